This is an optimization exercise on Yosys and OpenROAD, whose aim is small area and few clock cycles per item, not a production implementation.
At most, simulation tests tie the RTL to the original design; equivalence was not proved.
Order is by start time. A run may have started before the one above it ended, and the first run may already hold edits.
The series may have gaps, and a smaller design here may also do less where the tests do not look.
Only the layout flow was run in runs 2 to 15; the RTL was not checked for function there.

### design/flow/config.mk
export PLATFORM = sky130hd
export DESIGN_NAME = keccak
export DESIGN_NICKNAME = keccak
export VERILOG_FILES = /design/flow/design.v
export SDC_FILE = /design/flow/constraint.sdc
export NUM_CORES = 8
export LEC_CHECK = 0
export CAP_MARGIN = 35
export CORE_MARGIN = 2
export CORE_UTILIZATION = 25
export SLEW_MARGIN = 35
### design/flow/constraint.sdc
create_clock -name core_clock -period 5.0 [get_ports {clk}]
set_input_delay 1.0000 -clock core_clock [delete_from_list [all_inputs] [get_ports {clk}]]
set_output_delay 1.0000 -clock core_clock [all_outputs]
set_load 0.01 [all_outputs]
### design/flow/design.v
module padder1(in, byte_num, out);
    input      [63:0] in;
    input      [2:0]  byte_num;
    output reg [63:0] out;
    always @ (*)
      case (byte_num)
        0: out =             64'h0100000000000000;
        1: out = {in[63:56], 56'h01000000000000};
        2: out = {in[63:48], 48'h010000000000};
        3: out = {in[63:40], 40'h0100000000};
        4: out = {in[63:32], 32'h01000000};
        5: out = {in[63:24], 24'h010000};
        6: out = {in[63:16], 16'h0100};
        7: out = {in[63:8],   8'h01};
      endcase
endmodule
module padder(clk, reset, in, in_ready, is_last, byte_num, buffer_full, out, out_ready, f_ack);
    input              clk, reset;
    input      [63:0]  in;
    input              in_ready, is_last;
    input      [2:0]   byte_num;
    output             buffer_full;  
    output reg [575:0] out;          
    output             out_ready;    
    input              f_ack;        
    reg                state;       
    reg                done;         
    reg        [8:0]   i;            
    wire       [63:0]  v0;           
    reg        [63:0]  v1;           
    wire               accept,       
                       update;
    wire reset_r;
    assign buffer_full = i[8] | state;
    assign out_ready = i[8];
    assign accept = (~ state) & in_ready & (~ buffer_full);  
    assign update = (accept | (state & (~ out_ready))) & (~ done);  
    assign reset_r = reset | f_ack;
    always @ (posedge clk)
      if (reset_r)
        out <= 0;
      else if (update)
        out <= {out[575-64:0], v1};
    always @ (posedge clk)
      if (reset_r)
        i <= 0;
      else if (f_ack | update)
        i <= {i[7:0], 1'b1} & {9{~ f_ack}};
    always @ (posedge clk)
      if (reset_r)
        state <= 0;
      else if (accept & is_last)
        state <= 1;
    always @ (posedge clk)
      if (reset_r)
        done <= 0;
      else if (state & out_ready)
        done <= 1;
    padder1 p0 (in, byte_num, v0);
    always @ (*)
      begin
        if (state)
          begin
            v1 = 0;
            v1[7] = v1[7] | i[7];  
          end
        else if (is_last == 0)
          v1 = in;
        else
          begin
            v1 = v0;
            v1[7] = v1[7] | i[7];
          end
      end
endmodule
module rconst2in1 (
    i1,
    i2,
    rc1,
    rc2
);
    input [11:0] i1, i2;
    output [63:0] rc1, rc2;
    reg [63:0] rc1, rc2;
    always @(i1) begin
        rc1     = 0;
        rc1[0]  = i1[0] | i1[2] | i1[3] | i1[5] | i1[6] | i1[7] | i1[10] | i1[11];
        rc1[1]  = i1[1] | i1[2] | i1[4] | i1[6] | i1[8] | i1[9];
        rc1[3]  = i1[1] | i1[2] | i1[4] | i1[5] | i1[6] | i1[7] | i1[9];
        rc1[7]  = i1[1] | i1[2] | i1[3] | i1[4] | i1[6] | i1[7] | i1[10];
        rc1[15] = i1[1] | i1[2] | i1[3] | i1[5] | i1[6] | i1[7] | i1[8] | i1[9] | i1[10];
        rc1[31] = i1[3] | i1[5] | i1[6] | i1[10] | i1[11];
        rc1[63] = i1[1] | i1[3] | i1[7] | i1[8] | i1[10];
    end
    always @(i2) begin
        rc2     = 0;
        rc2[0]  = i2[2] | i2[3] | i2[6] | i2[7];
        rc2[1]  = i2[0] | i2[5] | i2[6] | i2[7] | i2[9];
        rc2[3]  = i2[3] | i2[4] | i2[5] | i2[6] | i2[9] | i2[11];
        rc2[7]  = i2[0] | i2[4] | i2[6] | i2[8] | i2[10];
        rc2[15] = i2[0] | i2[1] | i2[3] | i2[7] | i2[10] | i2[11];
        rc2[31] = i2[1] | i2[2] | i2[5] | i2[9] | i2[11];
        rc2[63] = i2[1] | i2[3] | i2[6] | i2[7] | i2[8] | i2[9] | i2[10] | i2[11];
    end
endmodule
module round2in1 (
    clk,
    reset,
    in,
    round_const_1,
    round_const_2,
    out
);
    input clk;
    input reset;
    input [1599:0] in;
    input [63:0] round_const_1, round_const_2;
    output [1599:0] out;
    wire [63:0] a[4:0] [4:0];
    wire [63:0] b[4:0];
    wire [63:0] c[4:0][4:0], d[4:0][4:0], e[4:0][4:0], f[4:0][4:0], g[4:0][4:0];
    reg  [63:0] e_r[4:0] [4:0];
    reg  [63:0] g_r[4:0] [4:0];
    wire [63:0] bb [4:0];
    wire [63:0] cc[4:0][4:0], dd[4:0][4:0], ee[4:0][4:0], ff[4:0][4:0], gg[4:0][4:0];
    reg [63:0] cc_r [4:0][4:0];
    genvar x, y;
    generate
        for (y = 0; y < 5; y = y + 1) begin : L0
            for (x = 0; x < 5; x = x + 1) begin : L1
                assign a[x][y] = in[1599 - 64*(5*y+x) : 1599 - 64*(5*y+x) - 63];
            end
        end
    endgenerate
    generate
        for (x = 0; x < 5; x = x + 1) begin : L2
            assign b[x] = a[x][0] ^ a[x][1] ^ a[x][2] ^ a[x][3] ^ a[x][4];
        end
    endgenerate
    generate
        for (y = 0; y < 5; y = y + 1) begin : L3
            for (x = 0; x < 5; x = x + 1) begin : L4
                assign c[x][y] = a[x][y] ^ b[(x == 0 ? 4 : x - 1)] ^ {b[(x == 4 ? 0 : x + 1)][62:0], b[(x == 4 ? 0 : x + 1)][63]};
            end
        end
    endgenerate
     assign d[0][0] = c[0][0];
     assign d[1][0] = {c[1][0][62:0], c[1][0][63]};
     assign d[2][0] = {c[2][0][63-62:0], c[2][0][63:63-62+1]};
     assign d[3][0] = {c[3][0][63-28:0], c[3][0][63:63-28+1]};
     assign d[4][0] = {c[4][0][63-27:0], c[4][0][63:63-27+1]};
     assign d[0][1] = {c[0][1][63-36:0], c[0][1][63:63-36+1]};
     assign d[1][1] = {c[1][1][63-44:0], c[1][1][63:63-44+1]};
     assign d[2][1] = {c[2][1][63-6:0], c[2][1][63:63-6+1]};
     assign d[3][1] = {c[3][1][63-55:0], c[3][1][63:63-55+1]};
     assign d[4][1] = {c[4][1][63-20:0], c[4][1][63:63-20+1]};
     assign d[0][2] = {c[0][2][63-3:0], c[0][2][63:63-3+1]};
     assign d[1][2] = {c[1][2][63-10:0], c[1][2][63:63-10+1]};
     assign d[2][2] = {c[2][2][63-43:0], c[2][2][63:63-43+1]};
     assign d[3][2] = {c[3][2][63-25:0], c[3][2][63:63-25+1]};
     assign d[4][2] = {c[4][2][63-39:0], c[4][2][63:63-39+1]};
     assign d[0][3] = {c[0][3][63-41:0], c[0][3][63:63-41+1]};
     assign d[1][3] = {c[1][3][63-45:0], c[1][3][63:63-45+1]};
     assign d[2][3] = {c[2][3][63-15:0], c[2][3][63:63-15+1]};
     assign d[3][3] = {c[3][3][63-21:0], c[3][3][63:63-21+1]};
     assign d[4][3] = {c[4][3][63-8:0], c[4][3][63:63-8+1]};
     assign d[0][4] = {c[0][4][63-18:0], c[0][4][63:63-18+1]};
     assign d[1][4] = {c[1][4][63-2:0], c[1][4][63:63-2+1]};
     assign d[2][4] = {c[2][4][63-61:0], c[2][4][63:63-61+1]};
     assign d[3][4] = {c[3][4][63-56:0], c[3][4][63:63-56+1]};
     assign d[4][4] = {c[4][4][63-14:0], c[4][4][63:63-14+1]};
    assign e[0][0] = d[0][0];
    assign e[0][2] = d[1][0];
    assign e[0][4] = d[2][0];
    assign e[0][1] = d[3][0];
    assign e[0][3] = d[4][0];
    assign e[1][3] = d[0][1];
    assign e[1][0] = d[1][1];
    assign e[1][2] = d[2][1];
    assign e[1][4] = d[3][1];
    assign e[1][1] = d[4][1];
    assign e[2][1] = d[0][2];
    assign e[2][3] = d[1][2];
    assign e[2][0] = d[2][2];
    assign e[2][2] = d[3][2];
    assign e[2][4] = d[4][2];
    assign e[3][4] = d[0][3];
    assign e[3][1] = d[1][3];
    assign e[3][3] = d[2][3];
    assign e[3][0] = d[3][3];
    assign e[3][2] = d[4][3];
    assign e[4][2] = d[0][4];
    assign e[4][4] = d[1][4];
    assign e[4][1] = d[2][4];
    assign e[4][3] = d[3][4];
    assign e[4][0] = d[4][4];
    integer yy, xx;
    always @(posedge clk) begin
        if (reset) begin
            for (yy = 0; yy < 5; yy = yy + 1) begin
                for (xx = 0; xx < 5; xx = xx + 1) begin
                    e_r[xx][yy] <= 0;
                end
            end
        end else begin
            for (yy = 0; yy < 5; yy = yy + 1) begin
                for (xx = 0; xx < 5; xx = xx + 1) begin
                    e_r[xx][yy] <= e[xx][yy];
                end
            end
        end
    end
    generate
        for (y = 0; y < 5; y = y + 1) begin : L5
            for (x = 0; x < 5; x = x + 1) begin : L6
                assign f[x][y] = e_r[x][y] ^ ((~e_r[(x == 4 ? 0 : x + 1)][y]) & e_r[(x == 3 ? 0 : x == 4 ? 1 : x + 2)][y]);
            end
        end
    endgenerate
    generate
        for (x = 0; x < 64; x = x + 1) begin : L60
            if (x == 0 || x == 1 || x == 3 || x == 7 || x == 15 || x == 31 || x == 63)
                assign g[0][0][x] = f[0][0][x] ^ round_const_1[x];
            else assign g[0][0][x] = f[0][0][x];
        end
    endgenerate
    generate
        for (y = 0; y < 5; y = y + 1) begin : L7
            for (x = 0; x < 5; x = x + 1) begin : L8
                if (x != 0 || y != 0) assign g[x][y] = f[x][y];
            end
        end
    endgenerate
    always @(posedge clk) begin
        if (reset) begin
            for (yy = 0; yy < 5; yy = yy + 1) begin
                for (xx = 0; xx < 5; xx = xx + 1) begin
                    g_r[xx][yy] <= 0;
                end
            end
        end else begin
            for (yy = 0; yy < 5; yy = yy + 1) begin
                for (xx = 0; xx < 5; xx = xx + 1) begin
                    g_r[xx][yy] <= g[xx][yy];
                end
            end
        end
    end
    generate
        for (x = 0; x < 5; x = x + 1) begin : L12
            assign bb[x] = g_r[x][0] ^ g_r[x][1] ^ g_r[x][2] ^ g_r[x][3] ^ g_r[x][4];
        end
    endgenerate
    generate
        for (y = 0; y < 5; y = y + 1) begin : L13
            for (x = 0; x < 5; x = x + 1) begin : L14
                assign cc[x][y] = g_r[x][y] ^ bb[(x == 0 ? 4 : x - 1)] ^ {bb[(x == 4 ? 0 : x + 1)][62:0], bb[(x == 4 ? 0 : x + 1)][63]};
            end
        end
    endgenerate
    always @(posedge clk) begin
        if (reset) begin
            for (yy = 0; yy < 5; yy = yy + 1) begin
                for (xx = 0; xx < 5; xx = xx + 1) begin
                    cc_r[xx][yy] <= 0;
                end
            end
        end else begin
            for (yy = 0; yy < 5; yy = yy + 1) begin
                for (xx = 0; xx < 5; xx = xx + 1) begin
                    cc_r[xx][yy] <= cc[xx][yy];
                end
            end
        end
    end
    assign dd[0][0] = cc_r[0][0];
    assign dd[1][0] = {cc_r[1][0][62:0], cc_r[1][0][63]};
    assign dd[2][0] = {cc_r[2][0][63-62:0], cc_r[2][0][63:63-62+1]};
    assign dd[3][0] = {cc_r[3][0][63-28:0], cc_r[3][0][63:63-28+1]};
    assign dd[4][0] = {cc_r[4][0][63-27:0], cc_r[4][0][63:63-27+1]};
    assign dd[0][1] = {cc_r[0][1][63-36:0], cc_r[0][1][63:63-36+1]};
    assign dd[1][1] = {cc_r[1][1][63-44:0], cc_r[1][1][63:63-44+1]};
    assign dd[2][1] = {cc_r[2][1][63-6:0], cc_r[2][1][63:63-6+1]};
    assign dd[3][1] = {cc_r[3][1][63-55:0], cc_r[3][1][63:63-55+1]};
    assign dd[4][1] = {cc_r[4][1][63-20:0], cc_r[4][1][63:63-20+1]};
    assign dd[0][2] = {cc_r[0][2][63-3:0], cc_r[0][2][63:63-3+1]};
    assign dd[1][2] = {cc_r[1][2][63-10:0], cc_r[1][2][63:63-10+1]};
    assign dd[2][2] = {cc_r[2][2][63-43:0], cc_r[2][2][63:63-43+1]};
    assign dd[3][2] = {cc_r[3][2][63-25:0], cc_r[3][2][63:63-25+1]};
    assign dd[4][2] = {cc_r[4][2][63-39:0], cc_r[4][2][63:63-39+1]};
    assign dd[0][3] = {cc_r[0][3][63-41:0], cc_r[0][3][63:63-41+1]};
    assign dd[1][3] = {cc_r[1][3][63-45:0], cc_r[1][3][63:63-45+1]};
    assign dd[2][3] = {cc_r[2][3][63-15:0], cc_r[2][3][63:63-15+1]};
    assign dd[3][3] = {cc_r[3][3][63-21:0], cc_r[3][3][63:63-21+1]};
    assign dd[4][3] = {cc_r[4][3][63-8:0], cc_r[4][3][63:63-8+1]};
    assign dd[0][4] = {cc_r[0][4][63-18:0], cc_r[0][4][63:63-18+1]};
    assign dd[1][4] = {cc_r[1][4][63-2:0], cc_r[1][4][63:63-2+1]};
    assign dd[2][4] = {cc_r[2][4][63-61:0], cc_r[2][4][63:63-61+1]};
    assign dd[3][4] = {cc_r[3][4][63-56:0], cc_r[3][4][63:63-56+1]};
    assign dd[4][4] = {cc_r[4][4][63-14:0], cc_r[4][4][63:63-14+1]};
    assign ee[0][0] = dd[0][0];
    assign ee[0][2] = dd[1][0];
    assign ee[0][4] = dd[2][0];
    assign ee[0][1] = dd[3][0];
    assign ee[0][3] = dd[4][0];
    assign ee[1][3] = dd[0][1];
    assign ee[1][0] = dd[1][1];
    assign ee[1][2] = dd[2][1];
    assign ee[1][4] = dd[3][1];
    assign ee[1][1] = dd[4][1];
    assign ee[2][1] = dd[0][2];
    assign ee[2][3] = dd[1][2];
    assign ee[2][0] = dd[2][2];
    assign ee[2][2] = dd[3][2];
    assign ee[2][4] = dd[4][2];
    assign ee[3][4] = dd[0][3];
    assign ee[3][1] = dd[1][3];
    assign ee[3][3] = dd[2][3];
    assign ee[3][0] = dd[3][3];
    assign ee[3][2] = dd[4][3];
    assign ee[4][2] = dd[0][4];
    assign ee[4][4] = dd[1][4];
    assign ee[4][1] = dd[2][4];
    assign ee[4][3] = dd[3][4];
    assign ee[4][0] = dd[4][4];
    generate
        for (y = 0; y < 5; y = y + 1) begin : L15
            for (x = 0; x < 5; x = x + 1) begin : L16
                assign ff[x][y] = ee[x][y] ^ ((~ee[(x == 4 ? 0 : x + 1)][y]) & ee[(x == 3 ? 0 : x == 4 ? 1 : x + 2)][y]);
            end
        end
    endgenerate
    generate
        for (x = 0; x < 64; x = x + 1) begin : L160
            if (x == 0 || x == 1 || x == 3 || x == 7 || x == 15 || x == 31 || x == 63)
                assign gg[0][0][x] = ff[0][0][x] ^ round_const_2[x];
            else assign gg[0][0][x] = ff[0][0][x];
        end
    endgenerate
    generate
        for (y = 0; y < 5; y = y + 1) begin : L17
            for (x = 0; x < 5; x = x + 1) begin : L18
                if (x != 0 || y != 0) assign gg[x][y] = ff[x][y];
            end
        end
    endgenerate
    generate
        for (y = 0; y < 5; y = y + 1) begin : L99
            for (x = 0; x < 5; x = x + 1) begin : L100
                assign out[1599 - 64*(5*y+x) : 1599 - 64*(5*y+x) - 63] = gg[x][y];
            end
        end
    endgenerate
endmodule
module f_permutation (
    clk,
    reset,
    in,
    in_ready,
    ack,
    out,
    out_ready
);
    input clk, reset;
    input [575:0] in;
    input in_ready;
    output ack;
    output reg [1599:0] out;
    output out_ready;
    reg [10:0] i;   
    reg [10:0] i1_r, i2_r, i3_r, i4_r;
    reg [10:0]
        i1_d_r, i2_d_r, i3_d_r, i4_d_r;  
    reg [10:0] i1_d_r1, i2_d_r1, i3_d_r1, i4_d_r1;  
    reg [10:0] i1_d_r2, i2_d_r2, i3_d_r2, i4_d_r2;
    reg [10:0] i1_d_r3, i2_d_r3, i3_d_r3, i4_d_r3;
    reg [10:0] i1_d_r4, i2_d_r4, i3_d_r4, i4_d_r4;
    reg i1_next_exce, i2_next_exce, i3_next_exce, i4_next_exce;
    reg [3:0] i1_h_rr, i2_h_rr, i3_h_rr, i4_h_rr;
    wire i1_h_fall, i2_h_fall, i3_h_fall, i4_h_fall;
    reg [ 3:0] pp_state_r; 
    reg [ 3:0] pp_state_r1;
    reg [10:0] i_d_r1;
    reg [ 3:0] clk_shift;
    wire [1599:0] round_in, round_out;
    wire [63:0] rc1, rc2;
    reg [11:0] rconst_i1, rconst_i2;
    reg  [575:0] in_buf; 
    wire         update;
    reg update_r1, update_r2, update_r3, update_r4;
    wire accept;
    reg accept_r1, accept_r2;
    reg        calc;   
    wire       in_ready_rise;
    reg  [1:0] in_ready_rr;
    reg input_change_r1, input_change_r2;
    wire input_hold;
    assign update        = calc | accept;
    assign accept        = in_ready & (|(clk_shift & ~pp_state_r));
    assign in_ready_rise = in_ready_rr == 2'b01 ? 1'b1 : 1'b0;
    assign ack           = accept;
    always @(posedge clk) begin
        if (reset) begin
            in_buf <= 0;
        end else if (accept) begin
            in_buf <= in;
        end
    end
    always @(posedge clk) begin
        if (reset) begin
            in_ready_rr <= 0;
        end else begin
            in_ready_rr <= {in_ready_rr[0], in_ready};
        end
    end
    always @(posedge clk)
        if (reset) begin
            calc <= 0;
        end else begin
            calc <= (pp_state_r != 4'b0000) | accept;
        end
    always @(posedge clk) begin
        if (reset) begin
            accept_r1 <= 0;
        end else begin
            accept_r1 <= accept;
        end
    end
    always @(posedge clk) begin
        if (reset) begin
            update_r1 <= 0;
            update_r2 <= 0;
            update_r3 <= 0;
            update_r4 <= 0;
        end else begin
            update_r1 <= update;
            update_r2 <= update_r1;
            update_r3 <= update_r2;
            update_r4 <= update_r3;
        end
    end
    always @(posedge clk) begin
        if (reset) begin
            clk_shift <= 2'b01;
        end else begin
            clk_shift <= {clk_shift[2:0], clk_shift[3]};
        end
    end
    always @(posedge clk)
        if (reset) begin
            i <= 0;
        end else if (accept) begin
            i <= {i[9:0], 1'b1};
        end else if (clk_shift == 2'd1) begin
            i <= {i[9:0], 1'b0};
        end
    always @(posedge clk) begin
        if (reset) begin
            i_d_r1 <= 0;
        end else begin
            i_d_r1 <= i;
        end
    end
    always @(posedge clk) begin
        if (reset) begin
            input_change_r1 <= 0;
            pp_state_r      <= 0;
            i1_r <= 0;
            i2_r <= 0;
            i3_r <= 0;
            i4_r <= 0;
            i1_d_r       <= 0;
            i2_d_r       <= 0;
            i3_d_r       <= 0;
            i4_d_r       <= 0;
            pp_state_r   <= 0;
            i1_next_exce <= 0;
            i2_next_exce <= 0;
            i3_next_exce <= 0;
            i4_next_exce <= 0;
        end else begin
            input_change_r1 <= 0;
            if (i1_h_fall) pp_state_r[0] <= 0;
            else if (i2_h_fall) pp_state_r[1] <= 0;
            else if (i3_h_fall) pp_state_r[2] <= 0;
            else if (i4_h_fall) pp_state_r[3] <= 0;
            case (clk_shift)
                'b0001: begin
                    i1_r        <= {i1_r[9:0], 1'b0};
                    i1_d_r      <= i1_r;
                    if (accept & ~pp_state_r[0]) begin
                        input_change_r1 <= 1;
                        pp_state_r[0]   <= 1;
                        i1_next_exce    <= 1;
                        i1_r            <= {10'b0, 1'b1};
                    end else if (i1_next_exce) begin
                        i1_next_exce <= 0;
                    end
                end
                'b0010: begin
                    i2_r   <= {i2_r[9:0], 1'b0};
                    i2_d_r <= i2_r;
                    if (accept & ~pp_state_r[1]) begin
                        input_change_r1 <= 1;
                        pp_state_r[1]   <= 1;
                        i2_next_exce    <= 1;
                        i2_r            <= {10'b0, 1'b1};
                    end else if (i2_next_exce) begin
                        i2_next_exce <= 0;
                    end
                end
                'b0100: begin
                    i3_r   <= {i3_r[9:0], 1'b0};
                    i3_d_r <= i3_r;
                    if (accept & ~pp_state_r[2]) begin
                        input_change_r1 <= 1;
                        pp_state_r[2]   <= 1;
                        i3_next_exce    <= 1;
                        i3_r            <= {10'b0, 1'b1};
                    end else if (i3_next_exce) begin
                        i3_next_exce <= 0;
                    end
                end
                'b1000: begin
                    i4_r   <= {i4_r[9:0], 1'b0};
                    i4_d_r <= i4_r;
                    if (accept & ~pp_state_r[3]) begin
                        input_change_r1 <= 1;
                        pp_state_r[3]   <= 1;
                        i4_next_exce    <= 1;
                        i4_r            <= {10'b0, 1'b1};
                    end else if (i4_next_exce) begin
                        i4_next_exce <= 0;
                    end
                end
            endcase
        end
    end
    always @(posedge clk) begin
        if (reset) begin
            i1_d_r1 <= 0;
            i2_d_r1 <= 0;
            i3_d_r1 <= 0;
            i4_d_r1 <= 0;
            i1_d_r2 <= 0;
            i2_d_r2 <= 0;
            i3_d_r2 <= 0;
            i4_d_r2 <= 0;
            i1_d_r3 <= 0;
            i2_d_r3 <= 0;
            i3_d_r3 <= 0;
            i4_d_r3 <= 0;
            i1_d_r4 <= 0;
            i2_d_r4 <= 0;
            i3_d_r4 <= 0;
            i4_d_r4 <= 0;
        end else begin
            i1_d_r1 <= i1_r;
            i1_d_r2 <= i1_d_r1;
            i1_d_r3 <= i1_d_r2;
            i1_d_r4 <= i1_d_r3;
            i2_d_r1 <= i2_r;
            i2_d_r2 <= i2_d_r1;
            i2_d_r3 <= i2_d_r2;
            i2_d_r4 <= i2_d_r3;
            i3_d_r1 <= i3_r;
            i3_d_r2 <= i3_d_r1;
            i3_d_r3 <= i3_d_r2;
            i3_d_r4 <= i3_d_r3;
            i4_d_r1 <= i4_r;
            i4_d_r2 <= i4_d_r1;
            i4_d_r3 <= i4_d_r2;
            i4_d_r4 <= i4_d_r3;
        end
    end
    always @(posedge clk) begin
        if (reset) input_change_r2 <= 0;
        else input_change_r2 <= input_change_r1;
    end
    assign i1_h_fall = i1_h_rr[3:0] == 4'b1111 ? 1'b1 : 1'b0;
    assign i2_h_fall = i2_h_rr[3:0] == 4'b1111 ? 1'b1 : 1'b0;
    assign i3_h_fall = i3_h_rr[3:0] == 4'b1111 ? 1'b1 : 1'b0;
    assign i4_h_fall = i4_h_rr[3:0] == 4'b1111 ? 1'b1 : 1'b0;
    always @(posedge clk) begin
        if (reset) begin
            i1_h_rr <= 0;
            i2_h_rr <= 0;
            i3_h_rr <= 0;
            i4_h_rr <= 0;
        end else begin
            i1_h_rr <= {i1_h_rr[2:0], i1_d_r[10]};
            i2_h_rr <= {i2_h_rr[2:0], i2_d_r[10]};
            i3_h_rr <= {i3_h_rr[2:0], i3_d_r[10]};
            i4_h_rr <= {i4_h_rr[2:0], i4_d_r[10]};
        end
    end
    assign out_ready  = i1_h_fall | i2_h_fall | i3_h_fall | i4_h_fall;
    assign input_hold = input_change_r1 | input_change_r2;
    assign round_in   = input_change_r1 ? {in_buf ^ 576'b0, 1024'b0} : out;
    always @(posedge clk) begin
        if (reset) begin
            rconst_i1 <= 0;
            rconst_i2 <= 0;
        end else begin
            case (clk_shift)
                'b0001: begin 
                    rconst_i1 <= {i4_d_r[10], i4_r};
                    rconst_i2 <= {i2_d_r[10], i2_r};
                end
                'b0010: begin 
                    rconst_i1 <= {i1_d_r[10], i1_r};
                    rconst_i2 <= {i3_d_r[10], i3_r};
                end
                'b0100: begin 
                    rconst_i1 <= {i2_d_r[10], i2_r};
                    rconst_i2 <= {i4_d_r[10], i4_r};
                end
                'b1000: begin 
                    rconst_i1 <= {i3_d_r[10], i3_r};
                    rconst_i2 <= {i1_d_r[10], i1_r};
                end
                default: begin
                    rconst_i1 <= 0;
                    rconst_i2 <= 0;
                end
            endcase
        end
    end
    rconst2in1 rconst_ (
        rconst_i1,
        rconst_i2,
        rc1,
        rc2
    );
    round2in1 round_ (
        clk,
        reset,
        round_in,
        rc1,
        rc2,
        round_out
    );
    always @(posedge clk)
        if (reset) begin
            out <= 0;
        end else if (update_r3) begin
            out <= round_out;
        end else begin
            out <= 0;
        end
endmodule
module keccak(clk, reset, in, in_ready, is_last, byte_num, buffer_full, out, out_ready);
    input              clk, reset;
    input      [63:0]  in;
    input              in_ready, is_last;
    input      [2:0]   byte_num;
    output             buffer_full;  
    output     [511:0] out;
    output out_ready;
    reg                state;     
    wire       [575:0] padder_out,
                       padder_out_1;  
    wire               padder_out_ready;
    wire               f_ack;
    wire      [1599:0] f_out;
    wire               f_out_ready;
    wire       [511:0] out1;       
    reg        [10:0]  i;          
    genvar w, b;
    assign out1 = f_out[1599:1599-511];
    always @ (posedge clk)
      if (reset)
        i <= 0;
      else
        i <= {i[9:0], state & f_ack};
    always @ (posedge clk)
      if (reset)
        state <= 0;
      else if (is_last)
        state <= 1;
    generate
      for(w=0; w<8; w=w+1)
        begin : L0
          for(b=0; b<8; b=b+1)
            begin : L1
              assign out[(((w)*64 + (b)*8) + 7):((w)*64 + (b)*8)] = out1[(((w)*64 + (7-b)*8) + 7):((w)*64 + (7-b)*8)];
            end
        end
    endgenerate
    generate
      for(w=0; w<9; w=w+1)
        begin : L2
          for(b=0; b<8; b=b+1)
            begin : L3
              assign padder_out[(((w)*64 + (b)*8) + 7):((w)*64 + (b)*8)] = padder_out_1[(((w)*64 + (7-b)*8) + 7):((w)*64 + (7-b)*8)];
            end
        end
    endgenerate
    padder
      padder_ (clk, reset, in, in_ready, is_last, byte_num, buffer_full, padder_out_1, padder_out_ready, f_ack);
    f_permutation
      f_permutation_ (clk, reset, padder_out, padder_out_ready, f_ack, f_out, f_out_ready);
    assign out_ready = f_out_ready;
endmodule
### design/flow/run.sh
#!/bin/bash
# synth_recipe.tcl (not shown) runs the flow's synth.tcl, then flattens the netlist and writes it again
# the make line also repeats each setting of config.mk as NAME=value (left out here)
make -C /OpenROAD-flow-scripts/flow DESIGN_CONFIG=/design/flow/config.mk WORK_HOME=/design/flow/orfs CLKGATE_MAP_FILE= SYNTH_SCRIPT=/design/flow/synth_recipe.tcl finish
==> results of run 1 <==
[worst register-to-register path: cells and delay by family (launching register included)]
kind / cells / cell delay (ns)
buffers and inverters: 6 / 2.17
DFF: 1 / 0.98
and+or+nand+nor: 1 / 0.39
AOI/OAI and AO/OA: 1 / 0.38
xor gates and xnor gates: 1 / 0.30
[cell families after synthesis]
group,after synthesis
AND/OR/NAND/NOR,15138
flip-flops,7664
XOR/XNOR,6029
AO/OA/AOI/OAI,4317
buffers and inverters,2337
multiplexers,1471
[cell usage in the layout (no fill, tap or decap), types with 241 or more instances in the layout]
cell | Yosys | routed
dfxtp_1 | 7664 | 6846
diode_2 | 0 | 4699
xnor2_1 | 4625 | 4458
nor2_1 | 4105 | 4072
nand2_1 | 3742 | 3741
nor2b_1 | 3287 | 3281
a21oi_1 | 3173 | 2884
buf_4 | 532 | 1814
or2_2 | 1288 | 1288
nor3b_1 | 1024 | 1024
clkbuf_16 | 0 | 978
mux2_2 | 940 | 941
xnor3_1 | 895 | 895
dfxtp_2 | 0 | 662
and2_1 | 640 | 640
clkdlybuf4s50_1 | 0 | 579
o21ai_0 | 418 | 417
mux2i_1 | 428 | 391
a21boi_0 | 385 | 385
nor3_1 | 647 | 379
nand2b_1 | 328 | 326
buf_12 | 0 | 308
xor2_1 | 261 | 258
xor2_2 | 248 | 251
clkbuf_8 | 0 | 250
nor3_2 | 0 | 241
[state kept, by name (all words and copies together), names as in the netlist, 4 cells and up]
signal,cells
f_permutation_.out,1600
f_permutation_.round_.cc_r,1600
f_permutation_.round_.e_r,1600
f_permutation_.round_.g_r,1600
f_permutation_.in_buf,576
padder_.out,576
f_permutation_.rconst_i1,12
f_permutation_.rconst_i2,12
f_permutation_.i1_r,11
f_permutation_.i2_r,11
f_permutation_.i3_r,11
f_permutation_.i4_r,11
padder_.i,9
f_permutation_.clk_shift,4
f_permutation_.i1_h_rr,4
f_permutation_.i2_h_rr,4
f_permutation_.i3_h_rr,4
f_permutation_.i4_h_rr,4
f_permutation_.pp_state_r,4
[routing by layer]
layer | global-route usage [%] | vias to the layer above | share of wire [%]
met4 | 44.7 | 232 | 11
met2 | 59.3 | 21408 | 38
met3 | 16.4 | 4565 | 11
li1 | - | 126545 | -
met5 | 0.233 | - | 0.069
met1 | 56.6 | 159746 | 40
[worst max path at each step]
stage / from / to / cells past startpoint / slack, ns
6_report: f_permutation_.input_change_r1 / f_permutation_.round_.e_r[16][63] / 9 / 0.68
4_1_cts: f_permutation_.out[1401] / out[257] / 1 / 0.63
5_1_grt: f_permutation_.out[1401] / out[257] / 1 / 0.77
3_5_place_dp: f_permutation_.input_change_r1 / f_permutation_.round_.e_r[23][55] / 9 / 0.91
3_3_place_gp: f_permutation_.input_change_r1 / f_permutation_.round_.e_r[23][55] / 9 / 0.63
2_1_floorplan: reset / f_permutation_.round_.g_r[0][56] / 7 / 2.29
[per-stage QoR]
step | instances | instance area (sq um) | worst slack, ns | util (%) | hold slack [ns]
3_3_place_gp | 55799 | 387000 | 0.628 | 28.0 | 0.417
6_report | 62430 | 437000 | 0.680 | 31.7 | 0.142
5_1_grt | 61453 | 435000 | 0.772 | 31.5 | 0.127
2_1_floorplan | 36956 | 346000 | 2.29 | - | 0.414
4_1_cts | 57722 | 425000 | 0.635 | 30.8 | 0.193
3_5_place_dp | 55938 | 392000 | 0.915 | 28.4 | 0.426
[area by class of cell]
class | instances | share of cell area (%)
multi-input combinational | 26955 | 42.7
sequential | 7664 | 35.4
clock buffer | 1432 | 6.56
timing repair buffer | 2747 | 6.13
tap | 18445 | 5.28
antenna | 4699 | 2.69
clock inverter | 352 | 1.09
inverter | 136 | 0.118
==> key figures, run 1 <==
Yosys
  • Synth warn: 9
  • Synth Area in Simple Gates: 21.8%
  • Biggest area consumer among synthesized cells: dfxtp_1
  • Mux contribution to synthesized area: 4.65%
  • Post-synth cell types: 45
  • Most common cell in the netlist: dfxtp_1
  • Post-synth EDFFs: 0
  • Syn Area/Cell: 9.36 sq um
  • Sequential share of the synthesized area: 44.4%
  • Synth Register Bits: 7,664
  • Ys async rst share: 0%
  • XOR/XNOR Fraction of Synth Area: 19.4%
  • Mapped Area: 346,000 sq um
  • Main area contributors after synthesis: dfxtp_1, xnor2_1, nor2b_1, xnor3_1, a21oi_1
  • Synth cell count leaders: dfxtp_1, xnor2_1, nor2_1
  • Top FF cell, synth: dfxtp_1
  • Top-area cell type share of the netlist area: 44.4%
  • Largest family of logic cells by synthesized area: simple AND/OR/NAND/NOR gates
  • Syn Inst Count: 37.0k
  • Adder-cell share of the synthesized area: 0%
  • Compound-gate portion of the synthesized area: 6.60%
  • Synthesized Nets: 37.0k

GRT
  • Gr usage total: 45.6%
  • First-pass GRT wire length: 3870 mm
  • Vias in the first global route: 261k
  • Total gr overflow: 0
  • Initial antenna violation count: 990
  • Largest net degree at the start of global routing: 137

Floorplan
  • Die area: 1,390,000 sq um
  • Die width: 1.18 mm
  • Number of cell rows: 432
  • I/O pin cnt: 585
  • Core area: 1,380,000 sq um
  • Initial Utilization: 25.0%
  • DIE HEIGHT: 1.18 mm

Worst setup path
  • Crit path max fanout: 19
  • Reg2reg path depth: 9
  • Crit path kind: flip-flop to flip-flop
  • Launching point of the worst reg2reg path: f_permutation_.input_change_r1
  • CP endpoint kind: flip-flop
  • Critical Path RT: 6.20 ns
  • CP Buf/Inv Count: 6
  • Crit-path most repeated cell: buf_4
  • Critical Path Source Type: flip-flop
  • R2R Setup Slk: 0.68 ns
  • Worst path top cell family by delay: buffers and inverters
  • R2r endpoint: f_permutation_.round_.e_r[16][63]
  • Arrival time worst endpoint: 5.52 ns
  • CP max stage cell: dfxtp_4
  • CP peak stage delay: 0.98 ns
  • Crit path cell chain: inv_8 -> buf_16 -> buf_12 -> buf_4 -> buf_4 -> a21boi_0 -> xnor3_1 -> nor2_2 -> buf_4

Timing
  • Setup_tns: 0 ns
  • Slew Viols, Final: 0
  • RSZ-0062 raised after global routing: no
  • Worst-margin pin slew: 1.29 ns
  • Tcrit/Tclk final: 86.4%
  • Clock skew: 0.143 ns
  • Setup-failing EPs final: 0
  • Fmax achieved: 0.231 GHz
  • Post-layout min period: 4.32 ns
  • Final Hold Viols: 0
  • Slew HR: 14.1%

Cells and area
  • # fillers: 145k
  • Synth-to-Final Area Change: 26.5%
  • Multi-input logic area: 187,000 sq um
  • Final nets: 38.5k
  • Register area: 155,000 sq um
  • Share of post-route cells with drive strength above 1: 20.1%

Routing
  • Initial DRC count: 55.0k
  • DRC viols: 0
  • Post-DRT Antenna Nets: 0
  • Via Count: 312k
  • Wire per inst: 53.0 um
  • First-pass DRT Iterations: 7
  • Total wire length: 3310 mm
  • Vias per cell: 5.01

Clock tree
  • Clock latency on the worst-skew pair: 1.37 ns
  • Clock-pin slew on the worst setup and hold paths: 0.06 ns
  • Root buf cell: clkbuf_16
  • Max H-tree Level: 6
  • CTS buffer count: 962
  • Setup Buffers After CTS: 0
  • Hold Buf Count CTS: 0
  • CTS Sinks: 7,664
  • Longest Clk Path Bufs: 5
  • CTS tree: done
  • Post-CTS Resized: 0

Placed design
  • Gpl congestion: 1.12
  • Hpwl dp: 2920 mm
  • IO Port Bufs: 584

Run
  • Max-cap violations: 0

Hold path
  • Hold Path Cell Cnt: 2
  • Worst min-delay path class: input pin to flip-flop
  • Hold worst-path end: f_permutation_.in_buf[185]
  • Min-delay src: reset

Outcome
  • Outcome: finished clean
Testbench counts, summed over its fixed seeds: cycles 21,104, items 1,600.
Power of run 1 is not shown: the default activity estimate is doubtful for this run.
==> run 2: changes to the inputs <==
==> design/flow/design.v (replaced) <==
module padder1(in, byte_num, out);
    input      [63:0] in;
    input      [2:0]  byte_num;
    output     [63:0] out;
    genvar j;
    generate
      for (j = 0; j < 8; j = j + 1) begin : B
        assign out[8*j+7:8*j] = (j < byte_num) ? in[8*j+7:8*j] :
                                (j == byte_num) ? 8'h01 : 8'h00;
      end
    endgenerate
endmodule
module padder(clk, reset, in, in_ready, is_last, byte_num, buffer_full, out, out_ready, out_ready_next, f_ack);
    input              clk, reset;
    input      [63:0]  in;
    input              in_ready, is_last;
    input      [2:0]   byte_num;
    output             buffer_full;
    output     [575:0] out;          
    output             out_ready;    
    output             out_ready_next;  
    input              f_ack;        
    reg        [63:0]  lane [0:8];
    reg        [8:0]   wp;           
    reg        [8:0]   vmask;        
    reg                full;
    wire       [63:0]  w, wpad, wd;
    wire               accept;
    assign buffer_full = full & ~f_ack;
    assign out_ready   = full;
    assign accept      = in_ready & ~buffer_full;
    assign out_ready_next = ~reset & ((full & ~f_ack) | (accept & is_last));
    genvar j;
    generate
      for (j = 0; j < 8; j = j + 1) begin : SW
        assign w[8*j+7:8*j] = in[63-8*j:56-8*j];
      end
    endgenerate
    padder1 p0 (w, byte_num, wpad);
    assign wd = is_last ? wpad : w;
    always @ (posedge clk)
      if (reset) begin
        wp    <= 9'b1;
        full  <= 1'b0;
        vmask <= 9'b0;
      end else begin
        if (f_ack)
          full <= 1'b0;
        if (accept) begin
          if (is_last) begin
            wp    <= 9'b1;
            full  <= 1'b1;
            vmask <= {wp[8], |wp[8:7], |wp[8:6], |wp[8:5], |wp[8:4],
                      |wp[8:3], |wp[8:2], |wp[8:1], 1'b1};
          end else
            wp <= {wp[7:0], 1'b0};
        end
      end
    generate
      for (j = 0; j < 9; j = j + 1) begin : L
        always @ (posedge clk)
          if (accept & wp[j])
            lane[j] <= wd;
        if (j == 8)
          assign out[64*j+63:64*j] = (lane[j] & {64{vmask[j]}}) | 64'h8000000000000000;
        else
          assign out[64*j+63:64*j] = lane[j] & {64{vmask[j]}};
      end
    endgenerate
endmodule
module rconst2in1(i, rc);
    input      [4:0]  i;
    output reg [63:0] rc;
    always @ (*)
      case (i)
        5'd0:  rc = 64'h0000000000000001;
        5'd1:  rc = 64'h0000000000008082;
        5'd2:  rc = 64'h800000000000808A;
        5'd3:  rc = 64'h8000000080008000;
        5'd4:  rc = 64'h000000000000808B;
        5'd5:  rc = 64'h0000000080000001;
        5'd6:  rc = 64'h8000000080008081;
        5'd7:  rc = 64'h8000000000008009;
        5'd8:  rc = 64'h000000000000008A;
        5'd9:  rc = 64'h0000000000000088;
        5'd10: rc = 64'h0000000080008009;
        5'd11: rc = 64'h000000008000000A;
        5'd12: rc = 64'h000000008000808B;
        5'd13: rc = 64'h800000000000008B;
        5'd14: rc = 64'h8000000000008089;
        5'd15: rc = 64'h8000000000008003;
        5'd16: rc = 64'h8000000000008002;
        5'd17: rc = 64'h8000000000000080;
        5'd18: rc = 64'h000000000000800A;
        5'd19: rc = 64'h800000008000000A;
        5'd20: rc = 64'h8000000080008081;
        5'd21: rc = 64'h8000000000008080;
        5'd22: rc = 64'h0000000080000001;
        5'd23: rc = 64'h8000000080008008;
        default: rc = 64'h0;
      endcase
endmodule
module round2in1(in, rc, out);
    input  [1599:0] in;
    input  [63:0]   rc;
    output [1599:0] out;
    wire [63:0] a [0:24];
    wire [63:0] c [0:4];
    wire [63:0] d [0:4];
    wire [63:0] b [0:24];
    wire [63:0] e [0:24];
    genvar x, y;
    generate
      for (x = 0; x < 25; x = x + 1) begin : A
        assign a[x] = in[64*x+63:64*x];
      end
      for (x = 0; x < 5; x = x + 1) begin : C
        assign c[x] = a[x] ^ a[x+5] ^ a[x+10] ^ a[x+15] ^ a[x+20];
      end
      for (x = 0; x < 5; x = x + 1) begin : D
        assign d[x] = c[(x+4)%5] ^ {c[(x+1)%5][62:0], c[(x+1)%5][63]};
      end
      for (x = 0; x < 5; x = x + 1) begin : RP
        for (y = 0; y < 5; y = y + 1) begin : RPY
          localparam integer N = (x == 0 && y == 0) ? 0 :
                                 (x == 1 && y == 0) ? 1 :
                                 (x == 2 && y == 0) ? 62 :
                                 (x == 3 && y == 0) ? 28 :
                                 (x == 4 && y == 0) ? 27 :
                                 (x == 0 && y == 1) ? 36 :
                                 (x == 1 && y == 1) ? 44 :
                                 (x == 2 && y == 1) ? 6 :
                                 (x == 3 && y == 1) ? 55 :
                                 (x == 4 && y == 1) ? 20 :
                                 (x == 0 && y == 2) ? 3 :
                                 (x == 1 && y == 2) ? 10 :
                                 (x == 2 && y == 2) ? 43 :
                                 (x == 3 && y == 2) ? 25 :
                                 (x == 4 && y == 2) ? 39 :
                                 (x == 0 && y == 3) ? 41 :
                                 (x == 1 && y == 3) ? 45 :
                                 (x == 2 && y == 3) ? 15 :
                                 (x == 3 && y == 3) ? 21 :
                                 (x == 4 && y == 3) ? 8 :
                                 (x == 0 && y == 4) ? 18 :
                                 (x == 1 && y == 4) ? 2 :
                                 (x == 2 && y == 4) ? 61 :
                                 (x == 3 && y == 4) ? 56 : 14;
          wire [63:0] t = a[x+5*y] ^ d[x];
          if (N == 0)
            assign b[y + 5*((2*x+3*y)%5)] = t;
          else
            assign b[y + 5*((2*x+3*y)%5)] = {t[63-N:0], t[63:64-N]};
        end
      end
      for (x = 0; x < 5; x = x + 1) begin : CHI
        for (y = 0; y < 5; y = y + 1) begin : CHIY
          assign e[x+5*y] = b[x+5*y] ^ (~b[(x+1)%5+5*y] & b[(x+2)%5+5*y]);
        end
      end
      for (x = 0; x < 25; x = x + 1) begin : O
        if (x == 0)
          assign out[63:0] = e[0] ^ rc;
        else
          assign out[64*x+63:64*x] = e[x];
      end
    endgenerate
endmodule
module f_permutation(clk, reset, in, in_ready, in_ready_next, ack, out, out_ready);
    parameter NR = 2;
    localparam NC = 24 / NR;
    input              clk, reset;
    input      [575:0] in;
    input              in_ready;
    input              in_ready_next;
    output reg         ack;           
    output     [1599:0] out;
    output reg         out_ready;
    reg        [1599:0] s;
    reg                 act;          
    reg         [4:0]   cnt;          
    wire                last = (cnt == NC - 1);
    wire                act_next = ack | (act & ~last);
    wire       [1599:0] r [0:NR];
    assign out = s;
    always @ (posedge clk)
      if (reset) begin
        act       <= 1'b0;
        ack       <= 1'b0;
        out_ready <= 1'b0;
      end else begin
        act       <= act_next;
        ack       <= in_ready_next & ~act_next;
        out_ready <= act & last;
      end
    always @ (posedge clk)
      if (reset | (in_ready_next & ~act_next))
        cnt <= 5'd0;
      else
        cnt <= cnt + 5'd1;
    assign r[0] = ack ? {1024'b0, in} : s;
    genvar k;
    generate
      for (k = 0; k < NR; k = k + 1) begin : R
        wire [63:0] rc;
        wire [4:0]  ri = cnt * NR + k;
        rconst2in1 rc_ (ri, rc);
        round2in1 round_ (r[k], rc, r[k+1]);
      end
    endgenerate
    always @ (posedge clk)
      s <= r[NR];
endmodule
module keccak(clk, reset, in, in_ready, is_last, byte_num, buffer_full, out, out_ready);
    input              clk, reset;
    input      [63:0]  in;
    input              in_ready, is_last;
    input      [2:0]   byte_num;
    output             buffer_full;
    output     [511:0] out;
    output             out_ready;
    wire       [575:0] block;
    wire               block_ready, block_ready_next;
    wire               f_ack;
    wire      [1599:0] f_out;
    padder
      padder_ (clk, reset, in, in_ready, is_last, byte_num, buffer_full, block, block_ready, block_ready_next, f_ack);
    f_permutation
      f_permutation_ (clk, reset, block, block_ready, block_ready_next, f_ack, f_out, out_ready);
    genvar j;
    generate
      for (j = 0; j < 64; j = j + 1) begin : O
        assign out[511-8*j:504-8*j] = f_out[64*(j/8)+8*(j%8)+7:64*(j/8)+8*(j%8)];
      end
    endgenerate
endmodule
--- a/design/flow/config.mk
+++ b/design/flow/config.mk
@@ -9,3 +9,3 @@
 export CORE_MARGIN = 2
-export CORE_UTILIZATION = 25
+export CORE_UTILIZATION = 40
 export SLEW_MARGIN = 35
==> run 2 against run 1 <==
The run now fails in 5_1_grt. Area after synthesis decreased by 34%. Synthesized cell count decreased by 28%.
==> key figures, run 2 <==
Yosys
  • Top FF cell, synth: dfxtp_1 (unchanged)
  • Ys async rst share: 0% (unchanged)
  • Synth Register Bits: 2,209 (was 7,664)
  • Main area contributors after synthesis: xnor2_1, dfxtp_1, xor2_1, edfxtp_1, xnor3_1 (was dfxtp_1, xnor2_1, nor2b_1, xnor3_1, a21oi_1)
  • Sequential share of the synthesized area: 21.9% (was 44.4%)
  • Most common cell in the netlist: xnor2_1 (was dfxtp_1)
  • Syn Inst Count: 26.5k (was 37.0k)
  • Post-synth cell types: 108 (was 45)
  • Synth cell count leaders: xnor2_1, nor2_1, xor2_1 (was dfxtp_1, xnor2_1, nor2_1)
  • Top-area cell type share of the netlist area: 23.4% (was 44.4%)
  • Synth warn: 5 (was 9)
  • Syn Area/Cell: 8.63 sq um (was 9.36 sq um)
  • Post-synth EDFFs: 575 (was 0)
  • Synthesized Nets: 26.6k (was 37.0k)
  • Biggest area consumer among synthesized cells: xnor2_1 (was dfxtp_1)
  • Mapped Area: 229,000 sq um (was 346,000 sq um)

Placed design
  • IO Port Bufs: 584 (unchanged)
  • Placed cell area: 345,000 sq um (was 392,000 sq um)
  • Hpwl dp: 2100 mm (was 2920 mm)
  • Gpl congestion: 1.75 (was 1.12)

Floorplan
  • I/O pin cnt: 585 (unchanged)
  • DIE HEIGHT: 760 um (was 1.18 mm)
  • Number of cell rows: 277 (was 432)
  • Initial Utilization: 40.2% (was 25.0%)
  • Die width: 760 um (was 1.18 mm)

Clock tree
  • Longest Clk Path Bufs: 4 (was 5)
  • Root buf cell: clkbuf_16 (unchanged)
  • CTS buffer count: 290 (was 962)
  • Max H-tree Level: 5 (was 6)
  • Hold Buf Count CTS: 0 (unchanged)
  • CTS Sinks: 2,209 (was 7,664)

GRT
  • Largest net degree at the start of global routing: 63
  • First-pass GRT wire length: 3700 mm
  • Vias in the first global route: 334k
  • Total gr overflow: 36.0k
  • Gr usage total: 93.3%

Outcome
  • Stopped at: 5_1_grt
  • Tool error: [ERROR GRT-0116] Global routing finished with congestion. Check the congestion regions in the DRC Viewer.
  • Outcome: did not finish (was finished clean)
## run 2: changes by cell type after synthesis, moves of 931 or more
cell     delta
xnor2_1  +1487
nand2_1  -1820
nor2b_1  -2741
nor3b_1   -931
xor2_1   +1939
a21oi_1  -2618
dfxtp_1  -6030
nor2_1   -1829
or2_2    -1236
## run 2: cells by family after synthesis
| kind of cell | Yosys count | share of synthesized area (%) |
|---|---|---|
| fa+ha+maj | 8 | 0.0438 |
| xor+xnor | 9560 | 43.0 |
| flops | 2209 | 21.9 |
| buf+inv | 2747 | 6.09 |
| mux | 232 | 1.06 |
| compound gates | 4278 | 12.2 |
| simple gates | 7467 | 15.8 |
## run 2: worst max-delay path by stage
| stage | endpoint | startpoint | slack [ns] | cells after the start |
|---|---|---|---|---|
| floorplan | padder_.lane[7][0] | f_permutation_.ack | 0.17 | 17 |
| global placement | f_permutation_.s[1491] | f_permutation_.ack | -2.79 | 25 |
| detailed placement | f_permutation_.s[1376] | f_permutation_.ack | -2.08 | 21 |
| CTS | f_permutation_.s[1581] | f_permutation_.ack | -0.89 | 24 |
## run 2: timing repair
action                                  in CTS
setup buffers                              124
endpoints found under the setup margin    1600
endpoints found under the hold margin        0
pin swaps                                  135
gates resized for setup                   1007
cloned                                       5
## run 2: metrics by stage
| stage | worst slack [ns] | cells | setup TNS (ns) | hold slack (ns) |
|---|---|---|---|---|
| 2_1_floorplan | 0.174 | 26501 | 0 | 0.444 |
| 3_3_place_gp | -2.79 | 44456 | -2286.86 | 0.469 |
| 3_5_place_dp | -2.08 | 44464 | -2050.27 | 0.475 |
| 4_1_cts | -0.889 | 45119 | -1125.62 | 0.480 |
## run 2: routing by layer
| layer | track usage [%] | overflow |
|---|---|---|
| met1 | 88.8 | 2385 |
| met2 | 110 | 25797 |
| met3 | 84.1 | 1933 |
| met4 | 88.0 | 5677 |
| met5 | 72.9 | 190 |
==> run 3: changes to the inputs <==
==> design/flow/flow/run.sh (new file) <==
#!/bin/bash
# Layout flow: the standard ORFS flow, except that ABC maps the logic for
# area (map -a) instead of the speed script. Registers are mapped before ABC
# runs, so they are the standard synthesis's, with the same names and cells.
set -euo pipefail
W=$PWD
rm -rf scripts_mod
mkdir -p scripts_mod
cp -r "$FLOW_HOME"/scripts/. scripts_mod/
cp flow/abc_area.script scripts_mod/abc_area.script
make -C "$FLOW_HOME" DESIGN_CONFIG="$W/config.mk" WORK_HOME="$W/orfs" CLKGATE_MAP_FILE= \
  SYNTH_SCRIPT="$W/synth_recipe.tcl" SCRIPTS_DIR="$W/scripts_mod" ABC_AREA=1 synth > synth.log 2>&1
bash standard.sh > standard.log 2>&1
==> design/flow/flow/abc_area.script (new file) <==
strash
dch
map -a
topo
==> design/flow/standard.sh (new file) <==
#!/bin/bash
# synth_recipe.tcl (not shown) runs the flow's synth.tcl, then flattens the netlist and writes it again
# the make line also repeats each setting of config.mk as NAME=value (left out here)
make -C /OpenROAD-flow-scripts/flow DESIGN_CONFIG=/design/flow/config.mk WORK_HOME=/design/flow/orfs CLKGATE_MAP_FILE= SYNTH_SCRIPT=/design/flow/synth_recipe.tcl "${@:-finish}"
removed: design/flow/run.sh
==> run 3 against run 2 <==
The flow again stops in 5_1_grt. Synthesized cell count shrank 19%. Area after synthesis shrank 24%.
==> key figures, run 3 <==
Yosys
  • Sequential share of the synthesized area: 28.9% (was 21.9%)
  • Adder-cell share of the synthesized area: 0.0579% (was 0.0438%)
  • Synth cell count leaders: xor2_1, nand2_1, xnor2_1 (was xnor2_1, nor2_1, xor2_1)
  • Top FF cell, synth: dfxtp_1 (unchanged)
  • Synth Area in Simple Gates: 14.4% (was 15.8%)
  • Synthesized Nets: 21.6k (was 26.6k)
  • Post-synth cell types: 26 (was 108)
  • Mapped Area: 173,000 sq um (was 229,000 sq um)
  • Compound-gate portion of the synthesized area: 3.65% (was 12.2%)
  • Syn Area/Cell: 8.04 sq um (was 8.63 sq um)
  • Synth warn: 5 (unchanged)
  • Main area contributors after synthesis: xor2_1, dfxtp_1, xnor2_1, edfxtp_1, nand2_1 (was xnor2_1, dfxtp_1, xor2_1, edfxtp_1, xnor3_1)
  • Syn Inst Count: 21.5k (was 26.5k)
  • Top-area cell type share of the netlist area: 28.1% (was 23.4%)
  • Largest family of logic cells by synthesized area: XOR/XNOR gates (unchanged)
  • Biggest area consumer among synthesized cells: xor2_1 (was xnor2_1)
  • XOR/XNOR Fraction of Synth Area: 44.9% (was 43.0%)
  • Mux contribution to synthesized area: 0% (was 1.06%)
  • Synth Register Bits: 2,209 (unchanged)
  • Most common cell in the netlist: xor2_1 (was xnor2_1)
  • Ys async rst share: 0% (unchanged)
  • Post-synth EDFFs: 575 (unchanged)

Clock tree
  • Max H-tree Level: 5 (unchanged)
  • Root buf cell: clkbuf_16 (unchanged)
  • CTS Sinks: 2,209 (unchanged)
  • Longest Clk Path Bufs: 4 (unchanged)
  • CTS buffer count: 270 (was 290)
  • Hold Buf Count CTS: 0 (unchanged)

Floorplan
  • DIE HEIGHT: 661 um (was 760 um)
  • I/O pin cnt: 585 (unchanged)
  • Number of cell rows: 241 (was 277)
  • Initial Utilization: 40.1% (was 40.2%)
  • Die width: 661 um (was 760 um)

Outcome
  • Tool error: [ERROR GRT-0116] Global routing finished with congestion. Check the congestion regions in the DRC Viewer. (unchanged)
  • Stopped at: 5_1_grt (unchanged)
  • Outcome: did not finish (unchanged)

GRT
  • Gr usage total: 83.2%
  • Vias in the first global route: 249k
  • Largest net degree at the start of global routing: 46
  • Total gr overflow: 13.6k
  • First-pass GRT wire length: 2540 mm

Placed design
  • Pre-CTS setup slack: -2.18 ns (was -2.08 ns)
  • IO Port Bufs: 584 (unchanged)
  • Gpl congestion: 1.75 (unchanged)
  • Hpwl dp: 1380 mm (was 2100 mm)
-- run 3: worst min-delay path by stage --
stage,start,end,slack (ns),depth (start not counted)
after detailed placement,f_permutation_.act,f_permutation_.out_ready,0.46,2
after floorplan,padder_.vmask[0],padder_.vmask[0],0.42,2
after global placement,padder_.wp[0],padder_.wp[0],0.46,2
after CTS,f_permutation_.act,f_permutation_.out_ready,0.47,2
-- run 3: what timing repair did --
| action | in CTS |
|---|---|
| hold endpoints to repair | 0 |
| gates resized for setup | 698 |
| pin swaps | 94 |
| cloned | 4 |
| setup endpoints to repair | 1600 |
| buffers inserted | 70 |
-- run 3: cell families after synthesis --
| group | after synthesis |
|---|---|
| compound gates | 837 |
| simple gates | 6387 |
| xor+xnor | 8856 |
| buf+inv | 3179 |
| flops | 2209 |
| fa+ha+maj | 8 |
-- run 3: metrics by stage --
stage          cells  util (%)  instance area [sq um]
2_1_floorplan  21476         -                 175000
3_3_place_gp   38433      65.0                 280000
3_5_place_dp   38437      65.0                 280000
4_1_cts        39005      68.5                 295000
-- run 3: metal layers --
| metal | overflow | track usage (%) |
|---|---|---|
| met1 | 408 | 81.4 |
| met4 | 3064 | 76.2 |
| met3 | 299 | 74.5 |
| met2 | 9823 | 98.1 |
| met5 | 22 | 55.2 |
==> run 4: changes to the inputs <==
--- a/design/flow/design.v
+++ b/design/flow/design.v
@@ -102,5 +102,4 @@
 endmodule
-module round2in1(in, rc, out);
+module keccak_theta(in, out);
     input  [1599:0] in;
-    input  [63:0]   rc;
     output [1599:0] out;
@@ -109,4 +108,2 @@
     wire [63:0] d [0:4];
-    wire [63:0] b [0:24];
-    wire [63:0] e [0:24];
     genvar x, y;
@@ -148,8 +145,21 @@
                                  (x == 3 && y == 4) ? 56 : 14;
+          localparam integer T = y + 5*((2*x+3*y)%5);
           wire [63:0] t = a[x+5*y] ^ d[x];
           if (N == 0)
-            assign b[y + 5*((2*x+3*y)%5)] = t;
+            assign out[64*T+63:64*T] = t;
           else
-            assign b[y + 5*((2*x+3*y)%5)] = {t[63-N:0], t[63:64-N]};
+            assign out[64*T+63:64*T] = {t[63-N:0], t[63:64-N]};
         end
+      end
+    endgenerate
+endmodule
+module keccak_chi(in, rc, out);
+    input  [1599:0] in;
+    input  [63:0]   rc;
+    output [1599:0] out;
+    wire [63:0] b [0:24];
+    genvar x, y;
+    generate
+      for (x = 0; x < 25; x = x + 1) begin : B
+        assign b[x] = in[64*x+63:64*x];
       end
@@ -157,11 +167,9 @@
         for (y = 0; y < 5; y = y + 1) begin : CHIY
-          assign e[x+5*y] = b[x+5*y] ^ (~b[(x+1)%5+5*y] & b[(x+2)%5+5*y]);
+          if (x == 0 && y == 0)
+            assign out[63:0] = b[0] ^ (~b[1] & b[2]) ^ rc;
+          else
+            assign out[64*(x+5*y)+63:64*(x+5*y)] =
+              b[x+5*y] ^ (~b[(x+1)%5+5*y] & b[(x+2)%5+5*y]);
         end
       end
-      for (x = 0; x < 25; x = x + 1) begin : O
-        if (x == 0)
-          assign out[63:0] = e[0] ^ rc;
-        else
-          assign out[64*x+63:64*x] = e[x];
-      end
     endgenerate
@@ -169,4 +177,2 @@
 module f_permutation(clk, reset, in, in_ready, in_ready_next, ack, out, out_ready);
-    parameter NR = 2;
-    localparam NC = 24 / NR;
     input              clk, reset;
@@ -177,37 +183,45 @@
     output     [1599:0] out;
-    output reg         out_ready;
-    reg        [1599:0] s;
-    reg                 act;          
-    reg         [4:0]   cnt;          
-    wire                last = (cnt == NC - 1);
-    wire                act_next = ack | (act & ~last);
-    wire       [1599:0] r [0:NR];
-    assign out = s;
+    output             out_ready;
+    reg        [1599:0] ra, rb;       
+    reg                 va, vb;       
+    reg         [2:0]   pa, pb;       
+    wire                b_busy  = vb & (pb != 3'd7);   
+    wire                va_in   = ack | b_busy;
+    wire        [2:0]   pa_in   = ack ? 3'd0 : pb + 3'd1;
+    wire                b_busy_next = va & (pa != 3'd7);
+    assign out       = rb;
+    assign out_ready = vb & (pb == 3'd7);
     always @ (posedge clk)
       if (reset) begin
-        act       <= 1'b0;
-        ack       <= 1'b0;
-        out_ready <= 1'b0;
+        va  <= 1'b0;
+        vb  <= 1'b0;
+        ack <= 1'b0;
       end else begin
-        act       <= act_next;
-        ack       <= in_ready_next & ~act_next;
-        out_ready <= act & last;
-      end
-    always @ (posedge clk)
-      if (reset | (in_ready_next & ~act_next))
-        cnt <= 5'd0;
-      else
-        cnt <= cnt + 5'd1;
-    assign r[0] = ack ? {1024'b0, in} : s;
-    genvar k;
-    generate
-      for (k = 0; k < NR; k = k + 1) begin : R
-        wire [63:0] rc;
-        wire [4:0]  ri = cnt * NR + k;
-        rconst2in1 rc_ (ri, rc);
-        round2in1 round_ (r[k], rc, r[k+1]);
-      end
-    endgenerate
-    always @ (posedge clk)
-      s <= r[NR];
+        va  <= va_in;
+        vb  <= va;
+        ack <= in_ready_next & ~b_busy_next;
+      end
+    always @ (posedge clk) begin
+      pa <= pa_in;
+      pb <= pa;
+    end
+    wire [4:0]    ia  = {pa_in, 1'b0} + pa_in;    
+    wire [4:0]    ib1 = {pa, 1'b0} + pa + 5'd1;
+    wire [4:0]    ib2 = {pa, 1'b0} + pa + 5'd2;
+    wire [63:0]   rca, rcb1, rcb2;
+    rconst2in1 rca_  (ia,  rca);
+    rconst2in1 rcb1_ (ib1, rcb1);
+    rconst2in1 rcb2_ (ib2, rcb2);
+    wire [1599:0] a0 = ack ? {1024'b0, in} : rb;
+    wire [1599:0] a1, a2, a3, b1, b2, b3;
+    keccak_theta ta1 (a0, a1);
+    keccak_chi   ca2 (a1, rca, a2);
+    keccak_theta ta3 (a2, a3);
+    keccak_chi   cb1 (ra, rcb1, b1);
+    keccak_theta tb2 (b1, b2);
+    keccak_chi   cb3 (b2, rcb2, b3);
+    always @ (posedge clk) begin
+      ra <= a3;
+      rb <= b3;
+    end
 endmodule
==> run 4 against run 3 <==
The flow again stops in 5_1_grt. Area after synthesis up 50%. Synthesized cell count rose by 44%.
==> key figures, run 4 <==
GRT
  • Total gr overflow: 32.4k
  • Vias in the first global route: 344k
  • First-pass GRT wire length: 4020 mm
  • Largest net degree at the start of global routing: 66
  • Gr usage total: 89.3%

Outcome
  • Outcome: did not finish (unchanged)
  • Tool error: [ERROR GRT-0116] Global routing finished with congestion. Check the congestion regions in the DRC Viewer. (unchanged)
  • Stopped at: 5_1_grt (unchanged)

Placed design
  • IO Port Bufs: 584 (unchanged)
  • Hpwl dp: 2250 mm (was 1380 mm)
  • Gpl congestion: 1.90 (was 1.75)
  • Pre-CTS setup slack: -1.69 ns (was -2.18 ns)

Clock tree
  • Root buf cell: clkbuf_16 (unchanged)
  • Longest Clk Path Bufs: 4 (unchanged)
  • Max H-tree Level: 5 (unchanged)
  • CTS buffer count: 437 (was 270)
  • CTS Sinks: 3,803 (was 2,209)

Yosys
  • Biggest area consumer among synthesized cells: xor2_1 (unchanged)
  • Synthesized Nets: 31.1k (was 21.6k)
  • Main area contributors after synthesis: xor2_1, dfxtp_1, xnor2_1, nand2_1, edfxtp_1 (was xor2_1, dfxtp_1, xnor2_1, edfxtp_1, nand2_1)
  • Synth warn: 6 (was 5)
  • Mapped Area: 259,000 sq um (was 173,000 sq um)
  • Post-synth EDFFs: 575 (unchanged)
  • Syn Inst Count: 31.0k (was 21.5k)
  • Post-synth cell types: 30 (was 26)
  • Syn Area/Cell: 8.35 sq um (was 8.04 sq um)
  • Synth cell count leaders: xor2_1, nand2_1, xnor2_1 (unchanged)
  • Ys async rst share: 0% (unchanged)
  • Top-area cell type share of the netlist area: 31.6% (was 28.1%)
  • Synth Register Bits: 3,803 (was 2,209)
  • Top FF cell, synth: dfxtp_1 (unchanged)
  • Sequential share of the synthesized area: 31.6% (was 28.9%)
  • Most common cell in the netlist: xor2_1 (unchanged)

Floorplan
  • Die width: 808 um (was 661 um)
  • Number of cell rows: 295 (was 241)
  • DIE HEIGHT: 808 um (was 661 um)
  • I/O pin cnt: 585 (unchanged)
  • Initial Utilization: 40.1% (about the same)
==> run 4: cells by family after synthesis <==
kind of cell    count (synthesis)  share of synthesized area [%]
fa+ha+maj                      26                          0.131
xor+xnor                    13539                           45.8
compound gates                898                           2.61
buf+inv                      4350                           7.05
mux                             1                        0.00387
simple gates                 8379                           12.8
flops                        3803                           31.6
==> run 4: per-layer routing <==
layer / GRT overflow / track usage [%]
met5: 162 / 67.1
met3: 1331 / 80.2
met2: 23319 / 106
met1: 1642 / 85.9
met4: 5963 / 82.4
==> run 4: how the worst max path moves through the flow <==
| stage | slack [ns] | cells after the start | endpoint |
|---|---|---|---|
| 4_1_cts | -0.53 | 25 | f_permutation_.ra[1279] |
| 3_5_place_dp | -1.69 | 24 | f_permutation_.ra[810] |
| 3_3_place_gp | -2.05 | 24 | f_permutation_.ra[810] |
| 2_1_floorplan | -29.86 | 19 | f_permutation_.ra[1090] |
==> run 4: what timing repair did <==
| item | CTS |
|---|---|
| hold buffers | 0 |
| buffers inserted | 56 |
| cloned | 1 |
| gates resized for setup | 554 |
| endpoints found under the setup margin | 1605 |
| pin swaps | 96 |
==> run 4: through the flow <==
stage | cell area [sq um] | utilization (%) | instances
2_1_floorplan | 260000 | - | 30996
3_3_place_gp | 366000 | 56.8 | 50004
3_5_place_dp | 367000 | 56.9 | 50010
4_1_cts | 387000 | 60.0 | 50891
==> run 5: changes to the inputs <==
==> design/flow/run.sh (new file) <==
#!/bin/bash
# synth_recipe.tcl (not shown) runs the flow's synth.tcl, then flattens the netlist and writes it again
# the make line also repeats each setting of config.mk as NAME=value (left out here)
make -C /OpenROAD-flow-scripts/flow DESIGN_CONFIG=/design/flow/config.mk WORK_HOME=/design/flow/orfs CLKGATE_MAP_FILE= SYNTH_SCRIPT=/design/flow/synth_recipe.tcl finish
removed: design/flow/flow/run.sh
removed: design/flow/flow/abc_area.script
removed: design/flow/standard.sh
==> run 5 against run 4 <==
The flow again stops in 5_1_grt. Synthesized cell count increased by 7.7%. Area after synthesis increased by 19%.
==> key figures, run 5 <==
Outcome
  • Outcome: did not finish (unchanged)
  • Stopped at: 5_1_grt (unchanged)
  • Tool error: [ERROR GRT-0116] Global routing finished with congestion. Check the congestion regions in the DRC Viewer. (unchanged)

Clock tree
  • CTS buffer count: 447 (was 437)
  • Longest Clk Path Bufs: 4 (unchanged)
  • Hold Buf Count CTS: 0 (unchanged)
  • CTS Sinks: 3,803 (unchanged)
  • Max H-tree Level: 5 (unchanged)
  • Root buf cell: clkbuf_16 (unchanged)

Placed design
  • Hpwl dp: 2880 mm (was 2250 mm)
  • IO Port Bufs: 584 (unchanged)
  • Placed cell area: 411,000 sq um (was 367,000 sq um)
  • Gpl congestion: 1.95 (was 1.90)

Floorplan
  • Number of cell rows: 322 (was 295)
  • DIE HEIGHT: 883 um (was 808 um)
  • I/O pin cnt: 585 (unchanged)
  • Die width: 883 um (was 808 um)
  • Initial Utilization: 40.2% (was 40.1%)

Yosys
  • Most common cell in the netlist: xnor2_1 (was xor2_1)
  • Ys async rst share: 0% (unchanged)
  • Post-synth EDFFs: 575 (unchanged)
  • Syn Area/Cell: 9.26 sq um (was 8.35 sq um)
  • Post-synth cell types: 123 (was 30)
  • Top-area cell type share of the netlist area: 26.6% (was 31.6%)
  • Syn Inst Count: 33.4k (was 31.0k)
  • Top FF cell, synth: dfxtp_1 (unchanged)
  • Mapped Area: 309,000 sq um (was 259,000 sq um)
  • Synth warn: 6 (unchanged)
  • Biggest area consumer among synthesized cells: xnor2_1 (was xor2_1)
  • Synth cell count leaders: xnor2_1, xor2_1, dfxtp_1 (was xor2_1, nand2_1, xnor2_1)
  • Synthesized Nets: 33.5k (was 31.1k)
  • Main area contributors after synthesis: xnor2_1, dfxtp_1, xor2_1, edfxtp_1, xnor3_1 (was xor2_1, dfxtp_1, xnor2_1, nand2_1, edfxtp_1)
  • Sequential share of the synthesized area: 26.5% (was 31.6%)
  • Synth Register Bits: 3,803 (unchanged)

GRT
  • Total gr overflow: 56.7k
  • First-pass GRT wire length: 5020 mm
  • Vias in the first global route: 404k
  • Largest net degree at the start of global routing: 51
  • Gr usage total: 95.4%
run 5: per-stage QoR:
stage	setup WS (ns)	cells	TNS (ns)	util [%]
3_3_place_gp	-1.39	51819	-686.51	53.2
2_1_floorplan	0.0252	33369	0	-
4_1_cts	-0.179	52917	-74.60	56.5
3_5_place_dp	-1.43	51825	-683.33	53.4
run 5: what timing repair did:
| item | 4_1_cts |
|---|---|
| pin swaps | 232 |
| setup endpoints to repair | 1617 |
| gates resized for setup | 822 |
| cloned | 12 |
| setup buffers | 241 |
run 5: how the worst max path moves through the flow:
stage                  startpoint                 endpoint  cells past startpoint
2_1_floorplan  f_permutation_.ack  f_permutation_.ra[1553]                     30
3_3_place_gp   f_permutation_.ack   f_permutation_.ra[939]                     18
3_5_place_dp   f_permutation_.ack  f_permutation_.ra[1085]                     18
4_1_cts        f_permutation_.ack   f_permutation_.ra[704]                     18
run 5: logic make-up after synthesis:
logic type                 after synthesis  share of synthesized area (%)
AOI/OAI and AO/OA                     3978                           8.39
buffers and inverters                 2504                           4.33
and+or+nand+nor                       8599                           14.1
muxes                                  237                          0.820
xor gates and xnor gates             14222                           45.8
adders and majority gates               26                          0.110
DFF                                   3803                           26.5
run 5: metal layers:
metal,track usage (%),GRT overflow
met4,90.1,7936
met2,114,37435
met1,90.5,6245
met3,85.2,4675
met5,74.4,404
==> run 6: changes to the inputs <==
--- a/design/flow/design.v
+++ b/design/flow/design.v
@@ -12,3 +12,3 @@
 endmodule
-module padder(clk, reset, in, in_ready, is_last, byte_num, buffer_full, out, out_ready, out_ready_next, f_ack);
+module padder(clk, reset, in, in_ready, is_last, byte_num, buffer_full, out, out_ready, f_ack);
     input              clk, reset;
@@ -20,3 +20,2 @@
     output             out_ready;    
-    output             out_ready_next;  
     input              f_ack;        
@@ -31,3 +30,2 @@
     assign accept      = in_ready & ~buffer_full;
-    assign out_ready_next = ~reset & ((full & ~f_ack) | (accept & is_last));
     genvar j;
@@ -176,3 +174,3 @@
 endmodule
-module f_permutation(clk, reset, in, in_ready, in_ready_next, ack, out, out_ready);
+module f_permutation(clk, reset, in, in_ready, ack, out, out_ready);
     input              clk, reset;
@@ -180,6 +178,5 @@
     input              in_ready;
-    input              in_ready_next;
-    output reg         ack;           
-    output     [1599:0] out;
-    output             out_ready;
+    output             ack;           
+    output reg [511:0] out;           
+    output reg         out_ready;
     reg        [1599:0] ra, rb;       
@@ -187,23 +184,19 @@
     reg         [2:0]   pa, pb;       
-    wire                b_busy  = vb & (pb != 3'd7);   
-    wire                va_in   = ack | b_busy;
-    wire        [2:0]   pa_in   = ack ? 3'd0 : pb + 3'd1;
-    wire                b_busy_next = va & (pa != 3'd7);
-    assign out       = rb;
-    assign out_ready = vb & (pb == 3'd7);
+    wire                fin = va & (pa == 3'd7);   
+    assign ack = in_ready & (~va | fin);
     always @ (posedge clk)
       if (reset) begin
-        va  <= 1'b0;
-        vb  <= 1'b0;
-        ack <= 1'b0;
+        va        <= 1'b0;
+        vb        <= 1'b0;
+        out_ready <= 1'b0;
       end else begin
-        va  <= va_in;
-        vb  <= va;
-        ack <= in_ready_next & ~b_busy_next;
+        va        <= vb;
+        vb        <= ack | (va & ~fin);
+        out_ready <= fin;
       end
     always @ (posedge clk) begin
-      pa <= pa_in;
-      pb <= pa;
+      pa <= pb;
+      pb <= ack ? 3'd0 : pa + 3'd1;
     end
-    wire [4:0]    ia  = {pa_in, 1'b0} + pa_in;    
+    wire [4:0]    ia  = {pb, 1'b0} + pb;          
     wire [4:0]    ib1 = {pa, 1'b0} + pa + 5'd1;
@@ -214,5 +207,4 @@
     rconst2in1 rcb2_ (ib2, rcb2);
-    wire [1599:0] a0 = ack ? {1024'b0, in} : rb;
     wire [1599:0] a1, a2, a3, b1, b2, b3;
-    keccak_theta ta1 (a0, a1);
+    keccak_theta ta1 (rb, a1);
     keccak_chi   ca2 (a1, rca, a2);
@@ -223,4 +215,5 @@
     always @ (posedge clk) begin
-      ra <= a3;
-      rb <= b3;
+      ra  <= a3;
+      rb  <= ack ? {1024'b0, in} : b3;
+      out <= b3[511:0];
     end
@@ -236,9 +229,9 @@
     wire       [575:0] block;
-    wire               block_ready, block_ready_next;
+    wire               block_ready;
     wire               f_ack;
-    wire      [1599:0] f_out;
+    wire       [511:0] f_out;
     padder
-      padder_ (clk, reset, in, in_ready, is_last, byte_num, buffer_full, block, block_ready, block_ready_next, f_ack);
+      padder_ (clk, reset, in, in_ready, is_last, byte_num, buffer_full, block, block_ready, f_ack);
     f_permutation
-      f_permutation_ (clk, reset, block, block_ready, block_ready_next, f_ack, f_out, out_ready);
+      f_permutation_ (clk, reset, block, block_ready, f_ack, f_out, out_ready);
     genvar j;
==> design/flow/flow/run.sh (new file) <==
#!/bin/bash
# Layout flow: the standard ORFS flow, except that ABC maps the logic for
# area (map -a) instead of the speed script. Registers are mapped before ABC
# runs, so they are the standard synthesis's, with the same names and cells.
set -euo pipefail
W=$PWD
rm -rf scripts_mod
mkdir -p scripts_mod
cp -r "$FLOW_HOME"/scripts/. scripts_mod/
cp flow/abc_area.script scripts_mod/abc_area.script
make -C "$FLOW_HOME" DESIGN_CONFIG="$W/config.mk" WORK_HOME="$W/orfs" CLKGATE_MAP_FILE= \
  SYNTH_SCRIPT="$W/synth_recipe.tcl" SCRIPTS_DIR="$W/scripts_mod" ABC_AREA=1 synth > synth.log 2>&1
bash standard.sh > standard.log 2>&1
==> design/flow/flow/abc_area.script (new file) <==
strash
dch
map -a
topo
==> design/flow/standard.sh (new file) <==
#!/bin/bash
# synth_recipe.tcl (not shown) runs the flow's synth.tcl, then flattens the netlist and writes it again
# the make line also repeats each setting of config.mk as NAME=value (left out here)
make -C /OpenROAD-flow-scripts/flow DESIGN_CONFIG=/design/flow/config.mk WORK_HOME=/design/flow/orfs CLKGATE_MAP_FILE= SYNTH_SCRIPT=/design/flow/synth_recipe.tcl "${@:-finish}"
--- a/design/flow/config.mk
+++ b/design/flow/config.mk
@@ -9,3 +9,3 @@
 export CORE_MARGIN = 2
-export CORE_UTILIZATION = 40
+export CORE_UTILIZATION = 25
 export SLEW_MARGIN = 35
removed: design/flow/run.sh
==> run 6 against run 5 <==
The flow again stops in 5_1_grt. Area after synthesis shrank 15%. Synthesized cell count shrank 7.1%.
==> key figures, run 6 <==
Yosys
  • Top-area cell type share of the netlist area: 28.6% (was 26.6%)
  • Syn Inst Count: 31.0k (was 33.4k)
  • Synth Register Bits: 4,315 (was 3,803)
  • Adder-cell share of the synthesized area: 0.130% (was 0.110%)
  • Ys async rst share: 0% (unchanged)
  • Post-synth cell types: 26 (was 123)
  • Post-synth EDFFs: 575 (unchanged)
  • Main area contributors after synthesis: dfxtp_1, xor2_1, xnor2_1, nand2_1, edfxtp_1 (was xnor2_1, dfxtp_1, xor2_1, edfxtp_1, xnor3_1)
  • Synth warn: 6 (unchanged)
  • Syn Area/Cell: 8.45 sq um (was 9.26 sq um)
  • Synthesized Nets: 31.1k (was 33.5k)
  • Most common cell in the netlist: xor2_1 (was xnor2_1)
  • Synth cell count leaders: xor2_1, nand2_1, xnor2_1 (was xnor2_1, xor2_1, dfxtp_1)
  • XOR/XNOR Fraction of Synth Area: 43.0% (was 45.8%)
  • Largest family of logic cells by synthesized area: XOR/XNOR gates (unchanged)
  • Synth Area in Simple Gates: 12.7% (was 14.1%)
  • Mux contribution to synthesized area: 0% (was 0.820%)
  • Compound-gate portion of the synthesized area: 4.21% (was 8.39%)
  • Top FF cell, synth: dfxtp_1 (unchanged)
  • Sequential share of the synthesized area: 35.2% (was 26.5%)
  • Mapped Area: 262,000 sq um (was 309,000 sq um)
  • Biggest area consumer among synthesized cells: dfxtp_1 (was xnor2_1)

GRT
  • First-pass GRT wire length: 5320 mm
  • Vias in the first global route: 361k
  • Total gr overflow: 4,677
  • Gr usage total: 76.1%
  • Largest net degree at the start of global routing: 110

Outcome
  • Tool error: [ERROR GRT-0116] Global routing finished with congestion. Check the congestion regions in the DRC Viewer. (unchanged)
  • Outcome: did not finish (unchanged)
  • Stopped at: 5_1_grt (unchanged)

Clock tree
  • Root buf cell: clkbuf_16 (unchanged)
  • CTS buffer count: 608 (was 447)
  • Longest Clk Path Bufs: 5 (was 4)
  • Max H-tree Level: 6 (was 5)
  • CTS Sinks: 4,315 (was 3,803)

Floorplan
  • Number of cell rows: 376 (was 322)
  • Initial Utilization: 25.0% (was 40.2%)
  • Die width: 1.03 mm (was 883 um)
  • I/O pin cnt: 585 (unchanged)
  • DIE HEIGHT: 1.03 mm (was 883 um)

Placed design
  • Gpl congestion: 1.40 (was 1.95)
  • Hpwl dp: 3390 mm (was 2880 mm)
  • IO Port Bufs: 584 (unchanged)
==> run 6: metal layers <==
metal | overflow | global-route usage, %
met5 | 0 | 31.8
met4 | 1943 | 68.9
met3 | 0 | 64.6
met2 | 2733 | 88.4
met1 | 1 | 79.6
==> run 6: worst max-delay path by stage <==
| stage | start | cells past startpoint | to |
|---|---|---|---|
| after floorplan | f_permutation_.pa[1] | 7 | f_permutation_.rb[1019] |
| after global placement | f_permutation_.pa[1] | 23 | f_permutation_.rb[1001] |
| after detailed placement | f_permutation_.pa[1] | 23 | f_permutation_.rb[1001] |
| after CTS | f_permutation_.pa[1] | 23 | f_permutation_.rb[1001] |
==> run 6: logic make-up after synthesis <==
family          count (synthesis)
fa+ha+maj                      26
flops                        4315
xor+xnor                    12861
compound gates               2189
simple gates                 8293
buf+inv                      3323
==> run 6: metrics by stage <==
step	utilization, %	std cells	area [sq um]	TNS, ns	setup slack (ns)
after floorplan	-	31007	262000	-	-26.71
after detailed placement	40.1	58024	419000	-39.18	-1.07
after CTS	42.1	59134	440000	-0.142	-0.141
after global placement	40.0	58006	418000	-144.77	-1.10
==> run 6: repair_timing <==
| action | CTS |
|---|---|
| hold buffers | 0 |
| gates resized for setup | 52 |
| pin swaps | 1 |
| buffers inserted | 1 |
| endpoints found under the setup margin | 266 |
==> run 7: changes to the inputs <==
--- a/design/flow/config.mk
+++ b/design/flow/config.mk
@@ -9,3 +9,3 @@
 export CORE_MARGIN = 2
-export CORE_UTILIZATION = 25
+export CORE_UTILIZATION = 32
 export SLEW_MARGIN = 35
==> run 7 against run 6 <==
The run again fails in 5_1_grt. Area after synthesis unchanged. Synthesized cell count unchanged.
==> key figures, run 7 <==
Outcome
  • Outcome: did not finish (unchanged)
  • Stopped at: 5_1_grt (unchanged)
  • Tool error: [ERROR GRT-0116] Global routing finished with congestion. Check the congestion regions in the DRC Viewer. (unchanged)

GRT
  • Total gr overflow: 21.1k
  • Gr usage total: 78.3%
  • Vias in the first global route: 354k
  • Largest net degree at the start of global routing: 147
  • First-pass GRT wire length: 4420 mm

Yosys
  • Ys async rst share: 0% (unchanged)
  • Synth warn: 6 (unchanged)
  • Synthesized Nets: 31.1k (unchanged)
  • Synth cell count leaders: xor2_1, nand2_1, xnor2_1 (unchanged)
  • Most common cell in the netlist: xor2_1 (unchanged)
  • Mapped Area: 262,000 sq um (unchanged)
  • Main area contributors after synthesis: dfxtp_1, xor2_1, xnor2_1, nand2_1, edfxtp_1 (unchanged)
  • Top FF cell, synth: dfxtp_1 (unchanged)
  • Biggest area consumer among synthesized cells: dfxtp_1 (unchanged)
  • Syn Inst Count: 31.0k (unchanged)
  • Synth Register Bits: 4,315 (unchanged)
  • Syn Area/Cell: 8.45 sq um (unchanged)
  • Post-synth EDFFs: 575 (unchanged)
  • Sequential share of the synthesized area: 35.2% (unchanged)
  • Top-area cell type share of the netlist area: 28.6% (unchanged)
  • Post-synth cell types: 26 (unchanged)

Placed design
  • Placed cell area: 328,000 sq um (was 419,000 sq um)
  • Hpwl dp: 2230 mm (was 3390 mm)
  • Gpl congestion: 1.89 (was 1.40)
  • IO Port Bufs: 584 (unchanged)

Floorplan
  • Die width: 909 um (was 1.03 mm)
  • Number of cell rows: 332 (was 376)
  • I/O pin cnt: 585 (unchanged)
  • Initial Utilization: 32.1% (was 25.0%)
  • DIE HEIGHT: 909 um (was 1.03 mm)

Clock tree
  • Longest Clk Path Bufs: 4 (was 5)
  • CTS buffer count: 538 (was 608)
  • Hold Buf Count CTS: 0 (unchanged)
  • Max H-tree Level: 6 (unchanged)
  • CTS Sinks: 4,315 (unchanged)
  • Root buf cell: clkbuf_16 (unchanged)
==> run 7: cell counts after synthesis <==
Identical to the previous run, type by type.
==> run 7: metrics by stage <==
stage | hold slack (ns) | cells | worst slack [ns]
2_1_floorplan | 0.383 | 31007 | -26.71
3_3_place_gp | 0.391 | 47821 | -1.77
3_5_place_dp | 0.412 | 47832 | -1.29
4_1_cts | 0.421 | 48812 | -0.0612
==> run 7: cells by family after synthesis <==
family                   Yosys count  share of synthesized area (%)
XOR/XNOR                       12861                           43.0
AND/OR/NAND/NOR                 8293                           12.7
flip-flops                      4315                           35.2
buffers and inverters           3323                           4.76
AO/OA/AOI/OAI                   2189                           4.21
adder cells (fa/ha/maj)           26                          0.130
==> run 7: worst max-delay path by stage <==
stage | start | to | cells after the start
3_3_place_gp | f_permutation_.pa[1] | f_permutation_.rb[1351] | 28
4_1_cts | f_permutation_.rb[1147] | f_permutation_.ra[493] | 17
2_1_floorplan | f_permutation_.pa[1] | f_permutation_.rb[1019] | 7
3_5_place_dp | f_permutation_.rb[759] | f_permutation_.ra[160] | 18
==> run 7: what timing repair did <==
| action | CTS |
|---|---|
| resized for setup | 158 |
| pin swaps | 2 |
| endpoints found under the hold margin | 0 |
| setup buffers | 4 |
| endpoints found under the setup margin | 597 |
==> run 7: per-layer routing <==
layer	GRT overflow	track usage, %
met1	1144	79.0
met2	14147	90.1
met3	961	70.4
met4	4800	70.0
met5	78	51.8
==> run 8: changes to the inputs <==
--- a/design/flow/design.v
+++ b/design/flow/design.v
@@ -70,30 +70,30 @@
     input      [4:0]  i;
-    output reg [63:0] rc;
+    output reg [6:0]  rc;
     always @ (*)
       case (i)
-        5'd0:  rc = 64'h0000000000000001;
-        5'd1:  rc = 64'h0000000000008082;
-        5'd2:  rc = 64'h800000000000808A;
-        5'd3:  rc = 64'h8000000080008000;
-        5'd4:  rc = 64'h000000000000808B;
-        5'd5:  rc = 64'h0000000080000001;
-        5'd6:  rc = 64'h8000000080008081;
-        5'd7:  rc = 64'h8000000000008009;
-        5'd8:  rc = 64'h000000000000008A;
-        5'd9:  rc = 64'h0000000000000088;
-        5'd10: rc = 64'h0000000080008009;
-        5'd11: rc = 64'h000000008000000A;
-        5'd12: rc = 64'h000000008000808B;
-        5'd13: rc = 64'h800000000000008B;
-        5'd14: rc = 64'h8000000000008089;
-        5'd15: rc = 64'h8000000000008003;
-        5'd16: rc = 64'h8000000000008002;
-        5'd17: rc = 64'h8000000000000080;
-        5'd18: rc = 64'h000000000000800A;
-        5'd19: rc = 64'h800000008000000A;
-        5'd20: rc = 64'h8000000080008081;
-        5'd21: rc = 64'h8000000000008080;
-        5'd22: rc = 64'h0000000080000001;
-        5'd23: rc = 64'h8000000080008008;
-        default: rc = 64'h0;
+        5'd0:  rc = 7'b0000001;
+        5'd1:  rc = 7'b0011010;
+        5'd2:  rc = 7'b1011110;
+        5'd3:  rc = 7'b1110000;
+        5'd4:  rc = 7'b0011111;
+        5'd5:  rc = 7'b0100001;
+        5'd6:  rc = 7'b1111001;
+        5'd7:  rc = 7'b1010101;
+        5'd8:  rc = 7'b0001110;
+        5'd9:  rc = 7'b0001100;
+        5'd10: rc = 7'b0110101;
+        5'd11: rc = 7'b0100110;
+        5'd12: rc = 7'b0111111;
+        5'd13: rc = 7'b1001111;
+        5'd14: rc = 7'b1011101;
+        5'd15: rc = 7'b1010011;
+        5'd16: rc = 7'b1010010;
+        5'd17: rc = 7'b1001000;
+        5'd18: rc = 7'b0010110;
+        5'd19: rc = 7'b1100110;
+        5'd20: rc = 7'b1111001;
+        5'd21: rc = 7'b1011000;
+        5'd22: rc = 7'b0100001;
+        5'd23: rc = 7'b1110100;
+        default: rc = 7'b0000000;
       endcase
@@ -155,4 +155,6 @@
     input  [1599:0] in;
-    input  [63:0]   rc;
+    input  [6:0]    rc;
     output [1599:0] out;
+    wire [63:0] rc64 = {rc[6], 31'b0, rc[5], 15'b0, rc[4], 7'b0, rc[3],
+                        3'b0, rc[2], 1'b0, rc[1], rc[0]};
     wire [63:0] b [0:24];
@@ -166,3 +168,3 @@
           if (x == 0 && y == 0)
-            assign out[63:0] = b[0] ^ (~b[1] & b[2]) ^ rc;
+            assign out[63:0] = b[0] ^ (~b[1] & b[2]) ^ rc64;
           else
@@ -196,13 +198,20 @@
       end
+    wire        [2:0]   pb_next = ack ? 3'd0 : pa + 3'd1;
     always @ (posedge clk) begin
       pa <= pb;
-      pb <= ack ? 3'd0 : pa + 3'd1;
+      pb <= pb_next;
     end
-    wire [4:0]    ia  = {pb, 1'b0} + pb;          
-    wire [4:0]    ib1 = {pa, 1'b0} + pa + 5'd1;
-    wire [4:0]    ib2 = {pa, 1'b0} + pa + 5'd2;
-    wire [63:0]   rca, rcb1, rcb2;
-    rconst2in1 rca_  (ia,  rca);
-    rconst2in1 rcb1_ (ib1, rcb1);
-    rconst2in1 rcb2_ (ib2, rcb2);
+    wire [4:0]    ia  = {pb_next, 1'b0} + pb_next;
+    wire [4:0]    ib1 = {pb, 1'b0} + pb + 5'd1;
+    wire [4:0]    ib2 = {pb, 1'b0} + pb + 5'd2;
+    wire [6:0]    rca_next, rcb1_next, rcb2_next;
+    reg  [6:0]    rca, rcb1, rcb2;
+    rconst2in1 rca_  (ia,  rca_next);
+    rconst2in1 rcb1_ (ib1, rcb1_next);
+    rconst2in1 rcb2_ (ib2, rcb2_next);
+    always @ (posedge clk) begin
+      rca  <= rca_next;
+      rcb1 <= rcb1_next;
+      rcb2 <= rcb2_next;
+    end
     wire [1599:0] a1, a2, a3, b1, b2, b3;
--- a/design/flow/config.mk
+++ b/design/flow/config.mk
@@ -7,5 +7,6 @@
 export LEC_CHECK = 0
-export CAP_MARGIN = 35
+export CAP_MARGIN = 10
 export CORE_MARGIN = 2
-export CORE_UTILIZATION = 32
-export SLEW_MARGIN = 35
+export CORE_UTILIZATION = 30
+export PLACE_DENSITY = 0.42
+export SLEW_MARGIN = 10
==> run 8 against run 7 <==
The flow again stops in 5_1_grt. Synthesized cell count is 0.88% lower. Area after synthesis decreased by 0.24%.
==> key figures, run 8 <==
Clock tree
  • Longest Clk Path Bufs: 4 (unchanged)
  • Root buf cell: clkbuf_16 (unchanged)
  • CTS buffer count: 578 (was 538)
  • Hold Buf Count CTS: 0 (unchanged)
  • CTS Sinks: 4,336 (was 4,315)
  • Max H-tree Level: 6 (unchanged)

Yosys
  • Syn Inst Count: 30.7k (was 31.0k)
  • Synth cell count leaders: xor2_1, nand2_1, xnor2_1 (unchanged)
  • Top FF cell, synth: dfxtp_1 (unchanged)
  • Post-synth cell types: 25 (was 26)
  • Ys async rst share: 0% (unchanged)
  • Mapped Area: 261,000 sq um (was 262,000 sq um)
  • Biggest area consumer among synthesized cells: dfxtp_1 (unchanged)
  • Syn Area/Cell: 8.50 sq um (was 8.45 sq um)
  • Synth Register Bits: 4,336 (was 4,315)
  • Synth warn: 6 (unchanged)
  • Most common cell in the netlist: xor2_1 (unchanged)
  • Synthesized Nets: 30.8k (was 31.1k)
  • Main area contributors after synthesis: dfxtp_1, xor2_1, xnor2_1, nand2_1, edfxtp_1 (unchanged)
  • Top-area cell type share of the netlist area: 28.8% (was 28.6%)
  • Sequential share of the synthesized area: 35.4% (was 35.2%)
  • Post-synth EDFFs: 575 (unchanged)

Placed design
  • Placed instance count: 52.2k (was 47.8k)
  • Hpwl dp: 2930 mm (was 2230 mm)
  • Gpl congestion: 1.52 (was 1.89)
  • IO Port Bufs: 584 (unchanged)

Outcome
  • Tool error: [ERROR GRT-0116] Global routing finished with congestion. Check the congestion regions in the DRC Viewer. (unchanged)
  • Outcome: did not finish (unchanged)
  • Stopped at: 5_1_grt (unchanged)

GRT
  • Largest net degree at the start of global routing: 117
  • Vias in the first global route: 362k
  • Total gr overflow: 13.5k
  • Gr usage total: 81.1%
  • First-pass GRT wire length: 4890 mm

Floorplan
  • Number of cell rows: 342 (was 332)
  • DIE HEIGHT: 937 um (was 909 um)
  • Initial Utilization: 30.1% (was 32.1%)
  • I/O pin cnt: 585 (unchanged)
  • Die width: 937 um (was 909 um)
==> run 8: changes by cell type after synthesis, sizes merged, moves of 14 or more <==
cell	previous run	this run
xor2	8253	8356
a21oi	1085	1058
clkinv	3323	3024
nand3	744	758
dfxtp	3740	3761
o21ai	1075	1046
xnor2	4608	4531
nor2	2392	2407
==> run 8: logic make-up after synthesis <==
group,count (synthesis),synth area share (%)
buf+inv,3024,4.34
compound gates,2135,4.12
flops,4336,35.4
fa+ha+maj,25,0.125
xor+xnor,12887,43.2
simple gates,8328,12.8
==> run 8: layer usage <==
layer	GRT overflow	GRT usage, %
met1	35	83.9
met2	8960	93.0
met3	31	70.9
met4	4444	72.9
met5	5	43.6
==> run 8: worst max-delay path by stage <==
stage	from	to	slack, ns	cells past startpoint
global placement	f_permutation_.rb[35]	f_permutation_.ra[1212]	-1.42	18
floorplan	f_permutation_.pa[0]	f_permutation_.rb[672]	-27.01	7
CTS	f_permutation_.rb[791]	f_permutation_.ra[1452]	0.002	20
detailed placement	f_permutation_.rb[1135]	f_permutation_.ra[1442]	-1.10	18
==> run 8: what timing repair did <==
action	4_1_cts
buffers inserted	8
pin swaps	10
endpoints found under the hold margin	0
resized for setup	175
endpoints found under the setup margin	580
==> run 8: per-stage QoR <==
step	area, sq um	setup slack, ns	utilization, %	setup TNS (ns)
CTS	403000	0.00227	46.4	0
detailed placement	381000	-1.10	43.9	-103.74
global placement	381000	-1.42	43.9	-174.00
floorplan	261000	-27.01	-	-
==> run 9: changes to the inputs <==
--- a/design/flow/config.mk
+++ b/design/flow/config.mk
@@ -9,4 +9,6 @@
 export CORE_MARGIN = 2
-export CORE_UTILIZATION = 30
-export PLACE_DENSITY = 0.42
+export CORE_UTILIZATION = 35
+export CTS_BUF_LIST = sky130_fd_sc_hd__clkbuf_8
+export CTS_CLUSTER_SIZE = 20
+export PLACE_DENSITY = 0.45
 export SLEW_MARGIN = 10
==> run 9 against run 8 <==
The flow again stops in 5_1_grt. Area after synthesis did not move. Synthesized cell count did not move.
==> key figures, run 9 <==
Yosys
  • Post-synth EDFFs: 575 (unchanged)
  • Post-synth cell types: 25 (unchanged)
  • Most common cell in the netlist: xor2_1 (unchanged)
  • Syn Inst Count: 30.7k (unchanged)
  • Sequential share of the synthesized area: 35.4% (unchanged)
  • Main area contributors after synthesis: dfxtp_1, xor2_1, xnor2_1, nand2_1, edfxtp_1 (unchanged)
  • Ys async rst share: 0% (unchanged)
  • Biggest area consumer among synthesized cells: dfxtp_1 (unchanged)
  • Compound-gate portion of the synthesized area: 4.12% (unchanged)
  • Synthesized Nets: 30.8k (unchanged)
  • Synth Area in Simple Gates: 12.8% (unchanged)
  • Mux contribution to synthesized area: 0% (unchanged)
  • Syn Area/Cell: 8.50 sq um (unchanged)
  • Top-area cell type share of the netlist area: 28.8% (unchanged)
  • Synth cell count leaders: xor2_1, nand2_1, xnor2_1 (unchanged)
  • Synth warn: 6 (unchanged)
  • Synth Register Bits: 4,336 (unchanged)
  • Top FF cell, synth: dfxtp_1 (unchanged)
  • Largest family of logic cells by synthesized area: XOR/XNOR gates (unchanged)
  • XOR/XNOR Fraction of Synth Area: 43.2% (unchanged)
  • Mapped Area: 261,000 sq um (unchanged)
  • Adder-cell share of the synthesized area: 0.125% (unchanged)

Outcome
  • Stopped at: 5_1_grt (unchanged)
  • Outcome: did not finish (unchanged)
  • Tool error: [ERROR GRT-0116] Global routing finished with congestion. Check the congestion regions in the DRC Viewer. (unchanged)

Placed design
  • Placed instance count: 49.7k (was 52.2k)
  • Hpwl dp: 2720 mm (was 2930 mm)
  • Gpl congestion: 1.63 (was 1.52)
  • IO Port Bufs: 584 (unchanged)

Clock tree
  • Hold Buf Count CTS: 0 (unchanged)
  • CTS Sinks: 4,336 (unchanged)
  • CTS buffer count: 824 (was 578)
  • Max H-tree Level: 6 (unchanged)
  • Root buf cell: clkbuf_8 (was clkbuf_16)
  • Longest Clk Path Bufs: 4 (unchanged)

GRT
  • Gr usage total: 87.7%
  • Vias in the first global route: 362k
  • Total gr overflow: 24.1k
  • Largest net degree at the start of global routing: 138
  • First-pass GRT wire length: 4590 mm

Floorplan
  • DIE HEIGHT: 868 um (was 937 um)
  • I/O pin cnt: 585 (unchanged)
  • Initial Utilization: 35.1% (was 30.1%)
  • Number of cell rows: 317 (was 342)
  • Die width: 868 um (was 937 um)
==> run 9: cell counts after synthesis <==
Identical to the previous run, type by type.
==> run 9: cell families after synthesis <==
family                     after synthesis
xor gates and xnor gates             12887
and+or+nand+nor                       8328
DFF                                   4336
buffers and inverters                 3024
AOI/OAI and AO/OA                     2135
adders and majority gates               25
==> run 9: repair_timing <==
action	in CTS
pin swaps	3
endpoints found under the setup margin	556
setup buffers	7
gates resized for setup	219
cloned	0
==> run 9: worst max-delay path by stage <==
stage | depth (start not counted) | start | slack, ns | to
CTS | 17 | f_permutation_.rb[826] | -0.04 | f_permutation_.ra[1453]
detailed placement | 20 | f_permutation_.rb[724] | -1.02 | f_permutation_.ra[698]
global placement | 17 | f_permutation_.rb[912] | -1.27 | f_permutation_.ra[532]
floorplan | 7 | f_permutation_.pa[0] | -27.01 | f_permutation_.rb[672]
==> run 9: through the flow <==
stage	setup WS (ns)	area, sq um
3_5_place_dp	-1.02	365000
3_3_place_gp	-1.27	365000
4_1_cts	-0.0389	385000
2_1_floorplan	-27.01	261000
==> run 9: per-layer routing <==
metal	GRT usage, %	overflow
met1	87.4	373
met2	103	17481
met3	77.4	239
met4	80.0	6017
met5	59.6	37
==> run 10: changes to the inputs <==
--- a/design/flow/design.v
+++ b/design/flow/design.v
@@ -181,48 +181,51 @@
     output             ack;           
-    output reg [511:0] out;           
-    output reg         out_ready;
-    reg        [1599:0] ra, rb;       
-    reg                 va, vb;       
-    reg         [2:0]   pa, pb;       
-    wire                fin = va & (pa == 3'd7);   
-    assign ack = in_ready & (~va | fin);
+    output     [511:0] out;           
+    output             out_ready;
+    reg        [1599:0] r1, r2, r3;   
+    reg                 v1, v2, v3;   
+    reg         [2:0]   p1, p2, p3;   
+    wire                fin = v3 & (p3 == 3'd7);   
+    wire        [2:0]   p0  = ack ? 3'd0 : p3 + 3'd1;
+    assign ack       = in_ready & (~v3 | fin);
+    assign out       = r3[511:0];
+    assign out_ready = fin;
     always @ (posedge clk)
       if (reset) begin
-        va        <= 1'b0;
-        vb        <= 1'b0;
-        out_ready <= 1'b0;
+        v1 <= 1'b0;
+        v2 <= 1'b0;
+        v3 <= 1'b0;
       end else begin
-        va        <= vb;
-        vb        <= ack | (va & ~fin);
-        out_ready <= fin;
-      end
-    wire        [2:0]   pb_next = ack ? 3'd0 : pa + 3'd1;
+        v1 <= ack | (v3 & ~fin);
+        v2 <= v1;
+        v3 <= v2;
+      end
     always @ (posedge clk) begin
-      pa <= pb;
-      pb <= pb_next;
+      p1 <= p0;
+      p2 <= p1;
+      p3 <= p2;
     end
-    wire [4:0]    ia  = {pb_next, 1'b0} + pb_next;
-    wire [4:0]    ib1 = {pb, 1'b0} + pb + 5'd1;
-    wire [4:0]    ib2 = {pb, 1'b0} + pb + 5'd2;
-    wire [6:0]    rca_next, rcb1_next, rcb2_next;
-    reg  [6:0]    rca, rcb1, rcb2;
-    rconst2in1 rca_  (ia,  rca_next);
-    rconst2in1 rcb1_ (ib1, rcb1_next);
-    rconst2in1 rcb2_ (ib2, rcb2_next);
+    wire [4:0]    i1 = {p0, 1'b0} + p0;
+    wire [4:0]    i2 = {p0, 1'b0} + p0 + 5'd1;
+    wire [4:0]    i3 = {p1, 1'b0} + p1 + 5'd2;
+    wire [6:0]    rc1, rc2_next, rc3_next;
+    reg  [6:0]    rc2, rc3;
+    rconst2in1 rc1_ (i1, rc1);
+    rconst2in1 rc2_ (i2, rc2_next);
+    rconst2in1 rc3_ (i3, rc3_next);
     always @ (posedge clk) begin
-      rca  <= rca_next;
-      rcb1 <= rcb1_next;
-      rcb2 <= rcb2_next;
+      rc2 <= rc2_next;
+      rc3 <= rc3_next;
     end
-    wire [1599:0] a1, a2, a3, b1, b2, b3;
-    keccak_theta ta1 (rb, a1);
-    keccak_chi   ca2 (a1, rca, a2);
-    keccak_theta ta3 (a2, a3);
-    keccak_chi   cb1 (ra, rcb1, b1);
-    keccak_theta tb2 (b1, b2);
-    keccak_chi   cb3 (b2, rcb2, b3);
+    wire [1599:0] s0 = ack ? {1024'b0, in} : r3;
+    wire [1599:0] t1, s1, t2, s2, t3, s3;
+    keccak_theta th1 (s0, t1);
+    keccak_chi   ch1 (t1, rc1, s1);
+    keccak_theta th2 (r1, t2);
+    keccak_chi   ch2 (t2, rc2, s2);
+    keccak_theta th3 (r2, t3);
+    keccak_chi   ch3 (t3, rc3, s3);
     always @ (posedge clk) begin
-      ra  <= a3;
-      rb  <= ack ? {1024'b0, in} : b3;
-      out <= b3[511:0];
+      r1 <= s1;
+      r2 <= s2;
+      r3 <= s3;
     end
--- a/design/flow/config.mk
+++ b/design/flow/config.mk
@@ -9,5 +9,3 @@
 export CORE_MARGIN = 2
-export CORE_UTILIZATION = 35
-export CTS_BUF_LIST = sky130_fd_sc_hd__clkbuf_8
-export CTS_CLUSTER_SIZE = 20
+export CORE_UTILIZATION = 28
 export PLACE_DENSITY = 0.45
==> run 10 against run 9 <==
The flow again stops in 5_1_grt. Area after synthesis is 10% higher. Synthesized cell count is 4.1% higher.
==> key figures, run 10 <==
Outcome
  • Outcome: did not finish (unchanged)
  • Stopped at: 5_1_grt (unchanged)
  • Tool error: [ERROR GRT-0116] Global routing finished with congestion. Check the congestion regions in the DRC Viewer. (unchanged)

Clock tree
  • Max H-tree Level: 6 (unchanged)
  • Root buf cell: clkbuf_16 (was clkbuf_8)
  • Hold Buf Count CTS: 0 (unchanged)
  • CTS Sinks: 5,420 (was 4,336)
  • Longest Clk Path Bufs: 5 (was 4)
  • CTS buffer count: 706 (was 824)

Yosys
  • Mapped Area: 288,000 sq um (was 261,000 sq um)
  • Sequential share of the synthesized area: 39.7% (was 35.4%)
  • Synthesized Nets: 32.1k (was 30.8k)
  • Synth cell count leaders: xor2_1, xnor2_1, dfxtp_1 (was xor2_1, nand2_1, xnor2_1)
  • Post-synth cell types: 28 (was 25)
  • Biggest area consumer among synthesized cells: dfxtp_1 (unchanged)
  • Syn Inst Count: 32.0k (was 30.7k)
  • Synth Register Bits: 5,420 (was 4,336)
  • Post-synth EDFFs: 575 (unchanged)
  • Most common cell in the netlist: xor2_1 (unchanged)
  • Top FF cell, synth: dfxtp_1 (unchanged)
  • Ys async rst share: 0% (unchanged)
  • Main area contributors after synthesis: dfxtp_1, xor2_1, xnor2_1, edfxtp_1, nand2_1 (was dfxtp_1, xor2_1, xnor2_1, nand2_1, edfxtp_1)
  • Synth warn: 6 (unchanged)
  • Top-area cell type share of the netlist area: 33.7% (was 28.8%)
  • Syn Area/Cell: 9.00 sq um (was 8.50 sq um)

Placed design
  • Gpl congestion: 1.46 (was 1.63)
  • Hpwl dp: 3320 mm (was 2720 mm)
  • IO Port Bufs: 584 (unchanged)

GRT
  • Vias in the first global route: 372k
  • First-pass GRT wire length: 5270 mm
  • Largest net degree at the start of global routing: 62
  • Gr usage total: 76.7%
  • Total gr overflow: 6,399

Floorplan
  • Number of cell rows: 372 (was 317)
  • Die width: 1.02 mm (was 868 um)
  • DIE HEIGHT: 1.02 mm (was 868 um)
  • Initial Utilization: 28.1% (was 35.1%)
  • I/O pin cnt: 585 (unchanged)
## run 10: changes by cell type after synthesis, sizes merged, moves of 361 or more
cell    before   now
a21oi     1058   322
nor2      2407  3050
or2        480    84
dfxtp     3761  4845
clkinv    3024  3387
xnor2     4531  6073
o21ai     1046   369
buf          0   512
nand3      758   269
xor2      8356  7995
## run 10: kinds of logic after synthesis
kind of cell / Yosys count / synth area share (%)
XOR/XNOR: 14068 / 42.8
AND/OR/NAND/NOR: 7874 / 10.5
flip-flops: 5420 / 39.7
buffers and inverters: 3899 / 5.75
AO/OA/AOI/OAI: 722 / 1.28
adder cells (fa/ha/maj): 25 / 0.111
multiplexers: 1 / 0.00347
## run 10: what timing repair did
item                                     CTS
endpoints found under the setup margin  1581
gates cloned                              34
pin swaps                                421
buffers inserted                         425
resized for setup                       2263
## run 10: worst max path at each step
stage,slack (ns),to,cells past startpoint,from
CTS,-0.23,f_permutation_.r1[710],28,f_permutation_.p3[1]
detailed placement,-1.93,f_permutation_.r1[1123],23,f_permutation_.p3[0]
global placement,-3.18,f_permutation_.r1[1564],23,f_permutation_.p3[0]
floorplan,-34.82,f_permutation_.r1[106],17,f_permutation_.p3[0]
## run 10: metal layers
| metal | GRT usage [%] | overflow |
|---|---|---|
| met5 | 39.0 | 3 |
| met4 | 70.4 | 2405 |
| met3 | 66.2 | 20 |
| met2 | 89.0 | 3960 |
| met1 | 78.7 | 11 |
## run 10: through the flow
step / setup slack (ns) / hold WS, ns / cell area (sq um) / instances
after global placement: -3.18 / 0.323 / 413000 / 55250
after CTS: -0.226 / 0.329 / 464000 / 57129
after detailed placement: -1.93 / 0.316 / 421000 / 55454
after floorplan: -34.82 / 0.310 / 290000 / 32009
==> run 11: changes to the inputs <==
--- a/design/flow/config.mk
+++ b/design/flow/config.mk
@@ -10,2 +10,3 @@
 export CORE_UTILIZATION = 28
+export GPL_TIMING_DRIVEN = 0
 export PLACE_DENSITY = 0.45
==> run 11 against run 10 <==
The run again fails in 5_1_grt. Area after synthesis unchanged. Synthesized cell count stayed put.
==> key figures, run 11 <==
Outcome
  • Outcome: did not finish (unchanged)
  • Stopped at: 5_1_grt (unchanged)
  • Tool error: [ERROR GRT-0116] Global routing finished with congestion. Check the congestion regions in the DRC Viewer. (unchanged)

GRT
  • First-pass GRT wire length: 4670 mm
  • Vias in the first global route: 334k
  • Gr usage total: 68.0%
  • Largest net degree at the start of global routing: 45
  • Total gr overflow: 5,964

Placed design
  • Hpwl dp: 2530 mm (was 3320 mm)
  • Placed instance count: 48.3k (was 55.5k)
  • Pre-CTS setup slack: -5.40 ns (was -1.93 ns)
  • Gpl congestion: 1.68 (was 1.46)
  • IO Port Bufs: 584 (unchanged)

Yosys
  • Top-area cell type share of the netlist area: 33.7% (unchanged)
  • Top FF cell, synth: dfxtp_1 (unchanged)
  • Mapped Area: 288,000 sq um (unchanged)
  • Post-synth EDFFs: 575 (unchanged)
  • Synth cell count leaders: xor2_1, xnor2_1, dfxtp_1 (unchanged)
  • Synth Register Bits: 5,420 (unchanged)
  • Main area contributors after synthesis: dfxtp_1, xor2_1, xnor2_1, edfxtp_1, nand2_1 (unchanged)
  • Post-synth cell types: 28 (unchanged)
  • Syn Inst Count: 32.0k (unchanged)
  • Synth warn: 6 (unchanged)
  • Syn Area/Cell: 9.00 sq um (unchanged)
  • Biggest area consumer among synthesized cells: dfxtp_1 (unchanged)
  • Synthesized Nets: 32.1k (unchanged)
  • Sequential share of the synthesized area: 39.7% (unchanged)
  • Ys async rst share: 0% (unchanged)
  • Most common cell in the netlist: xor2_1 (unchanged)

Clock tree
  • Hold Buf Count CTS: 0 (unchanged)
  • CTS buffer count: 681 (was 706)
  • Max H-tree Level: 6 (unchanged)
  • Root buf cell: clkbuf_16 (unchanged)
  • Longest Clk Path Bufs: 5 (unchanged)
  • CTS Sinks: 5,420 (unchanged)

Floorplan
  • Number of cell rows: 372 (unchanged)
  • Die width: 1.02 mm (unchanged)
  • I/O pin cnt: 585 (unchanged)
  • DIE HEIGHT: 1.02 mm (unchanged)
  • Initial Utilization: 28.1% (unchanged)
[run 11: worst min path at each step]
stage,from,to,slack [ns],cells after the start
2_1_floorplan,f_permutation_.p2[0],f_permutation_.p3[0],0.31,0
3_3_place_gp,f_permutation_.p2[2],f_permutation_.p3[2],0.31,0
3_5_place_dp,f_permutation_.p2[0],f_permutation_.p3[0],0.32,0
4_1_cts,f_permutation_.p2[0],f_permutation_.p3[0],0.33,0
[run 11: kinds of logic after synthesis]
kind of cell | share of synthesized area [%]
fa+ha+maj | 0.111
buf+inv | 5.75
simple gates | 10.5
flops | 39.7
xor+xnor | 42.8
compound gates | 1.28
mux | 0.00347
[run 11: routing by layer]
layer  overflow  track usage (%)
met3        160             60.4
met1        153             70.8
met5         16             37.5
met2       3435             78.1
met4       2200             58.2
[run 11: per-stage QoR]
stage / cell area (sq um) / hold WS [ns] / util, %
floorplan: 290000 / 0.310 / -
global placement: 313000 / 0.314 / 30.5
detailed placement: 375000 / 0.317 / 36.5
CTS: 422000 / 0.332 / 41.2
[run 11: repair_timing]
item | CTS
cloned | 58
setup buffers | 615
gates resized for setup | 2061
endpoints found under the setup margin | 1608
pin swaps | 372
==> run 12: changes to the inputs <==
==> design/flow/design.v: back to that of run 8 <==
--- a/design/flow/config.mk
+++ b/design/flow/config.mk
@@ -9,5 +9,4 @@
 export CORE_MARGIN = 2
-export CORE_UTILIZATION = 28
-export GPL_TIMING_DRIVEN = 0
-export PLACE_DENSITY = 0.45
+export CORE_UTILIZATION = 24
+export PLACE_DENSITY = 0.5
 export SLEW_MARGIN = 10
==> run 12 against run 11 <==
The run again fails in 5_1_grt. Synthesized cell count is 4.0% lower. Area after synthesis is 9.3% lower.
==> key figures, run 12 <==
Outcome
  • Outcome: did not finish (unchanged)
  • Stopped at: 5_1_grt (unchanged)
  • Tool error: [ERROR GRT-0116] Global routing finished with congestion. Check the congestion regions in the DRC Viewer. (unchanged)

Yosys
  • Mapped Area: 261,000 sq um (was 288,000 sq um)
  • Synth Register Bits: 4,336 (was 5,420)
  • Biggest area consumer among synthesized cells: dfxtp_1 (unchanged)
  • Sequential share of the synthesized area: 35.4% (was 39.7%)
  • Syn Area/Cell: 8.50 sq um (was 9.00 sq um)
  • Main area contributors after synthesis: dfxtp_1, xor2_1, xnor2_1, nand2_1, edfxtp_1 (was dfxtp_1, xor2_1, xnor2_1, edfxtp_1, nand2_1)
  • Top-area cell type share of the netlist area: 28.8% (was 33.7%)
  • Ys async rst share: 0% (unchanged)
  • Post-synth cell types: 25 (was 28)
  • Post-synth EDFFs: 575 (unchanged)
  • Most common cell in the netlist: xor2_1 (unchanged)
  • Synth cell count leaders: xor2_1, nand2_1, xnor2_1 (was xor2_1, xnor2_1, dfxtp_1)
  • Synthesized Nets: 30.8k (was 32.1k)
  • Syn Inst Count: 30.7k (was 32.0k)
  • Synth warn: 6 (unchanged)
  • Top FF cell, synth: dfxtp_1 (unchanged)

Clock tree
  • Max H-tree Level: 6 (unchanged)
  • CTS buffer count: 604 (was 681)
  • Longest Clk Path Bufs: 5 (unchanged)
  • CTS Sinks: 4,336 (was 5,420)
  • Root buf cell: clkbuf_16 (unchanged)

Placed design
  • Placed cell area: 409,000 sq um (was 375,000 sq um)
  • Pre-CTS setup slack: -0.767 ns (was -5.40 ns)
  • Gpl congestion: 1.40 (was 1.68)
  • Placed instance count: 57.4k (was 48.3k)
  • IO Port Bufs: 584 (unchanged)
  • Hpwl dp: 3290 mm (was 2530 mm)

Floorplan
  • Initial Utilization: 24.1% (was 28.1%)
  • Number of cell rows: 383 (was 372)
  • I/O pin cnt: 585 (unchanged)
  • DIE HEIGHT: 1.05 mm (was 1.02 mm)
  • Die width: 1.05 mm (was 1.02 mm)

GRT
  • Largest net degree at the start of global routing: 118
  • Vias in the first global route: 323k
  • First-pass GRT wire length: 4760 mm
  • Total gr overflow: 943
  • Gr usage total: 68.0%
==> run 12: cell count changes after synthesis, moves of 208 or more <==
| cell | change |
|---|---|
| a21oi_1 | +736 |
| xnor2_1 | -1542 |
| or2_2 | +396 |
| clkinv_1 | -363 |
| buf_4 | -512 |
| xor2_1 | +361 |
| dfxtp_1 | -1084 |
| nor2_1 | -643 |
| nand3_1 | +489 |
| nand2_1 | +208 |
| o21ai_0 | +677 |
==> run 12: worst min path at each step <==
stage	start	endpoint	slack [ns]
after floorplan	f_permutation_.vb	f_permutation_.va	0.38
after CTS	f_permutation_.vb	f_permutation_.va	0.40
after global placement	f_permutation_.vb	f_permutation_.va	0.39
after detailed placement	f_permutation_.vb	f_permutation_.va	0.39
==> run 12: cell families after synthesis <==
family,share of synthesized area [%]
AOI/OAI and AO/OA,4.12
adders and majority gates,0.125
DFF,35.4
buffers and inverters,4.34
and+or+nand+nor,12.8
xor gates and xnor gates,43.2
==> run 12: repair_timing <==
item	4_1_cts
pin swaps	5
hold buffers	0
buffers inserted	5
gates resized for setup	197
endpoints found under the setup margin	603
endpoints found under the hold margin	0
==> run 12: metrics by stage <==
stage	TNS, ns	hold WS (ns)
after detailed placement	-92.62	0.390
after floorplan	-	0.383
after global placement	-212.98	0.392
after CTS	0	0.404
==> run 12: layer usage <==
layer / track usage, % / overflow
met1: 71.8 / 0
met2: 82.0 / 560
met3: 52.9 / 3
met4: 62.3 / 380
met5: 24.4 / 0
==> run 13: changes to the inputs <==
--- a/design/flow/config.mk
+++ b/design/flow/config.mk
@@ -9,4 +9,4 @@
 export CORE_MARGIN = 2
-export CORE_UTILIZATION = 24
-export PLACE_DENSITY = 0.5
+export CORE_UTILIZATION = 28
+export PLACE_DENSITY = 0.55
 export SLEW_MARGIN = 10
==> run 13 against run 12 <==
The run again fails in 5_1_grt. Synthesized cell count stayed put. Area after synthesis stayed put.
==> key figures, run 13 <==
Outcome
  • Outcome: did not finish (unchanged)
  • Stopped at: 5_1_grt (unchanged)
  • Tool error: [ERROR GRT-0116] Global routing finished with congestion. Check the congestion regions in the DRC Viewer. (unchanged)

Clock tree
  • Hold Buf Count CTS: 0 (unchanged)
  • Max H-tree Level: 6 (unchanged)
  • Root buf cell: clkbuf_16 (unchanged)
  • Longest Clk Path Bufs: 5 (unchanged)
  • CTS buffer count: 599 (was 604)
  • CTS Sinks: 4,336 (unchanged)

Yosys
  • Most common cell in the netlist: xor2_1 (unchanged)
  • Mapped Area: 261,000 sq um (unchanged)
  • Main area contributors after synthesis: dfxtp_1, xor2_1, xnor2_1, nand2_1, edfxtp_1 (unchanged)
  • Syn Area/Cell: 8.50 sq um (unchanged)
  • Biggest area consumer among synthesized cells: dfxtp_1 (unchanged)
  • Post-synth EDFFs: 575 (unchanged)
  • Synth warn: 6 (unchanged)
  • Syn Inst Count: 30.7k (unchanged)
  • XOR/XNOR Fraction of Synth Area: 43.2% (unchanged)
  • Synthesized Nets: 30.8k (unchanged)
  • Synth Register Bits: 4,336 (unchanged)
  • Largest family of logic cells by synthesized area: XOR/XNOR gates (unchanged)
  • Synth cell count leaders: xor2_1, nand2_1, xnor2_1 (unchanged)
  • Mux contribution to synthesized area: 0% (unchanged)
  • Compound-gate portion of the synthesized area: 4.12% (unchanged)
  • Adder-cell share of the synthesized area: 0.125% (unchanged)
  • Synth Area in Simple Gates: 12.8% (unchanged)
  • Sequential share of the synthesized area: 35.4% (unchanged)
  • Ys async rst share: 0% (unchanged)
  • Post-synth cell types: 25 (unchanged)
  • Top-area cell type share of the netlist area: 28.8% (unchanged)
  • Top FF cell, synth: dfxtp_1 (unchanged)

GRT
  • Total gr overflow: 9,028
  • First-pass GRT wire length: 5070 mm
  • Gr usage total: 79.6%
  • Largest net degree at the start of global routing: 125
  • Vias in the first global route: 362k

Placed design
  • IO Port Bufs: 584 (unchanged)
  • Gpl congestion: 1.47 (was 1.40)
  • Placed cell area: 399,000 sq um (was 409,000 sq um)
  • Hpwl dp: 3130 mm (was 3290 mm)

Floorplan
  • Number of cell rows: 354 (was 383)
  • Initial Utilization: 28.1% (was 24.1%)
  • DIE HEIGHT: 970 um (was 1.05 mm)
  • I/O pin cnt: 585 (unchanged)
  • Die width: 970 um (was 1.05 mm)
## run 13: cell counts after synthesis
No cell type changed its count.
## run 13: worst min path at each step
stage                         from                      to  slack, ns
2_1_floorplan    f_permutation_.vb       f_permutation_.va       0.38
3_3_place_gp     f_permutation_.vb       f_permutation_.va       0.39
3_5_place_dp     f_permutation_.vb       f_permutation_.va       0.40
4_1_cts        padder_.lane[1][62]  f_permutation_.rb[126]       0.40
## run 13: layer usage
layer | track usage, % | GRT overflow
met1 | 82.1 | 3
met2 | 91.7 | 5589
met3 | 68.9 | 11
met4 | 73.1 | 3424
met5 | 40.1 | 1
## run 13: cells by family after synthesis
| kind of cell | count (synthesis) |
|---|---|
| AO/OA/AOI/OAI | 2135 |
| adder cells (fa/ha/maj) | 25 |
| flip-flops | 4336 |
| buffers and inverters | 3024 |
| AND/OR/NAND/NOR | 8328 |
| XOR/XNOR | 12887 |
## run 13: per-stage QoR
stage	util [%]	TNS [ns]	hold slack, ns	worst slack (ns)	instances
floorplan	-	-	0.383	-27.01	30735
global placement	42.8	-264.63	0.390	-1.22	54589
detailed placement	42.9	-122.93	0.400	-0.829	54607
CTS	45.3	0	0.405	0.00413	55693
## run 13: what timing repair did
action	CTS
setup endpoints to repair	704
buffers inserted	7
resized for setup	177
pin swaps	11
endpoints found under the hold margin	0
==> run 14: changes to the inputs <==
--- a/design/flow/design.v
+++ b/design/flow/design.v
@@ -183,46 +183,50 @@
     output reg         out_ready;
-    reg        [1599:0] ra, rb;       
-    reg                 va, vb;       
-    reg         [2:0]   pa, pb;       
-    wire                fin = va & (pa == 3'd7);   
-    assign ack = in_ready & (~va | fin);
+    reg        [1599:0] r1, r2, r3;   
+    reg                 v1, v2, v3;   
+    reg         [2:0]   p1, p2, p3;   
+    wire                fin = v2 & (p2 == 3'd7);   
+    assign ack = in_ready & (~v2 | fin);
     always @ (posedge clk)
       if (reset) begin
-        va        <= 1'b0;
-        vb        <= 1'b0;
+        v1        <= 1'b0;
+        v2        <= 1'b0;
+        v3        <= 1'b0;
         out_ready <= 1'b0;
       end else begin
-        va        <= vb;
-        vb        <= ack | (va & ~fin);
+        v1        <= v3;
+        v2        <= v1;
+        v3        <= ack | (v2 & ~fin);
         out_ready <= fin;
       end
-    wire        [2:0]   pb_next = ack ? 3'd0 : pa + 3'd1;
+    wire        [2:0]   p3_next = ack ? 3'd0 : p2 + 3'd1;
     always @ (posedge clk) begin
-      pa <= pb;
-      pb <= pb_next;
+      p1 <= p3;
+      p2 <= p1;
+      p3 <= p3_next;
     end
-    wire [4:0]    ia  = {pb_next, 1'b0} + pb_next;
-    wire [4:0]    ib1 = {pb, 1'b0} + pb + 5'd1;
-    wire [4:0]    ib2 = {pb, 1'b0} + pb + 5'd2;
-    wire [6:0]    rca_next, rcb1_next, rcb2_next;
-    reg  [6:0]    rca, rcb1, rcb2;
-    rconst2in1 rca_  (ia,  rca_next);
-    rconst2in1 rcb1_ (ib1, rcb1_next);
-    rconst2in1 rcb2_ (ib2, rcb2_next);
+    wire [4:0]    i1 = {p3_next, 1'b0} + p3_next;
+    wire [4:0]    i2 = {p3, 1'b0} + p3 + 5'd1;
+    wire [4:0]    i3 = {p1, 1'b0} + p1 + 5'd2;
+    wire [6:0]    rc1_next, rc2_next, rc3_next;
+    reg  [6:0]    rc1, rc2, rc3;
+    rconst2in1 rc1_ (i1, rc1_next);
+    rconst2in1 rc2_ (i2, rc2_next);
+    rconst2in1 rc3_ (i3, rc3_next);
     always @ (posedge clk) begin
-      rca  <= rca_next;
-      rcb1 <= rcb1_next;
-      rcb2 <= rcb2_next;
+      rc1 <= rc1_next;
+      rc2 <= rc2_next;
+      rc3 <= rc3_next;
     end
-    wire [1599:0] a1, a2, a3, b1, b2, b3;
-    keccak_theta ta1 (rb, a1);
-    keccak_chi   ca2 (a1, rca, a2);
-    keccak_theta ta3 (a2, a3);
-    keccak_chi   cb1 (ra, rcb1, b1);
-    keccak_theta tb2 (b1, b2);
-    keccak_chi   cb3 (b2, rcb2, b3);
+    wire [1599:0] t1, s1, t2, s2, t3, s3;
+    keccak_theta th1 (r3, t1);
+    keccak_chi   ch1 (t1, rc1, s1);
+    keccak_theta th2 (r1, t2);
+    keccak_chi   ch2 (t2, rc2, s2);
+    keccak_theta th3 (r2, t3);
+    keccak_chi   ch3 (t3, rc3, s3);
     always @ (posedge clk) begin
-      ra  <= a3;
-      rb  <= ack ? {1024'b0, in} : b3;
-      out <= b3[511:0];
+      r1  <= s1;
+      r2  <= s2;
+      r3  <= ack ? {1024'b0, in} : s3;
+      out <= s3[511:0];
     end
==> design/flow/flow/run.sh (replaced) <==
#!/bin/bash
# Layout flow: the standard ORFS flow, except that
#  - ABC maps the logic for area (map -a) instead of the speed script;
#    registers are mapped before ABC runs, so they are the standard
#    synthesis's, with the same names and cells;
#  - clock tree: larger sink clusters and no dummy loads.
set -euo pipefail
W=$PWD
rm -rf scripts_mod
mkdir -p scripts_mod
cp -r "$FLOW_HOME"/scripts/. scripts_mod/
cp flow/abc_area.script scripts_mod/abc_area.script
make -C "$FLOW_HOME" DESIGN_CONFIG="$W/config.mk" WORK_HOME="$W/orfs" CLKGATE_MAP_FILE= \
  SYNTH_SCRIPT="$W/synth_recipe.tcl" SCRIPTS_DIR="$W/scripts_mod" ABC_AREA=1 synth > synth.log 2>&1
export CTS_ARGS="-sink_clustering_enable -repair_clock_nets -sink_clustering_size 25 -sink_clustering_max_diameter 100 -dont_use_dummy_load"
bash standard.sh > standard.log 2>&1
--- a/design/flow/config.mk
+++ b/design/flow/config.mk
@@ -9,4 +9,5 @@
 export CORE_MARGIN = 2
-export CORE_UTILIZATION = 28
-export PLACE_DENSITY = 0.55
+export CORE_UTILIZATION = 24
+export PLACE_DENSITY = 0.45
+export SETUP_SLACK_MARGIN = 0.1
 export SLEW_MARGIN = 10
==> run 14 against run 13 <==
The run again fails in 5_1_grt. Area after synthesis increased by 11%. Synthesized cell count increased by 0.54%.
==> key figures, run 14 <==
Outcome
  • Outcome: did not finish (unchanged)
  • Stopped at: 5_1_grt (unchanged)
  • Tool error: [ERROR GRT-0116] Global routing finished with congestion. Check the congestion regions in the DRC Viewer. (unchanged)

Yosys
  • Syn Area/Cell: 9.37 sq um (was 8.50 sq um)
  • Syn Inst Count: 30.9k (was 30.7k)
  • Ys async rst share: 0% (unchanged)
  • Synth cell count leaders: xor2_1, xnor2_1, dfxtp_1 (was xor2_1, nand2_1, xnor2_1)
  • Post-synth cell types: 28 (was 25)
  • Biggest area consumer among synthesized cells: dfxtp_1 (unchanged)
  • Synthesized Nets: 31.0k (was 30.8k)
  • Mapped Area: 290,000 sq um (was 261,000 sq um)
  • Top-area cell type share of the netlist area: 37.1% (was 28.8%)
  • Most common cell in the netlist: xor2_1 (unchanged)
  • Post-synth EDFFs: 575 (unchanged)
  • Top FF cell, synth: dfxtp_1 (unchanged)
  • Synth warn: 6 (unchanged)
  • Main area contributors after synthesis: dfxtp_1, xor2_1, xnor2_1, edfxtp_1, nand2_1 (was dfxtp_1, xor2_1, xnor2_1, nand2_1, edfxtp_1)
  • Synth Register Bits: 5,940 (was 4,336)
  • Sequential share of the synthesized area: 43.1% (was 35.4%)

Clock tree
  • Setup Buffers After CTS: 0 (was 7)
  • CTS Sinks: 5,940 (was 4,336)
  • Hold Buf Count CTS: 0 (unchanged)
  • Root buf cell: clkbuf_16 (unchanged)
  • Max H-tree Level: 5 (was 6)
  • Longest Clk Path Bufs: 5 (unchanged)
  • Post-CTS Resized: 0 (was 177)
  • CTS buffer count: 369 (was 599)

GRT
  • Gr usage total: 55.0%
  • Largest net degree at the start of global routing: 198
  • First-pass GRT wire length: 4220 mm
  • Vias in the first global route: 291k
  • Total gr overflow: 333

Placed design
  • IO Port Bufs: 584 (unchanged)
  • Hpwl dp: 2570 mm (was 3130 mm)
  • Gpl congestion: 1.68 (was 1.47)
  • Pre-CTS setup slack: 0.394 ns (was -0.829 ns)

Floorplan
  • DIE HEIGHT: 1.10 mm (was 970 um)
  • I/O pin cnt: 585 (unchanged)
  • Die width: 1.10 mm (was 970 um)
  • Initial Utilization: 24.1% (was 28.1%)
  • Number of cell rows: 403 (was 354)
## run 14: routing by layer
layer  GRT overflow  track usage, %
met2            190            64.3
met5              0            30.6
met1              1            55.8
met3              3            49.9
met4            139            46.7
## run 14: stage by stage
stage / cells / area, sq um / utilization (%) / setup TNS [ns]
global placement: 48971 / 336000 / 27.9 / -0.814
detailed placement: 49467 / 352000 / 29.2 / 0
floorplan: 30900 / 290000 / - / -
CTS: 49836 / 361000 / 30.0 / 0
## run 14: worst max-delay path by stage
stage / start / to / slack [ns]
after CTS: f_permutation_.r3[1270] / f_permutation_.r1[986] / 0.39
after detailed placement: f_permutation_.r2[686] / f_permutation_.r3[1080] / 0.39
after global placement: f_permutation_.r2[1408] / f_permutation_.r3[348] / -0.34
after floorplan: f_permutation_.p2[1] / f_permutation_.rc1[4] / -28.93
## run 14: logic make-up after synthesis
logic type                 synth area share, %
AOI/OAI and AO/OA                         3.75
xor gates and xnor gates                  40.5
adders and majority gates                0.139
buffers and inverters                     3.50
DFF                                       43.1
and+or+nand+nor                           9.07
==> run 15: changes to the inputs <==
--- a/design/flow/config.mk
+++ b/design/flow/config.mk
@@ -9,4 +9,4 @@
 export CORE_MARGIN = 2
-export CORE_UTILIZATION = 24
-export PLACE_DENSITY = 0.45
+export CORE_UTILIZATION = 27
+export PLACE_DENSITY = 0.5
 export SETUP_SLACK_MARGIN = 0.1
==> run 15 against run 14 <==
The run again fails in 5_1_grt. Synthesized cell count unchanged. Area after synthesis unchanged.
==> key figures, run 15 <==
Placed design
  • Pre-CTS setup slack: 0.230 ns (was 0.394 ns)
  • Placed instance count: 47.8k (was 49.5k)
  • IO Port Bufs: 584 (unchanged)
  • Gpl congestion: 1.98 (was 1.68)
  • Hpwl dp: 2440 mm (was 2570 mm)
  • Placed cell area: 360,000 sq um (was 352,000 sq um)

GRT
  • Largest net degree at the start of global routing: 192
  • Total gr overflow: 21.8k
  • First-pass GRT wire length: 5340 mm
  • Vias in the first global route: 393k
  • Gr usage total: 73.2%

Yosys
  • Biggest area consumer among synthesized cells: dfxtp_1 (unchanged)
  • Most common cell in the netlist: xor2_1 (unchanged)
  • Top FF cell, synth: dfxtp_1 (unchanged)
  • Post-synth cell types: 28 (unchanged)
  • Top-area cell type share of the netlist area: 37.1% (unchanged)
  • Syn Area/Cell: 9.37 sq um (unchanged)
  • Ys async rst share: 0% (unchanged)
  • Synth warn: 6 (unchanged)
  • Synth cell count leaders: xor2_1, xnor2_1, dfxtp_1 (unchanged)
  • Post-synth EDFFs: 575 (unchanged)
  • Syn Inst Count: 30.9k (unchanged)
  • Sequential share of the synthesized area: 43.1% (unchanged)
  • Synth Register Bits: 5,940 (unchanged)
  • Synthesized Nets: 31.0k (unchanged)
  • Mapped Area: 290,000 sq um (unchanged)
  • Main area contributors after synthesis: dfxtp_1, xor2_1, xnor2_1, edfxtp_1, nand2_1 (unchanged)

Clock tree
  • Setup Buffers After CTS: 0 (unchanged)
  • CTS buffer count: 355 (was 369)
  • Hold Buf Count CTS: 0 (unchanged)
  • Root buf cell: clkbuf_16 (unchanged)
  • Longest Clk Path Bufs: 5 (unchanged)
  • Post-CTS Resized: 0 (unchanged)
  • Max H-tree Level: 5 (unchanged)
  • CTS Sinks: 5,940 (unchanged)

Floorplan
  • Die width: 1.04 mm (was 1.10 mm)
  • DIE HEIGHT: 1.04 mm (was 1.10 mm)
  • Number of cell rows: 380 (was 403)
  • Initial Utilization: 27.1% (was 24.1%)
  • I/O pin cnt: 585 (unchanged)

Outcome
  • Tool error: [ERROR GRT-0116] Global routing finished with congestion. Check the congestion regions in the DRC Viewer. (unchanged)
  • Outcome: did not finish (unchanged)
  • Stopped at: 5_1_grt (unchanged)
run 15: cell counts after synthesis:
No cell type changed its count.
run 15: cell families after synthesis:
family	synth area share, %
XOR/XNOR	40.5
adder cells (fa/ha/maj)	0.139
AND/OR/NAND/NOR	9.07
flip-flops	43.1
AO/OA/AOI/OAI	3.75
buffers and inverters	3.50
run 15: metrics by stage:
step | TNS [ns] | utilization, %
2_1_floorplan | - | -
3_3_place_gp | -15.64 | 29.9
3_5_place_dp | 0 | 33.6
4_1_cts | 0 | 34.5
run 15: worst min path at each step:
stage | endpoint
after CTS | f_permutation_.v1
after detailed placement | f_permutation_.v1
after global placement | f_permutation_.v2
after floorplan | f_permutation_.p2[2]
run 15: per-layer routing:
metal	track usage, %	GRT overflow
met1	78.0	2792
met2	83.6	11768
met3	62.0	2302
met4	63.8	4700
met5	40.7	274
==> run 16: changes to the inputs <==
--- a/design/flow/design.v
+++ b/design/flow/design.v
@@ -26,6 +26,7 @@
     wire       [63:0]  w, wpad, wd;
-    wire               accept;
+    wire               accept, pass;
     assign buffer_full = full & ~f_ack;
-    assign out_ready   = full;
     assign accept      = in_ready & ~buffer_full;
+    assign pass        = ~full & in_ready & is_last;   
+    assign out_ready   = full | pass;
     genvar j;
@@ -49,3 +50,3 @@
             wp    <= 9'b1;
-            full  <= 1'b1;
+            full  <= ~(pass & f_ack);
             vmask <= {wp[8], |wp[8:7], |wp[8:6], |wp[8:5], |wp[8:4],
@@ -61,6 +62,9 @@
             lane[j] <= wd;
+        wire keep = full ? vmask[j] : |(wp >> (j + 1));
+        wire now  = ~full & wp[j];
+        wire [63:0] v = (lane[j] & {64{keep}}) | (wd & {64{now}});
         if (j == 8)
-          assign out[64*j+63:64*j] = (lane[j] & {64{vmask[j]}}) | 64'h8000000000000000;
+          assign out[64*j+63:64*j] = v | 64'h8000000000000000;
         else
-          assign out[64*j+63:64*j] = lane[j] & {64{vmask[j]}};
+          assign out[64*j+63:64*j] = v;
       end
--- a/design/flow/flow/run.sh
+++ b/design/flow/flow/run.sh
@@ -5,3 +5,5 @@
 #    synthesis's, with the same names and cells;
-#  - clock tree: larger sink clusters and no dummy loads.
+#  - clock tree: larger sink clusters and no dummy loads;
+#  - global routing may end with a little congestion, left to the detailed
+#    router, after fewer congestion iterations.
 set -euo pipefail
@@ -15,2 +17,3 @@
 export CTS_ARGS="-sink_clustering_enable -repair_clock_nets -sink_clustering_size 25 -sink_clustering_max_diameter 100 -dont_use_dummy_load"
+export GLOBAL_ROUTE_ARGS="-congestion_iterations 10 -congestion_report_iter_step 5 -verbose -allow_congestion"
 bash standard.sh > standard.log 2>&1
--- a/design/flow/config.mk
+++ b/design/flow/config.mk
@@ -9,4 +9,4 @@
 export CORE_MARGIN = 2
-export CORE_UTILIZATION = 27
-export PLACE_DENSITY = 0.5
+export CORE_UTILIZATION = 22
+export PLACE_DENSITY = 0.42
 export SETUP_SLACK_MARGIN = 0.1
==> run 16 against run 15 <==
Now fails the layout checks on capacitance limit, slew limit, setup timing. Area after synthesis up 1.4%. Synthesized cell count up 2.8%.
==> key figures, run 16 <==
Outcome
  • Outcome: complete, but fails checks (was did not finish)
  • Failing Checks: capacitance limit, slew limit, setup timing

Timing
  • Slew HR: -11.2%
  • Worst-margin pin slew: 1.66 ns
  • Tcrit/Tclk final: 100%
  • Clock skew: 0.0982 ns
  • Post-layout min period: 5.02 ns
  • Final Hold Viols: 0
  • Setup ws final: -0.0227 ns
  • WHS: 0.408 ns
  • Fmax achieved: 0.199 GHz
  • RSZ-0062 raised after global routing: no
  • Slew Viols, Final: 83
  • Setup-failing EPs final: 2

Yosys
  • Main area contributors after synthesis: dfxtp_1, xor2_1, xnor2_1, edfxtp_1, nand2_1 (unchanged)
  • Synth Register Bits: 5,940 (unchanged)
  • Sequential share of the synthesized area: 42.5% (was 43.1%)
  • Syn Area/Cell: 9.24 sq um (was 9.37 sq um)
  • Synth warn: 6 (unchanged)
  • Mapped Area: 294,000 sq um (was 290,000 sq um)
  • Biggest area consumer among synthesized cells: dfxtp_1 (unchanged)
  • Top FF cell, synth: dfxtp_1 (unchanged)
  • Top-area cell type share of the netlist area: 36.6% (was 37.1%)
  • Synth cell count leaders: xor2_1, xnor2_1, dfxtp_1 (unchanged)
  • Synthesized Nets: 31.9k (was 31.0k)
  • Post-synth EDFFs: 575 (unchanged)
  • Post-synth cell types: 29 (was 28)
  • Ys async rst share: 0% (unchanged)
  • Syn Inst Count: 31.8k (was 30.9k)
  • Most common cell in the netlist: xor2_1 (unchanged)

Routing
  • Post-DRT Antenna Nets: 0
  • Via Count: 321k
  • DRC viols: 0
  • First-pass DRT Iterations: 14
  • Vias per cell: 5.67
  • Wire per inst: 73.1 um
  • Total wire length: 4140 mm
  • Initial DRC count: 63.5k

Clock tree
  • Setup Buffers After CTS: 0 (unchanged)
  • Clock latency on the worst-skew pair: 1.27 ns
  • CTS tree: done
  • Max H-tree Level: 6 (was 5)
  • CTS Sinks: 5,940 (unchanged)
  • CTS buffer count: 541 (was 355)
  • Post-CTS Resized: 0 (unchanged)
  • Clock-pin slew on the worst setup and hold paths: 0.09 ns
  • Root buf cell: clkbuf_16 (unchanged)
  • Longest Clk Path Bufs: 5 (unchanged)
  • Hold Buf Count CTS: 0 (unchanged)

Cells and area
  • Final nets: 37.9k
  • # fillers: 139k
  • Most frequent cells in the layout: xor2_1, dfxtp_1, buf_4, xnor2_1, nand2_1
  • Largest regs: f_permutation_.r1 x1600, f_permutation_.r2 x1600, f_permutation_.r3 x1600
  • Synth-to-Final Area Change: 39.0%
  • Layout Cells excl Fill: 56.6k
  • Share of post-route cells with drive strength above 1: 23.1%
  • Most common cell after layout, fill and taps aside: xor2_1

Placed design
  • Gpl congestion: 1.29 (was 1.98)
  • Placed instance count: 54.9k (was 47.8k)
  • IO Port Bufs: 584 (unchanged)
  • Hpwl dp: 3790 mm (was 2440 mm)
  • Pre-CTS setup slack: 0.0561 ns (was 0.230 ns)

GRT
  • Vias in the first global route: 255k
  • Initial antenna violation count: 775
  • Largest net degree at the start of global routing: 153
  • Gr usage total: 59.3%
  • Total gr overflow: 0
  • First-pass GRT wire length: 4660 mm

Floorplan
  • Core area: 1,330,000 sq um
  • DIE HEIGHT: 1.16 mm (was 1.04 mm)
  • Initial Utilization: 22.0% (was 27.1%)
  • Die width: 1.16 mm (was 1.04 mm)
  • Number of cell rows: 424 (was 380)
  • Die area: 1,340,000 sq um
  • I/O pin cnt: 585 (unchanged)

Worst setup path
  • Arrival time worst endpoint: 6.19 ns
  • Critical Path Source Type: flip-flop
  • Crit path max fanout: 3
  • Critical Path RT: 6.17 ns
  • CP endpoint kind: flip-flop
  • Crit path kind: flip-flop to flip-flop

Hold path
  • Worst min-delay path class: flip-flop to flip-flop

Run
  • Max-cap violations: 32
==> run 16: changes by cell type after synthesis, moves of 22 or more <==
| cell | delta |
|---|---|
| nand3_1 | -436 |
| o22ai_1 | +316 |
| clkinv_1 | +297 |
| a21oi_1 | +275 |
| nor2_1 | +237 |
| a22oi_1 | +121 |
| o21ai_0 | +112 |
| nand2_1 | +71 |
| nor3_1 | -58 |
| a32o_1 | -39 |
| xor2_1 | -36 |
| xnor2_1 | +26 |
| o31ai_1 | -22 |
==> run 16: final timing paths <==
path | depth (start not counted) | start | end | slack, ns
max | 10 | f_permutation_.r2[690] | f_permutation_.r3[415] | -0.02
min | 2 | f_permutation_.v3 | f_permutation_.v1 | 0.41
max reg2reg | 10 | f_permutation_.r2[690] | f_permutation_.r3[415] | -0.02
min reg2reg | 2 | f_permutation_.v3 | f_permutation_.v1 | 0.41
==> run 16: metal layers <==
layer / wire length [um] / vias to the layer above / part of all wire, % / global-route usage (%)
li1: - / 110058 / - / -
met1: 1420000 / 164253 / 34 / 60.2
met2: 1490000 / 35779 / 36 / 74.8
met3: 649000 / 10770 / 16 / 40.9
met4: 568000 / 224 / 14 / 65.0
met5: 12600 / - / 0.30 / 8.49
==> run 16: area by class of cell <==
| cell class | instances | area [sq um] | area share (%) |
|---|---|---|---|
| diodes | 1122 | 2810 | 0.688 |
| clock buffers | 541 | 13500 | 3.32 |
| inverters | 2992 | 11300 | 2.77 |
| multi-input cells | 22841 | 189000 | 46.3 |
| flip-flops and latches | 5940 | 125000 | 30.6 |
| well taps | 17679 | 22100 | 5.42 |
| repair buffers | 5474 | 44700 | 11.0 |
==> run 16: through the flow <==
| stage | utilization, % | area, sq um | setup TNS (ns) |
|---|---|---|---|
| 2_1_floorplan | - | 294000 | - |
| 3_3_place_gp | 29.3 | 390000 | -4.72 |
| 3_5_place_dp | 29.4 | 391000 | 0 |
| 4_1_cts | 30.4 | 405000 | 0 |
| 5_1_grt | 30.5 | 406000 | 0 |
| 6_report | 30.6 | 408000 | -0.0227 |
==> run 16: cells by family (layout without fill, tap and decap cells) <==
logic type               after synthesis  count (layout)  synth area share (%)
buffers and inverters               2993            9007                  3.83
other                                  0            1122                     0
flip-flops                          5940            5940                  42.5
AO/OA/AOI/OAI                       2873            2873                  5.17
XOR/XNOR                           13373           13373                  39.9
adder cells (fa/ha/maj)               31              31                 0.137
AND/OR/NAND/NOR                     6564            6564                  8.50
==> run 16: critical path, stage by stage (launching register included) <==
cell and delay [ns]:
dfxtp_1 0.35, xnor2_1 0.54, xor2_1 0.23, xor2_1 0.99, xnor2_1 0.37, xor2_1 1.03, clkinv_1 0.34, nand2_1 0.16
xor2_1 0.74, nand2_1 0.10, o21ai_0 0.10
Testbench counts for the RTL of run 16, summed over its fixed seeds: cycles 13,126, items 1,600.
Power of run 16 is not shown: default switching activity piles up to over one toggle a cycle in this logic, so the estimate is an artifact.
==> run 17: changes to the inputs <==
--- a/design/flow/config.mk
+++ b/design/flow/config.mk
@@ -7,3 +7,3 @@
 export LEC_CHECK = 0
-export CAP_MARGIN = 10
+export CAP_MARGIN = 30
 export CORE_MARGIN = 2
@@ -11,3 +11,3 @@
 export PLACE_DENSITY = 0.42
-export SETUP_SLACK_MARGIN = 0.1
-export SLEW_MARGIN = 10
+export SETUP_SLACK_MARGIN = 0.3
+export SLEW_MARGIN = 30
==> run 17 against run 16 <==
Critical path depth grew 2. The run now finishes clean. Sequential cell count unchanged. Maximum frequency is 5.1% higher. Area after synthesis stayed put. Global-route usage is essentially flat.
==> key figures, run 17 <==
Routing
  • First-pass DRT Iterations: 12 (was 14)
  • Wire per inst: 73.1 um (about the same)
  • DRC viols: 0 (unchanged)
  • Total wire length: 4140 mm (about the same)
  • Via Count: 320k (was 321k)
  • Initial DRC count: 62.3k (was 63.5k)
  • Post-DRT Antenna Nets: 0 (unchanged)
  • Vias per cell: 5.65 (was 5.67)

Yosys
  • Main area contributors after synthesis: dfxtp_1, xor2_1, xnor2_1, edfxtp_1, nand2_1 (unchanged)
  • Post-synth EDFFs: 575 (unchanged)
  • Mapped Area: 294,000 sq um (unchanged)
  • Synthesized Nets: 31.9k (unchanged)
  • Ys async rst share: 0% (unchanged)
  • Most common cell in the netlist: xor2_1 (unchanged)
  • Top FF cell, synth: dfxtp_1 (unchanged)
  • Syn Area/Cell: 9.24 sq um (unchanged)
  • Top-area cell type share of the netlist area: 36.6% (unchanged)
  • Syn Inst Count: 31.8k (unchanged)
  • Post-synth cell types: 29 (unchanged)
  • Synth cell count leaders: xor2_1, xnor2_1, dfxtp_1 (unchanged)
  • Biggest area consumer among synthesized cells: dfxtp_1 (unchanged)
  • Synth Register Bits: 5,940 (unchanged)
  • Sequential share of the synthesized area: 42.5% (unchanged)
  • Synth warn: 6 (unchanged)

Timing
  • Worst-margin pin slew: 1.46 ns (was 1.66 ns)
  • WHS: 0.413 ns (was 0.408 ns)
  • Slew HR: 2.80% (was -11.2%)
  • Tcrit/Tclk final: 95.6% (was 100%)
  • Setup-failing EPs final: 0 (was 2)
  • Clock skew: 0.117 ns (was 0.0982 ns)
  • RSZ-0062 raised after global routing: no (unchanged)
  • Final Hold Viols: 0 (unchanged)
  • Post-layout min period: 4.78 ns (was 5.02 ns)
  • Slew Viols, Final: 0 (was 83)
  • Fmax achieved: 0.209 GHz (was 0.199 GHz)

Worst setup path
  • Crit path kind: flip-flop to flip-flop (unchanged)
  • CP endpoint kind: flip-flop (unchanged)
  • Crit-path most repeated cell: buf_4 (was xor2_1)
  • Launching point of the worst reg2reg path: f_permutation_.r3[1172] (was f_permutation_.r2[690])
  • Critical Path RT: 6.12 ns (was 6.17 ns)
  • Critical Path Source Type: flip-flop (unchanged)
  • CP peak stage delay: 0.68 ns (was 1.03 ns)
  • CP Buf/Inv Count: 5 (was 1)
  • Crit path cell chain: xnor2_1 -> xor2_1 -> xor2_1 -> buf_4 -> xnor2_1 -> buf_4 -> xnor2_2 -> buf_4 -> clkinv_1 -> nand2_1 -> xor2_4 -> buf_12 (was xnor2_1 -> xor2_1 -> xor2_1 -> xnor2_1 -> xor2_1 -> clkinv_1 -> nand2_1 -> xor2_1 -> nand2_1 -> o21ai_0)
  • CP startpoint: f_permutation_.r3[1172] (was f_permutation_.r2[690])
  • Crit path max fanout: 4 (was 3)
  • Arrival time worst endpoint: 5.90 ns (was 6.19 ns)
  • CP max stage cell: xor2_4 (was xor2_1)
  • Worst path top cell family by delay: XOR/XNOR gates (unchanged)

Clock tree
  • CTS tree: done (unchanged)
  • Max H-tree Level: 6 (unchanged)
  • Setup Buffers After CTS: 0 (unchanged)
  • CTS buffer count: 533 (was 541)
  • Hold Buf Count CTS: 0 (unchanged)
  • Clock latency on the worst-skew pair: 1.28 ns (was 1.27 ns)
  • Longest Clk Path Bufs: 5 (unchanged)
  • Clock-pin slew on the worst setup and hold paths: 0.11 ns (was 0.09 ns)
  • Post-CTS Resized: 0 (unchanged)
  • CTS Sinks: 5,940 (unchanged)
  • Root buf cell: clkbuf_16 (unchanged)

Cells and area
  • Final nets: 37.9k (about the same)
  • Synth-to-Final Area Change: 41.0% (was 39.0%)
  • Fin util: 31.1% (was 30.6%)
  • Register area: 125,000 sq um (about the same)
  • Most frequent cells in the layout: xor2_1, dfxtp_1, buf_4, xnor2_1, nand2_1 (unchanged)
  • Share of post-route cells with drive strength above 1: 24.1% (was 23.1%)
  • Most common cell after layout, fill and taps aside: xor2_1 (unchanged)
  • Largest regs: f_permutation_.r1 x1600, f_permutation_.r2 x1600, f_permutation_.r3 x1600 (unchanged)
  • # fillers: 138k (was 139k)
  • Multi-input logic area: 194,000 sq um (was 189,000 sq um)

Floorplan
  • Number of cell rows: 424 (unchanged)
  • I/O pin cnt: 585 (unchanged)
  • Die area: 1,340,000 sq um (unchanged)
  • Die width: 1.16 mm (unchanged)
  • DIE HEIGHT: 1.16 mm (unchanged)
  • Core area: 1,330,000 sq um (unchanged)
  • Initial Utilization: 22.0% (unchanged)

Hold path
  • Worst min-delay path class: flip-flop to flip-flop (unchanged)
  • Min-delay src: f_permutation_.v3 (unchanged)

Outcome
  • Outcome: finished clean (was complete, but fails checks)

GRT
  • Total gr overflow: 0 (unchanged)
  • Gr usage total: 59.3% (about the same)
  • Gr busiest metal: met2 (unchanged)
  • Largest net degree at the start of global routing: 153 (unchanged)
  • Grt met2 use: 74.8% (about the same)
  • First-pass GRT wire length: 4660 mm (about the same)
  • Vias in the first global route: 256k (was 255k)
  • GRT met3 Usage: 41.1% (was 40.9%)
  • Initial antenna violation count: 731 (was 775)
  • Met1 global-route usage: 60.1% (was 60.2%)

Placed design
  • IO Port Bufs: 584 (unchanged)
  • Gpl congestion: 1.29 (unchanged)
  • Hpwl dp: 3790 mm (about the same)

Run
  • Max-cap violations: 0 (was 32)
run 17: cell count changes in the layout (fill, tap and decap cells not counted), moves of 58 or more:
cell     previous run  this run
buf_12            160       218
diode_2          1122      1062
xnor2_1          4657      4424
xnor2_2          1799      1889
xnor2_4            17       160
xor2_1           5539      5424
xor2_4            597       673
run 17: routing by layer:
metal | part of all wire [%] | vias to the layer above
met5 | 0.22 | -
met4 | 14 | 170
met3 | 16 | 10505
met2 | 36 | 35381
met1 | 34 | 163730
li1 | - | 110163
run 17: layout make-up:
class	instances	area share [%]
antenna	1062	0.642
clock buffer	533	3.22
inverter	2992	2.73
multi-input combinational	22841	46.8
sequential	5940	30.1
tap	17679	5.34
timing repair buffer	5537	11.1
run 17: final timing paths:
| kind | end | slack (ns) | depth (start not counted) |
|---|---|---|---|
| setup reg to reg | f_permutation_.r1[667] | 0.22 | 12 |
| hold reg to reg | f_permutation_.v1 | 0.41 | 2 |
| setup / recovery | f_permutation_.r1[667] | 0.22 | 12 |
| hold / removal | f_permutation_.v1 | 0.41 | 2 |
run 17: worst reg2reg max path: stages, from the launching register on:
cell	delay, ns
dfxtp_1	0.56
xnor2_1	0.19
xor2_1	0.20
xor2_1	0.58
buf_4	0.29
xnor2_1	0.28
buf_4	0.31
xnor2_2	0.13
buf_4	0.50
clkinv_1	0.35
nand2_1	0.21
xor2_4	0.68
buf_12	0.31
run 17: logic make-up after synthesis:
logic type      share of synthesized area, %
buf+inv                                 3.83
xor+xnor                                39.9
compound gates                          5.17
simple gates                            8.50
flops                                   42.5
fa+ha+maj                              0.137
run 17: through the flow:
step / setup TNS [ns] / setup slack (ns) / cell area (sq um) / cells
CTS: 0 / 0.624 / 410000 / 55495
global placement: -4.72 / -1.98 / 390000 / 54878
finish: 0 / 0.220 / 414000 / 56584
global route: 0 / 0.528 / 412000 / 55716
floorplan: - / -27.46 / 294000 / 31774
detailed placement: 0 / 0.0314 / 397000 / 54962
Power of run 17 is left out for the same reason.
==> run 18: changes to the inputs <==
--- a/design/flow/design.v
+++ b/design/flow/design.v
@@ -191,3 +191,4 @@
     wire                fin = v2 & (p2 == 3'd7);   
-    assign ack = in_ready & (~v2 | fin);
+    reg                 free;         
+    assign ack = in_ready & free;
     always @ (posedge clk)
@@ -197,4 +198,6 @@
         v3        <= 1'b0;
+        free      <= 1'b1;
         out_ready <= 1'b0;
       end else begin
+        free      <= ~v1 | (p1 == 3'd7);
         v1        <= v3;
--- a/design/flow/flow/run.sh
+++ b/design/flow/flow/run.sh
@@ -18,2 +18,3 @@
 export GLOBAL_ROUTE_ARGS="-congestion_iterations 10 -congestion_report_iter_step 5 -verbose -allow_congestion"
+export DONT_USE_CELLS="sky130_fd_sc_hd__xor2_4 sky130_fd_sc_hd__xnor2_4"
 bash standard.sh > standard.log 2>&1
--- a/design/flow/config.mk
+++ b/design/flow/config.mk
@@ -10,3 +10,3 @@
 export CORE_UTILIZATION = 22
-export PLACE_DENSITY = 0.42
+export PLACE_DENSITY = 0.45
 export SETUP_SLACK_MARGIN = 0.3
==> run 18 against run 17 <==
The run now fails in 5_1_grt. Synthesized cell count barely moved. Area after synthesis about the same.
==> key figures, run 18 <==
Outcome
  • Outcome: did not finish (was finished clean)
  • Stopped at: 5_1_grt
  • Tool error: [ERROR GRT-0232] Routing congestion too high. Check the congestion heatmap in the GUI.

Yosys
  • Mapped Area: 293,000 sq um (was 294,000 sq um)
  • Synth cell count leaders: xor2_1, xnor2_1, dfxtp_1 (unchanged)
  • Biggest area consumer among synthesized cells: dfxtp_1 (unchanged)
  • Compound-gate portion of the synthesized area: 5.19% (was 5.17%)
  • Synth Register Bits: 5,941 (was 5,940)
  • Sequential share of the synthesized area: 42.5% (about the same)
  • Top FF cell, synth: dfxtp_1 (unchanged)
  • Adder-cell share of the synthesized area: 0.137% (about the same)
  • Largest family of logic cells by synthesized area: XOR/XNOR gates (unchanged)
  • Syn Inst Count: 31.7k (was 31.8k)
  • XOR/XNOR Fraction of Synth Area: 39.9% (about the same)
  • Main area contributors after synthesis: dfxtp_1, xor2_1, xnor2_1, edfxtp_1, nand2_1 (unchanged)
  • Syn Area/Cell: 9.24 sq um (about the same)
  • Synth warn: 6 (unchanged)
  • Synthesized Nets: 31.8k (was 31.9k)
  • Post-synth EDFFs: 575 (unchanged)
  • Most common cell in the netlist: xor2_1 (unchanged)
  • Post-synth cell types: 28 (was 29)
  • Ys async rst share: 0% (unchanged)
  • Mux contribution to synthesized area: 0% (unchanged)
  • Synth Area in Simple Gates: 8.48% (was 8.50%)
  • Top-area cell type share of the netlist area: 36.6% (about the same)

Clock tree
  • Hold Buf Count CTS: 0 (unchanged)
  • Root buf cell: clkbuf_16 (unchanged)
  • CTS buffer count: 382 (was 533)
  • Longest Clk Path Bufs: 5 (unchanged)
  • CTS Sinks: 5,941 (was 5,940)
  • Post-CTS Resized: 0 (unchanged)
  • Max H-tree Level: 5 (was 6)
  • Setup Buffers After CTS: 0 (unchanged)

Floorplan
  • Die width: 1.16 mm (about the same)
  • DIE HEIGHT: 1.16 mm (about the same)
  • Number of cell rows: 424 (unchanged)
  • I/O pin cnt: 585 (unchanged)
  • Initial Utilization: 22.0% (about the same)

Placed design
  • Hpwl dp: 2630 mm (was 3790 mm)
  • IO Port Bufs: 584 (unchanged)
  • Gpl congestion: 1.67 (was 1.29)

GRT
  • Largest net degree at the start of global routing: 205
  • Total gr overflow: 12
  • Gr usage total: 47.9%
## run 18: changes by cell type after synthesis, moves of 6 or more
cell	previous run	this run
xor2_1	6900	6908
nand2_1	3604	3598
nand3_1	172	157
o21ai_0	1133	1139
clkinv_1	2992	2964
xnor2_1	6473	6463
nor2_1	2743	2762
## run 18: routing by layer
metal,GRT overflow,global-route usage [%]
met1,0,44.2
met4,8,47.9
met2,4,54.4
met3,0,46.4
met5,0,39.7
## run 18: stage by stage
stage	setup slack, ns	area (sq um)	util [%]	cells	hold WS (ns)
floorplan	-28.73	294000	-	31746	0.383
CTS	0.656	378000	28.4	52285	0.425
detailed placement	0.169	369000	27.7	51903	0.412
global placement	0.00690	345000	25.9	51604	0.395
## run 18: logic make-up after synthesis
family                     after synthesis
and+or+nand+nor                       6556
AOI/OAI and AO/OA                     2882
adders and majority gates               31
buffers and inverters                 2965
xor gates and xnor gates             13371
DFF                                   5941
## run 18: worst max path at each step
stage | startpoint | endpoint | slack, ns | cells after the start
detailed placement | is_last | f_permutation_.r3[8] | 0.17 | 11
global placement | byte_num[2] | f_permutation_.r3[18] | 0.007 | 11
CTS | f_permutation_.r2[1256] | f_permutation_.r3[427] | 0.66 | 10
floorplan | padder_.full | f_permutation_.rc1[4] | -28.73 | 11
Testbench counts for the RTL of run 18, summed over its fixed seeds: cycles 13,126, items 1,600.
==> run 19: changes to the inputs <==
--- a/design/flow/flow/run.sh
+++ b/design/flow/flow/run.sh
@@ -5,3 +5,3 @@
 #    synthesis's, with the same names and cells;
-#  - clock tree: larger sink clusters and no dummy loads;
+#  - clock tree: larger sink clusters of X8 clock buffers and no dummy loads.
 #  - global routing may end with a little congestion, left to the detailed
@@ -16,5 +16,4 @@
   SYNTH_SCRIPT="$W/synth_recipe.tcl" SCRIPTS_DIR="$W/scripts_mod" ABC_AREA=1 synth > synth.log 2>&1
-export CTS_ARGS="-sink_clustering_enable -repair_clock_nets -sink_clustering_size 25 -sink_clustering_max_diameter 100 -dont_use_dummy_load"
+export CTS_ARGS="-sink_clustering_enable -repair_clock_nets -sink_clustering_size 20 -sink_clustering_max_diameter 100 -dont_use_dummy_load -buf_list sky130_fd_sc_hd__clkbuf_8"
 export GLOBAL_ROUTE_ARGS="-congestion_iterations 10 -congestion_report_iter_step 5 -verbose -allow_congestion"
-export DONT_USE_CELLS="sky130_fd_sc_hd__xor2_4 sky130_fd_sc_hd__xnor2_4"
 bash standard.sh > standard.log 2>&1
--- a/design/flow/config.mk
+++ b/design/flow/config.mk
@@ -10,3 +10,3 @@
 export CORE_UTILIZATION = 22
-export PLACE_DENSITY = 0.45
+export PLACE_DENSITY = 0.42
 export SETUP_SLACK_MARGIN = 0.3
==> run 19 against run 18 <==
The run again fails in 5_1_grt. Synthesized cell count did not move. Area after synthesis did not move.
==> key figures, run 19 <==
Outcome
  • Outcome: did not finish (unchanged)
  • Stopped at: 5_1_grt (unchanged)
  • Tool error: [ERROR GRT-0232] Routing congestion too high. Check the congestion heatmap in the GUI. (unchanged)

Yosys
  • Top FF cell, synth: dfxtp_1 (unchanged)
  • Synthesized Nets: 31.8k (unchanged)
  • Post-synth EDFFs: 575 (unchanged)
  • Ys async rst share: 0% (unchanged)
  • Synth cell count leaders: xor2_1, xnor2_1, dfxtp_1 (unchanged)
  • Syn Inst Count: 31.7k (unchanged)
  • Biggest area consumer among synthesized cells: dfxtp_1 (unchanged)
  • Post-synth cell types: 28 (unchanged)
  • Syn Area/Cell: 9.24 sq um (unchanged)
  • Sequential share of the synthesized area: 42.5% (unchanged)
  • Top-area cell type share of the netlist area: 36.6% (unchanged)
  • Synth Register Bits: 5,941 (unchanged)
  • Main area contributors after synthesis: dfxtp_1, xor2_1, xnor2_1, edfxtp_1, nand2_1 (unchanged)
  • Most common cell in the netlist: xor2_1 (unchanged)
  • Mapped Area: 293,000 sq um (unchanged)
  • Synth warn: 6 (unchanged)

Clock tree
  • CTS Sinks: 5,941 (unchanged)
  • CTS buffer count: 400 (was 382)
  • Max H-tree Level: 5 (unchanged)
  • Longest Clk Path Bufs: 5 (unchanged)
  • Post-CTS Resized: 3 (was 0)
  • Root buf cell: clkbuf_8 (was clkbuf_16)
  • Setup Buffers After CTS: 0 (unchanged)
  • Hold Buf Count CTS: 0 (unchanged)

GRT
  • Gr usage total: 47.8%
  • Largest net degree at the start of global routing: 206
  • Total gr overflow: 1

Floorplan
  • I/O pin cnt: 585 (unchanged)
  • DIE HEIGHT: 1.16 mm (unchanged)
  • Die width: 1.16 mm (unchanged)
  • Number of cell rows: 424 (unchanged)
  • Initial Utilization: 22.0% (unchanged)

Placed design
  • IO Port Bufs: 584 (unchanged)
  • Gpl congestion: 1.65 (was 1.67)
  • Hpwl dp: 2710 mm (was 2630 mm)
==> run 19: cell families after synthesis <==
logic type / count (synthesis) / share of synthesized area, %
xor+xnor: 13371 / 39.9
fa+ha+maj: 31 / 0.137
buf+inv: 2965 / 3.79
flops: 5941 / 42.5
compound gates: 2882 / 5.19
simple gates: 6556 / 8.48
==> run 19: worst max-delay path by stage <==
stage,start,to,depth (start not counted)
after floorplan,padder_.full,f_permutation_.rc1[4],11
after detailed placement,byte_num[1],f_permutation_.r3[8],10
after global placement,byte_num[2],f_permutation_.r3[344],12
after CTS,f_permutation_.r2[983],f_permutation_.out[3],10
==> run 19: per-stage QoR <==
stage | setup WS (ns) | utilization, % | area [sq um] | cells | hold slack (ns)
2_1_floorplan | -28.73 | - | 294000 | 31746 | 0.383
3_3_place_gp | 0.0291 | 26.2 | 349000 | 51858 | 0.396
3_5_place_dp | 0.171 | 27.8 | 370000 | 52073 | 0.401
4_1_cts | 0.455 | 28.2 | 375000 | 52473 | 0.102
==> run 19: routing by layer <==
metal / GRT usage [%] / overflow
met5: 36.3 / 0
met1: 44.3 / 0
met2: 54.8 / 0
met3: 45.3 / 0
met4: 49.0 / 1
==> run 20: changes to the inputs <==
==> design/flow/flow/run.sh (replaced) <==
#!/bin/bash
# Layout flow: the standard ORFS flow, except that
#  - ABC maps the logic for area (map -a) instead of the speed script;
#    registers are mapped before ABC runs, so they are the standard
#    synthesis's, with the same names and cells;
#  - clock tree: larger sink clusters and no dummy loads;
#  - a fanout limit for the resizer (flow/maxfanout.tcl), so that it splits
#    the large control nets into local trees.
set -euo pipefail
W=$PWD
rm -rf scripts_mod
mkdir -p scripts_mod
cp -r "$FLOW_HOME"/scripts/. scripts_mod/
cp flow/abc_area.script scripts_mod/abc_area.script
make -C "$FLOW_HOME" DESIGN_CONFIG="$W/config.mk" WORK_HOME="$W/orfs" CLKGATE_MAP_FILE= \
  SYNTH_SCRIPT="$W/synth_recipe.tcl" SCRIPTS_DIR="$W/scripts_mod" ABC_AREA=1 synth > synth.log 2>&1
export CTS_ARGS="-sink_clustering_enable -repair_clock_nets -sink_clustering_size 25 -sink_clustering_max_diameter 100 -dont_use_dummy_load"
export FLOW_MAX_FANOUT=24
for step in FLOORPLAN GLOBAL_PLACE RESIZE CTS GLOBAL_ROUTE; do
  export PRE_${step}_TCL="$W/flow/maxfanout.tcl"
done
bash standard.sh > standard.log 2>&1
==> design/flow/flow/maxfanout.tcl (new file) <==
# Limit the fanout of every net, so that the resizer splits the large
# control nets (block load select, buffer lane enables) into local trees.
set_max_fanout $::env(FLOW_MAX_FANOUT) [current_design]
--- a/design/flow/config.mk
+++ b/design/flow/config.mk
@@ -10,3 +10,3 @@
 export CORE_UTILIZATION = 22
-export PLACE_DENSITY = 0.42
+export PLACE_DENSITY = 0.39
 export SETUP_SLACK_MARGIN = 0.3
==> run 20 against run 19 <==
The run again fails in 5_1_grt. Area after synthesis unchanged. Synthesized cell count unchanged.
==> key figures, run 20 <==
Yosys
  • Sequential share of the synthesized area: 42.5% (unchanged)
  • Top FF cell, synth: dfxtp_1 (unchanged)
  • Syn Area/Cell: 9.24 sq um (unchanged)
  • Synth cell count leaders: xor2_1, xnor2_1, dfxtp_1 (unchanged)
  • Post-synth EDFFs: 575 (unchanged)
  • Post-synth cell types: 28 (unchanged)
  • Synthesized Nets: 31.8k (unchanged)
  • Synth warn: 6 (unchanged)
  • Ys async rst share: 0% (unchanged)
  • Syn Inst Count: 31.7k (unchanged)
  • Main area contributors after synthesis: dfxtp_1, xor2_1, xnor2_1, edfxtp_1, nand2_1 (unchanged)
  • Biggest area consumer among synthesized cells: dfxtp_1 (unchanged)
  • Mapped Area: 293,000 sq um (unchanged)
  • Top-area cell type share of the netlist area: 36.6% (unchanged)
  • Synth Register Bits: 5,941 (unchanged)
  • Most common cell in the netlist: xor2_1 (unchanged)

Outcome
  • Outcome: did not finish (unchanged)
  • Stopped at: 5_1_grt (unchanged)
  • Tool error: [ERROR GRT-0116] Global routing finished with congestion. Check the congestion regions in the DRC Viewer. (was [ERROR GRT-0232] Routing congestion too high. Check the congestion heatmap in the GUI.)

Floorplan
  • Number of cell rows: 424 (unchanged)
  • Die width: 1.16 mm (unchanged)
  • Initial Utilization: 22.0% (unchanged)
  • I/O pin cnt: 585 (unchanged)
  • DIE HEIGHT: 1.16 mm (unchanged)

GRT
  • Vias in the first global route: 426k
  • Largest net degree at the start of global routing: 25
  • First-pass GRT wire length: 5970 mm
  • Total gr overflow: 32.9k
  • Gr usage total: 67.3%

Placed design
  • IO Port Bufs: 584 (unchanged)
  • Gpl congestion: 2.11 (was 1.65)
  • Hpwl dp: 2630 mm (was 2710 mm)

Clock tree
  • CTS buffer count: 343 (was 400)
  • Longest Clk Path Bufs: 5 (unchanged)
  • Max H-tree Level: 5 (unchanged)
  • CTS Sinks: 5,941 (unchanged)
  • Root buf cell: clkbuf_16 (was clkbuf_8)
  • Setup Buffers After CTS: 0 (unchanged)
[run 20: cell counts after synthesis]
Identical to the previous run, type by type.
[run 20: what timing repair did]
item,4_1_cts
hold buffers,0
gates resized for setup,3
endpoints found under the hold margin,0
pin swaps,0
setup endpoints to repair,4
[run 20: logic make-up after synthesis]
kind of cell / Yosys count / synth area share (%)
AOI/OAI and AO/OA: 2882 / 5.19
xor gates and xnor gates: 13371 / 39.9
adders and majority gates: 31 / 0.137
buffers and inverters: 2965 / 3.79
DFF: 5941 / 42.5
and+or+nand+nor: 6556 / 8.48
[run 20: how the worst max path moves through the flow]
stage | from | end | depth (start not counted)
after CTS | byte_num[1] | f_permutation_.r3[8] | 12
after detailed placement | byte_num[1] | f_permutation_.r3[8] | 12
after global placement | byte_num[1] | f_permutation_.r3[8] | 12
after floorplan | padder_.full | f_permutation_.rc1[4] | 11
[run 20: metal layers]
metal | overflow | GRT usage, %
met5 | 471 | 38.8
met4 | 5424 | 57.1
met3 | 4875 | 55.1
met2 | 15734 | 77.2
met1 | 6356 | 72.9
[run 20: per-stage QoR]
step	cells	setup slack [ns]	util (%)	cell area, sq um
2_1_floorplan	31746	-28.73	-	294000
3_3_place_gp	51424	-1.55	25.0	333000
3_5_place_dp	52688	-1.26	28.5	380000
4_1_cts	53031	0.266	29.2	388000
==> run 21: changes to the inputs <==
--- a/design/flow/flow/run.sh
+++ b/design/flow/flow/run.sh
@@ -7,3 +7,4 @@
 #  - a fanout limit for the resizer (flow/maxfanout.tcl), so that it splits
-#    the large control nets into local trees.
+#    the large control nets into local trees;
+#  - the global router holds back more routing capacity (flow/fastroute.tcl).
 set -euo pipefail
@@ -21,2 +22,3 @@
 done
+export FASTROUTE_TCL="$W/flow/fastroute.tcl"
 bash standard.sh > standard.log 2>&1
==> design/flow/flow/fastroute.tcl (new file) <==
# As the platform's fastroute.tcl, but the global router holds back more
# routing capacity (0.3 instead of 0.2), to leave the detailed router room.
set_global_routing_layer_adjustment $::env(MIN_ROUTING_LAYER)-$::env(MAX_ROUTING_LAYER) 0.3

set_routing_layers -clock $::env(MIN_CLK_ROUTING_LAYER)-$::env(MAX_ROUTING_LAYER)
set_routing_layers -signal $::env(MIN_ROUTING_LAYER)-$::env(MAX_ROUTING_LAYER)
--- a/design/flow/config.mk
+++ b/design/flow/config.mk
@@ -10,3 +10,3 @@
 export CORE_UTILIZATION = 22
-export PLACE_DENSITY = 0.39
+export PLACE_DENSITY = 0.42
 export SETUP_SLACK_MARGIN = 0.3
==> run 21 against run 20 <==
The flow again stops in 5_1_grt. Area after synthesis did not move. Synthesized cell count unchanged.
==> key figures, run 21 <==
Clock tree
  • Longest Clk Path Bufs: 5 (unchanged)
  • Max H-tree Level: 5 (unchanged)
  • Hold Buf Count CTS: 0 (unchanged)
  • CTS Sinks: 5,941 (unchanged)
  • Setup Buffers After CTS: 0 (unchanged)
  • Root buf cell: clkbuf_16 (unchanged)
  • Post-CTS Resized: 0 (was 3)
  • CTS buffer count: 368 (was 343)

Outcome
  • Stopped at: 5_1_grt (unchanged)
  • Outcome: did not finish (unchanged)
  • Tool error: [ERROR GRT-0116] Global routing finished with congestion. Check the congestion regions in the DRC Viewer. (unchanged)

Yosys
  • Top FF cell, synth: dfxtp_1 (unchanged)
  • Synth Register Bits: 5,941 (unchanged)
  • Main area contributors after synthesis: dfxtp_1, xor2_1, xnor2_1, edfxtp_1, nand2_1 (unchanged)
  • Syn Inst Count: 31.7k (unchanged)
  • Synthesized Nets: 31.8k (unchanged)
  • Biggest area consumer among synthesized cells: dfxtp_1 (unchanged)
  • Post-synth cell types: 28 (unchanged)
  • Sequential share of the synthesized area: 42.5% (unchanged)
  • Synth cell count leaders: xor2_1, xnor2_1, dfxtp_1 (unchanged)
  • Top-area cell type share of the netlist area: 36.6% (unchanged)
  • Syn Area/Cell: 9.24 sq um (unchanged)
  • Ys async rst share: 0% (unchanged)
  • Synth warn: 6 (unchanged)
  • Most common cell in the netlist: xor2_1 (unchanged)
  • Mapped Area: 293,000 sq um (unchanged)
  • Post-synth EDFFs: 575 (unchanged)

Placed design
  • Placed cell area: 391,000 sq um (was 380,000 sq um)
  • IO Port Bufs: 584 (unchanged)
  • Hpwl dp: 2690 mm (was 2630 mm)
  • Gpl congestion: 1.80 (was 2.11)

Floorplan
  • Die width: 1.16 mm (unchanged)
  • I/O pin cnt: 585 (unchanged)
  • DIE HEIGHT: 1.16 mm (unchanged)
  • Number of cell rows: 424 (unchanged)
  • Initial Utilization: 22.0% (unchanged)

GRT
  • Gr usage total: 71.0%
  • Largest net degree at the start of global routing: 25
  • Vias in the first global route: 395k
  • Total gr overflow: 23.4k
  • First-pass GRT wire length: 5530 mm
[run 21: cell counts after synthesis]
Identical to the previous run, type by type.
[run 21: logic make-up after synthesis]
kind of cell    Yosys count  synth area share, %
compound gates         2882                 5.19
xor+xnor              13371                 39.9
fa+ha+maj                31                0.137
buf+inv                2965                 3.79
flops                  5941                 42.5
simple gates           6556                 8.48
[run 21: worst min path at each step]
stage / from / to / slack [ns] / depth (start not counted)
floorplan: f_permutation_.v3 / f_permutation_.v1 / 0.38 / 2
global placement: f_permutation_.v3 / f_permutation_.v1 / 0.41 / 2
detailed placement: f_permutation_.v3 / f_permutation_.v1 / 0.40 / 2
CTS: f_permutation_.v1 / f_permutation_.v2 / 0.36 / 2
[run 21: layer usage]
layer | overflow | track usage, %
met3 | 2279 | 60.5
met5 | 263 | 43.3
met4 | 4933 | 60.5
met2 | 12951 | 81.8
met1 | 3016 | 75.5
[run 21: through the flow]
stage | setup slack, ns | TNS [ns] | utilization [%] | std cells | hold slack, ns
floorplan | -28.73 | - | - | 31746 | 0.383
global placement | -1.29 | -61.46 | 24.9 | 51311 | 0.406
detailed placement | -0.383 | -9.76 | 29.4 | 52963 | 0.399
CTS | 0.386 | 0 | 30.1 | 53331 | 0.359

re-timing with driven ports:
How much do the figures lean on ideal ports? The routed layouts below were timed once more, with nothing changed but the port constraints. Step 1: set_driving_cell puts a clkbuf_16 on clk and a buf_2 on each other input, an assumption about the parent block. Step 2 times the ports against the registers' clock, not the clock port: input delays grow and output delays shrink by t, the midpoint of the rising clock arrivals with the driver on. Three values: no drivers, after step 1, after step 2; two values: the first two.
run | t, ns | setup WS [ns] | hold slack, ns | slew at the worst register clock pin (ns)
run 1 | 1.501 | 0.680 / 0.524 / 0.680 | 0.142 / 0.005 / 0.406 | 0.07 / 0.07
run 16 | 1.425 | -0.023 / -0.023 / -0.329 | 0.408 / 0.359 / 0.408 | 0.11 / 0.11
run 17 | 1.417 | 0.220 / 0.220 / -0.460 | 0.413 / 0.374 / 0.413 | 0.12 / 0.12
Met with ideal ports but missed after step 2: setup timing in run 17. The setup slack of run 17, which loses most, moves by 0.000 ns with the drivers and by -0.680 ns with both steps.
